Background: an optimization exercise with open tools, aiming at small area. Do not read the settings as production practice. At most, simulation tests tie the RTL to the original design; equivalence was not proved. Order is by start time. A run may have started before the one above it ended, and the first run may already hold edits. The series may have gaps, and a smaller design here may also do less where the tests do not look. For runs 1, 3 to 7 and 12 to 19, only the layout was checked, not whether the RTL still works. Power is estimated from default activity; no workload was simulated.

<file path="flow/config.mk">
export PLATFORM = sky130hd
export DESIGN_NAME = led_matrix_soc
export DESIGN_NICKNAME = led_matrix_soc
export VERILOG_FILES = /design/flow/design.v
export SDC_FILE = /design/flow/constraint.sdc
export NUM_CORES = 4
export LEC_CHECK = 0
export CAP_MARGIN = 20
export CORE_MARGIN = 2
export CORE_UTILIZATION = 40
export SLEW_MARGIN = 20
</file>
<file path="flow/constraint.sdc">
create_clock -name core_clock -period 5.0 [get_ports {clk}]
set_input_delay 1.0000 -clock core_clock [delete_from_list [all_inputs] [get_ports {clk}]]
set_output_delay 1.0000 -clock core_clock [all_outputs]
set_load 0.01 [all_outputs]
</file>
<file path="flow/design.v">
`timescale 1 ps / 1 ps
module avalon_csr
(
		input   wire		 clk,
		input   wire         rst, 
		output  wire         mm_waitrequest,       
		output  wire [31:0]  mm_readdata,          
		output  wire         mm_readdatavalid,     
		input wire [31:0] 	 mm_writedata,         
		input wire [9:0]  	 mm_address,           
		input wire        	 mm_write,             
		input wire        	 mm_read,             
		output wire [31:0]   reg0,
		output wire [31:0]   reg1,
		output wire [31:0]   reg2,
		output wire [31:0]   reg3,
		output wire [31:0]   reg4,
		output wire [31:0]   reg5,
		output wire [31:0]   reg6,
		output wire [31:0]   reg7,
		input wire  [31:0]   reg8
);
	assign reg0 = slv_reg0;
	assign reg1 = slv_reg1;
	assign reg2 = slv_reg2;
	assign reg3 = slv_reg3;
	assign reg4 = slv_reg4;
	assign reg5 = slv_reg5;
	assign reg6 = slv_reg6;
	assign reg7 = slv_reg7;
	reg [31:0]	slv_reg0;
	reg [31:0]	slv_reg1;
	reg [31:0]	slv_reg2;
	reg [31:0]	slv_reg3;
	reg [31:0]	slv_reg4;
	reg [31:0]	slv_reg5;
	reg [31:0]	slv_reg6;
	reg [31:0]	slv_reg7;
    reg [31:0] reg_mm_readdata;
	reg [31:0] reg_data_out;
	reg reg_readdatavalid;
	wire	 slv_reg_rden;
	wire	 slv_reg_wren;
	assign mm_waitrequest = 1'b0;
	assign mm_readdatavalid = reg_readdatavalid;
    assign mm_readdata = reg_mm_readdata;
	assign slv_reg_rden = mm_read;
	assign slv_reg_wren = mm_write;
	always @(posedge clk)
	begin
		if(rst == 1'b1)
			begin
				slv_reg0 <= 0;
	      		slv_reg1 <= 0;
	      		slv_reg2 <= 0;
	      		slv_reg3 <= 0;
	      		slv_reg4 <= 0;
	      		slv_reg5 <= 0;
	      		slv_reg6 <= 0;
	      		slv_reg7 <= 0;
			end
		else
			begin
				if (slv_reg_wren)
	      		begin
	      	  		case ( mm_address )
	      	    		5'h0:
						  slv_reg0 <= mm_writedata;
	      	    		5'h4:
						  slv_reg1 <= mm_writedata;
	      	    		5'h8:
						  slv_reg2 <= mm_writedata;						  
	      	    		5'hC:
						  slv_reg3 <= mm_writedata;
	      	    		5'h10:
						  slv_reg4 <= mm_writedata;
	      	    		5'h14:
						  slv_reg5 <= mm_writedata;
	      	    		5'h18:
						  slv_reg6 <= mm_writedata;
	      	    		5'h1C:
						  slv_reg7 <= mm_writedata;
	      	    	default : begin
	      	    	            slv_reg0 <= slv_reg0;
	      	    	            slv_reg1 <= slv_reg1;
	      	    	            slv_reg2 <= slv_reg2;
	      	    	            slv_reg3 <= slv_reg3;
	      	    	            slv_reg4 <= slv_reg4;
	      	    	            slv_reg5 <= slv_reg5;
	      	    	            slv_reg6 <= slv_reg6;
	      	    	            slv_reg7 <= slv_reg7;
	      	    	          end
	      	  		endcase
				end
			end
	end	
	always @(*)
	begin
	      case ( mm_address )
	        6'h0   : reg_data_out <= slv_reg0;
	        6'h4   : reg_data_out <= slv_reg1;
	        6'h8   : reg_data_out <= slv_reg2;
	        6'hC   : reg_data_out <= slv_reg3;
	        6'h10   : reg_data_out <= slv_reg4;
	        6'h14   : reg_data_out <= slv_reg5;
	        6'h18   : reg_data_out <= slv_reg6;
	        6'h1C   : reg_data_out <= slv_reg7;
			  6'h20	: reg_data_out <= reg8;
	        default : reg_data_out <= 0;
	      endcase
	end
	always @( posedge clk )
	begin
	  if ( rst == 1'b1 )
	    begin
	      reg_mm_readdata  <= 0;
		  reg_readdatavalid <= 0;
	    end 
	  else
	    begin    
	      if (slv_reg_rden)
	        begin
		      reg_readdatavalid <= 1;			
	          reg_mm_readdata <= reg_data_out;      
	        end
		  else
		  	reg_readdatavalid <= 0;	   
	    end
	 end
	endmodule
`timescale 1 ps / 1 ps
module dma_from_sdram
(
    input wire clk,
    input wire rst,
	input wire start,
	input wire [28:0] begin_address,
	input wire [31:0] size_buffer,
	output  wire [28:0] sdram0_data_address,          
	input wire        sdram0_data_waitrequest,        
	input wire [63:0] sdram0_data_readdata,           
	input wire        sdram0_data_readdatavalid,      
	output  wire        sdram0_data_read,
	output wire [7:0] sdram0_data_burstcount,
	output wire [9:0] dist_address,
	output wire [47:0] dist_data,
	output wire write_enable,
	output wire dist_clk  
);
   	parameter IDLE = 3'b00;
   	parameter READ_FROM_SDRAM = 3'b01;
   	parameter WAIT_RESPONSE_FROM_SDRAM = 3'b10;
   	parameter WRITE_TO_DIST_ONE = 3'b011;
   	parameter WRITE_TO_DIST_TWO = 3'b100;
   	parameter WRITE_TO_DIST_THREE = 3'b101;
   	parameter WRITE_TO_DIST_FOUR = 3'b110;
		parameter WAIT = 3'b111;
  	reg [2:0] state;
	reg [63:0] read_data_from_sdram;
	reg [28:0] reg_address;
   reg [9:0]  reg_dist_address;
	reg [31:0] reg_count_size;
	assign sdram0_data_address = reg_address;
   assign sdram0_data_read = (state == READ_FROM_SDRAM);
   assign sdram0_data_burstcount = 1'b1;
   assign dist_address = reg_dist_address;
   assign dist_clk = clk;
	assign dist_data = read_data_from_sdram;	
	assign write_enable = (state == WRITE_TO_DIST_ONE) || (state == WRITE_TO_DIST_TWO) || (state == WRITE_TO_DIST_THREE) || (state == WRITE_TO_DIST_FOUR);
   	always @(posedge clk)
      	if (rst == 1'b1) begin
        	state <= IDLE;
        	read_data_from_sdram <= 0;
        	reg_address <= 0;
        	reg_dist_address <= 0;
			reg_count_size <= 0;
      	end
      	else
         	case (state)
			 	IDLE : begin
            		if (start) begin
            			state <= READ_FROM_SDRAM;
						reg_address <= begin_address;
						reg_dist_address <= 0;
					end
            		else 
		            	state <= IDLE;
            	end
            	READ_FROM_SDRAM : begin
               		if (sdram0_data_waitrequest == 1'b0) begin 
            			state <= WAIT_RESPONSE_FROM_SDRAM;
					   end
               		else begin
                		state <= READ_FROM_SDRAM;
					   end
            		end
            	WAIT_RESPONSE_FROM_SDRAM : begin
            	    if (sdram0_data_readdatavalid == 1'b1) begin 
            			state <= WRITE_TO_DIST_FOUR;
						reg_count_size <= reg_count_size + 1;
						reg_address <= reg_address + 1;
						read_data_from_sdram <= sdram0_data_readdata;
					   end
               		else begin
                		state <= WAIT_RESPONSE_FROM_SDRAM;
					   end
            		end
				WRITE_TO_DIST_FOUR : begin
					reg_dist_address <= reg_dist_address + 1;
					if(reg_count_size == size_buffer)
						state <= WAIT;
					else
						state <= READ_FROM_SDRAM;
				end
				WAIT : begin
					state <= WAIT;
				end
         	endcase
endmodule
module matrix
(
	input	wire			rst_n,
	input	wire			clk,
	output	reg				r0,
	output	reg				g0,
	output	reg				b0,
	output	reg				r1,
	output	reg				g1,
	output	reg				b1,
	output	reg				r2,
	output	reg				g2,
	output	reg				b2,
	output	reg				r3,
	output	reg				g3,
	output	reg				b3,
	output	reg		[2:0]	a,
	output	reg				blank,
	output	reg				sclk,
	output	reg				latch,
	output wire [9:0] mem_address,
	output wire mem_clk,
	output wire mem_write_enable,
	input wire [47:0] mem_output_data
);
localparam WAIT = 0,
		   BLANK = 1,
		   LATCH = 2,
		   UNBLANK = 3,
		   READ = 4,
		   SHIFT1 = 5,
		   SHIFT2 = 6,
		   WAIT_SHIFT = 7;
reg [8:0] level;
reg [2:0] state;
reg [12:0] timer;
reg [12:0] blanktimer;
reg [3:0] delay;
reg rd_buffer;
reg [1:0] rd_bit;
reg [2:0] rd_row;
reg [6:0] rd_col;
wire [9:0] rd_addr;
reg [9:0] rd_app;
wire [47:0] rd_data;
wire [3:0] rd_r1, rd_g1, rd_b1, rd_r0, rd_g0, rd_b0;
wire rd_r1_bit, rd_g1_bit, rd_b1_bit, rd_r0_bit, rd_g0_bit, rd_b0_bit;
wire [3:0] rd_r3, rd_g3, rd_b3, rd_r2, rd_g2, rd_b2;
wire rd_r3_bit, rd_g3_bit, rd_b3_bit, rd_r2_bit, rd_g2_bit, rd_b2_bit;
assign mem_address = rd_addr;
assign mem_clk = clk;
assign mem_write_enable = 1'b0;
assign rd_data = mem_output_data;
assign rd_addr =  rd_col + rd_app;
assign rd_r3 = rd_data[47:44];
assign rd_g3 = rd_data[43:40];
assign rd_b3 = rd_data[39:36];
assign rd_r2 = rd_data[35: 32];
assign rd_g2 = rd_data[ 31: 28];
assign rd_b2 = rd_data[ 27: 24];
assign rd_r1 = rd_data[23:20];
assign rd_g1 = rd_data[19:16];
assign rd_b1 = rd_data[15:12];
assign rd_r0 = rd_data[11: 8];
assign rd_g0 = rd_data[ 7: 4];
assign rd_b0 = rd_data[ 3: 0];
assign rd_r3_bit = rd_r3[rd_bit];
assign rd_g3_bit = rd_g3[rd_bit];
assign rd_b3_bit = rd_b3[rd_bit];
assign rd_r2_bit = rd_r2[rd_bit];
assign rd_g2_bit = rd_g2[rd_bit];
assign rd_b2_bit = rd_b2[rd_bit];
assign rd_r1_bit = rd_r1[rd_bit];
assign rd_g1_bit = rd_g1[rd_bit];
assign rd_b1_bit = rd_b1[rd_bit];
assign rd_r0_bit = rd_r0[rd_bit];
assign rd_g0_bit = rd_g0[rd_bit];
assign rd_b0_bit = rd_b0[rd_bit];
always @ (posedge clk)
begin
	if (rst_n)
	begin
		r0 <= 0;
		g0 <= 0;
		b0 <= 0;
		r1 <= 0;
		g1 <= 0;
		b1 <= 0;
		r2 <= 0;
		g2 <= 0;
		b2 <= 0;
		r3 <= 0;
		g3 <= 0;
		b3 <= 0;
		a <= 0;
		rd_app <= 0;
		blank <= 1;
		sclk <= 0;
		latch <= 0;
		level <= 0;
		state <= READ;
		timer <= 0;
		blanktimer <= 0;
		delay <= 0;
		rd_buffer <= 0;
		rd_row <= 0;
		rd_bit <= 0;
		rd_col <= 0;
	end
	else
	begin
		if (timer == 0)
		begin
			case (rd_bit)
				0: timer <= 959;
				1: timer <= 1919;
				2: timer <= 3839;
				3: timer <= 7679;
			endcase
			case (rd_bit)
				0: blanktimer <= (959 * level) >> 8;
				1: blanktimer <= (1919 * level) >> 8;
				2: blanktimer <= (3839 * level) >> 8;
				3: blanktimer <= (7679 * level) >> 8;
			endcase
		end
		else
		begin
			timer <= timer - 1;
			blanktimer <= blanktimer - 1;
		end
		if ((blanktimer == 0) || (timer == 0))
		begin
			blank <= 1;
		end
		else if ((state == LATCH) && (delay == 0))
		begin
			blank <= 0;
		end
		case (state)
			WAIT: begin
				sclk <= 0;
				if (timer == 0)
				begin
					delay <= 8;
					state <= BLANK;
				end
			end
			BLANK: begin
				if (delay == 0)
				begin
					latch <= 1;
					delay <= 8;
					state <= LATCH;
					a <= rd_row;
				end
				else
				begin
					delay <= delay - 1;
				end
			end
			LATCH: begin
				if (delay == 0)
				begin
					latch <= 0;
					state <= UNBLANK;
				end
				else
				begin
					delay <= delay - 1;
				end
			end
			UNBLANK: begin
				if (rd_bit == 3)
				begin
					rd_bit <= 0;
					if (rd_row == 7)
					begin
						rd_row <= 0;
						rd_app <= 0;
					end
					else
					begin
						rd_row <= rd_row + 1;
						rd_app <= rd_app + 128;
					end
				end
				else
				begin
					rd_bit <= rd_bit + 1;
				end
				state <= READ;
			end
			READ: begin
				state <= SHIFT1;
				sclk <= 0;
			end
			SHIFT1: begin
				r0 <= rd_r0_bit;
				g0 <= rd_g0_bit;
				b0 <= rd_b0_bit;
				r1 <= rd_r1_bit;
				g1 <= rd_g1_bit;
				b1 <= rd_b1_bit;
				r2 <= rd_r2_bit;
				g2 <= rd_g2_bit;
				b2 <= rd_b2_bit;
				r3 <= rd_r3_bit;
				g3 <= rd_g3_bit;
				b3 <= rd_b3_bit;
				state <= WAIT_SHIFT;
			end
			WAIT_SHIFT: begin
			    state <= SHIFT2;
			end
			SHIFT2: begin
				sclk <= 1;
				if (rd_col == 127)
				begin
					state <= WAIT;
					rd_col<= 0;
				end
				else
				begin
					state <= READ;
					rd_col <= rd_col + 1;
				end
			end
		endcase
	end
end
endmodule
`timescale 1 ps / 1 ps
module memory_mux (
	output wire [47:0] 	slave_0_dist_out,
   	input wire 	[9:0] 	slave_0_dist_address,
	input wire 	[47:0] 	slave_0_dist_data,
	input wire 			slave_0_write_enable,
	input wire 			slave_0_dist_clk, 
	output wire [47:0] 	slave_1_dist_out,
   	input wire 	[9:0] 	slave_1_dist_address,
	input wire 	[47:0] 	slave_1_dist_data,
	input wire 			slave_1_write_enable,
	input wire 			slave_1_dist_clk,  
	input wire  [47:0] 	master_dist_out,
   	output wire [9:0] 	master_dist_address,
	output wire [47:0] 	master_dist_data,
	output wire 		master_write_enable,
	output wire 		master_dist_clk,
	input wire mux
);
assign master_dist_address = mux ? (slave_1_dist_address) : (slave_0_dist_address);
assign master_dist_data = mux ? (slave_1_dist_data) : (slave_0_dist_data);
assign master_write_enable = mux ? (slave_1_write_enable) : (slave_0_write_enable);
assign master_dist_clk = mux ? (slave_1_dist_clk) : (slave_0_dist_clk);
assign slave_1_dist_out = mux ? (master_dist_out) : (0);
assign slave_0_dist_out = 0;
endmodule
module led_matrix_soc (
	input  wire         clk,
	input  wire         rst,
	output wire         mm_waitrequest,
	output wire [31:0]  mm_readdata,
	output wire         mm_readdatavalid,
	input  wire [31:0]  mm_writedata,
	input  wire [9:0]   mm_address,
	input  wire         mm_write,
	input  wire         mm_read,
	output wire [28:0]  sdram_address,
	input  wire         sdram_waitrequest,
	input  wire [63:0]  sdram_readdata,
	input  wire         sdram_readdatavalid,
	output wire         sdram_read,
	output wire [7:0]   sdram_burstcount,
	output wire [9:0]   ram_address,
	output wire [47:0]  ram_data,
	output wire         ram_wren,
	input  wire [47:0]  ram_q,
	output wire         r0,
	output wire         g0,
	output wire         b0,
	output wire         r1,
	output wire         g1,
	output wire         b1,
	output wire         r2,
	output wire         g2,
	output wire         b2,
	output wire         r3,
	output wire         g3,
	output wire         b3,
	output wire [2:0]   a,
	output wire         blank,
	output wire         sclk,
	output wire         latch
);
wire [31:0] dma_start;
wire [31:0] begin_dma_address;
wire [31:0] size_of_buffer;
wire [31:0] mem_mux;
wire [31:0] matrix_rst;
wire [47:0] dist_dma;
wire        write_enable;
wire [9:0]  dist_address;
wire [47:0] matrix_memory_data;
wire        matrix_write_enable;
wire [9:0]  matrix_memory_address;
avalon_csr avalon_csr (
	.clk              (clk),
	.rst              (rst),
	.mm_waitrequest   (mm_waitrequest),
	.mm_readdata      (mm_readdata),
	.mm_readdatavalid (mm_readdatavalid),
	.mm_writedata     (mm_writedata),
	.mm_address       (mm_address),
	.mm_write         (mm_write),
	.mm_read          (mm_read),
	.reg0             (dma_start),
	.reg1             (begin_dma_address),
	.reg2             (size_of_buffer),
	.reg3             (mem_mux),
	.reg4             (matrix_rst),
	.reg5             (),
	.reg6             (),
	.reg7             (),
	.reg8             (32'd0)
);
matrix matrix (
	.rst_n            (matrix_rst[0]),
	.clk              (clk),
	.r0               (r0),
	.g0               (g0),
	.b0               (b0),
	.r1               (r1),
	.g1               (g1),
	.b1               (b1),
	.r2               (r2),
	.g2               (g2),
	.b2               (b2),
	.r3               (r3),
	.g3               (g3),
	.b3               (b3),
	.a                (a),
	.blank            (blank),
	.sclk             (sclk),
	.latch            (latch),
	.mem_address      (matrix_memory_address),
	.mem_clk          (),
	.mem_write_enable (matrix_write_enable),
	.mem_output_data  (matrix_memory_data)
);
dma_from_sdram dma_from_sdram (
	.clk                       (clk),
	.rst                       (rst),
	.start                     (dma_start[0]),
	.begin_address             (begin_dma_address[28:0]),
	.size_buffer               (size_of_buffer),
	.sdram0_data_address       (sdram_address),
	.sdram0_data_waitrequest   (sdram_waitrequest),
	.sdram0_data_readdata      (sdram_readdata),
	.sdram0_data_readdatavalid (sdram_readdatavalid),
	.sdram0_data_read          (sdram_read),
	.sdram0_data_burstcount    (sdram_burstcount),
	.dist_address              (dist_address),
	.dist_data                 (dist_dma),
	.write_enable              (write_enable),
	.dist_clk                  ()
);
memory_mux memory_mux (
	.slave_0_dist_out     (),
	.slave_0_dist_address (dist_address),
	.slave_0_dist_data    (dist_dma),
	.slave_0_write_enable (write_enable),
	.slave_0_dist_clk     (1'b0),
	.slave_1_dist_out     (matrix_memory_data),
	.slave_1_dist_address (matrix_memory_address),
	.slave_1_dist_data    (48'd0),
	.slave_1_write_enable (matrix_write_enable),
	.slave_1_dist_clk     (1'b0),
	.master_dist_out      (ram_q),
	.master_dist_address  (ram_address),
	.master_dist_data     (ram_data),
	.master_write_enable  (ram_wren),
	.master_dist_clk      (),
	.mux                  (mem_mux[0])
);
endmodule
</file>
<file path="flow/run.sh">
#!/bin/bash
# synth_recipe.tcl (not shown) runs the flow's synth.tcl, then flattens the netlist and writes it again
# the make line also repeats each setting of config.mk as NAME=value (left out here)
make -C /OpenROAD-flow-scripts/flow DESIGN_CONFIG=/design/flow/config.mk WORK_HOME=/design/flow/orfs CLKGATE_MAP_FILE= SYNTH_SCRIPT=/design/flow/synth_recipe.tcl finish
</file>
==> results.sh, run 1 <==
export IMPL_min_period_ns=3.43
export IMPL_power_frac_seq_pct=47.2
export IMPL_finalMaxSlewViolations=0
export IMPL_htree_levels=2
export IMPL_drt_initial_drc_count=1832
export IMPL_cts_root_buf="clkbuf_16"
export IMPL_insertion_delay_ns=0.60
export IMPL_worst_slew_pin_slew_ns=1.04
export IMPL_synthMuxAreaShare_pct=6.35
export IMPL_rsz0062_at_grt="no"
export IMPL_fin_skew_ns=0.0136
export IMPL_setup_viol=0
export IMPL_synth_distinct_cells=76
export IMPL_setup_slack_ns=1.57
export IMPL_arrival_ns=2.43
export IMPL_utilization_pct=49.4
export IMPL_pwr_share_comb_pct=9.8
export IMPL_area_growth_pct=21.6
export IMPL_ctsHoldBuffers=0
export IMPL_power_frac_clock_pct=43.0
export IMPL_syn_area_um2=22000
export IMPL_cts_buffers=52
export IMPL_cts_path_max_buffers=3
export IMPL_hold_class="reg2reg"
export IMPL_p_leak_nw=9.15
export IMPL_synth_top_family_by_area="simple AND/OR/NAND/NOR gates"
export IMPL_crit_fanout=32
export IMPL_path_clk_slew_ns=0.06
export IMPL_highest_layer="met4"
export IMPL_critPathRequiredTime_ns=4.00
export IMPL_ys_seq_area_share_pct=43.4
export IMPL_slowest_delay_ns=0.77
export IMPL_max_freq_ghz=0.292
export IMPL_place_ws_ns=1.42
export IMPL_final_hold_violation_count=0
export IMPL_start_kind="flop"
export IMPL_vias_per_cell=5.64
export IMPL_wl_met3_um=6790
export IMPL_hold_path_depth=2
export IMPL_post_route_drc_count=0
export IMPL_end_kind="output port"
export IMPL_grt_max_degree=125
export IMPL_period_share_pct=68.5
export IMPL_die_area_um2=56900
export IMPL_grt_overflow=0
export IMPL_tns_ns=0
export IMPL_path_cells="buf_4 -> nor2b_1 -> clkdlybuf4s50_1"
export IMPL_layout_common_cells="727 x nand2_1, 475 x dfxtp_1, 378 x a21oi_1"
export IMPL_final_layout_size_suffix_gt1_share_pct=8.33
export IMPL_avgSynthCellArea_um2=8.00
export IMPL_post_drt_wl_per_cell_um=20.9
export IMPL_final_common_cell="nand2_1"
export IMPL_cts_setup_buffers=0
export IMPL_drt_pass1_iterations=5
export IMPL_vdd_ir_drop_max_uv=253
export IMPL_cts_resized_gates=0
export IMPL_synth_simple_area_share_pct=24.3
export IMPL_crit_type="reg2out"
export IMPL_ys_async_sr_fraction_pct=0
export IMPL_ys_warn_count=3
export IMPL_clkSinkCount=477
export IMPL_portBuffers=283
export IMPL_die_height_um=239
export IMPL_drt_total_wl_um=76400
export IMPL_track_usage_pct=26.0
export IMPL_initial_core_util_pct=40.6
export IMPL_post_dp_hpwl_um=51700
export IMPL_switching_power_mw=2.20
export IMPL_wl_met1_um=32500
export IMPL_power_density_nw_per_um2=324
export IMPL_maxCapViolCount=0
export IMPL_grt_pass1_vias=19400
export IMPL_wl_met2_um=34700
export IMPL_nets=3097
export IMPL_synth_seq_cells=477
export IMPL_critPathSlowestCell="dfxtp_2"
export IMPL_synthAdderAreaFrac_pct=1.08
export IMPL_r2r_cells=5
export IMPL_synth_xor_area_share_pct=3.30
export IMPL_gp_congestion=0.905
export IMPL_final_antenna_net_count=0
export IMPL_synth_edf_count=0
export IMPL_ios=309
export IMPL_status="complete, no violations"
export IMPL_cts_tree="built"
export IMPL_switching_share_pct=25.4
export IMPL_slew_headroom_pct=30.8
export IMPL_die_width_um=239
export IMPL_core_um2=54100
export IMPL_antenna_found_initial=0
export IMPL_fp_row_count=85
export IMPL_ys_flop_type="dfxtp_1"
export IMPL_p_int_mw=6.45
export IMPL_grt_pass1_wl_um=115000
export IMPL_synthCells=2749
export IMPL_num_vias=20600
export IMPL_synth_compound_area_share_pct=16.2
power groups by stage:
stage,Combinational (mW),Clock [mW],Sequential (mW)
after global placement,0.827,0,4.16
after floorplan,0.565,0,4.11
after CTS,0.846,3.79,4.08
after global routing,0.921,3.93,4.11
final,0.847,3.73,4.08
after detailed placement,0.839,0,4.17
registers in the layout, summed over array words and instances, names as in the netlist, 4 cells and up:
| signal | count |
|---|---|
| avalon_csr.slv_reg1 | 32 |
| avalon_csr.slv_reg6 | 32 |
| avalon_csr.slv_reg5 | 32 |
| matrix.blanktimer | 13 |
| avalon_csr.slv_reg2 | 32 |
| matrix.rd_col | 7 |
| avalon_csr.slv_reg3 | 32 |
| avalon_csr.reg_mm_readdata | 32 |
| matrix.delay | 4 |
| avalon_csr.slv_reg4 | 32 |
| dma_from_sdram.reg_address | 29 |
| dma_from_sdram.read_data_from_sdram | 48 |
| dma_from_sdram.reg_dist_address | 10 |
| avalon_csr.slv_reg7 | 32 |
| dma_from_sdram.reg_count_size | 32 |
| avalon_csr.slv_reg0 | 32 |
| matrix.timer | 13 |
Yosys cell counts (all sizes together) (10+ instances only):
| master | n | area [um2] |
|---|---|---|
| ha | 19 | 238 |
| o21ai | 57 | 285 |
| nor2 | 168 | 636 |
| nand3 | 45 | 225 |
| a22oi | 58 | 435 |
| buf | 86 | 546 |
| a211oi | 14 | 115 |
| and4 | 13 | 114 |
| mux2i | 36 | 360 |
| and2 | 10 | 62.6 |
| xnor2 | 37 | 332 |
| inv | 24 | 90.1 |
| clkbuf | 147 | 552 |
| mux2 | 36 | 405 |
| nor2b | 64 | 400 |
| or2 | 10 | 62.6 |
| and3 | 13 | 81.3 |
| nand4 | 22 | 150 |
| mux4 | 28 | 631 |
| o22ai | 18 | 113 |
| nand2 | 728 | 2730 |
| dfxtp | 477 | 9550 |
| xor2 | 45 | 394 |
| nor3 | 50 | 265 |
| a21oi | 378 | 1890 |
| nor4 | 33 | 236 |
cells by family after synthesis:
kind of cell,after synthesis
fa+ha+maj,19
other cells,2
mux,100
simple gates,1201
compound gates,610
xor+xnor,82
flops,477
buf+inv,258
area by class of cell:
class | instances | area, um2
Multi-Input combinational cell | 2021 | 11300
Fill cell | 5138 | 27400
Timing Repair Buffer | 341 | 3300
Clock buffer | 71 | 1460
Clock inverter | 17 | 145
Inverter | 25 | 93.8
Antenna cell | 1 | 2.50
Tap cell | 696 | 871
Sequential cell | 477 | 9550
final timing paths:
path | to | start | slack [ns]
worst min-delay path | dma_from_sdram.read_data_from_sdram[25]$_SDFFE_PP0P_ | dma_from_sdram.read_data_from_sdram[25]$_SDFFE_PP0P_ | 0.45
worst max-delay path | ram_data[27] | avalon_csr.slv_reg3[0]$_SDFFE_PP0P_ | 1.57
worst min register to register | dma_from_sdram.read_data_from_sdram[25]$_SDFFE_PP0P_ | dma_from_sdram.read_data_from_sdram[25]$_SDFFE_PP0P_ | 0.45
worst max register to register | dma_from_sdram.reg_count_size[31]$_SDFFE_PP0P_ | dma_from_sdram.state[1]$_SDFFE_PP0P_ | 2.24
through the flow:
stage | hold WS (ns) | area [um2] | total power [mW] | cells
global placement | 0.438 | 25100 | 4.98 | 3560
detailed placement | 0.442 | 25100 | 5.01 | 3560
finish | 0.449 | 26700 | 8.66 | 3649
CTS | 0.450 | 26700 | 8.72 | 3648
floorplan | 0.425 | 22000 | 4.68 | 2756
global route | 0.463 | 26700 | 8.96 | 3648
per-layer routing:
layer | vias to the layer above | GRT usage, %
met3 | 161 | 4.75
met4 | 0 | 8.73
met2 | 926 | 42.2
li1 | 9703 | -
met1 | 9793 | 34.9
met5 | - | 0
worst max-delay path, delay by kind of cell (launching register included):
family / cells / cell delay, ns
AND/OR/NAND/NOR: 1 / 0.09
buffers and inverters: 2 / 0.95
flip-flops: 1 / 0.77
==> run 2: changes to the inputs <==
==> flow/design.v (replaced) <==
module avalon_csr
(
	input  wire         clk,
	input  wire         rst,
	output wire         mm_waitrequest,
	output wire [31:0]  mm_readdata,
	output wire         mm_readdatavalid,
	input  wire [31:0]  mm_writedata,
	input  wire [9:0]   mm_address,
	input  wire         mm_write,
	input  wire         mm_read,
	output wire [31:0]  reg0,
	output wire [31:0]  reg1,
	output wire [31:0]  reg2,
	output wire [31:0]  reg3,
	output wire [31:0]  reg4
);
reg [31:0] regs [0:7];
reg        rvalid;
reg [2:0]  ridx;
reg        rhit;
wire        hit = (mm_address[9:5] == 5'd0) && (mm_address[1:0] == 2'd0);
wire [31:0] wdata = mm_writedata & {32{~rst}};
genvar i;
generate
	for (i = 0; i < 8; i = i + 1) begin : g_reg
		always @(posedge clk)
			if (rst || (mm_write && hit && mm_address[4:2] == i))
				regs[i] <= wdata;
	end
endgenerate
always @(posedge clk) begin
	rvalid <= mm_read & ~rst;
	ridx   <= mm_address[4:2];
	rhit   <= hit;
end
assign mm_waitrequest   = 1'b0;
assign mm_readdatavalid = rvalid;
assign mm_readdata      = regs[ridx] & {32{rhit}};
assign reg0 = regs[0];
assign reg1 = regs[1];
assign reg2 = regs[2];
assign reg3 = regs[3];
assign reg4 = regs[4];
endmodule
module dma_from_sdram
(
	input  wire        clk,
	input  wire        rst,
	input  wire        start,
	input  wire [28:0] begin_address,
	input  wire [31:0] size_buffer,
	output wire [28:0] sdram0_data_address,
	input  wire        sdram0_data_waitrequest,
	input  wire [47:0] sdram0_data_readdata,
	input  wire        sdram0_data_readdatavalid,
	output wire        sdram0_data_read,
	output wire [7:0]  sdram0_data_burstcount,
	output wire [9:0]  dist_address,
	output wire [47:0] dist_data,
	output wire        write_enable
);
localparam IDLE = 3'd0, READ = 3'd1, RESP = 3'd2, WRITE = 3'd3, STOP = 3'd4;
reg [2:0]  state;
reg [28:0] addr;
reg [31:0] count;
reg [47:0] data;
wire [31:0] count_inc = count + 32'd1;
always @(posedge clk) begin
	data <= sdram0_data_readdata;
	if (state == IDLE && start)
		addr <= begin_address;
	else if (state == WRITE)
		addr <= addr + 29'd1;
	if (rst) begin
		state <= IDLE;
		count <= 32'd0;
	end else begin
		case (state)
			IDLE:  if (start) state <= READ;
			READ:  if (!sdram0_data_waitrequest) state <= RESP;
			RESP:  if (sdram0_data_readdatavalid) state <= WRITE;
			WRITE: begin
				count <= count_inc;
				state <= (count_inc == size_buffer) ? STOP : READ;
			end
			default: state <= STOP;
		endcase
	end
end
assign sdram0_data_address    = addr;
assign sdram0_data_read       = (state == READ);
assign sdram0_data_burstcount = 8'd1;
assign dist_address           = count[9:0];
assign dist_data              = data;
assign write_enable           = (state == WRITE);
endmodule
module matrix
(
	input  wire        rst_n,
	input  wire        clk,
	output reg         r0,
	output reg         g0,
	output reg         b0,
	output reg         r1,
	output reg         g1,
	output reg         b1,
	output reg         r2,
	output reg         g2,
	output reg         b2,
	output reg         r3,
	output reg         g3,
	output reg         b3,
	output reg  [2:0]  a,
	output reg         blank,
	output reg         sclk,
	output reg         latch,
	output wire [9:0]  mem_address,
	input  wire        mem_enable,
	input  wire [47:0] mem_output_data
);
reg [12:0] t;
reg        first;
reg [1:0]  rd_bit;
reg [2:0]  rd_row;
wire shifting = (t[12:9] == 4'd0);
reg [12:0] t_end;
always @(*) begin
	if (first)
		t_end = 13'd960;
	else
		case (rd_bit)
			2'd1: t_end = 13'd940;
			2'd2: t_end = 13'd1900;
			2'd3: t_end = 13'd3820;
			default: t_end = 13'd7660;
		endcase
end
wire expire = (t == t_end);
wire [11:0] bits;
genvar i;
generate
	for (i = 0; i < 12; i = i + 1) begin : g_bit
		wire [3:0] nib = mem_output_data[4*i+3:4*i];
		assign bits[i] = nib[rd_bit] & mem_enable;
	end
endgenerate
always @(posedge clk) begin
	if (rst_n) begin
		t      <= 13'd0;
		first  <= 1'b1;
		rd_bit <= 2'd0;
		rd_row <= 3'd0;
		a      <= 3'd0;
		blank  <= 1'b1;
		sclk   <= 1'b0;
		latch  <= 1'b0;
		{r3, g3, b3, r2, g2, b2, r1, g1, b1, r0, g0, b0} <= 12'd0;
	end else begin
		if (expire) begin
			t     <= -13'sd19;
			first <= 1'b0;
		end else
			t <= t + 13'd1;
		if (expire)
			blank <= 1'b1;
		else if (t == -13'sd2)
			blank <= 1'b0;
		if (t == -13'sd11) begin
			latch <= 1'b1;
			a     <= rd_row;
		end else if (t == -13'sd2)
			latch <= 1'b0;
		if (t == -13'sd1) begin
			rd_bit <= rd_bit + 2'd1;
			if (rd_bit == 2'd3)
				rd_row <= rd_row + 3'd1;
		end
		sclk <= shifting && (t[1:0] == 2'd3);
		if (shifting && t[1:0] == 2'd1)
			{r3, g3, b3, r2, g2, b2, r1, g1, b1, r0, g0, b0} <= bits;
	end
end
assign mem_address = {rd_row, shifting ? t[8:2] : 7'd0};
endmodule
module memory_mux (
	input  wire [9:0]  slave_0_dist_address,
	input  wire [47:0] slave_0_dist_data,
	input  wire        slave_0_write_enable,
	input  wire [9:0]  slave_1_dist_address,
	output wire [9:0]  master_dist_address,
	output wire [47:0] master_dist_data,
	output wire        master_write_enable,
	input  wire        mux
);
assign master_dist_address = mux ? slave_1_dist_address : slave_0_dist_address;
assign master_dist_data    = slave_0_dist_data;
assign master_write_enable = ~mux & slave_0_write_enable;
endmodule
module led_matrix_soc (
	input  wire         clk,
	input  wire         rst,
	output wire         mm_waitrequest,
	output wire [31:0]  mm_readdata,
	output wire         mm_readdatavalid,
	input  wire [31:0]  mm_writedata,
	input  wire [9:0]   mm_address,
	input  wire         mm_write,
	input  wire         mm_read,
	output wire [28:0]  sdram_address,
	input  wire         sdram_waitrequest,
	input  wire [63:0]  sdram_readdata,
	input  wire         sdram_readdatavalid,
	output wire         sdram_read,
	output wire [7:0]   sdram_burstcount,
	output wire [9:0]   ram_address,
	output wire [47:0]  ram_data,
	output wire         ram_wren,
	input  wire [47:0]  ram_q,
	output wire         r0,
	output wire         g0,
	output wire         b0,
	output wire         r1,
	output wire         g1,
	output wire         b1,
	output wire         r2,
	output wire         g2,
	output wire         b2,
	output wire         r3,
	output wire         g3,
	output wire         b3,
	output wire [2:0]   a,
	output wire         blank,
	output wire         sclk,
	output wire         latch
);
wire [31:0] dma_start;
wire [31:0] begin_dma_address;
wire [31:0] size_of_buffer;
wire [31:0] mem_mux;
wire [31:0] matrix_rst;
wire [47:0] dist_dma;
wire        write_enable;
wire [9:0]  dist_address;
wire [9:0]  matrix_memory_address;
avalon_csr avalon_csr (
	.clk              (clk),
	.rst              (rst),
	.mm_waitrequest   (mm_waitrequest),
	.mm_readdata      (mm_readdata),
	.mm_readdatavalid (mm_readdatavalid),
	.mm_writedata     (mm_writedata),
	.mm_address       (mm_address),
	.mm_write         (mm_write),
	.mm_read          (mm_read),
	.reg0             (dma_start),
	.reg1             (begin_dma_address),
	.reg2             (size_of_buffer),
	.reg3             (mem_mux),
	.reg4             (matrix_rst)
);
matrix matrix (
	.rst_n            (matrix_rst[0]),
	.clk              (clk),
	.r0               (r0),
	.g0               (g0),
	.b0               (b0),
	.r1               (r1),
	.g1               (g1),
	.b1               (b1),
	.r2               (r2),
	.g2               (g2),
	.b2               (b2),
	.r3               (r3),
	.g3               (g3),
	.b3               (b3),
	.a                (a),
	.blank            (blank),
	.sclk             (sclk),
	.latch            (latch),
	.mem_address      (matrix_memory_address),
	.mem_enable       (mem_mux[0]),
	.mem_output_data  (ram_q)
);
dma_from_sdram dma_from_sdram (
	.clk                       (clk),
	.rst                       (rst),
	.start                     (dma_start[0]),
	.begin_address             (begin_dma_address[28:0]),
	.size_buffer               (size_of_buffer),
	.sdram0_data_address       (sdram_address),
	.sdram0_data_waitrequest   (sdram_waitrequest),
	.sdram0_data_readdata      (sdram_readdata[47:0]),
	.sdram0_data_readdatavalid (sdram_readdatavalid),
	.sdram0_data_read          (sdram_read),
	.sdram0_data_burstcount    (sdram_burstcount),
	.dist_address              (dist_address),
	.dist_data                 (dist_dma),
	.write_enable              (write_enable)
);
memory_mux memory_mux (
	.slave_0_dist_address (dist_address),
	.slave_0_dist_data    (dist_dma),
	.slave_0_write_enable (write_enable),
	.slave_1_dist_address (matrix_memory_address),
	.master_dist_address  (ram_address),
	.master_dist_data     (ram_data),
	.master_write_enable  (ram_wren),
	.mux                  (mem_mux[0])
);
endmodule
==> run 2 against run 1 <==
Effect of this change:
- register-to-register slack lost 0.60 ns
- synthesized area down 20%
- critical path depth increased by 4
- via count shrank 40%
- clock-buffer cell count is 6 lower
- wire length shrank 36%
- die area is 20% lower
- global-route usage down 4.6 points
- critical endpoint is now mm_readdata[16]
==> results.sh, run 2 <==
export IMPL_synth_top_cell_by_area="edfxtp_1"
export IMPL_ys_flop_type="edfxtp_1"
export IMPL_cp_startpoint="avalon_csr.ridx[2]$_DFF_P_"
export IMPL_setup_viol=0
export IMPL_final_antenna_net_count=0
export IMPL_end_kind="output port"
export IMPL_fp_row_count=76
export IMPL_cts_root_buf="clkbuf_16"
export IMPL_cp_top_family="buffers and inverters"
export IMPL_reg_top3="avalon_csr.regs (256), dma_from_sdram.data (48), dma_from_sdram.count (32)"
export IMPL_synth_top_area_share_pct=48.8
export IMPL_synth_seq_cells=410
export IMPL_track_usage_pct=21.4
export IMPL_cp_common_cell="buf_4"
export IMPL_hp_start="matrix.blank$_SDFFE_PP1P_"
export IMPL_crit_fanout=25
export IMPL_netlist_top_cells_area="edfxtp_1 49%, dfxtp_1 14%, mux4_2 3.6%"
export IMPL_path_clk_slew_ns=0.06
export IMPL_slowest_delay_ns=0.70
export IMPL_clkSinkCount=410
export IMPL_fin_skew_ns=0.0234
export IMPL_die_area_um2=45500
export IMPL_cts_path_max_buffers=3
export IMPL_rsz0062_at_grt="no"
export IMPL_hold_class="reg2reg"
export IMPL_path_cells="inv_1 -> buf_4 -> nand2_1 -> buf_4 -> o21ai_0 -> a21oi_1 -> clkdlybuf4s50_1"
export IMPL_status="complete, no violations"
export IMPL_ys_async_sr_fraction_pct=0
export IMPL_cts_resized_gates=0
export IMPL_core_um2=43200
export IMPL_num_vias=12400
export IMPL_power_density_nw_per_um2=365
export IMPL_final_common_cell="edfxtp_1"
export IMPL_synthTopCellsByCount="285 x edfxtp_1, 126 x nor2_1, 125 x dfxtp_1, 110 x nand2_1, 100 x o21ai_0"
export IMPL_ys_seq_area_share_pct=63.1
export IMPL_finalMaxSlewViolations=0
export IMPL_portBuffers=283
export IMPL_antenna_found_initial=0
export IMPL_start_kind="flop"
export IMPL_die_height_um=213
export IMPL_cts_buffers=45
export IMPL_worst_slew_pin_slew_ns=0.783
export IMPL_post_route_drc_count=0
export IMPL_avgSynthCellArea_um2=12.2
export IMPL_gp_congestion=0.889
export IMPL_grt_max_degree=59
export IMPL_htree_levels=2
export IMPL_area_growth_pct=28.6
export IMPL_diodes=0
export IMPL_grt_pass1_vias=12300
export IMPL_cts_tree="built"
export IMPL_initial_core_util_pct=40.6
export IMPL_p_total_mw=8.23
export IMPL_yosysMostFrequentCell="edfxtp_1"
export IMPL_vias_per_cell=5.33
export IMPL_reg2reg_from="dma_from_sdram.count[0]$_SDFFE_PP0N_"
export IMPL_synth_distinct_cells=63
export IMPL_critPathRequiredTime_ns=4.00
export IMPL_tns_ns=0
export IMPL_nets=1877
export IMPL_vdd_ir_drop_max_uv=274
export IMPL_final_layout_size_suffix_gt1_share_pct=9.02
export IMPL_max_freq_ghz=0.232
export IMPL_min_period_ns=4.32
export IMPL_cts_setup_buffers=0
export IMPL_drt_initial_drc_count=819
export IMPL_p_leak_nw=7.75
export IMPL_final_hold_violation_count=0
export IMPL_largest_register_ffs=256
export IMPL_arrival_ns=3.32
export IMPL_grt_pass1_wl_um=73400
export IMPL_crit_buf_inv=4
export IMPL_ctsHoldBuffers=0
export IMPL_synthCells=1435
export IMPL_post_drt_wl_per_cell_um=21.0
export IMPL_slew_headroom_pct=47.4
export IMPL_maxCapViolCount=0
export IMPL_insertion_delay_ns=0.58
export IMPL_period_share_pct=86.3
export IMPL_crit_type="reg2out"
export IMPL_synth_edf_count=285
export IMPL_ys_warn_count=4
export IMPL_drt_total_wl_um=48800
export IMPL_post_dp_hpwl_um=32100
export IMPL_syn_area_um2=17500
export IMPL_critPathSlowestCell="dfxtp_2"
export IMPL_grt_overflow=0
export IMPL_ios=309
export IMPL_layout_common_cells="285 x edfxtp_1, 282 x clkdlybuf4s50_1, 126 x nor2_1"
export IMPL_largest_register="avalon_csr.regs"
export IMPL_die_width_um=213
export IMPL_drt_pass1_iterations=5
-- run 2: cell count changes in the layout (fill, tap and decap cells not counted), moves of 29 or more --
cell      change
o21ai_0      +44
dfxtp_1     -355
edfxtp_1    +285
nor3_1       -33
buf_4        -33
a21oi_1     -294
nand2_1     -617
a22oi_1      -42
mux2_2       -29
nor2_1       -35
-- run 2: worst reg2reg max path, stage by stage (launching register included) --
cell	delay (ns)
dfxtp_1	0.49
ha_1	0.29
nand3_2	0.16
or3_1	0.62
nor2_1	0.36
inv_1	0.07
a2111oi_0	0.65
o2111a_1	0.35
and4b_1	0.22
nor3_1	0.05
-- run 2: layout make-up --
cell class                 count  area, um2
clock buffer                  65       1300
clock inverter                18        201
fill                        3845      20600
inverter                      35        131
multi-input combinational    904       6030
sequential                   410      11100
tap                          585        732
timing repair buffer         309       3070
-- run 2: metal layers --
layer | share of wire (%) | track usage [%] | vias up
met5 | 0 | 0 | -
met4 | 2.3 | 5.91 | 0
met3 | 7.8 | 4.57 | 76
met2 | 46 | 34.2 | 462
met1 | 44 | 29.6 | 6092
li1 | - | - | 5765
-- run 2: worst paths after layout --
kind / endpoint / slack (ns) / cells past startpoint
setup / recovery: mm_readdata[16] / 0.68 / 7
hold / removal: matrix.blank$_SDFFE_PP1P_ / 0.44 / 2
setup reg to reg: dma_from_sdram.state[0]$_SDFFE_PP0P_ / 1.64 / 9
hold reg to reg: matrix.blank$_SDFFE_PP1P_ / 0.44 / 2
-- run 2: metrics by stage --
step / util (%) / setup slack [ns] / instances / instance area (um2) / hold slack [ns]
after floorplan: - / 0.756 / 1442 / 17500 / 0.462
after global placement: 48.7 / 1.24 / 2243 / 21000 / 0.437
after detailed placement: 48.7 / 1.24 / 2243 / 21000 / 0.434
after CTS: 52.2 / 0.660 / 2326 / 22500 / 0.444
after global routing: 52.2 / 0.481 / 2326 / 22500 / 0.481
final: 52.2 / 0.683 / 2326 / 22500 / 0.438
-- run 2: kinds of logic after synthesis --
logic type | count (synthesis) | synth area share, %
compound gates | 273 | 9.23
xor+xnor | 106 | 5.30
fa+ha+maj | 12 | 0.857
buf+inv | 128 | 2.98
flops | 410 | 63.1
mux | 82 | 6.73
other cells | 2 | 0.0429
simple gates | 422 | 11.7
-- run 2: power by group --
group,switching [mW],internal [mW],total [mW],leakage [nW]
Combinational,0.409,0.394,0.803,3.22
Clock,1.38,1.98,3.36,0.746
Sequential,0.158,3.91,4.07,3.78
Total,1.95,6.28,8.23,7.75
==> run 3: changes to the inputs <==
--- a/flow/design.v
+++ b/flow/design.v
@@ -17,8 +17,7 @@
 );
 reg [31:0] regs [0:7];
 reg        rvalid;
-reg [2:0]  ridx;
-reg        rhit;
+reg [7:0]  rsel;
 wire        hit = (mm_address[9:5] == 5'd0) && (mm_address[1:0] == 2'd0);
 wire [31:0] wdata = mm_writedata & {32{~rst}};
 genvar i;
@@ -31,12 +30,23 @@
 endgenerate
 always @(posedge clk) begin
 	rvalid <= mm_read & ~rst;
-	ridx   <= mm_address[4:2];
-	rhit   <= hit;
+end
+generate
+	for (i = 0; i < 8; i = i + 1) begin : g_sel
+		always @(posedge clk)
+			rsel[i] <= hit && (mm_address[4:2] == i);
+	end
+endgenerate
+reg [31:0] rdata;
+integer k;
+always @(*) begin
+	rdata = 32'd0;
+	for (k = 0; k < 8; k = k + 1)
+		rdata = rdata | (regs[k] & {32{rsel[k]}});
 end
 assign mm_waitrequest   = 1'b0;
 assign mm_readdatavalid = rvalid;
-assign mm_readdata      = regs[ridx] & {32{rhit}};
+assign mm_readdata      = rdata;
 assign reg0 = regs[0];
 assign reg1 = regs[1];
 assign reg2 = regs[2];
==> flow/flow/run.sh (new file) <==
#!/bin/bash
# The standard layout (standard.sh, standard synthesis unchanged),
# with each port buffered by the smallest buffer cell instead of the
# default clkdlybuf4s50_1.
set -euo pipefail
bash standard.sh "BUFFER_PORTS_ARGS=-buffer_cell sky130_fd_sc_hd__buf_1" finish > flow_standard.log 2>&1
==> flow/standard.sh (new file) <==
#!/bin/bash
# synth_recipe.tcl (not shown) runs the flow's synth.tcl, then flattens the netlist and writes it again
# the make line also repeats each setting of config.mk as NAME=value (left out here)
make -C /OpenROAD-flow-scripts/flow DESIGN_CONFIG=/design/flow/config.mk WORK_HOME=/design/flow/orfs CLKGATE_MAP_FILE= SYNTH_SCRIPT=/design/flow/synth_recipe.tcl "${@:-finish}"
removed: flow/run.sh
==> run 3 against run 2 <==
Effect of this change:
- via count fell by 3.2%
- core utilization down 4.4 points
- die area shrank 3.1%
- wire length decreased by 5.9%
- first-iteration DRC count rose by 22%
- total power is 0.23% lower
- synthesized cell count shrank 6.8%
- clock power about the same
- non-clock buffer count decreased by 12
- synthesized area shrank 3.1%
- cell count shrank 6.6%
- sequential share of layout area rose by 6.4 points
- largest power group unchanged
- highest routed layer unchanged
==> results.sh, run 3 <==
export IMPL_num_vias=12000
export IMPL_r2r_cells=8
export IMPL_drt_pass1_iterations=5
export IMPL_r2r_end="dma_from_sdram.state[2]$_SDFFE_PP0P_"
export IMPL_crit_buf_inv=0
export IMPL_grt_overflow=0
export IMPL_final_common_cell="edfxtp_1"
export IMPL_htree_levels=2
export IMPL_drt_initial_drc_count=1001
export IMPL_setup_viol=0
export IMPL_netlist_top_cells_area="edfxtp_1 50%, dfxtp_1 15%, a22oi_1 6.3%"
export IMPL_ys_flop_type="edfxtp_1"
export IMPL_start_kind="flop"
export IMPL_slew_headroom_pct=32.1
export IMPL_initial_core_util_pct=40.5
export IMPL_nets=1771
export IMPL_cts_setup_buffers=0
export IMPL_cts_root_buf="clkbuf_16"
export IMPL_fin_skew_ns=0.0198
export IMPL_critPathSlowestCell="or4_1"
export IMPL_final_layout_size_suffix_gt1_share_pct=8.08
export IMPL_path_clk_slew_ns=0.06
export IMPL_post_route_drc_count=0
export IMPL_ys_seq_area_share_pct=65.6
export IMPL_finalMaxSlewViolations=0
export IMPL_die_height_um=210
export IMPL_cp_top_family="simple AND/OR/NAND/NOR gates"
export IMPL_core_um2=41900
export IMPL_crit_type="reg2reg"
export IMPL_avgSynthCellArea_um2=12.7
export IMPL_place_area_um2=18600
export IMPL_cts_tree="built"
export IMPL_post_dp_hpwl_um=29400
export IMPL_die_area_um2=44100
export IMPL_min_period_ns=3.41
export IMPL_syn_area_um2=17000
export IMPL_end_kind="flop"
export IMPL_final_hold_violation_count=0
export IMPL_insertion_delay_ns=0.58
export IMPL_synth_distinct_cells=65
export IMPL_p_total_mw=8.21
export IMPL_maxCapViolCount=0
export IMPL_ctsHoldBuffers=0
export IMPL_layout_common_cells="285 x edfxtp_1, 282 x buf_1, 142 x a22oi_1"
export IMPL_synth_seq_cells=414
export IMPL_cts_resized_gates=0
export IMPL_hold_class="reg2reg"
export IMPL_power_density_nw_per_um2=409
export IMPL_stdcell_area_um2=20100
export IMPL_status="complete, no violations"
export IMPL_gp_congestion=0.844
export IMPL_min_to="matrix.a[2]$_SDFFE_PP0P_"
export IMPL_area_growth_pct=18.2
export IMPL_grt_pass1_wl_um=68800
export IMPL_tns_ns=0
export IMPL_max_freq_ghz=0.293
export IMPL_slowest_delay_ns=0.77
export IMPL_die_width_um=210
export IMPL_largest_register="avalon_csr.regs"
export IMPL_ys_async_sr_fraction_pct=0
export IMPL_synth_edf_count=285
export IMPL_synthTopCellsByCount="285 x edfxtp_1, 142 x a22oi_1, 129 x dfxtp_1, 88 x nand2_1, 86 x nor2_1"
export IMPL_vdd_ir_drop_max_uv=250
export IMPL_grt_max_degree=71
export IMPL_cts_buffers=45
export IMPL_reg_top3="avalon_csr.regs (256), dma_from_sdram.data (48), dma_from_sdram.count (32)"
export IMPL_hp_start="matrix.a[2]$_SDFFE_PP0P_"
export IMPL_ys_warn_count=4
export IMPL_critPathRequiredTime_ns=5.51
export IMPL_track_usage_pct=20.5
export IMPL_final_antenna_net_count=0
export IMPL_arrival_ns=3.92
export IMPL_nFillCells=3801
export IMPL_post_drt_wl_per_cell_um=21.1
export IMPL_p_leak_nw=6.52
export IMPL_clkSinkCount=414
export IMPL_rsz0062_at_grt="no"
export IMPL_path_cells="ha_1 -> nand3_1 -> or4_1 -> or4_4 -> a211oi_2 -> o21ai_1 -> nor4_2 -> a22o_1"
export IMPL_fp_row_count=75
export IMPL_hold_ws_ns=0.493
export IMPL_worst_slew_pin_slew_ns=1.02
export IMPL_cts_path_max_buffers=3
export IMPL_synth_top_area_share_pct=50.4
export IMPL_period_share_pct=68.1
export IMPL_r2r_setup_slack_ns=1.59
export IMPL_hold_path_depth=2
export IMPL_largest_register_ffs=256
export IMPL_utilization_pct=47.9
export IMPL_portBuffers=283
export IMPL_diodes=0
export IMPL_crit_fanout=9
export IMPL_yosysMostFrequentCell="edfxtp_1"
export IMPL_grt_pass1_vias=11600
export IMPL_synth_top_cell_by_area="edfxtp_1"
export IMPL_reg2reg_from="dma_from_sdram.count[0]$_SDFFE_PP0P_"
export IMPL_drt_total_wl_um=45900
export IMPL_antenna_found_initial=0
export IMPL_vias_per_cell=5.52
export IMPL_synthCells=1337
export IMPL_ios=309
[run 3: changes by cell type after synthesis, moves of 16 or more]
cell / change
o21ai_0: -47
nand2_1: -22
a22oi_1: +126
a21oi_1: -58
nor2_1: -40
mux2i_1: -42
a211oi_1: -17
mux4_2: -16
nand4_1: +27
[run 3: power breakdown]
part           total, mW  leakage [nW]  switching (mW)  internal, mW
Combinational      0.644          1.98           0.425         0.219
Sequential          4.20          3.81           0.192          4.01
Clock               3.37         0.734            1.37          2.00
[run 3: worst register-to-register path, cell delays in order (launching register included)]
cell and delay (ns):
dfxtp_1 0.49, ha_1 0.31, nand3_1 0.32, or4_1 0.77, or4_4 0.54, a211oi_2 0.23
o21ai_1 0.13, nor4_2 0.40, a22o_1 0.18
[run 3: kinds of logic after synthesis]
logic type	synth area share, %
AO/OA/AOI/OAI	10.4
XOR/XNOR	5.21
adder cells (fa/ha/maj)	0.884
buffers and inverters	2.76
flip-flops	65.6
multiplexers	2.22
other	0.0442
AND/OR/NAND/NOR	12.8
[run 3: how the worst max path moves through the flow]
stage	start	end	slack, ns	cells after the start
after global placement	mm_address[7]	avalon_csr.regs[2][28]$_DFFE_PP_	1.53	8
after floorplan	mm_address[7]	avalon_csr.regs[0][0]$_DFFE_PP_	0.32	6
after global routing	dma_from_sdram.count[9]$_SDFFE_PP0P_	dma_from_sdram.state[2]$_SDFFE_PP0P_	1.35	7
after CTS	dma_from_sdram.count[0]$_SDFFE_PP0P_	dma_from_sdram.state[2]$_SDFFE_PP0P_	1.56	8
final	dma_from_sdram.count[0]$_SDFFE_PP0P_	dma_from_sdram.state[2]$_SDFFE_PP0P_	1.59	8
after detailed placement	mm_address[7]	avalon_csr.regs[2][20]$_DFFE_PP_	1.52	8
[run 3: final cells by class]
type / instances / area, um2 / share of cell area [%]
flip-flops and latches: 414 / 11200 / 55.6
multi-input cells: 818 / 5490 / 27.4
clock buffers: 61 / 1280 / 6.37
repair buffers: 297 / 1170 / 5.82
well taps: 539 / 674 / 3.36
clock inverters: 21 / 220 / 1.10
inverters: 23 / 86.3 / 0.430
[run 3: metrics by stage]
step	setup slack (ns)	std cells
6_report	1.59	2173
5_1_grt	1.35	2173
4_1_cts	1.56	2173
3_5_place_dp	1.52	2091
3_3_place_gp	1.53	2091
2_1_floorplan	0.323	1344
[run 3: routing by layer]
metal	wire length [um]	part of all wire (%)	global-route usage (%)
met5	0	0	0
met4	1220	2.7	7.02
met3	3060	6.7	3.81
met2	21100	46	32.4
met1	20600	45	28.5
==> run 4: changes to the inputs <==
==> flow/run.sh (new file) <==
#!/bin/bash
# synth_recipe.tcl (not shown) runs the flow's synth.tcl, then flattens the netlist and writes it again
# the make line also repeats each setting of config.mk as NAME=value (left out here)
make -C /OpenROAD-flow-scripts/flow DESIGN_CONFIG=/design/flow/config.mk WORK_HOME=/design/flow/orfs CLKGATE_MAP_FILE= SYNTH_SCRIPT=/design/flow/synth_recipe.tcl finish
removed: flow/flow/run.sh
removed: flow/standard.sh
==> run 4 against run 3 <==
Effect of this change:
- largest power group unchanged
- critical path depth fell by 5
- core utilization rose by 4.1 points
- still clean on timing, DRC and antenna
- clock power fell by 3%
- cell count barely moved
- sequential cell count did not move
- wire length rose by 3.6%
- highest routed layer unchanged
- first-iteration DRC count rose by 2.3%
- hold slack improved by 0.0045 ns
==> results.sh, run 4 <==
export IMPL_cts_setup_buffers=0
export IMPL_core_um2=41900
export IMPL_maxCapViolCount=0
export IMPL_post_route_drc_count=0
export IMPL_ys_async_sr_fraction_pct=0
export IMPL_track_usage_pct=21.3
export IMPL_drt_pass1_iterations=5
export IMPL_ys_seq_area_share_pct=65.6
export IMPL_die_width_um=210
export IMPL_tns_ns=0
export IMPL_power_frac_clock_pct=39.3
export IMPL_synth_edf_count=285
export IMPL_antenna_found_initial=0
export IMPL_max_freq_ghz=0.271
export IMPL_finalMaxSlewViolations=0
export IMPL_crit_fanout=32
export IMPL_synthAdderAreaFrac_pct=0.884
export IMPL_path_clk_slew_ns=0.06
export IMPL_period_share_pct=73.9
export IMPL_end_kind="output port"
export IMPL_fin_skew_ns=0.0244
export IMPL_synth_simple_area_share_pct=12.8
export IMPL_vias_per_cell=5.53
export IMPL_vdd_ir_drop_max_uv=267
export IMPL_crit_type="reg2out"
export IMPL_largest_register="avalon_csr.regs"
export IMPL_p_int_mw=6.28
export IMPL_grt_pass1_vias=11800
export IMPL_cts_root_buf="clkbuf_16"
export IMPL_die_area_um2=44100
export IMPL_layout_common_cells="285 x edfxtp_1, 282 x clkdlybuf4s50_1, 142 x a22oi_1"
export IMPL_cts_buffers=45
export IMPL_initial_core_util_pct=40.5
export IMPL_status="complete, no violations"
export IMPL_start_kind="flop"
export IMPL_area_growth_pct=28.4
export IMPL_final_layout_size_suffix_gt1_share_pct=8.19
export IMPL_switching_power_mw=2.03
export IMPL_ctsHoldBuffers=0
export IMPL_grt_max_degree=59
export IMPL_avgSynthCellArea_um2=12.7
export IMPL_critPathRequiredTime_ns=4.00
export IMPL_slew_headroom_pct=33.6
export IMPL_ys_warn_count=4
export IMPL_largest_register_ffs=256
export IMPL_cts_tree="built"
export IMPL_post_drt_wl_per_cell_um=21.9
export IMPL_final_antenna_net_count=0
export IMPL_ios=309
export IMPL_fp_row_count=75
export IMPL_final_common_cell="edfxtp_1"
export IMPL_arrival_ns=2.69
export IMPL_synth_compound_area_share_pct=10.4
export IMPL_place_area_um2=20300
export IMPL_gp_congestion=0.838
export IMPL_min_period_ns=3.69
export IMPL_num_vias=12000
export IMPL_synth_top_family_by_area="simple AND/OR/NAND/NOR gates"
export IMPL_worst_slew_pin_slew_ns=0.996
export IMPL_grt_pass1_wl_um=71300
export IMPL_p_total_mw=8.32
export IMPL_netlist_top_cells_area="edfxtp_1 50%, dfxtp_1 15%, a22oi_1 6.3%"
export IMPL_stdcell_area_um2=21800
export IMPL_cts_resized_gates=0
export IMPL_diodes=0
export IMPL_multi_input_area_um2=5490
export IMPL_nets=1772
export IMPL_portBuffers=283
export IMPL_switching_share_pct=24.5
export IMPL_ys_flop_type="edfxtp_1"
export IMPL_drt_total_wl_um=47600
export IMPL_nFillCells=3563
export IMPL_synthMuxAreaShare_pct=2.22
export IMPL_rsz0062_at_grt="no"
export IMPL_grt_overflow=0
export IMPL_insertion_delay_ns=0.59
export IMPL_die_height_um=210
export IMPL_htree_levels=2
export IMPL_synth_distinct_cells=65
export IMPL_syn_area_um2=17000
export IMPL_power_density_nw_per_um2=382
export IMPL_yosysMostFrequentCell="edfxtp_1"
export IMPL_final_hold_violation_count=0
export IMPL_drt_initial_drc_count=1024
export IMPL_pwr_share_comb_pct=10.1
export IMPL_synth_top_area_share_pct=50.4
export IMPL_synthTopCellsByCount="285 x edfxtp_1, 142 x a22oi_1, 129 x dfxtp_1, 88 x nand2_1, 86 x nor2_1"
export IMPL_synthCells=1337
export IMPL_synth_top_cell_by_area="edfxtp_1"
export IMPL_hold_class="reg2reg"
export IMPL_synth_seq_cells=414
export IMPL_synth_xor_area_share_pct=5.21
export IMPL_cts_path_max_buffers=3
export IMPL_regArea_um2=11200
export IMPL_power_frac_seq_pct=50.6
export IMPL_reg_top3="avalon_csr.regs (256), dma_from_sdram.data (48), dma_from_sdram.count (32)"
export IMPL_p_leak_nw=7.23
export IMPL_clkSinkCount=414
export IMPL_setup_viol=0
export IMPL_post_dp_hpwl_um=30400
[run 4: cell counts after synthesis]
Identical to the previous run, type by type.
[run 4: per-layer routing]
layer | up-vias | track usage, % | wire [um]
met4 | 0 | 6.87 | 1150
met1 | 5931 | 29.6 | 21000
met5 | - | 0 | 0
met2 | 472 | 34.0 | 22100
met3 | 70 | 3.77 | 3350
li1 | 5560 | - | -
[run 4: critical path, stage by stage (launching register included)]
cell and delay (ns):
dfxtp_2 0.97, a22oi_1 0.23, nand4_1 0.28, clkdlybuf4s50_1 0.59
[run 4: area by class of cell]
type,instances,area share [%]
inverters,23,0.396
repair buffers,298,13.5
multi-input cells,818,25.2
flip-flops and latches,414,51.2
clock buffers,54,5.41
clock inverters,29,1.28
well taps,539,3.09
[run 4: cells by family (layout without fill, tap and decap cells)]
logic type,count (synthesis),in the layout
other,2,9
adder cells (fa/ha/maj),12,12
multiplexers,22,22
XOR/XNOR,101,101
flip-flops,414,414
AND/OR/NAND/NOR,414,414
AO/OA/AOI/OAI,260,260
buffers and inverters,112,404
[run 4: per-stage QoR]
stage	worst slack [ns]	util, %	hold slack (ns)	cells
3_5_place_dp	1.36	48.5	0.494	2092
5_1_grt	1.22	52.0	0.533	2175
3_3_place_gp	1.37	48.5	0.479	2092
2_1_floorplan	0.323	-	0.462	1344
6_report	1.31	52.0	0.498	2175
4_1_cts	1.31	52.0	0.506	2175
[run 4: power by group through the flow]
stage	clock (mW)	sequential, mW	combinational (mW)
after detailed placement	0	4.27	0.848
final	3.27	4.21	0.843
after global placement	0	4.26	0.840
after floorplan	0	4.26	0.346
after CTS	3.34	4.21	0.852
after global routing	3.46	4.24	0.918
[run 4: path summary, 6_finish.rpt]
| check | slack [ns] | to | start | cells after the start |
|---|---|---|---|---|
| hold reg to reg | 0.50 | matrix.blank$_SDFFE_PP1P_ | matrix.blank$_SDFFE_PP1P_ | 2 |
| hold / removal | 0.50 | matrix.blank$_SDFFE_PP1P_ | matrix.blank$_SDFFE_PP1P_ | 2 |
| setup reg to reg | 1.56 | dma_from_sdram.state[0]$_SDFFE_PP0P_ | dma_from_sdram.count[0]$_SDFFE_PP0P_ | 8 |
| setup / recovery | 1.31 | mm_readdata[4] | avalon_csr.rsel[0]$_DFF_P_ | 3 |
==> run 5: changes to the inputs <==
==> flow/flow/run.sh (new file) <==
#!/bin/bash
# The standard layout (standard.sh, standard synthesis unchanged),
# with each port buffered by the smallest buffer cell instead of the
# default clkdlybuf4s50_1.
set -euo pipefail
bash standard.sh "BUFFER_PORTS_ARGS=-buffer_cell sky130_fd_sc_hd__buf_1" finish > flow_standard.log 2>&1
==> flow/standard.sh (new file) <==
#!/bin/bash
# synth_recipe.tcl (not shown) runs the flow's synth.tcl, then flattens the netlist and writes it again
# the make line also repeats each setting of config.mk as NAME=value (left out here)
make -C /OpenROAD-flow-scripts/flow DESIGN_CONFIG=/design/flow/config.mk WORK_HOME=/design/flow/orfs CLKGATE_MAP_FILE= SYNTH_SCRIPT=/design/flow/synth_recipe.tcl "${@:-finish}"
--- a/flow/config.mk
+++ b/flow/config.mk
@@ -8,4 +8,5 @@
 export CAP_MARGIN = 20
 export CORE_MARGIN = 2
 export CORE_UTILIZATION = 40
+export CTS_BUF_LIST = sky130_fd_sc_hd__clkbuf_8
 export SLEW_MARGIN = 20
removed: flow/run.sh
==> run 5 against run 4 <==
Effect of this change:
- still clean
- sequential power hardly changed
- sequential share of layout area is 4.8 points higher
- critical path depth up 5
- global-route usage down 0.63 points
- register-to-register slack about the same
- non-clock buffer count shrank 1
- clock-buffer cell count grew 22
- maximum frequency rose by 7.2%
- critical endpoint is now dma_from_sdram.state[0]$_SDFFE_PP0P_
- largest power group unchanged
==> results.sh, run 5 <==
export IMPL_arrival_ns=3.93
export IMPL_r2r_cells=8
export IMPL_max_freq_ghz=0.290
export IMPL_synth_distinct_cells=65
export IMPL_critPathSlowestCell="or4_1"
export IMPL_place_area_um2=18600
export IMPL_hold_path_depth=1
export IMPL_drt_total_wl_um=46300
export IMPL_core_um2=41900
export IMPL_synth_top_cell_by_area="edfxtp_1"
export IMPL_cts_resized_gates=0
export IMPL_netlist_top_cells_area="edfxtp_1 50%, dfxtp_1 15%, a22oi_1 6.3%"
export IMPL_cts_setup_buffers=0
export IMPL_nets=1796
export IMPL_layout_common_cells="285 x edfxtp_1, 282 x buf_1, 142 x a22oi_1"
export IMPL_synth_top_area_share_pct=50.4
export IMPL_num_vias=12100
export IMPL_setup_slack_ns=1.56
export IMPL_maxCapViolCount=0
export IMPL_final_hold_violation_count=0
export IMPL_ys_async_sr_fraction_pct=0
export IMPL_vias_per_cell=5.47
export IMPL_drt_initial_drc_count=925
export IMPL_ios=309
export IMPL_final_antenna_net_count=0
export IMPL_start_kind="flop"
export IMPL_grt_pass1_vias=11900
export IMPL_cts_path_max_buffers=3
export IMPL_status="complete, no violations"
export IMPL_place_ws_ns=1.52
export IMPL_portBuffers=283
export IMPL_cts_tree="built"
export IMPL_track_usage_pct=20.6
export IMPL_hold_ws_ns=0.441
export IMPL_antenna_found_initial=0
export IMPL_gp_congestion=0.844
export IMPL_synthTopCellsByCount="285 x edfxtp_1, 142 x a22oi_1, 129 x dfxtp_1, 88 x nand2_1, 86 x nor2_1"
export IMPL_synth_edf_count=285
export IMPL_grt_overflow=0
export IMPL_r2r_setup_slack_ns=1.56
export IMPL_power_frac_seq_pct=53.7
export IMPL_reg_top3="avalon_csr.regs (256), dma_from_sdram.data (48), dma_from_sdram.count (32)"
export IMPL_utilization_pct=47.5
export IMPL_ctsHoldBuffers=0
export IMPL_grt_max_degree=71
export IMPL_post_drt_wl_per_cell_um=20.9
export IMPL_die_height_um=210
export IMPL_post_route_drc_count=0
export IMPL_syn_area_um2=17000
export IMPL_min_period_ns=3.44
export IMPL_switching_share_pct=25.9
export IMPL_largest_register="avalon_csr.regs"
export IMPL_fp_row_count=75
export IMPL_cts_buffers=70
export IMPL_synthCells=1337
export IMPL_finalMaxSlewViolations=0
export IMPL_initial_core_util_pct=40.5
export IMPL_post_dp_hpwl_um=29400
export IMPL_path_clk_slew_ns=0.06
export IMPL_pwr_share_comb_pct=8.3
export IMPL_largest_register_ffs=256
export IMPL_grt_pass1_wl_um=69300
export IMPL_htree_levels=3
export IMPL_stdcell_area_um2=19900
export IMPL_slew_headroom_pct=32.6
export IMPL_p_total_mw=7.82
export IMPL_power_density_nw_per_um2=392
export IMPL_avgSynthCellArea_um2=12.7
export IMPL_place_inst=2091
export IMPL_switching_power_mw=2.02
export IMPL_power_frac_clock_pct=38.0
export IMPL_final_common_cell="edfxtp_1"
export IMPL_path_cells="ha_1 -> nand3_1 -> or4_1 -> or4_4 -> a211oi_2 -> o21ai_1 -> nor4_2 -> o21ai_1"
export IMPL_synth_seq_cells=414
export IMPL_ys_flop_type="edfxtp_1"
export IMPL_slowest_delay_ns=0.77
export IMPL_end_kind="flop"
export IMPL_setup_viol=0
export IMPL_tns_ns=0
export IMPL_area_growth_pct=17.4
export IMPL_vdd_ir_drop_max_uv=243
export IMPL_critPathRequiredTime_ns=5.48
export IMPL_p_int_mw=5.80
export IMPL_diodes=0
export IMPL_insertion_delay_ns=0.65
export IMPL_die_width_um=210
export IMPL_fin_skew_ns=0.0484
export IMPL_worst_slew_pin_slew_ns=1.01
export IMPL_instances_no_fill=2216
export IMPL_p_leak_nw=6.59
export IMPL_cts_root_buf="clkbuf_8"
export IMPL_crit_type="reg2reg"
export IMPL_yosysMostFrequentCell="edfxtp_1"
export IMPL_period_share_pct=68.9
export IMPL_clkSinkCount=414
export IMPL_drt_pass1_iterations=5
export IMPL_crit_fanout=9
export IMPL_hold_class="in2reg"
export IMPL_rsz0062_at_grt="no"
export IMPL_cp_common_cell="o21ai_1"
export IMPL_final_layout_size_suffix_gt1_share_pct=9.06
export IMPL_die_area_um2=44100
export IMPL_ys_warn_count=4
export IMPL_ys_seq_area_share_pct=65.6
[run 5: cell counts after synthesis]
Identical to the previous run, type by type.
[run 5: cell type report]
type / instances / area (um2)
fillers: 3853 / 22000
clock buffers: 76 / 1050
repair buffers: 297 / 1170
well taps: 539 / 674
clock inverters: 49 / 318
inverters: 23 / 86.3
flip-flops and latches: 414 / 11200
multi-input cells: 818 / 5490
[run 5: path summary, 6_finish.rpt]
kind / start / endpoint
worst max-delay path: dma_from_sdram.count[0]$_SDFFE_PP0P_ / dma_from_sdram.state[0]$_SDFFE_PP0P_
worst min-delay path: sdram_readdata[34] / dma_from_sdram.data[34]$_DFF_P_
worst max register to register: dma_from_sdram.count[0]$_SDFFE_PP0P_ / dma_from_sdram.state[0]$_SDFFE_PP0P_
worst min register to register: matrix.a[2]$_SDFFE_PP0P_ / matrix.a[2]$_SDFFE_PP0P_
[run 5: cell families (layout without fill, tap and decap cells)]
kind of cell / after synthesis / in the layout / synth area share [%]
other: 2 / 9 / 0.0442
buffers and inverters: 112 / 445 / 2.76
multiplexers: 22 / 22 / 2.22
AND/OR/NAND/NOR: 414 / 414 / 12.8
flip-flops: 414 / 414 / 65.6
adder cells (fa/ha/maj): 12 / 12 / 0.884
XOR/XNOR: 101 / 101 / 5.21
AO/OA/AOI/OAI: 260 / 260 / 10.4
[run 5: metal layers]
metal | vias to the layer above | global-route usage [%] | part of all wire [%]
met5 | - | 0 | 0
met4 | 0 | 7.04 | 2.4
met3 | 86 | 4.75 | 7.2
met2 | 452 | 32.5 | 46
met1 | 5967 | 28.2 | 44
li1 | 5616 | - | -
[run 5: power groups by stage]
stage | clock network (mW) | registers [mW] | logic [mW]
detailed placement | 0 | 4.27 | 0.648
floorplan | 0 | 4.26 | 0.346
global placement | 0 | 4.26 | 0.643
CTS | 3.03 | 4.20 | 0.654
global route | 3.17 | 4.23 | 0.713
finish | 2.97 | 4.20 | 0.648
[run 5: critical path: cells and delay by family, from the launching register on]
family | cells | cell delay [ns]
AO/OA/AOI/OAI | 3 | 0.47
adder cells (fa/ha/maj) | 1 | 0.31
flip-flops | 1 | 0.49
AND/OR/NAND/NOR | 4 | 2.01
==> run 6: changes to the inputs <==
--- a/flow/config.mk
+++ b/flow/config.mk
@@ -8,5 +8,5 @@
 export CAP_MARGIN = 20
 export CORE_MARGIN = 2
 export CORE_UTILIZATION = 40
-export CTS_BUF_LIST = sky130_fd_sc_hd__clkbuf_8
+export CTS_BUF_LIST = sky130_fd_sc_hd__clkbuf_4
 export SLEW_MARGIN = 20
==> run 6 against run 5 <==
Effect of this change:
- combinational power is essentially flat
- sequential power hardly changed
- critical path type is now reg2out
- non-clock buffer count did not move
- global-route usage increased by 0.15 points
- cell count grew 2.5%
- worst setup slack lost 0.13 ns
- first-iteration DRC count increased by 5.7%
- clock skew rose by 0.0094 ns
- critical endpoint is now ram_address[4]
==> results.sh, run 6 <==
export IMPL_post_dp_hpwl_um=29400
export IMPL_reg2reg_from="dma_from_sdram.count[0]$_SDFFE_PP0P_"
export IMPL_clkSinkCount=414
export IMPL_regArea_um2=11200
export IMPL_fp_row_count=75
export IMPL_synth_top_cell_by_area="edfxtp_1"
export IMPL_synth_edf_count=285
export IMPL_cts_root_buf="clkbuf_4"
export IMPL_yosysMostFrequentCell="edfxtp_1"
export IMPL_final_layout_size_suffix_gt1_share_pct=13.0
export IMPL_core_um2=41900
export IMPL_rsz0062_at_grt="no"
export IMPL_highest_layer="met4"
export IMPL_ctsHoldBuffers=0
export IMPL_drt_total_wl_um=46500
export IMPL_antenna_found_initial=1
export IMPL_synth_top_area_share_pct=50.4
export IMPL_portBuffers=283
export IMPL_end_kind="output port"
export IMPL_finalMaxSlewViolations=0
export IMPL_die_height_um=210
export IMPL_grt_pass1_vias=12200
export IMPL_ys_flop_type="edfxtp_1"
export IMPL_cp_top_family="simple AND/OR/NAND/NOR gates"
export IMPL_num_vias=12400
export IMPL_arrival_ns=2.58
export IMPL_slowest_delay_ns=0.54
export IMPL_ys_async_sr_fraction_pct=0
export IMPL_cts_buffers=104
export IMPL_fin_skew_ns=0.0579
export IMPL_die_width_um=210
export IMPL_syn_area_um2=17000
export IMPL_synthCells=1337
export IMPL_gp_congestion=0.844
export IMPL_track_usage_pct=20.8
export IMPL_min_to="dma_from_sdram.data[18]$_DFF_P_"
export IMPL_drt_pass1_iterations=8
export IMPL_hold_class="in2reg"
export IMPL_place_area_um2=18600
export IMPL_netlist_top_cells_area="edfxtp_1 50%, dfxtp_1 15%, a22oi_1 6.3%"
export IMPL_synthTopCellsByCount="285 x edfxtp_1, 142 x a22oi_1, 129 x dfxtp_1, 88 x nand2_1, 86 x nor2_1"
export IMPL_start_kind="flop"
export IMPL_avgSynthCellArea_um2=12.7
export IMPL_final_antenna_net_count=0
export IMPL_initial_core_util_pct=40.5
export IMPL_synth_distinct_cells=65
export IMPL_path_clk_slew_ns=0.06
export IMPL_path_cells="nor4_1 -> and2_1 -> nand2_1 -> o21ai_0 -> buf_1"
export IMPL_cts_resized_gates=0
export IMPL_r2r_setup_slack_ns=1.54
export IMPL_synth_seq_cells=414
export IMPL_p_leak_nw=6.59
export IMPL_max_freq_ghz=0.280
export IMPL_hold_path_depth=1
export IMPL_tns_ns=0
export IMPL_largest_register_ffs=256
export IMPL_drt_initial_drc_count=978
export IMPL_wl_met3_um=3330
export IMPL_r2r_end="dma_from_sdram.state[0]$_SDFFE_PP0P_"
export IMPL_maxCapViolCount=0
export IMPL_crit_type="reg2out"
export IMPL_period_share_pct=71.5
export IMPL_ios=309
export IMPL_htree_levels=3
export IMPL_place_inst=2091
export IMPL_power_density_nw_per_um2=391
export IMPL_nFillCells=3901
export IMPL_multi_input_area_um2=5490
export IMPL_grt_overflow=0
export IMPL_wl_met1_um=20300
export IMPL_area_growth_pct=17.4
export IMPL_post_drt_wl_per_cell_um=20.5
export IMPL_slew_headroom_pct=31.9
export IMPL_crit_fanout=8
export IMPL_grt_pass1_wl_um=69600
export IMPL_nets=1830
export IMPL_insertion_delay_ns=0.84
export IMPL_reg_top3="avalon_csr.regs (256), dma_from_sdram.data (48), dma_from_sdram.count (32)"
export IMPL_vias_per_cell=5.45
export IMPL_cts_path_max_buffers=3
export IMPL_stdcell_area_um2=19900
export IMPL_grt_max_degree=71
export IMPL_largest_register="avalon_csr.regs"
export IMPL_setup_viol=0
export IMPL_crit_buf_inv=1
export IMPL_min_period_ns=3.58
export IMPL_final_hold_violation_count=0
export IMPL_post_route_drc_count=0
export IMPL_worst_slew_pin_slew_ns=1.02
export IMPL_r2r_cells=8
export IMPL_die_area_um2=44100
export IMPL_status="complete, no violations"
export IMPL_cts_setup_buffers=0
export IMPL_ys_seq_area_share_pct=65.6
export IMPL_wl_met2_um=21700
export IMPL_ys_warn_count=4
export IMPL_critPathRequiredTime_ns=4.00
export IMPL_hp_start="sdram_readdata[18]"
export IMPL_layout_common_cells="285 x edfxtp_1, 282 x buf_1, 151 x clkbuf_4"
export IMPL_final_common_cell="edfxtp_1"
export IMPL_critPathSlowestCell="nor4_1"
export IMPL_vdd_ir_drop_max_uv=235
export IMPL_cts_tree="built"
export IMPL_instances_no_fill=2271
## run 6: per-stage QoR
step | worst slack, ns | util, % | hold WS (ns) | total power [mW]
detailed placement | 1.52 | 44.3 | 0.487 | 4.92
finish | 1.42 | 47.5 | 0.259 | 7.79
CTS | 1.37 | 47.5 | 0.164 | 7.87
global route | 1.19 | 47.5 | 0.180 | 8.12
global placement | 1.53 | 44.3 | 0.475 | 4.90
floorplan | 0.323 | - | 0.462 | 4.61
## run 6: worst max-delay path by stage
stage,start,end,slack (ns),cells past startpoint
floorplan,mm_address[7],avalon_csr.regs[0][0]$_DFFE_PP_,0.32,6
global placement,mm_address[7],avalon_csr.regs[2][28]$_DFFE_PP_,1.53,8
detailed placement,mm_address[7],avalon_csr.regs[2][20]$_DFFE_PP_,1.52,8
CTS,matrix.t[10]$_SDFF_PP0_,ram_address[0],1.37,5
global route,matrix.t[10]$_SDFF_PP0_,ram_address[0],1.19,5
finish,matrix.t[10]$_SDFF_PP0_,ram_address[4],1.42,5
## run 6: worst register-to-register path: stages (launching register included)
cell and delay (ns):
dfxtp_1 0.50, ha_1 0.32, nand3_1 0.32, or4_1 0.77
or4_4 0.54, a211oi_2 0.23, o21ai_1 0.13, nor4_2 0.40
o21ai_1 0.11
## run 6: logic make-up (layout without fill, tap and decap cells)
group / after synthesis / in the layout / share of synthesized area, %
xor gates and xnor gates: 101 / 101 / 5.21
AOI/OAI and AO/OA: 260 / 260 / 10.4
and+or+nand+nor: 414 / 414 / 12.8
other: 2 / 10 / 0.0442
DFF: 414 / 414 / 65.6
muxes: 22 / 22 / 2.22
buffers and inverters: 112 / 499 / 2.76
adders and majority gates: 12 / 12 / 0.884
## run 6: routing by layer
metal	vias up	global-route usage [%]
li1	5731	-
met1	6071	27.6
met2	496	32.9
met3	83	4.93
met4	0	8.56
met5	-	0
## run 6: area by class of cell
type	instances	area share, %
clock inverter	28	1.13
inverter	23	0.433
clock buffer	151	5.69
timing repair buffer	297	5.86
antenna	1	0.0126
tap	539	3.38
sequential	414	55.9
multi-input combinational	818	27.6
## run 6: where the power goes
part	internal, mW	leakage [nW]	switching [mW]
logic	0.219	1.98	0.427
registers	4.01	3.81	0.193
clock network	1.58	0.804	1.36
total	5.81	6.59	1.98
==> run 7: changes to the inputs <==
--- a/flow/config.mk
+++ b/flow/config.mk
@@ -8,5 +8,7 @@
 export CAP_MARGIN = 20
 export CORE_MARGIN = 2
 export CORE_UTILIZATION = 40
-export CTS_BUF_LIST = sky130_fd_sc_hd__clkbuf_4
+export CTS_BUF_LIST = sky130_fd_sc_hd__clkbuf_16
+export CTS_CLUSTER_DIAMETER = 100
+export CTS_CLUSTER_SIZE = 30
 export SLEW_MARGIN = 20
==> run 7 against run 6 <==
Effect of this change:
- largest cell class unchanged
- still clean
- sequential cell count unchanged
- clock power decreased by 38%
- cell area decreased by 3.9%
==> results.sh, run 7 <==
export IMPL_synth_seq_cells=414
export IMPL_path_cells="ha_1 -> nand3_1 -> or4_1 -> or4_4 -> a211oi_2 -> o21ai_1 -> nor4_2 -> a22o_1"
export IMPL_cts_resized_gates=0
export IMPL_synthTopCellsByCount="285 x edfxtp_1, 142 x a22oi_1, 129 x dfxtp_1, 88 x nand2_1, 86 x nor2_1"
export IMPL_htree_levels=1
export IMPL_max_freq_ghz=0.291
export IMPL_switching_share_pct=25.4
export IMPL_pwr_share_comb_pct=9.7
export IMPL_critPathSlowestCell="or4_1"
export IMPL_drt_initial_drc_count=1147
export IMPL_p_total_mw=6.66
export IMPL_slew_headroom_pct=30.3
export IMPL_finalMaxSlewViolations=0
export IMPL_rsz0062_at_grt="no"
export IMPL_ys_flop_type="edfxtp_1"
export IMPL_fp_row_count=75
export IMPL_fin_skew_ns=0.0297
export IMPL_track_usage_pct=19.9
export IMPL_netlist_top_cells_area="edfxtp_1 50%, dfxtp_1 15%, a22oi_1 6.3%"
export IMPL_stdcell_area_um2=19200
export IMPL_ys_warn_count=4
export IMPL_reg_top3="avalon_csr.regs (256), dma_from_sdram.data (48), dma_from_sdram.count (32)"
export IMPL_power_frac_clock_pct=27.4
export IMPL_critPathRequiredTime_ns=5.50
export IMPL_gp_congestion=0.844
export IMPL_layout_common_cells="285 x edfxtp_1, 282 x buf_1, 142 x a22oi_1"
export IMPL_avgSynthCellArea_um2=12.7
export IMPL_drt_total_wl_um=45400
export IMPL_ios=309
export IMPL_drt_pass1_iterations=5
export IMPL_place_ws_ns=1.52
export IMPL_utilization_pct=45.7
export IMPL_vdd_ir_drop_max_uv=208
export IMPL_path_clk_slew_ns=0.11
export IMPL_slowest_delay_ns=0.77
export IMPL_cts_setup_buffers=0
export IMPL_cts_root_buf="clkbuf_16"
export IMPL_cp_top_family="simple AND/OR/NAND/NOR gates"
export IMPL_synth_distinct_cells=65
export IMPL_hold_class="reg2reg"
export IMPL_syn_area_um2=17000
export IMPL_final_hold_violation_count=0
export IMPL_final_common_cell="edfxtp_1"
export IMPL_grt_pass1_wl_um=67600
export IMPL_ctsHoldBuffers=0
export IMPL_insertion_delay_ns=0.55
export IMPL_largest_register_ffs=256
export IMPL_ys_async_sr_fraction_pct=0
export IMPL_largest_register="avalon_csr.regs"
export IMPL_p_leak_nw=6.10
export IMPL_arrival_ns=3.94
export IMPL_maxCapViolCount=0
export IMPL_clkSinkCount=414
export IMPL_setup_slack_ns=1.56
export IMPL_initial_core_util_pct=40.5
export IMPL_post_dp_hpwl_um=29400
export IMPL_antenna_found_initial=0
export IMPL_crit_fanout=9
export IMPL_setup_viol=0
export IMPL_portBuffers=283
export IMPL_synthCells=1337
export IMPL_switching_power_mw=1.70
export IMPL_die_width_um=210
export IMPL_period_share_pct=68.8
export IMPL_crit_type="reg2reg"
export IMPL_cts_path_max_buffers=3
export IMPL_grt_max_degree=71
export IMPL_power_density_nw_per_um2=348
export IMPL_min_period_ns=3.44
export IMPL_cts_buffers=18
export IMPL_synth_edf_count=285
export IMPL_diodes=0
export IMPL_p_int_mw=4.97
export IMPL_nets=1744
export IMPL_area_growth_pct=12.8
export IMPL_place_area_um2=18600
export IMPL_die_area_um2=44100
export IMPL_status="complete, no violations"
export IMPL_nFillCells=3890
export IMPL_crit_buf_inv=0
export IMPL_vias_per_cell=5.55
export IMPL_synth_top_cell_by_area="edfxtp_1"
export IMPL_ys_seq_area_share_pct=65.6
export IMPL_cts_tree="built"
export IMPL_yosysMostFrequentCell="edfxtp_1"
export IMPL_post_route_drc_count=0
export IMPL_tns_ns=0
export IMPL_grt_overflow=0
export IMPL_grt_pass1_vias=11300
export IMPL_die_height_um=210
export IMPL_worst_slew_pin_slew_ns=1.05
export IMPL_post_drt_wl_per_cell_um=21.4
export IMPL_final_antenna_net_count=0
export IMPL_core_um2=41900
export IMPL_num_vias=11800
export IMPL_power_frac_seq_pct=62.9
export IMPL_start_kind="flop"
export IMPL_final_layout_size_suffix_gt1_share_pct=5.49
export IMPL_synth_top_area_share_pct=50.4
export IMPL_end_kind="flop"
## run 7: cell counts after synthesis
No cell type changed its count.
## run 7: tightest hold or removal path, cell delays in order (launching register included)
cell and delay, ns:
dfxtp_1 0.34, mux2i_1 0.07, nor2_1 0.07
## run 7: cell families after synthesis
kind of cell / Yosys count / synth area share [%]
adder cells (fa/ha/maj): 12 / 0.884
other: 2 / 0.0442
multiplexers: 22 / 2.22
XOR/XNOR: 101 / 5.21
buffers and inverters: 112 / 2.76
AND/OR/NAND/NOR: 414 / 12.8
flip-flops: 414 / 65.6
AO/OA/AOI/OAI: 260 / 10.4
## run 7: metrics by stage
step | hold WS (ns) | instances
3_5_place_dp | 0.487 | 2091
2_1_floorplan | 0.462 | 1344
3_3_place_gp | 0.475 | 2091
4_1_cts | 0.515 | 2123
5_1_grt | 0.512 | 2123
6_report | 0.505 | 2123
## run 7: worst paths after layout
kind | from | to | slack, ns | cells past startpoint
max | dma_from_sdram.count[0]$_SDFFE_PP0P_ | dma_from_sdram.state[2]$_SDFFE_PP0P_ | 1.56 | 8
min reg2reg | matrix.a[2]$_SDFFE_PP0P_ | matrix.a[2]$_SDFFE_PP0P_ | 0.50 | 2
max reg2reg | dma_from_sdram.count[0]$_SDFFE_PP0P_ | dma_from_sdram.state[2]$_SDFFE_PP0P_ | 1.56 | 8
min | matrix.a[2]$_SDFFE_PP0P_ | matrix.a[2]$_SDFFE_PP0P_ | 0.50 | 2
## run 7: power groups by stage
| stage | registers, mW | logic [mW] | clock network, mW |
|---|---|---|---|
| 2_1_floorplan | 4.26 | 0.346 | 0 |
| 3_3_place_gp | 4.26 | 0.643 | 0 |
| 3_5_place_dp | 4.27 | 0.648 | 0 |
| 4_1_cts | 4.19 | 0.653 | 1.86 |
| 5_1_grt | 4.23 | 0.712 | 1.98 |
| 6_report | 4.19 | 0.645 | 1.83 |
## run 7: area by class of cell
| cell class | instances | area (um2) | area share [%] |
|---|---|---|---|
| Timing Repair Buffer | 297 | 1170 | 6.10 |
| Clock buffer | 20 | 500 | 2.61 |
| Tap cell | 539 | 674 | 3.52 |
| Inverter | 23 | 86.3 | 0.451 |
| Sequential cell | 414 | 11200 | 58.2 |
| Multi-Input combinational cell | 818 | 5490 | 28.7 |
| Clock inverter | 12 | 77.6 | 0.405 |
## run 7: per-layer routing
layer,GRT usage [%],up-vias,wire (um)
met5,0,-,0
li1,-,5467,-
met1,28.3,5846,20200
met4,3.94,0,718
met2,32.7,431,21400
met3,3.05,42,3080
==> run 8: changes to the inputs <==
--- a/flow/design.v
+++ b/flow/design.v
@@ -134,19 +134,22 @@
 reg [1:0]  rd_bit;
 reg [2:0]  rd_row;
 wire shifting = (t[12:9] == 4'd0);
-reg [12:0] t_end;
+wire neg = &t[12:9];
+reg  expire;
 always @(*) begin
 	if (first)
-		t_end = 13'd960;
+		expire = t[9] & t[8] & t[7] & t[6];                         
 	else
 		case (rd_bit)
-			2'd1: t_end = 13'd940;
-			2'd2: t_end = 13'd1900;
-			2'd3: t_end = 13'd3820;
-			default: t_end = 13'd7660;
+			2'd1: expire = ~t[12] & t[9] & t[8] & t[7] & t[5] & t[3] & t[2];           
+			2'd2: expire = ~t[12] & t[10] & t[9] & t[8] & t[6] & t[5] & t[3] & t[2];   
+			2'd3: expire = ~t[12] & t[11] & t[10] & t[9] & t[7] & t[6] & t[5] & t[3] & t[2];  
+			default: expire = ~t[9] & t[12] & t[11] & t[10] & t[8] & t[7] & t[6] & t[5] & t[3] & t[2];  
 		endcase
 end
-wire expire = (t == t_end);
+wire at_m11 = neg & (t[4:0] == 5'b10101);    
+wire at_m2  = neg & (t[4:0] == 5'b11110);    
+wire at_m1  = neg & (t[4:0] == 5'b11111);    
 wire [11:0] bits;
 genvar i;
 generate
@@ -174,14 +177,14 @@
 			t <= t + 13'd1;
 		if (expire)
 			blank <= 1'b1;
-		else if (t == -13'sd2)
+		else if (at_m2)
 			blank <= 1'b0;
-		if (t == -13'sd11) begin
+		if (at_m11) begin
 			latch <= 1'b1;
 			a     <= rd_row;
-		end else if (t == -13'sd2)
+		end else if (at_m2)
 			latch <= 1'b0;
-		if (t == -13'sd1) begin
+		if (at_m1) begin
 			rd_bit <= rd_bit + 2'd1;
 			if (rd_bit == 2'd3)
 				rd_row <= rd_row + 3'd1;
==> run 8 against run 7 <==
Effect of this change:
- cell area down 1.8%
- wire length decreased by 2.7%
- via count fell by 3.3%
- total power shrank 5.2%
- clock-buffer cell count down 1
- sequential share of layout area increased by 1.1 points
==> results.sh, run 8 <==
export IMPL_status="complete, no violations"
export IMPL_area_growth_pct=13.4
export IMPL_vdd_ir_drop_max_uv=268
export IMPL_hold_class="reg2reg"
export IMPL_drt_pass1_iterations=5
export IMPL_final_hold_violation_count=0
export IMPL_slowest_delay_ns=0.66
export IMPL_synthTopCellsByCount="285 x edfxtp_1, 140 x a22oi_1, 129 x dfxtp_1, 85 x nor2_1, 79 x nand2_1"
export IMPL_cts_resized_gates=0
export IMPL_ys_seq_area_share_pct=67.1
export IMPL_tns_ns=0
export IMPL_drt_total_wl_um=44100
export IMPL_ios=309
export IMPL_critPathRequiredTime_ns=4.00
export IMPL_synth_distinct_cells=53
export IMPL_nets=1695
export IMPL_synth_edf_count=285
export IMPL_synth_top_cell_by_area="edfxtp_1"
export IMPL_nFillCells=3793
export IMPL_diodes=0
export IMPL_utilization_pct=46.0
export IMPL_syn_area_um2=16600
export IMPL_synthCells=1274
export IMPL_final_antenna_net_count=0
export IMPL_grt_overflow=0
export IMPL_min_period_ns=3.38
export IMPL_portBuffers=283
export IMPL_layout_common_cells="285 x edfxtp_1, 282 x buf_1, 140 x a22oi_1"
export IMPL_cts_tree="built"
export IMPL_ys_flop_type="edfxtp_1"
export IMPL_reg_top3="avalon_csr.regs (256), dma_from_sdram.data (48), dma_from_sdram.count (32)"
export IMPL_crit_buf_inv=1
export IMPL_avgSynthCellArea_um2=13.0
export IMPL_htree_levels=1
export IMPL_final_common_cell="edfxtp_1"
export IMPL_fin_skew_ns=0.0153
export IMPL_synth_seq_cells=414
export IMPL_ctsHoldBuffers=0
export IMPL_arrival_ns=2.38
export IMPL_netlist_top_cells_area="edfxtp_1 52%, dfxtp_1 16%, a22oi_1 6.3%"
export IMPL_initial_core_util_pct=40.5
export IMPL_path_cells="nor4_1 -> and2_1 -> nand2_1 -> o21ai_0 -> buf_1"
export IMPL_die_height_um=208
export IMPL_setup_viol=0
export IMPL_p_leak_nw=6.06
export IMPL_gp_congestion=0.845
export IMPL_yosysMostFrequentCell="edfxtp_1"
export IMPL_cts_buffers=18
export IMPL_grt_pass1_wl_um=67200
export IMPL_worst_slew_pin_slew_ns=0.959
export IMPL_die_area_um2=43100
export IMPL_end_kind="output port"
export IMPL_cts_path_max_buffers=3
export IMPL_ys_async_sr_fraction_pct=0
export IMPL_synth_top_area_share_pct=51.6
export IMPL_grt_pass1_vias=11100
export IMPL_cp_top_family="simple AND/OR/NAND/NOR gates"
export IMPL_period_share_pct=67.6
export IMPL_path_clk_slew_ns=0.10
export IMPL_clkSinkCount=414
export IMPL_track_usage_pct=20.0
export IMPL_cts_setup_buffers=0
export IMPL_slew_headroom_pct=36.0
export IMPL_post_route_drc_count=0
export IMPL_die_width_um=208
export IMPL_max_freq_ghz=0.296
export IMPL_rsz0062_at_grt="no"
export IMPL_vias_per_cell=5.51
export IMPL_finalMaxSlewViolations=0
export IMPL_final_layout_size_suffix_gt1_share_pct=5.40
export IMPL_grt_max_degree=59
export IMPL_cts_root_buf="clkbuf_16"
export IMPL_post_drt_wl_per_cell_um=21.3
export IMPL_crit_type="reg2out"
export IMPL_core_um2=40900
export IMPL_crit_fanout=7
export IMPL_antenna_found_initial=1
export IMPL_insertion_delay_ns=0.54
export IMPL_maxCapViolCount=0
export IMPL_regArea_um2=11200
export IMPL_start_kind="flop"
export IMPL_largest_register_ffs=256
export IMPL_critPathSlowestCell="nor4_1"
export IMPL_power_density_nw_per_um2=336
export IMPL_ys_warn_count=4
export IMPL_drt_initial_drc_count=891
export IMPL_largest_register="avalon_csr.regs"
export IMPL_post_dp_hpwl_um=29500
export IMPL_num_vias=11400
export IMPL_multi_input_area_um2=5170
export IMPL_fp_row_count=74
run 8: cells by family after synthesis:
logic type | share of synthesized area, %
compound gates | 9.81
flops | 67.1
xor+xnor | 5.81
mux | 2.14
fa+ha+maj | 0.754
buf+inv | 2.49
other cells | 0.0453
simple gates | 11.8
run 8: final cells by class:
class                   instances  area share [%]
clock buffers                  19            2.53
flip-flops and latches        414            59.3
well taps                     532            3.54
repair buffers                300            6.33
multi-input cells             770            27.5
inverters                      21           0.419
clock inverters                13           0.432
run 8: final timing paths:
path | start | endpoint | slack (ns) | depth (start not counted)
worst max-delay path | matrix.t[9]$_SDFF_PP0_ | ram_address[6] | 1.62 | 5
worst min-delay path | matrix.first$_SDFFE_PP1P_ | matrix.first$_SDFFE_PP1P_ | 0.47 | 1
worst max register to register | dma_from_sdram.count[0]$_SDFFE_PP0P_ | dma_from_sdram.state[0]$_SDFFE_PP0P_ | 1.91 | 8
worst min register to register | matrix.first$_SDFFE_PP1P_ | matrix.first$_SDFFE_PP1P_ | 0.47 | 1
run 8: power breakdown:
group          total (mW)  internal (mW)  switching, mW
clock                1.77          0.717           1.06
sequential           4.08           3.94          0.139
combinational       0.471          0.158          0.313
total                6.32           4.81           1.51
run 8: metrics by stage:
stage / area, um2 / worst slack (ns) / total power, mW / instances / hold WS (ns)
finish: 18800 / 1.62 / 6.32 / 2069 / 0.468
detailed placement: 18300 / 1.45 / 4.63 / 2037 / 0.448
global route: 18800 / 1.53 / 6.53 / 2069 / 0.505
CTS: 18800 / 1.68 / 6.38 / 2069 / 0.471
floorplan: 16600 / 0.323 / 4.39 / 1281 / 0.427
global placement: 18200 / 1.48 / 4.62 / 2036 / 0.437
run 8: layer usage:
layer  part of all wire, %  GRT usage (%)
met1                    43           27.6
met2                    49           33.5
met3                   6.4           2.62
met4                   2.3           4.99
met5                 0.041              0
==> run 9: changes to the inputs <==
--- a/flow/config.mk
+++ b/flow/config.mk
@@ -10,5 +10,5 @@
 export CORE_UTILIZATION = 40
 export CTS_BUF_LIST = sky130_fd_sc_hd__clkbuf_16
 export CTS_CLUSTER_DIAMETER = 100
-export CTS_CLUSTER_SIZE = 30
+export CTS_CLUSTER_SIZE = 20
 export SLEW_MARGIN = 20
==> run 9 against run 8 <==
Effect of this change:
- total power up 4.3%
- cell area is 0.84% higher
- register-to-register slack gained 0.03 ns
- global-route usage increased by 0.14 points
- critical endpoint unchanged
==> results.sh, run 9 <==
export IMPL_portBuffers=283
export IMPL_period_share_pct=67.3
export IMPL_ys_flop_type="edfxtp_1"
export IMPL_synth_seq_cells=414
export IMPL_ys_warn_count=4
export IMPL_power_frac_clock_pct=31.0
export IMPL_die_height_um=208
export IMPL_diodes=0
export IMPL_r2r_end="dma_from_sdram.state[0]$_SDFFE_PP0P_"
export IMPL_pwr_share_comb_pct=7.2
export IMPL_grt_overflow=0
export IMPL_core_um2=40900
export IMPL_p_total_mw=6.59
export IMPL_place_area_um2=18300
export IMPL_stdcell_area_um2=19000
export IMPL_rsz0062_at_grt="no"
export IMPL_cts_resized_gates=0
export IMPL_reg2reg_from="dma_from_sdram.count[0]$_SDFFE_PP0P_"
export IMPL_worst_slew_pin_slew_ns=0.989
export IMPL_netlist_top_cells_area="edfxtp_1 52%, dfxtp_1 16%, a22oi_1 6.3%"
export IMPL_synth_distinct_cells=53
export IMPL_ys_seq_area_share_pct=67.1
export IMPL_slew_headroom_pct=34.0
export IMPL_vdd_ir_drop_max_uv=264
export IMPL_crit_type="reg2out"
export IMPL_ctsHoldBuffers=0
export IMPL_synthCells=1274
export IMPL_end_kind="output port"
export IMPL_drt_total_wl_um=44500
export IMPL_tns_ns=0
export IMPL_htree_levels=1
export IMPL_min_period_ns=3.37
export IMPL_cts_setup_buffers=0
export IMPL_vias_per_cell=5.49
export IMPL_p_leak_nw=6.16
export IMPL_die_area_um2=43100
export IMPL_antenna_found_initial=1
export IMPL_fp_row_count=74
export IMPL_synthTopCellsByCount="285 x edfxtp_1, 140 x a22oi_1, 129 x dfxtp_1, 85 x nor2_1, 79 x nand2_1"
export IMPL_post_dp_hpwl_um=29500
export IMPL_critPathSlowestCell="nor4_1"
export IMPL_largest_register_ffs=256
export IMPL_final_common_cell="edfxtp_1"
export IMPL_r2r_setup_slack_ns=1.94
export IMPL_hold_ws_ns=0.464
export IMPL_path_cells="nor4_1 -> and2_1 -> nand2_1 -> o21ai_0 -> buf_1"
export IMPL_cts_path_max_buffers=3
export IMPL_setup_slack_ns=1.63
export IMPL_hp_start="matrix.first$_SDFFE_PP1P_"
export IMPL_drt_pass1_iterations=5
export IMPL_yosysMostFrequentCell="edfxtp_1"
export IMPL_grt_pass1_vias=11200
export IMPL_synth_top_area_share_pct=51.6
export IMPL_hold_path_depth=1
export IMPL_max_freq_ghz=0.297
export IMPL_post_drt_wl_per_cell_um=21.4
export IMPL_grt_max_degree=59
export IMPL_area_growth_pct=14.3
export IMPL_instances_no_fill=2081
export IMPL_setup_viol=0
export IMPL_utilization_pct=46.3
export IMPL_num_vias=11400
export IMPL_start_kind="flop"
export IMPL_p_int_mw=5.03
export IMPL_synth_edf_count=285
export IMPL_nFillCells=3778
export IMPL_final_antenna_net_count=0
export IMPL_arrival_ns=2.37
export IMPL_track_usage_pct=20.1
export IMPL_cts_tree="built"
export IMPL_place_ws_ns=1.45
export IMPL_min_to="matrix.first$_SDFFE_PP1P_"
export IMPL_cts_buffers=24
export IMPL_final_layout_size_suffix_gt1_share_pct=5.62
export IMPL_layout_common_cells="285 x edfxtp_1, 282 x buf_1, 140 x a22oi_1"
export IMPL_slowest_delay_ns=0.65
export IMPL_maxCapViolCount=0
export IMPL_critPathRequiredTime_ns=4.00
export IMPL_post_route_drc_count=0
export IMPL_avgSynthCellArea_um2=13.0
export IMPL_largest_register="avalon_csr.regs"
export IMPL_syn_area_um2=16600
export IMPL_reg_top3="avalon_csr.regs (256), dma_from_sdram.data (48), dma_from_sdram.count (32)"
export IMPL_r2r_cells=8
export IMPL_fin_skew_ns=0.0141
export IMPL_path_clk_slew_ns=0.08
export IMPL_nets=1701
export IMPL_final_hold_violation_count=0
export IMPL_finalMaxSlewViolations=0
export IMPL_switching_power_mw=1.56
export IMPL_cts_root_buf="clkbuf_16"
export IMPL_ios=309
export IMPL_hold_class="reg2reg"
export IMPL_grt_pass1_wl_um=67500
export IMPL_die_width_um=208
export IMPL_initial_core_util_pct=40.5
export IMPL_power_density_nw_per_um2=348
export IMPL_gp_congestion=0.845
export IMPL_synth_top_cell_by_area="edfxtp_1"
export IMPL_crit_fanout=7
export IMPL_status="complete, no violations"
export IMPL_switching_share_pct=23.7
export IMPL_insertion_delay_ns=0.58
export IMPL_place_inst=2037
export IMPL_clkSinkCount=414
export IMPL_drt_initial_drc_count=874
export IMPL_power_frac_seq_pct=61.8
export IMPL_ys_async_sr_fraction_pct=0
run 9: changes by cell type in the layout (fill, tap and decap cells not counted), sizes merged:
cell	previous run	this run
clkinv	2	1
bufinv	0	1
clkbuf	19	24
inv	32	39
run 9: cells by family after synthesis:
kind of cell / after synthesis / synth area share, %
buf+inv: 97 / 2.49
flops: 414 / 67.1
other cells: 2 / 0.0453
fa+ha+maj: 10 / 0.754
mux: 20 / 2.14
xor+xnor: 110 / 5.81
compound gates: 246 / 9.81
simple gates: 375 / 11.8
run 9: cell type report:
class | instances | area [um2] | area share, %
inverter | 21 | 78.8 | 0.416
tap | 532 | 666 | 3.51
sequential | 414 | 11200 | 58.8
timing repair buffer | 300 | 1190 | 6.28
clock buffer | 24 | 601 | 3.17
clock inverter | 20 | 114 | 0.600
multi-input combinational | 770 | 5170 | 27.2
run 9: power by group through the flow:
stage               registers [mW]  logic, mW  clock network, mW
floorplan                     4.15      0.243                  0
global placement              4.15      0.468                  0
detailed placement            4.16      0.477                  0
CTS                           4.08      0.480               2.08
global route                  4.10      0.519               2.19
finish                        4.08      0.473               2.04
run 9: worst max path at each step:
stage / end / slack (ns) / cells after the start / start
after floorplan: avalon_csr.regs[0][0]$_DFFE_PP_ / 0.32 / 6 / mm_address[7]
after global placement: avalon_csr.regs[0][29]$_DFFE_PP_ / 1.48 / 8 / mm_address[7]
after detailed placement: avalon_csr.regs[0][29]$_DFFE_PP_ / 1.45 / 8 / mm_address[7]
after CTS: ram_address[6] / 1.66 / 5 / matrix.t[9]$_SDFF_PP0_
after global routing: ram_address[6] / 1.52 / 5 / matrix.t[9]$_SDFF_PP0_
final: ram_address[6] / 1.63 / 5 / matrix.t[9]$_SDFF_PP0_
run 9: per-layer routing:
| layer | part of all wire (%) | track usage, % | vias up |
|---|---|---|---|
| li1 | - | - | 5260 |
| met2 | 48 | 33.4 | 447 |
| met4 | 2.5 | 5.58 | 2 |
| met1 | 43 | 27.8 | 5653 |
| met5 | 0.040 | 0 | - |
| met3 | 6.8 | 2.81 | 53 |
run 9: worst max-delay path, delay by kind of cell (launching register included):
family | cells | cell delay (ns)
DFF | 1 | 0.37
and+or+nand+nor | 3 | 1.10
AOI/OAI and AO/OA | 1 | 0.11
buffers and inverters | 1 | 0.23
==> run 10: changes to the inputs <==
--- a/flow/config.mk
+++ b/flow/config.mk
@@ -7,7 +7,7 @@
 export LEC_CHECK = 0
 export CAP_MARGIN = 20
 export CORE_MARGIN = 2
-export CORE_UTILIZATION = 40
+export CORE_UTILIZATION = 65
 export CTS_BUF_LIST = sky130_fd_sc_hd__clkbuf_16
 export CTS_CLUSTER_DIAMETER = 100
 export CTS_CLUSTER_SIZE = 20
==> run 10 against run 9 <==
Effect of this change:
- highest routed layer unchanged
- maximum frequency rose by 3.6%
- critical path type unchanged
- clock power is 4% lower
- hold slack gained 0.015 ns
- largest cell class unchanged
==> results.sh, run 10 <==
export IMPL_final_hold_violation_count=0
export IMPL_post_dp_hpwl_um=25900
export IMPL_p_total_mw=6.50
export IMPL_cts_path_max_buffers=3
export IMPL_post_drt_wl_per_cell_um=21.4
export IMPL_stdcell_area_um2=18700
export IMPL_cp_startpoint="matrix.t[9]$_SDFF_PP0_"
export IMPL_status="complete, no violations"
export IMPL_nFillCells=1772
export IMPL_cts_setup_buffers=0
export IMPL_switching_share_pct=23.0
export IMPL_finalMaxSlewViolations=0
export IMPL_drt_total_wl_um=40000
export IMPL_grt_overflow=0
export IMPL_setup_viol=0
export IMPL_antenna_found_initial=1
export IMPL_critPathRequiredTime_ns=4.00
export IMPL_ys_async_sr_fraction_pct=0
export IMPL_vias_per_cell=6.05
export IMPL_netlist_top_cells_area="edfxtp_1 52%, dfxtp_1 16%, a22oi_1 6.3%"
export IMPL_r2r_end="dma_from_sdram.state[0]$_SDFFE_PP0P_"
export IMPL_synthCells=1274
export IMPL_cts_tree="built"
export IMPL_fp_row_count=58
export IMPL_synth_edf_count=285
export IMPL_ctsHoldBuffers=0
export IMPL_portBuffers=283
export IMPL_maxCapViolCount=0
export IMPL_htree_levels=1
export IMPL_synth_top_cell_by_area="edfxtp_1"
export IMPL_die_area_um2=26800
export IMPL_insertion_delay_ns=0.55
export IMPL_synth_top_area_share_pct=51.6
export IMPL_arrival_ns=2.25
export IMPL_crit_fanout=7
export IMPL_ys_warn_count=4
export IMPL_tns_ns=0
export IMPL_avgSynthCellArea_um2=13.0
export IMPL_die_width_um=164
export IMPL_crit_type="reg2out"
export IMPL_r2r_cells=8
export IMPL_power_frac_seq_pct=62.9
export IMPL_switching_power_mw=1.49
export IMPL_fin_skew_ns=0.0119
export IMPL_grt_max_degree=70
export IMPL_pwr_share_comb_pct=7.0
export IMPL_p_leak_nw=6.13
export IMPL_area_growth_pct=12.5
export IMPL_r2r_setup_slack_ns=2.06
export IMPL_cts_root_buf="clkbuf_16"
export IMPL_hold_path_depth=1
export IMPL_layout_common_cells="285 x edfxtp_1, 282 x buf_1, 140 x a22oi_1"
export IMPL_yosysMostFrequentCell="edfxtp_1"
export IMPL_hold_class="reg2reg"
export IMPL_drt_pass1_iterations=5
export IMPL_synth_seq_cells=414
export IMPL_cts_resized_gates=0
export IMPL_initial_core_util_pct=66.1
export IMPL_drt_initial_drc_count=1145
export IMPL_hp_start="matrix.first$_SDFFE_PP1P_"
export IMPL_hold_ws_ns=0.479
export IMPL_start_kind="flop"
export IMPL_min_to="matrix.first$_SDFFE_PP1P_"
export IMPL_gp_congestion=0.901
export IMPL_ys_seq_area_share_pct=67.1
export IMPL_syn_area_um2=16600
export IMPL_final_layout_size_suffix_gt1_share_pct=5.38
export IMPL_synth_distinct_cells=53
export IMPL_diodes=0
export IMPL_place_area_um2=18000
export IMPL_max_freq_ghz=0.308
export IMPL_end_kind="output port"
export IMPL_p_int_mw=5.00
export IMPL_rsz0062_at_grt="no"
export IMPL_grt_pass1_vias=10700
export IMPL_slew_headroom_pct=37.7
export IMPL_post_route_drc_count=0
export IMPL_vdd_ir_drop_max_uv=343
export IMPL_largest_register="avalon_csr.regs"
export IMPL_final_common_cell="edfxtp_1"
export IMPL_cts_buffers=24
export IMPL_num_vias=11300
export IMPL_nets=1696
export IMPL_synthTopCellsByCount="285 x edfxtp_1, 140 x a22oi_1, 129 x dfxtp_1, 85 x nor2_1, 79 x nand2_1"
export IMPL_power_density_nw_per_um2=348
export IMPL_largest_register_ffs=256
export IMPL_path_clk_slew_ns=0.08
export IMPL_worst_slew_pin_slew_ns=0.934
export IMPL_grt_pass1_wl_um=59400
export IMPL_ios=309
export IMPL_die_height_um=164
export IMPL_power_frac_clock_pct=30.1
export IMPL_reg_top3="avalon_csr.regs (256), dma_from_sdram.data (48), dma_from_sdram.count (32)"
export IMPL_period_share_pct=65.0
export IMPL_ys_flop_type="edfxtp_1"
export IMPL_reg2reg_from="dma_from_sdram.count[0]$_SDFFE_PP0P_"
export IMPL_clkSinkCount=414
export IMPL_track_usage_pct=29.4
export IMPL_final_antenna_net_count=0
export IMPL_min_period_ns=3.25
export IMPL_core_um2=25100
run 10: how the worst max path moves through the flow:
stage	to	slack [ns]
finish	ram_address[4]	1.75
global route	ram_address[3]	1.56
CTS	ram_address[4]	1.78
detailed placement	avalon_csr.regs[2][25]$_DFFE_PP_	1.53
global placement	avalon_csr.regs[2][25]$_DFFE_PP_	1.57
floorplan	avalon_csr.regs[0][0]$_DFFE_PP_	0.32
run 10: power by group through the flow:
stage          Combinational, mW  Clock (mW)  Sequential (mW)
2_1_floorplan              0.243           0             4.15
3_3_place_gp               0.443           0             4.15
3_5_place_dp               0.451           0             4.17
4_1_cts                    0.454        1.97             4.09
5_1_grt                    0.502        2.09             4.11
6_report                   0.453        1.95             4.09
run 10: kinds of logic (layout without fill, tap and decap cells):
logic type	count (synthesis)	in the layout	share of synthesized area, %
AOI/OAI and AO/OA	246	246	9.81
other	2	9	0.0453
muxes	20	20	2.14
xor gates and xnor gates	110	110	5.81
and+or+nand+nor	375	375	11.8
buffers and inverters	97	359	2.49
adders and majority gates	10	10	0.754
DFF	414	414	67.1
run 10: through the flow:
step	setup WS, ns	util (%)	std cells
4_1_cts	1.78	74.3	1873
6_report	1.75	74.3	1873
3_5_place_dp	1.53	71.5	1830
2_1_floorplan	0.323	-	1281
3_3_place_gp	1.57	71.5	1830
5_1_grt	1.56	74.3	1873
run 10: cell type report:
class	instances	area (um2)	area share (%)
Multi-Input combinational cell	770	5170	27.7
Tap cell	330	413	2.21
Inverter	21	78.8	0.422
Clock inverter	18	72.6	0.389
Timing Repair Buffer	295	1150	6.18
Sequential cell	414	11200	59.7
Clock buffer	25	626	3.35
run 10: critical path, stage by stage, from the launching register on:
cell,delay [ns]
dfxtp_1,0.37
nor4_1,0.64
and2_1,0.34
nand2_1,0.08
o21ai_0,0.09
buf_1,0.17
run 10: per-layer routing:
metal	track usage, %	vias up	routed length (um)
li1	-	5261	-
met1	41.1	5459	16200
met2	47.8	552	18700
met3	4.77	61	3760
met4	9.29	2	1250
met5	0	-	12
==> run 11: changes to the inputs <==
==> flow/config.mk (replaced) <==
export PLATFORM = sky130hd
export DESIGN_NAME = led_matrix_soc
export DESIGN_NICKNAME = led_matrix_soc
export VERILOG_FILES = /design/flow/design.v
export SDC_FILE = /design/flow/constraint.sdc
export NUM_CORES = 4
export LEC_CHECK = 0
export CAP_MARGIN = 0
export CORE_MARGIN = 2
export CORE_UTILIZATION = 65
export CTS_BUF_LIST = sky130_fd_sc_hd__clkbuf_16
export CTS_CLUSTER_DIAMETER = 100
export CTS_CLUSTER_SIZE = 25
export SLEW_MARGIN = 0
==> run 11 against run 10 <==
Effect of this change:
- register-to-register slack lost 0.16 ns
- cell area shrank 0.59%
- non-clock buffer count is the same
- clock-buffer cell count shrank 4
- still clean
- total power shrank 2.4%
- sequential share of layout area grew 0.35 points
- combinational power is essentially flat
- cell count shrank 0.37%
==> results.sh, run 11 <==
export IMPL_status="complete, no violations"
export IMPL_final_common_cell="edfxtp_1"
export IMPL_crit_fanout=7
export IMPL_min_period_ns=3.19
export IMPL_insertion_delay_ns=0.53
export IMPL_finalMaxSlewViolations=0
export IMPL_utilization_pct=73.9
export IMPL_gp_congestion=0.901
export IMPL_grt_overflow=0
export IMPL_fp_row_count=58
export IMPL_cts_path_max_buffers=3
export IMPL_maxCapViolCount=0
export IMPL_die_area_um2=26800
export IMPL_stdcell_area_um2=18600
export IMPL_rsz0062_at_grt="no"
export IMPL_regArea_um2=11200
export IMPL_slew_headroom_pct=18.8
export IMPL_cts_buffers=20
export IMPL_grt_max_degree=70
export IMPL_ys_flop_type="edfxtp_1"
export IMPL_multi_input_area_um2=5170
export IMPL_ios=309
export IMPL_track_usage_pct=29.3
export IMPL_post_route_drc_count=0
export IMPL_power_density_nw_per_um2=342
export IMPL_diodes=0
export IMPL_synth_edf_count=285
export IMPL_layout_common_cells="285 x edfxtp_1, 282 x buf_1, 140 x a22oi_1"
export IMPL_vdd_ir_drop_max_uv=313
export IMPL_tns_ns=0
export IMPL_path_clk_slew_ns=0.10
export IMPL_start_kind="flop"
export IMPL_ys_warn_count=4
export IMPL_synthTopCellsByCount="285 x edfxtp_1, 140 x a22oi_1, 129 x dfxtp_1, 85 x nor2_1, 79 x nand2_1"
export IMPL_cts_setup_buffers=0
export IMPL_grt_pass1_vias=10600
export IMPL_synth_top_cell_by_area="edfxtp_1"
export IMPL_ctsHoldBuffers=0
export IMPL_netlist_top_cells_area="edfxtp_1 52%, dfxtp_1 16%, a22oi_1 6.3%"
export IMPL_cts_tree="built"
export IMPL_p_leak_nw=6.07
export IMPL_reg_top3="avalon_csr.regs (256), dma_from_sdram.data (48), dma_from_sdram.count (32)"
export IMPL_post_drt_wl_per_cell_um=21.5
export IMPL_ys_seq_area_share_pct=67.1
export IMPL_initial_core_util_pct=66.1
export IMPL_antenna_found_initial=0
export IMPL_final_hold_violation_count=0
export IMPL_synth_seq_cells=414
export IMPL_final_antenna_net_count=0
export IMPL_critPathRequiredTime_ns=4.00
export IMPL_cts_resized_gates=0
export IMPL_largest_register_ffs=256
export IMPL_drt_pass1_iterations=7
export IMPL_crit_type="reg2out"
export IMPL_num_vias=11300
export IMPL_portBuffers=283
export IMPL_largest_register="avalon_csr.regs"
export IMPL_max_freq_ghz=0.313
export IMPL_period_share_pct=63.8
export IMPL_ys_async_sr_fraction_pct=0
export IMPL_synth_distinct_cells=53
export IMPL_setup_viol=0
export IMPL_core_um2=25100
export IMPL_avgSynthCellArea_um2=13.0
export IMPL_worst_slew_pin_slew_ns=1.21
export IMPL_arrival_ns=2.19
export IMPL_fin_skew_ns=0.0181
export IMPL_cts_root_buf="clkbuf_16"
export IMPL_vias_per_cell=6.06
export IMPL_p_total_mw=6.34
export IMPL_nFillCells=1785
export IMPL_hold_class="reg2reg"
export IMPL_synth_top_area_share_pct=51.6
export IMPL_clkSinkCount=414
export IMPL_syn_area_um2=16600
export IMPL_yosysMostFrequentCell="edfxtp_1"
export IMPL_end_kind="output port"
export IMPL_die_width_um=164
export IMPL_post_dp_hpwl_um=25900
export IMPL_final_layout_size_suffix_gt1_share_pct=5.08
export IMPL_drt_total_wl_um=40100
export IMPL_drt_initial_drc_count=1075
export IMPL_nets=1692
export IMPL_synthCells=1274
export IMPL_place_area_um2=18000
export IMPL_htree_levels=1
export IMPL_grt_pass1_wl_um=59000
export IMPL_area_growth_pct=11.8
export IMPL_die_height_um=164
[run 11: cell counts after synthesis]
No cell type changed its count.
[run 11: path summary, 6_finish.rpt]
kind                                                    start                        end  cells past startpoint  slack, ns
worst min register to register      matrix.first$_SDFFE_PP1P_  matrix.first$_SDFFE_PP1P_                      1       0.48
worst max register to register  matrix.rd_bit[0]$_SDFFE_PP0P_     matrix.t[1]$_SDFF_PP0_                      8       1.90
worst min-delay path                matrix.first$_SDFFE_PP1P_  matrix.first$_SDFFE_PP1P_                      1       0.48
worst max-delay path                   matrix.t[9]$_SDFF_PP0_             ram_address[4]                      5       1.81
[run 11: logic make-up (layout without fill, tap and decap cells)]
family | after synthesis | after routing | share of synthesized area (%)
and+or+nand+nor | 375 | 375 | 11.8
AOI/OAI and AO/OA | 246 | 246 | 9.81
other | 2 | 9 | 0.0453
DFF | 414 | 414 | 67.1
muxes | 20 | 20 | 2.14
xor gates and xnor gates | 110 | 110 | 5.81
buffers and inverters | 97 | 352 | 2.49
adders and majority gates | 10 | 10 | 0.754
[run 11: per-stage QoR]
| stage | setup WS (ns) | hold WS (ns) | cells |
|---|---|---|---|
| 2_1_floorplan | 0.323 | 0.427 | 1281 |
| 6_report | 1.81 | 0.482 | 1866 |
| 3_5_place_dp | 1.53 | 0.455 | 1830 |
| 4_1_cts | 1.80 | 0.478 | 1866 |
| 5_1_grt | 1.57 | 0.516 | 1866 |
| 3_3_place_gp | 1.57 | 0.438 | 1830 |
[run 11: layout make-up]
| type | instances | share of cell area (%) |
|---|---|---|
| flip-flops and latches | 414 | 60.1 |
| multi-input cells | 770 | 27.8 |
| repair buffers | 295 | 6.22 |
| clock buffers | 21 | 2.83 |
| well taps | 330 | 2.23 |
| inverters | 21 | 0.425 |
| clock inverters | 15 | 0.371 |
[run 11: power breakdown]
group / internal [mW] / switching (mW) / total, mW
clock network: 0.774 / 1.02 / 1.80
logic: 0.157 / 0.296 / 0.453
registers: 3.94 / 0.152 / 4.09
[run 11: worst max-delay path: stages (launching register included)]
cell and delay, ns:
dfxtp_1 0.38, nor4_1 0.60, and2_1 0.34, nand2_1 0.08
o21ai_0 0.09, buf_1 0.17
[run 11: metal layers]
metal / up-vias / wire (um) / GRT usage (%)
li1: 5245 / - / -
met1: 5442 / 16600 / 41.0
met2: 570 / 18700 / 47.5
met3: 60 / 3490 / 4.32
met4: 0 / 1380 / 10.1
met5: - / 0 / 0
==> run 12: changes to the inputs <==
--- a/flow/design.v
+++ b/flow/design.v
@@ -121,10 +121,10 @@
 	output reg         r3,
 	output reg         g3,
 	output reg         b3,
-	output reg  [2:0]  a,
-	output reg         blank,
+	output wire [2:0]  a,
+	output wire        blank,
 	output reg         sclk,
-	output reg         latch,
+	output wire        latch,
 	output wire [9:0]  mem_address,
 	input  wire        mem_enable,
 	input  wire [47:0] mem_output_data
@@ -138,7 +138,7 @@
 reg  expire;
 always @(*) begin
 	if (first)
-		expire = t[9] & t[8] & t[7] & t[6];                         
+		expire = ~t[12] & t[9] & t[8] & t[7] & t[6];               
 	else
 		case (rd_bit)
 			2'd1: expire = ~t[12] & t[9] & t[8] & t[7] & t[5] & t[3] & t[2];           
@@ -147,8 +147,7 @@
 			default: expire = ~t[9] & t[12] & t[11] & t[10] & t[8] & t[7] & t[6] & t[5] & t[3] & t[2];  
 		endcase
 end
-wire at_m11 = neg & (t[4:0] == 5'b10101);    
-wire at_m2  = neg & (t[4:0] == 5'b11110);    
+wire late   = neg & t[4] & (t[3] | (t[2] & t[1]));    
 wire at_m1  = neg & (t[4:0] == 5'b11111);    
 wire [11:0] bits;
 genvar i;
@@ -164,27 +163,15 @@
 		first  <= 1'b1;
 		rd_bit <= 2'd0;
 		rd_row <= 3'd0;
-		a      <= 3'd0;
-		blank  <= 1'b1;
 		sclk   <= 1'b0;
-		latch  <= 1'b0;
 		{r3, g3, b3, r2, g2, b2, r1, g1, b1, r0, g0, b0} <= 12'd0;
 	end else begin
-		if (expire) begin
-			t     <= -13'sd19;
-			first <= 1'b0;
-		end else
-			t <= t + 13'd1;
 		if (expire)
-			blank <= 1'b1;
-		else if (at_m2)
-			blank <= 1'b0;
-		if (at_m11) begin
-			latch <= 1'b1;
-			a     <= rd_row;
-		end else if (at_m2)
-			latch <= 1'b0;
+			t <= -13'sd19;
+		else
+			t <= t + 13'd1;
 		if (at_m1) begin
+			first  <= 1'b0;
 			rd_bit <= rd_bit + 2'd1;
 			if (rd_bit == 2'd3)
 				rd_row <= rd_row + 3'd1;
@@ -194,6 +181,10 @@
 			{r3, g3, b3, r2, g2, b2, r1, g1, b1, r0, g0, b0} <= bits;
 	end
 end
+assign blank = neg ? ~at_m1 : first;
+assign latch = late & ~at_m1;
+wire a_lags = (rd_bit == 2'd0) & ~first & ~late;
+assign a = rd_row - {2'd0, a_lags};
 assign mem_address = {rd_row, shifting ? t[8:2] : 7'd0};
 endmodule
 module memory_mux (
--- a/flow/config.mk
+++ b/flow/config.mk
@@ -5,10 +5,10 @@
 export SDC_FILE = /design/flow/constraint.sdc
 export NUM_CORES = 4
 export LEC_CHECK = 0
-export CAP_MARGIN = 0
+export CAP_MARGIN = 20
 export CORE_MARGIN = 2
-export CORE_UTILIZATION = 65
+export CORE_UTILIZATION = 80
 export CTS_BUF_LIST = sky130_fd_sc_hd__clkbuf_16
 export CTS_CLUSTER_DIAMETER = 100
 export CTS_CLUSTER_SIZE = 25
-export SLEW_MARGIN = 0
+export SLEW_MARGIN = 20
==> run 12 against run 11 <==
Effect of this change:
- cell count down 3.1%
- critical path type unchanged
- worst setup slack lost 0.64 ns
- synthesized cell count down 0.47%
- hold slack improved by 0.014 ns
- cell area is 0.59% lower
- register-to-register slack is essentially flat
- maximum frequency shrank 17%
- wire length grew 30%
- core utilization is 17 points higher
- first-iteration DRC count is 95% higher
==> results.sh, run 12 <==
export IMPL_core_um2=20300
export IMPL_grt_pass1_wl_um=78200
export IMPL_largest_register_ffs=256
export IMPL_synth_seq_cells=409
export IMPL_max_freq_ghz=0.261
export IMPL_netlist_top_cells_area="edfxtp_1 52%, dfxtp_1 15%, a22oi_1 6.4%"
export IMPL_end_kind="output port"
export IMPL_reg_top3="avalon_csr.regs (256), dma_from_sdram.data (48), dma_from_sdram.count (32)"
export IMPL_synth_distinct_cells=62
export IMPL_grt_overflow=0
export IMPL_instances_no_fill=1808
export IMPL_post_dp_hpwl_um=30100
export IMPL_nFillCells=730
export IMPL_die_width_um=148
export IMPL_ios=309
export IMPL_place_inst=1771
export IMPL_place_area_um2=17900
export IMPL_hold_path_depth=1
export IMPL_post_drt_wl_per_cell_um=28.9
export IMPL_grt_pass1_vias=12800
export IMPL_ys_async_sr_fraction_pct=0
export IMPL_slew_headroom_pct=28.3
export IMPL_cts_buffers=20
export IMPL_cts_tree="built"
export IMPL_status="complete, no violations"
export IMPL_setup_viol=0
export IMPL_layout_common_cells="285 x edfxtp_1, 282 x buf_1, 141 x a22oi_1"
export IMPL_clkSinkCount=409
export IMPL_path_clk_slew_ns=0.10
export IMPL_multi_input_area_um2=5190
export IMPL_ctsHoldBuffers=0
export IMPL_critPathRequiredTime_ns=4.00
export IMPL_cp_startpoint="matrix.rd_bit[0]$_SDFFE_PP0P_"
export IMPL_power_density_nw_per_um2=351
export IMPL_start_kind="flop"
export IMPL_r2r_setup_slack_ns=1.89
export IMPL_r2r_end="dma_from_sdram.addr[25]$_DFFE_PP_"
export IMPL_tns_ns=0
export IMPL_vdd_ir_drop_max_uv=360
export IMPL_die_area_um2=21900
export IMPL_arrival_ns=2.83
export IMPL_setup_slack_ns=1.17
export IMPL_syn_area_um2=16600
export IMPL_gp_congestion=0.897
export IMPL_finalMaxSlewViolations=0
export IMPL_hold_ws_ns=0.496
export IMPL_min_period_ns=3.83
export IMPL_final_hold_violation_count=0
export IMPL_drt_initial_drc_count=2096
export IMPL_synthTopCellsByCount="285 x edfxtp_1, 141 x a22oi_1, 124 x dfxtp_1, 85 x nor2_1, 83 x nand2_1"
export IMPL_post_route_drc_count=0
export IMPL_hold_class="reg2reg"
export IMPL_endpoint="a[1]"
export IMPL_worst_slew_pin_slew_ns=1.08
export IMPL_drt_total_wl_um=52300
export IMPL_ys_seq_area_share_pct=66.7
export IMPL_track_usage_pct=48.0
export IMPL_cts_setup_buffers=0
export IMPL_final_antenna_net_count=0
export IMPL_maxCapViolCount=0
export IMPL_avgSynthCellArea_um2=13.1
export IMPL_cts_path_max_buffers=3
export IMPL_final_layout_size_suffix_gt1_share_pct=5.47
export IMPL_synth_edf_count=285
export IMPL_ys_warn_count=4
export IMPL_largest_register="avalon_csr.regs"
export IMPL_synth_top_cell_by_area="edfxtp_1"
export IMPL_p_total_mw=6.47
export IMPL_insertion_delay_ns=0.55
export IMPL_regArea_um2=11000
export IMPL_synthCells=1268
export IMPL_portBuffers=283
export IMPL_cts_resized_gates=0
export IMPL_utilization_pct=90.9
export IMPL_fin_skew_ns=0.0308
export IMPL_htree_levels=1
export IMPL_grt_max_degree=69
export IMPL_cts_root_buf="clkbuf_16"
export IMPL_period_share_pct=76.6
export IMPL_stdcell_area_um2=18400
export IMPL_place_ws_ns=1.56
export IMPL_crit_type="reg2out"
export IMPL_die_height_um=148
export IMPL_antenna_found_initial=0
export IMPL_r2r_cells=8
export IMPL_yosysMostFrequentCell="edfxtp_1"
export IMPL_rsz0062_at_grt="no"
export IMPL_drt_pass1_iterations=9
export IMPL_final_common_cell="edfxtp_1"
export IMPL_initial_core_util_pct=81.6
export IMPL_vias_per_cell=7.29
export IMPL_crit_fanout=15
export IMPL_num_vias=13200
export IMPL_reg2reg_from="dma_from_sdram.addr[2]$_DFFE_PP_"
export IMPL_ys_flop_type="edfxtp_1"
export IMPL_area_growth_pct=11.4
export IMPL_p_leak_nw=6.08
export IMPL_synth_top_area_share_pct=51.7
export IMPL_nets=1695
export IMPL_fp_row_count=52
## run 12: cell types whose count changed after synthesis, sizes merged, moves of 3 or more
cell   change
nor3      +12
nand4      -3
and3       -5
a21oi     -13
inv        +5
xnor2      -4
a31oi      +3
nand2      +5
dfxtp      -5
and4       +4
or3        -8
xor2       +6
nor3b      +4
o21ai      -6
## run 12: final cells by class
| class | instances | share of cell area (%) |
|---|---|---|
| antenna | 1 | 0.0136 |
| multi-input combinational | 768 | 28.1 |
| tap | 270 | 1.83 |
| clock inverter | 15 | 0.373 |
| inverter | 26 | 0.529 |
| sequential | 409 | 59.9 |
| clock buffer | 21 | 2.85 |
| timing repair buffer | 298 | 6.38 |
## run 12: worst min path at each step
stage / startpoint / endpoint / slack (ns)
after floorplan: matrix.t[0]$_SDFF_PP0_ / matrix.t[0]$_SDFF_PP0_ / 0.45
after global placement: matrix.t[0]$_SDFF_PP0_ / matrix.t[0]$_SDFF_PP0_ / 0.47
after detailed placement: matrix.t[0]$_SDFF_PP0_ / matrix.t[0]$_SDFF_PP0_ / 0.48
after CTS: matrix.t[0]$_SDFF_PP0_ / matrix.t[0]$_SDFF_PP0_ / 0.50
after global routing: matrix.t[0]$_SDFF_PP0_ / matrix.t[0]$_SDFF_PP0_ / 0.52
final: matrix.t[0]$_SDFF_PP0_ / matrix.t[0]$_SDFF_PP0_ / 0.50
## run 12: cell families after synthesis
kind of cell / share of synthesized area, %
other cells: 0.0454
mux: 2.03
flops: 66.7
simple gates: 11.8
buf+inv: 2.72
xor+xnor: 5.93
fa+ha+maj: 0.907
compound gates: 9.84
## run 12: critical path: stages (launching register included)
cell and delay, ns:
dfxtp_1 0.90, inv_1 0.23, ha_1 0.27, and3b_1 0.16, ha_1 0.19, ha_1 0.29, inv_1 0.08, buf_1 0.17
## run 12: layer usage
| metal | up-vias | share of wire [%] | track usage [%] |
|---|---|---|---|
| li1 | 5243 | - | - |
| met1 | 6042 | 30 | 59.9 |
| met2 | 1535 | 46 | 75.8 |
| met3 | 366 | 15 | 13.5 |
| met4 | 0 | 8.4 | 28.9 |
| met5 | - | 0 | 0.455 |
## run 12: power by group
group | internal (mW) | switching (mW) | leakage [nW] | total (mW)
registers | 3.90 | 0.211 | 3.77 | 4.11
logic | 0.154 | 0.342 | 1.97 | 0.495
clock network | 0.778 | 1.08 | 0.341 | 1.86
total | 4.83 | 1.64 | 6.08 | 6.47
==> run 13: changes to the inputs <==
--- a/flow/config.mk
+++ b/flow/config.mk
@@ -7,7 +7,7 @@
 export LEC_CHECK = 0
 export CAP_MARGIN = 20
 export CORE_MARGIN = 2
-export CORE_UTILIZATION = 80
+export CORE_UTILIZATION = 65
 export CTS_BUF_LIST = sky130_fd_sc_hd__clkbuf_16
 export CTS_CLUSTER_DIAMETER = 100
 export CTS_CLUSTER_SIZE = 25
==> run 13 against run 12 <==
Effect of this change:
- still clean
- combinational power shrank 11%
- maximum frequency is 2.4% higher
- non-clock buffer count down 2
- total power decreased by 2.9%
- sequential power is 1% lower
- register-to-register slack about the same
- critical path type unchanged
- critical endpoint unchanged
- largest cell class unchanged
- largest power group unchanged
==> results.sh, run 13 <==
export IMPL_drt_initial_drc_count=1322
export IMPL_synth_distinct_cells=62
export IMPL_synth_top_area_share_pct=51.7
export IMPL_slew_headroom_pct=38.3
export IMPL_fin_skew_ns=0.0210
export IMPL_crit_type="reg2out"
export IMPL_tns_ns=0
export IMPL_cts_setup_buffers=0
export IMPL_post_drt_wl_per_cell_um=22.0
export IMPL_antenna_found_initial=0
export IMPL_status="complete, no violations"
export IMPL_end_kind="output port"
export IMPL_worst_slew_pin_slew_ns=0.926
export IMPL_post_route_drc_count=0
export IMPL_die_height_um=164
export IMPL_wl_met1_um=16400
export IMPL_final_common_cell="edfxtp_1"
export IMPL_synthAdderAreaFrac_pct=0.907
export IMPL_hold_class="reg2reg"
export IMPL_nets=1693
export IMPL_synth_simple_area_share_pct=11.9
export IMPL_ys_flop_type="edfxtp_1"
export IMPL_insertion_delay_ns=0.55
export IMPL_synth_seq_cells=409
export IMPL_post_dp_hpwl_um=26600
export IMPL_path_clk_slew_ns=0.10
export IMPL_area_growth_pct=11.8
export IMPL_slowest_delay_ns=0.90
export IMPL_setup_viol=0
export IMPL_htree_levels=1
export IMPL_wl_met3_um=3560
export IMPL_crit_buf_inv=3
export IMPL_ys_seq_area_share_pct=66.7
export IMPL_netlist_top_cells_area="edfxtp_1 52%, dfxtp_1 15%, a22oi_1 6.4%"
export IMPL_setup_slack_ns=1.26
export IMPL_largest_register="avalon_csr.regs"
export IMPL_yosysMostFrequentCell="edfxtp_1"
export IMPL_ctsHoldBuffers=0
export IMPL_ys_async_sr_fraction_pct=0
export IMPL_path_cells="inv_1 -> ha_1 -> and3b_1 -> ha_1 -> ha_1 -> inv_1 -> buf_1"
export IMPL_syn_area_um2=16600
export IMPL_grt_max_degree=69
export IMPL_maxCapViolCount=0
export IMPL_place_ws_ns=1.47
export IMPL_grt_overflow=0
export IMPL_cp_top_family="flip-flops"
export IMPL_critPathRequiredTime_ns=4.00
export IMPL_cts_root_buf="clkbuf_16"
export IMPL_initial_core_util_pct=65.9
export IMPL_num_vias=11400
export IMPL_max_freq_ghz=0.267
export IMPL_ios=309
export IMPL_die_width_um=164
export IMPL_synthTopCellsByCount="285 x edfxtp_1, 141 x a22oi_1, 124 x dfxtp_1, 85 x nor2_1, 83 x nand2_1"
export IMPL_cts_tree="built"
export IMPL_largest_register_ffs=256
export IMPL_cts_buffers=20
export IMPL_die_area_um2=26800
export IMPL_cts_resized_gates=0
export IMPL_finalMaxSlewViolations=0
export IMPL_p_total_mw=6.28
export IMPL_layout_common_cells="285 x edfxtp_1, 282 x buf_1, 141 x a22oi_1"
export IMPL_final_hold_violation_count=0
export IMPL_highest_layer="met4"
export IMPL_wl_met2_um=19700
export IMPL_synth_top_family_by_area="simple AND/OR/NAND/NOR gates"
export IMPL_start_kind="flop"
export IMPL_diodes=0
export IMPL_synthMuxAreaShare_pct=2.03
export IMPL_reg_top3="avalon_csr.regs (256), dma_from_sdram.data (48), dma_from_sdram.count (32)"
export IMPL_place_area_um2=17900
export IMPL_vdd_ir_drop_max_uv=366
export IMPL_avgSynthCellArea_um2=13.1
export IMPL_gp_congestion=0.837
export IMPL_synth_top_cell_by_area="edfxtp_1"
export IMPL_track_usage_pct=30.5
export IMPL_stdcell_area_um2=18500
export IMPL_final_layout_size_suffix_gt1_share_pct=5.54
export IMPL_cts_path_max_buffers=3
export IMPL_drt_pass1_iterations=5
export IMPL_ys_warn_count=4
export IMPL_crit_fanout=15
export IMPL_power_density_nw_per_um2=339
export IMPL_arrival_ns=2.74
export IMPL_min_period_ns=3.74
export IMPL_critPathSlowestCell="dfxtp_1"
export IMPL_synthCells=1268
export IMPL_p_leak_nw=6.07
export IMPL_cp_common_cell="ha_1"
export IMPL_clkSinkCount=409
export IMPL_synth_edf_count=285
export IMPL_portBuffers=283
export IMPL_grt_pass1_wl_um=61000
export IMPL_period_share_pct=74.8
export IMPL_fp_row_count=58
export IMPL_core_um2=25100
export IMPL_final_antenna_net_count=0
export IMPL_rsz0062_at_grt="no"
export IMPL_vias_per_cell=6.11
export IMPL_drt_total_wl_um=41000
export IMPL_synth_compound_area_share_pct=9.84
export IMPL_grt_pass1_vias=10800
export IMPL_synth_xor_area_share_pct=5.93
-- run 13: layout make-up --
type	count	area [um2]
flip-flops and latches	409	11000
clock buffers	20	500
fillers	1755	6600
well taps	330	413
inverters	26	97.6
clock inverters	16	87.6
repair buffers	296	1170
multi-input cells	768	5190
-- run 13: per-stage QoR --
stage / instances / utilization [%] / hold slack, ns
floorplan: 1275 / - / 0.450
global placement: 1828 / 71.3 / 0.486
detailed placement: 1828 / 71.3 / 0.498
CTS: 1864 / 73.7 / 0.522
global route: 1865 / 73.7 / 0.518
finish: 1865 / 73.7 / 0.518
-- run 13: worst register-to-register path, delay by kind of cell, from the launching register on --
kind	cells	cell delay, ns
adders and majority gates	1	0.28
DFF	1	0.48
AOI/OAI and AO/OA	4	1.00
and+or+nand+nor	4	1.24
-- run 13: cell families (layout without fill, tap and decap cells) --
group           after synthesis  after routing
compound gates              238            238
xor+xnor                    112            112
fa+ha+maj                    12             12
buf+inv                      98            358
flops                       409            409
mux                          18             18
other cells                   2              9
simple gates                379            379
-- run 13: final timing paths --
kind | startpoint | endpoint | slack (ns) | depth (start not counted)
setup reg to reg | dma_from_sdram.count[0]$_SDFFE_PP0P_ | dma_from_sdram.state[0]$_SDFFE_PP0P_ | 1.89 | 9
hold reg to reg | matrix.b3$_SDFFE_PP0P_ | matrix.b3$_SDFFE_PP0P_ | 0.52 | 2
hold / removal | matrix.b3$_SDFFE_PP0P_ | matrix.b3$_SDFFE_PP0P_ | 0.52 | 2
setup / recovery | matrix.rd_bit[0]$_SDFFE_PP0P_ | a[1] | 1.26 | 7
-- run 13: power by group --
group	switching (mW)	total (mW)	leakage (nW)	internal (mW)
sequential	0.159	4.06	3.77	3.90
clock	1.03	1.78	0.334	0.749
combinational	0.288	0.442	1.96	0.154
-- run 13: routing by layer --
| metal | up-vias | GRT usage, % |
|---|---|---|
| met5 | - | 0 |
| met1 | 5536 | 42.1 |
| met4 | 0 | 10.6 |
| met3 | 76 | 5.36 |
| met2 | 550 | 49.4 |
| li1 | 5229 | - |
==> run 14: changes to the inputs <==
--- a/flow/config.mk
+++ b/flow/config.mk
@@ -9,6 +9,6 @@
 export CORE_MARGIN = 2
 export CORE_UTILIZATION = 65
 export CTS_BUF_LIST = sky130_fd_sc_hd__clkbuf_16
-export CTS_CLUSTER_DIAMETER = 100
-export CTS_CLUSTER_SIZE = 25
+export CTS_CLUSTER_DIAMETER = 50
+export CTS_CLUSTER_SIZE = 30
 export SLEW_MARGIN = 20
==> run 14 against run 13 <==
Effect of this change:
- sequential power about the same
- largest power group unchanged
- via count increased by 1.8%
- still clean on timing, DRC and antenna
- hold slack got worse by 0.0022 ns
==> results.sh, run 14 <==
export IMPL_status="complete, no violations"
export IMPL_p_leak_nw=6.36
export IMPL_track_usage_pct=31.3
export IMPL_diodes=0
export IMPL_min_period_ns=3.71
export IMPL_regArea_um2=11000
export IMPL_final_hold_violation_count=0
export IMPL_utilization_pct=76.4
export IMPL_layout_common_cells="285 x edfxtp_1, 282 x buf_1, 141 x a22oi_1"
export IMPL_largest_register_ffs=256
export IMPL_synth_top_cell_by_area="edfxtp_1"
export IMPL_cts_tree="built"
export IMPL_nets=1708
export IMPL_initial_core_util_pct=65.9
export IMPL_clkSinkCount=409
export IMPL_switching_power_mw=1.87
export IMPL_rsz0062_at_grt="no"
export IMPL_place_ws_ns=1.47
export IMPL_insertion_delay_ns=0.55
export IMPL_power_density_nw_per_um2=387
export IMPL_synth_distinct_cells=62
export IMPL_grt_max_degree=69
export IMPL_die_width_um=164
export IMPL_nFillCells=1647
export IMPL_crit_fanout=15
export IMPL_final_common_cell="edfxtp_1"
export IMPL_hold_class="reg2reg"
export IMPL_place_area_um2=17900
export IMPL_largest_register="avalon_csr.regs"
export IMPL_drt_total_wl_um=42000
export IMPL_die_area_um2=26800
export IMPL_ios=309
export IMPL_gp_congestion=0.837
export IMPL_max_freq_ghz=0.270
export IMPL_cts_resized_gates=0
export IMPL_period_share_pct=74.1
export IMPL_start_kind="flop"
export IMPL_final_antenna_net_count=0
export IMPL_num_vias=11600
export IMPL_post_drt_wl_per_cell_um=22.2
export IMPL_htree_levels=2
export IMPL_p_int_mw=5.55
export IMPL_maxCapViolCount=0
export IMPL_post_dp_hpwl_um=26600
export IMPL_setup_viol=0
export IMPL_avgSynthCellArea_um2=13.1
export IMPL_cp_startpoint="matrix.rd_bit[0]$_SDFFE_PP0P_"
export IMPL_stdcell_area_um2=19200
export IMPL_reg_top3="avalon_csr.regs (256), dma_from_sdram.data (48), dma_from_sdram.count (32)"
export IMPL_cts_buffers=35
export IMPL_arrival_ns=2.71
export IMPL_area_growth_pct=15.9
export IMPL_finalMaxSlewViolations=0
export IMPL_netlist_top_cells_area="edfxtp_1 52%, dfxtp_1 15%, a22oi_1 6.4%"
export IMPL_vdd_ir_drop_max_uv=401
export IMPL_multi_input_area_um2=5190
export IMPL_die_height_um=164
export IMPL_switching_share_pct=25.2
export IMPL_ys_warn_count=4
export IMPL_portBuffers=283
export IMPL_cts_setup_buffers=0
export IMPL_yosysMostFrequentCell="edfxtp_1"
export IMPL_core_um2=25100
export IMPL_worst_slew_pin_slew_ns=0.997
export IMPL_path_clk_slew_ns=0.09
export IMPL_cts_path_max_buffers=3
export IMPL_cts_root_buf="clkbuf_16"
export IMPL_grt_pass1_wl_um=62600
export IMPL_critPathRequiredTime_ns=4.00
export IMPL_hp_start="matrix.b2$_SDFFE_PP0P_"
export IMPL_hold_ws_ns=0.516
export IMPL_synth_seq_cells=409
export IMPL_antenna_found_initial=0
export IMPL_drt_pass1_iterations=5
export IMPL_fp_row_count=58
export IMPL_tns_ns=0
export IMPL_fin_skew_ns=0.0313
export IMPL_power_frac_seq_pct=54.7
export IMPL_synthTopCellsByCount="285 x edfxtp_1, 141 x a22oi_1, 124 x dfxtp_1, 85 x nor2_1, 83 x nand2_1"
export IMPL_post_route_drc_count=0
export IMPL_grt_overflow=0
export IMPL_end_kind="output port"
export IMPL_synth_edf_count=285
export IMPL_ys_flop_type="edfxtp_1"
export IMPL_synthCells=1268
export IMPL_vias_per_cell=6.13
export IMPL_synth_top_area_share_pct=51.7
export IMPL_slew_headroom_pct=33.5
export IMPL_drt_initial_drc_count=1302
export IMPL_ctsHoldBuffers=0
export IMPL_setup_slack_ns=1.29
export IMPL_crit_type="reg2out"
export IMPL_reg2reg_from="dma_from_sdram.count[0]$_SDFFE_PP0P_"
export IMPL_final_layout_size_suffix_gt1_share_pct=7.75
export IMPL_ys_seq_area_share_pct=66.7
export IMPL_grt_pass1_vias=11000
export IMPL_pwr_share_comb_pct=6.0
export IMPL_syn_area_um2=16600
export IMPL_power_frac_clock_pct=39.3
export IMPL_ys_async_sr_fraction_pct=0
run 14: cell counts after synthesis:
Identical to the previous run, type by type.
run 14: worst paths after layout:
| check | to | slack, ns | cells after the start |
|---|---|---|---|
| hold reg to reg | matrix.b2$_SDFFE_PP0P_ | 0.52 | 2 |
| setup reg to reg | dma_from_sdram.state[0]$_SDFFE_PP0P_ | 1.90 | 9 |
| setup / recovery | a[2] | 1.29 | 7 |
| hold / removal | matrix.b2$_SDFFE_PP0P_ | 0.52 | 2 |
run 14: cell type report:
type                    count  share of cell area (%)
clock buffers              38                    4.96
repair buffers            296                    6.16
inverters                  26                   0.509
multi-input cells         768                    27.1
clock inverters            24                    1.55
flip-flops and latches    409                    57.6
well taps                 330                    2.15
run 14: power groups by stage:
stage	clock network (mW)	logic [mW]	registers [mW]
finish	2.92	0.445	4.06
global route	3.04	0.492	4.08
CTS	2.92	0.439	4.06
detailed placement	0	0.436	4.13
global placement	0	0.426	4.12
floorplan	0	0.237	4.10
run 14: worst max-delay path, cell delays in order (launching register included):
cell and delay [ns]:
dfxtp_1 0.89, inv_1 0.23, ha_1 0.26, and3b_1 0.16, ha_1 0.17, ha_1 0.20
xor2_1 0.13, buf_1 0.16
run 14: kinds of logic after synthesis:
kind of cell	share of synthesized area (%)
multiplexers	2.03
XOR/XNOR	5.93
AO/OA/AOI/OAI	9.84
flip-flops	66.7
adder cells (fa/ha/maj)	0.907
buffers and inverters	2.72
other	0.0454
AND/OR/NAND/NOR	11.8
run 14: layer usage:
metal  global-route usage, %  part of all wire (%)  up-vias  wire (um)
met5                       0                     0        -          0
met4                    9.97                   2.9        0       1230
met3                    4.60                   8.6       92       3610
met2                    51.6                    49      618      20400
met1                    43.6                    40     5616      16800
li1                        -                     -     5275          -
run 14: per-stage QoR:
stage | total power [mW] | instances
final | 7.42 | 1891
after global routing | 7.62 | 1891
after CTS | 7.42 | 1890
after detailed placement | 4.57 | 1828
after global placement | 4.55 | 1828
after floorplan | 4.34 | 1275
==> run 15: changes to the inputs <==
--- a/flow/config.mk
+++ b/flow/config.mk
@@ -9,6 +9,6 @@
 export CORE_MARGIN = 2
 export CORE_UTILIZATION = 65
 export CTS_BUF_LIST = sky130_fd_sc_hd__clkbuf_16
-export CTS_CLUSTER_DIAMETER = 50
-export CTS_CLUSTER_SIZE = 30
+export CTS_CLUSTER_DIAMETER = 60
+export CTS_CLUSTER_SIZE = 40
 export SLEW_MARGIN = 20
==> run 15 against run 14 <==
Effect of this change:
- register-to-register slack improved by 0.02 ns
- clock-buffer cell count is 10 lower
- hold slack got worse by 0.028 ns
- first-iteration DRC count increased by 2.1%
- total power shrank 5.6%
- maximum frequency down 2.2%
- critical path depth unchanged
- non-clock buffer count did not move
- sequential power about the same
- synthesized cell count unchanged
- wire length shrank 1.2%
- via count is 1.1% lower
- critical endpoint is now a[1]
- largest power group unchanged
- highest routed layer unchanged
==> results.sh, run 15 <==
export IMPL_status="complete, no violations"
export IMPL_yosysMostFrequentCell="edfxtp_1"
export IMPL_cts_tree="built"
export IMPL_cts_setup_buffers=0
export IMPL_synthMuxAreaShare_pct=2.03
export IMPL_grt_overflow=0
export IMPL_final_hold_violation_count=0
export IMPL_final_common_cell="edfxtp_1"
export IMPL_initial_core_util_pct=65.9
export IMPL_synthTopCellsByCount="285 x edfxtp_1, 141 x a22oi_1, 124 x dfxtp_1, 85 x nor2_1, 83 x nand2_1"
export IMPL_netlist_top_cells_area="edfxtp_1 52%, dfxtp_1 15%, a22oi_1 6.4%"
export IMPL_finalMaxSlewViolations=0
export IMPL_ctsHoldBuffers=0
export IMPL_synth_seq_cells=409
export IMPL_syn_area_um2=16600
export IMPL_setup_viol=0
export IMPL_p_leak_nw=6.23
export IMPL_synth_top_cell_by_area="edfxtp_1"
export IMPL_cts_resized_gates=0
export IMPL_post_route_drc_count=0
export IMPL_grt_max_degree=69
export IMPL_synth_xor_area_share_pct=5.93
export IMPL_synth_compound_area_share_pct=9.84
export IMPL_diodes=0
export IMPL_vdd_ir_drop_max_uv=323
export IMPL_synth_simple_area_share_pct=11.9
export IMPL_synth_distinct_cells=62
export IMPL_synthAdderAreaFrac_pct=0.907
export IMPL_hold_class="in2reg"
export IMPL_final_layout_size_suffix_gt1_share_pct=7.17
export IMPL_fin_skew_ns=0.0235
export IMPL_drt_total_wl_um=41500
export IMPL_period_share_pct=75.8
export IMPL_ys_async_sr_fraction_pct=0
export IMPL_grt_pass1_wl_um=62000
export IMPL_cts_buffers=27
export IMPL_worst_slew_pin_slew_ns=0.967
export IMPL_die_width_um=164
export IMPL_track_usage_pct=31.0
export IMPL_fp_row_count=58
export IMPL_avgSynthCellArea_um2=13.1
export IMPL_max_freq_ghz=0.264
export IMPL_insertion_delay_ns=0.59
export IMPL_crit_fanout=15
export IMPL_path_clk_slew_ns=0.10
export IMPL_ys_warn_count=4
export IMPL_largest_register="avalon_csr.regs"
export IMPL_cts_root_buf="clkbuf_16"
export IMPL_crit_type="reg2out"
export IMPL_drt_initial_drc_count=1329
export IMPL_vias_per_cell=6.10
export IMPL_die_area_um2=26800
export IMPL_htree_levels=1
export IMPL_reg_top3="avalon_csr.regs (256), dma_from_sdram.data (48), dma_from_sdram.count (32)"
export IMPL_critPathRequiredTime_ns=4.00
export IMPL_ios=309
export IMPL_tns_ns=0
export IMPL_grt_pass1_vias=10800
export IMPL_gp_congestion=0.837
export IMPL_area_growth_pct=14.5
export IMPL_start_kind="flop"
export IMPL_core_um2=25100
export IMPL_final_antenna_net_count=0
export IMPL_synth_top_family_by_area="simple AND/OR/NAND/NOR gates"
export IMPL_arrival_ns=2.79
export IMPL_synthCells=1268
export IMPL_maxCapViolCount=0
export IMPL_synth_top_area_share_pct=51.7
export IMPL_nets=1700
export IMPL_drt_pass1_iterations=5
export IMPL_num_vias=11500
export IMPL_rsz0062_at_grt="no"
export IMPL_ys_seq_area_share_pct=66.7
export IMPL_end_kind="output port"
export IMPL_synth_edf_count=285
export IMPL_clkSinkCount=409
export IMPL_antenna_found_initial=0
export IMPL_ys_flop_type="edfxtp_1"
export IMPL_slew_headroom_pct=35.6
export IMPL_die_height_um=164
export IMPL_p_total_mw=7.01
export IMPL_power_density_nw_per_um2=370
export IMPL_portBuffers=283
export IMPL_min_period_ns=3.79
export IMPL_post_dp_hpwl_um=26600
export IMPL_post_drt_wl_per_cell_um=22.1
export IMPL_cts_path_max_buffers=3
export IMPL_nFillCells=1676
export IMPL_largest_register_ffs=256
export IMPL_layout_common_cells="285 x edfxtp_1, 282 x buf_1, 141 x a22oi_1"
run 15: final timing paths:
check | startpoint | endpoint | slack [ns] | cells after the start
setup reg to reg | dma_from_sdram.count[0]$_SDFFE_PP0P_ | dma_from_sdram.state[0]$_SDFFE_PP0P_ | 1.92 | 9
hold / removal | sdram_readdata[35] | dma_from_sdram.data[35]$_DFF_P_ | 0.49 | 1
setup / recovery | matrix.rd_bit[0]$_SDFFE_PP0P_ | a[1] | 1.21 | 7
hold reg to reg | matrix.b3$_SDFFE_PP0P_ | matrix.b3$_SDFFE_PP0P_ | 0.52 | 2
run 15: power by group:
group,switching [mW],internal (mW),total (mW)
Combinational,0.289,0.154,0.443
Sequential,0.160,3.90,4.06
Clock,1.36,1.15,2.51
Total,1.81,5.20,7.01
run 15: stage by stage:
stage | hold slack [ns] | cells | cell area, um2 | util [%] | setup slack (ns)
2_1_floorplan | 0.450 | 1275 | 16600 | - | 0.323
3_3_place_gp | 0.486 | 1828 | 17900 | 71.3 | 1.52
3_5_place_dp | 0.498 | 1828 | 17900 | 71.3 | 1.47
4_1_cts | 0.480 | 1878 | 18900 | 75.4 | 1.13
5_1_grt | 0.473 | 1879 | 19000 | 75.5 | 0.971
6_report | 0.487 | 1879 | 19000 | 75.5 | 1.21
run 15: metal layers:
| layer | track usage (%) | wire length, um | up-vias |
|---|---|---|---|
| li1 | - | - | 5270 |
| met2 | 50.7 | 20100 | 566 |
| met5 | 0 | 0 | - |
| met1 | 43.9 | 17000 | 5553 |
| met4 | 9.73 | 1230 | 0 |
| met3 | 3.99 | 3180 | 82 |
run 15: kinds of logic (layout without fill, tap and decap cells):
family / Yosys count / in the layout
DFF: 409 / 409
and+or+nand+nor: 379 / 379
AOI/OAI and AO/OA: 238 / 238
xor gates and xnor gates: 112 / 112
buffers and inverters: 98 / 372
muxes: 18 / 18
adders and majority gates: 12 / 12
other: 2 / 9
run 15: critical path, stage by stage, from the launching register on:
cell	delay (ns)
dfxtp_1	0.89
inv_1	0.22
ha_1	0.27
and3b_1	0.16
ha_1	0.17
ha_1	0.26
inv_1	0.05
buf_1	0.18
run 15: final cells by class:
type	instances	area, um2	area share [%]
tap	330	413	2.18
timing repair buffer	296	1170	6.17
sequential	409	11000	58.3
inverter	26	97.6	0.515
multi-input combinational	768	5190	27.4
clock buffer	28	701	3.70
clock inverter	22	332	1.75
==> run 16: changes to the inputs <==
--- a/flow/config.mk
+++ b/flow/config.mk
@@ -9,6 +9,6 @@
 export CORE_MARGIN = 2
 export CORE_UTILIZATION = 65
 export CTS_BUF_LIST = sky130_fd_sc_hd__clkbuf_16
-export CTS_CLUSTER_DIAMETER = 60
-export CTS_CLUSTER_SIZE = 40
+export CTS_CLUSTER_DIAMETER = 300
+export CTS_CLUSTER_SIZE = 20
 export SLEW_MARGIN = 20
==> run 16 against run 15 <==
Effect of this change:
- total power is 7.5% lower
- cell area is 1.6% lower
- wire length is 0.26% higher
- largest cell class unchanged
- sequential cell count stayed put
- critical path depth stayed put
- cell count is 0.32% lower
- global-route usage is 0.11 points lower
- sequential share of layout area is 0.97 points higher
- highest routed layer is now met5
==> results.sh, run 16 <==
export IMPL_status="complete, no violations"
export IMPL_rsz0062_at_grt="no"
export IMPL_worst_slew_pin_slew_ns=0.932
export IMPL_p_leak_nw=6.15
export IMPL_grt_pass1_wl_um=61900
export IMPL_cts_root_buf="clkbuf_16"
export IMPL_layout_common_cells="285 x edfxtp_1, 282 x buf_1, 141 x a22oi_1"
export IMPL_cts_setup_buffers=0
export IMPL_utilization_pct=74.2
export IMPL_ys_seq_area_share_pct=66.7
export IMPL_critPathSlowestCell="dfxtp_1"
export IMPL_grt_max_degree=69
export IMPL_synth_seq_cells=409
export IMPL_reg_top3="avalon_csr.regs (256), dma_from_sdram.data (48), dma_from_sdram.count (32)"
export IMPL_largest_register_ffs=256
export IMPL_tns_ns=0
export IMPL_hold_class="reg2reg"
export IMPL_critPathRequiredTime_ns=4.00
export IMPL_largest_register="avalon_csr.regs"
export IMPL_area_growth_pct=12.6
export IMPL_period_share_pct=75.6
export IMPL_num_vias=11400
export IMPL_grt_pass1_vias=10900
export IMPL_slew_headroom_pct=37.9
export IMPL_start_kind="flop"
export IMPL_min_period_ns=3.78
export IMPL_htree_levels=1
export IMPL_ys_async_sr_fraction_pct=0
export IMPL_avgSynthCellArea_um2=13.1
export IMPL_core_um2=25100
export IMPL_nFillCells=1746
export IMPL_grt_overflow=0
export IMPL_insertion_delay_ns=0.55
export IMPL_path_cells="inv_1 -> ha_1 -> and3b_1 -> ha_1 -> ha_1 -> inv_1 -> buf_1"
export IMPL_fin_skew_ns=0.0188
export IMPL_min_to="matrix.b2$_SDFFE_PP0P_"
export IMPL_cts_tree="built"
export IMPL_synthTopCellsByCount="285 x edfxtp_1, 141 x a22oi_1, 124 x dfxtp_1, 85 x nor2_1, 83 x nand2_1"
export IMPL_cts_buffers=24
export IMPL_synth_top_area_share_pct=51.7
export IMPL_place_inst=1828
export IMPL_vias_per_cell=6.09
export IMPL_synth_edf_count=285
export IMPL_yosysMostFrequentCell="edfxtp_1"
export IMPL_cp_common_cell="ha_1"
export IMPL_drt_initial_drc_count=1126
export IMPL_final_hold_violation_count=0
export IMPL_ys_flop_type="edfxtp_1"
export IMPL_die_width_um=164
export IMPL_instances_no_fill=1873
export IMPL_vdd_ir_drop_max_uv=333
export IMPL_path_clk_slew_ns=0.09
export IMPL_cts_resized_gates=0
export IMPL_slowest_delay_ns=0.91
export IMPL_hp_start="matrix.b2$_SDFFE_PP0P_"
export IMPL_setup_viol=0
export IMPL_reg2reg_from="dma_from_sdram.count[0]$_SDFFE_PP0P_"
export IMPL_ys_warn_count=4
export IMPL_arrival_ns=2.78
export IMPL_antenna_found_initial=1
export IMPL_synthCells=1268
export IMPL_ctsHoldBuffers=0
export IMPL_maxCapViolCount=0
export IMPL_post_route_drc_count=0
export IMPL_end_kind="output port"
export IMPL_portBuffers=283
export IMPL_synth_distinct_cells=62
export IMPL_crit_buf_inv=3
export IMPL_die_area_um2=26800
export IMPL_r2r_end="dma_from_sdram.state[0]$_SDFFE_PP0P_"
export IMPL_finalMaxSlewViolations=0
export IMPL_clkSinkCount=409
export IMPL_power_density_nw_per_um2=348
export IMPL_synth_top_cell_by_area="edfxtp_1"
export IMPL_nets=1697
export IMPL_ios=309
export IMPL_initial_core_util_pct=65.9
export IMPL_final_layout_size_suffix_gt1_share_pct=5.70
export IMPL_r2r_setup_slack_ns=1.88
export IMPL_post_drt_wl_per_cell_um=22.2
export IMPL_netlist_top_cells_area="edfxtp_1 52%, dfxtp_1 15%, a22oi_1 6.4%"
export IMPL_diodes=0
export IMPL_syn_area_um2=16600
export IMPL_crit_fanout=15
export IMPL_final_common_cell="edfxtp_1"
export IMPL_hold_path_depth=2
export IMPL_post_dp_hpwl_um=26600
export IMPL_gp_congestion=0.837
export IMPL_drt_total_wl_um=41600
export IMPL_cp_top_family="flip-flops"
export IMPL_track_usage_pct=30.9
export IMPL_cts_path_max_buffers=3
export IMPL_die_height_um=164
export IMPL_max_freq_ghz=0.265
export IMPL_crit_type="reg2out"
export IMPL_r2r_cells=9
export IMPL_final_antenna_net_count=0
export IMPL_fp_row_count=58
export IMPL_drt_pass1_iterations=5
export IMPL_hold_ws_ns=0.516
run 16: cell counts after synthesis:
Identical to the previous run, type by type.
run 16: power by group:
group          internal, mW  leakage, nW  switching, mW
clock network         0.911        0.411           1.07
registers              3.90         3.77          0.160
logic                 0.156         1.97          0.289
run 16: worst max path at each step:
stage	from	end	slack, ns	depth (start not counted)
2_1_floorplan	mm_address[7]	avalon_csr.regs[0][0]$_DFFE_PP_	0.32	6
3_3_place_gp	mm_address[7]	avalon_csr.regs[2][11]$_DFFE_PP_	1.52	8
3_5_place_dp	mm_address[7]	avalon_csr.regs[2][11]$_DFFE_PP_	1.47	8
4_1_cts	matrix.rd_bit[0]$_SDFFE_PP0P_	a[2]	1.15	7
5_1_grt	matrix.rd_bit[0]$_SDFFE_PP0P_	a[2]	1.01	7
6_report	matrix.rd_bit[0]$_SDFFE_PP0P_	a[1]	1.22	7
run 16: worst reg2reg max path: cells and delay by family (launching register included):
kind / cells / cell delay [ns]
AOI/OAI and AO/OA: 4 / 1.00
adders and majority gates: 1 / 0.28
DFF: 1 / 0.48
and+or+nand+nor: 4 / 1.24
run 16: kinds of logic after synthesis:
group	after synthesis	share of synthesized area, %
xor+xnor	112	5.93
mux	18	2.03
other cells	2	0.0454
buf+inv	98	2.72
flops	409	66.7
fa+ha+maj	12	0.907
compound gates	238	9.84
simple gates	379	11.8
run 16: final cells by class:
cell class | count | area, um2 | share of cell area [%]
sequential | 409 | 11000 | 59.3
multi-input combinational | 768 | 5190 | 27.9
timing repair buffer | 296 | 1180 | 6.34
clock buffer | 25 | 626 | 3.36
tap | 330 | 413 | 2.21
inverter | 26 | 97.6 | 0.523
clock inverter | 19 | 83.8 | 0.450
run 16: metal layers:
layer  wire length [um]  GRT usage (%)  vias to the layer above
met5                  7              0                        -
met4               1420           10.1                        2
met3               3580           6.04                       91
met2              19900           50.4                      534
met1              16700           42.2                     5531
li1                   -              -                     5246
run 16: metrics by stage:
step	area [um2]	worst slack, ns	total power [mW]
final	18600	1.22	6.48
after global routing	18600	1.01	6.67
after CTS	18600	1.15	6.49
after detailed placement	17900	1.47	4.57
after global placement	17900	1.52	4.55
after floorplan	16600	0.323	4.34
==> run 17: changes to the inputs <==
--- a/flow/config.mk
+++ b/flow/config.mk
@@ -9,6 +9,6 @@
 export CORE_MARGIN = 2
 export CORE_UTILIZATION = 65
 export CTS_BUF_LIST = sky130_fd_sc_hd__clkbuf_16
-export CTS_CLUSTER_DIAMETER = 300
-export CTS_CLUSTER_SIZE = 20
+export CTS_CLUSTER_DIAMETER = 200
+export CTS_CLUSTER_SIZE = 25
 export SLEW_MARGIN = 20
==> run 17 against run 16 <==
Effect of this change:
- cell area shrank 0.73%
- global-route usage shrank 0.33 points
- critical path depth is the same
- core utilization shrank 0.54 points
- largest cell class unchanged
- hold slack gained 0.0031 ns
- sequential cell count is the same
- synthesized cell count is the same
- wire length shrank 1.5%
- die area is the same
==> results.sh, run 17 <==
export IMPL_status="complete, no violations"
export IMPL_highest_layer="met4"
export IMPL_end_kind="output port"
export IMPL_period_share_pct=74.7
export IMPL_place_inst=1828
export IMPL_reg_top3="avalon_csr.regs (256), dma_from_sdram.data (48), dma_from_sdram.count (32)"
export IMPL_synthTopCellsByCount="285 x edfxtp_1, 141 x a22oi_1, 124 x dfxtp_1, 85 x nor2_1, 83 x nand2_1"
export IMPL_finalMaxSlewViolations=0
export IMPL_p_leak_nw=6.07
export IMPL_arrival_ns=2.74
export IMPL_start_kind="flop"
export IMPL_yosysMostFrequentCell="edfxtp_1"
export IMPL_netlist_top_cells_area="edfxtp_1 52%, dfxtp_1 15%, a22oi_1 6.4%"
export IMPL_grt_pass1_vias=10700
export IMPL_synth_edf_count=285
export IMPL_drt_initial_drc_count=1268
export IMPL_ios=309
export IMPL_synth_top_cell_by_area="edfxtp_1"
export IMPL_wl_met3_um=3440
export IMPL_wl_met2_um=19700
export IMPL_max_freq_ghz=0.268
export IMPL_insertion_delay_ns=0.56
export IMPL_layout_common_cells="285 x edfxtp_1, 282 x buf_1, 141 x a22oi_1"
export IMPL_final_antenna_net_count=0
export IMPL_cts_root_buf="clkbuf_16"
export IMPL_ctsHoldBuffers=0
export IMPL_syn_area_um2=16600
export IMPL_initial_core_util_pct=65.9
export IMPL_synth_seq_cells=409
export IMPL_grt_max_degree=69
export IMPL_crit_fanout=15
export IMPL_crit_type="reg2out"
export IMPL_die_area_um2=26800
export IMPL_die_height_um=164
export IMPL_tns_ns=0
export IMPL_largest_register="avalon_csr.regs"
export IMPL_vias_per_cell=6.10
export IMPL_drt_total_wl_um=40900
export IMPL_instances_no_fill=1865
export IMPL_worst_slew_pin_slew_ns=0.930
export IMPL_grt_overflow=0
export IMPL_post_drt_wl_per_cell_um=22.0
export IMPL_avgSynthCellArea_um2=13.1
export IMPL_cts_path_max_buffers=3
export IMPL_largest_register_ffs=256
export IMPL_synth_top_area_share_pct=51.7
export IMPL_critPathRequiredTime_ns=4.00
export IMPL_htree_levels=1
export IMPL_gp_congestion=0.837
export IMPL_rsz0062_at_grt="no"
export IMPL_cts_tree="built"
export IMPL_wl_met1_um=16500
export IMPL_drt_pass1_iterations=5
export IMPL_final_common_cell="edfxtp_1"
export IMPL_cts_setup_buffers=0
export IMPL_path_clk_slew_ns=0.10
export IMPL_ys_seq_area_share_pct=66.7
export IMPL_hold_class="reg2reg"
export IMPL_core_um2=25100
export IMPL_fin_skew_ns=0.0329
export IMPL_vdd_ir_drop_max_uv=389
export IMPL_num_vias=11400
export IMPL_setup_viol=0
export IMPL_fp_row_count=58
export IMPL_cts_buffers=20
export IMPL_cts_resized_gates=0
export IMPL_grt_pass1_wl_um=61200
export IMPL_die_width_um=164
export IMPL_ys_warn_count=4
export IMPL_area_growth_pct=11.8
export IMPL_maxCapViolCount=0
export IMPL_antenna_found_initial=0
export IMPL_synthCells=1268
export IMPL_ys_async_sr_fraction_pct=0
export IMPL_post_dp_hpwl_um=26600
export IMPL_nets=1693
export IMPL_final_layout_size_suffix_gt1_share_pct=5.47
export IMPL_diodes=0
export IMPL_portBuffers=283
export IMPL_slew_headroom_pct=38.0
export IMPL_post_route_drc_count=0
export IMPL_clkSinkCount=409
export IMPL_min_period_ns=3.74
export IMPL_synth_distinct_cells=62
export IMPL_track_usage_pct=30.6
export IMPL_final_hold_violation_count=0
export IMPL_power_density_nw_per_um2=339
export IMPL_ys_flop_type="edfxtp_1"
## run 17: cell counts after synthesis
No cell type changed its count.
## run 17: layer usage
layer,vias up,global-route usage [%]
met5,-,0
met1,5496,42.9
met4,0,9.17
li1,5228,-
met2,568,49.9
met3,84,4.85
## run 17: layout make-up
cell class | count | area [um2]
sequential | 409 | 11000
clock buffer | 20 | 500
multi-input combinational | 768 | 5190
inverter | 26 | 97.6
clock inverter | 16 | 85.1
fill | 1741 | 6600
timing repair buffer | 296 | 1170
tap | 330 | 413
## run 17: logic make-up (layout without fill, tap and decap cells)
logic type | after synthesis | after routing | synth area share (%)
AOI/OAI and AO/OA | 238 | 238 | 9.84
xor gates and xnor gates | 112 | 112 | 5.93
adders and majority gates | 12 | 12 | 0.907
buffers and inverters | 98 | 358 | 2.72
DFF | 409 | 409 | 66.7
muxes | 18 | 18 | 2.03
other | 2 | 9 | 0.0454
and+or+nand+nor | 379 | 379 | 11.8
## run 17: metrics by stage
step                      hold WS (ns)  power, mW  utilization, %  area, um2  setup WS, ns
after CTS                        0.515       6.28            73.6      18500          1.18
final                            0.520       6.28            73.7      18500          1.26
after floorplan                  0.450       4.34               -      16600         0.323
after detailed placement         0.498       4.57            71.3      17900          1.47
after global routing             0.512       6.47            73.7      18500          1.02
after global placement           0.486       4.55            71.3      17900          1.52
## run 17: worst paths after layout
kind,startpoint,endpoint,slack (ns),depth (start not counted)
setup reg to reg,dma_from_sdram.count[0]$_SDFFE_PP0P_,dma_from_sdram.state[0]$_SDFFE_PP0P_,1.93,9
hold reg to reg,matrix.b3$_SDFFE_PP0P_,matrix.b3$_SDFFE_PP0P_,0.52,2
setup / recovery,matrix.rd_bit[0]$_SDFFE_PP0P_,a[1],1.26,7
hold / removal,matrix.b3$_SDFFE_PP0P_,matrix.b3$_SDFFE_PP0P_,0.52,2
## run 17: worst max-delay path: stages (launching register included)
cell	delay, ns
dfxtp_1	0.90
inv_1	0.22
ha_1	0.26
and3b_1	0.16
ha_1	0.17
ha_1	0.26
inv_1	0.05
buf_1	0.18
## run 17: power by group
group / internal [mW] / total [mW] / switching (mW)
sequential: 3.90 / 4.06 / 0.159
combinational: 0.154 / 0.442 / 0.288
clock: 0.749 / 1.78 / 1.03
==> run 18: changes to the inputs <==
--- a/flow/design.v
+++ b/flow/design.v
@@ -75,13 +75,27 @@
 reg [28:0] addr;
 reg [31:0] count;
 reg [47:0] data;
-wire [31:0] count_inc = count + 32'd1;
+wire [32:0] count_c;
+wire [29:0] addr_c;
+assign count_c[0] = 1'b1;
+assign addr_c[0]  = 1'b1;
+genvar i;
+generate
+	for (i = 0; i < 32; i = i + 1) begin : g_cinc
+		assign count_c[i+1] = count_c[i] & count[i];
+	end
+	for (i = 0; i < 29; i = i + 1) begin : g_ainc
+		assign addr_c[i+1] = addr_c[i] & addr[i];
+	end
+endgenerate
+wire [31:0] count_inc = count ^ count_c[31:0];
+wire [28:0] addr_inc  = addr ^ addr_c[28:0];
 always @(posedge clk) begin
 	data <= sdram0_data_readdata;
 	if (state == IDLE && start)
 		addr <= begin_address;
 	else if (state == WRITE)
-		addr <= addr + 29'd1;
+		addr <= addr_inc;
 	if (rst) begin
 		state <= IDLE;
 		count <= 32'd0;
@@ -134,6 +148,15 @@
 reg [1:0]  rd_bit;
 reg [2:0]  rd_row;
 wire shifting = (t[12:9] == 4'd0);
+wire [13:0] t_c;
+assign t_c[0] = 1'b1;
+genvar j;
+generate
+	for (j = 0; j < 13; j = j + 1) begin : g_tinc
+		assign t_c[j+1] = t_c[j] & t[j];
+	end
+endgenerate
+wire [12:0] t_inc = t ^ t_c[12:0];
 wire neg = &t[12:9];
 reg  expire;
 always @(*) begin
@@ -169,7 +192,7 @@
 		if (expire)
 			t <= -13'sd19;
 		else
-			t <= t + 13'd1;
+			t <= t_inc;
 		if (at_m1) begin
 			first  <= 1'b0;
 			rd_bit <= rd_bit + 2'd1;
--- a/flow/config.mk
+++ b/flow/config.mk
@@ -9,6 +9,6 @@
 export CORE_MARGIN = 2
 export CORE_UTILIZATION = 65
 export CTS_BUF_LIST = sky130_fd_sc_hd__clkbuf_16
-export CTS_CLUSTER_DIAMETER = 200
+export CTS_CLUSTER_DIAMETER = 100
 export CTS_CLUSTER_SIZE = 25
 export SLEW_MARGIN = 20
==> run 18 against run 17 <==
Effect of this change:
- the layout now fails its checks (negative setup slack)
- first-iteration DRC count fell by 32%
- wire length down 6.6%
- die area is 3.5% lower
- hold slack got worse by 0.029 ns
- sequential power fell by 1%
- clock power about the same
- clock skew is 0.015 ns lower
- via count fell by 9.6%
- sequential cell count did not move
- maximum frequency fell by 40%
- synthesized cell count down 14%
- critical endpoint is now dma_from_sdram.state[0]$_SDFFE_PP0P_
- highest routed layer unchanged
==> results.sh, run 18 <==
export IMPL_largest_register_ffs=256
export IMPL_core_um2=24200
export IMPL_grt_max_degree=49
export IMPL_synth_top_family_by_area="compound AO/OA/AOI/OAI gates"
export IMPL_cts_buffers=20
export IMPL_synthTopCellsByCount="285 x edfxtp_1, 140 x a22oi_1, 124 x dfxtp_1, 81 x nand2_1, 76 x ha_1"
export IMPL_reg2reg_from="dma_from_sdram.count[0]$_SDFFE_PP0P_"
export IMPL_yosysMostFrequentCell="edfxtp_1"
export IMPL_maxCapViolCount=0
export IMPL_post_dp_hpwl_um=25100
export IMPL_num_vias=10300
export IMPL_syn_area_um2=16000
export IMPL_synthMuxAreaShare_pct=3.94
export IMPL_ios=309
export IMPL_synthCells=1093
export IMPL_crit_type="reg2reg"
export IMPL_nets=1605
export IMPL_die_width_um=161
export IMPL_post_route_drc_count=0
export IMPL_synth_edf_count=285
export IMPL_setup_viol=9
export IMPL_fp_row_count=57
export IMPL_antenna_found_initial=0
export IMPL_setup_slack_ns=-1.18
export IMPL_ys_async_sr_fraction_pct=0
export IMPL_fin_skew_ns=0.0178
export IMPL_end_kind="flop"
export IMPL_reg_top3="avalon_csr.regs (256), dma_from_sdram.data (48), dma_from_sdram.count (32)"
export IMPL_status="complete, but fails checks"
export IMPL_max_freq_ghz=0.162
export IMPL_r2r_cells=35
export IMPL_ys_seq_area_share_pct=69.1
export IMPL_rsz0062_at_grt="yes"
export IMPL_grt_pass1_vias=10200
export IMPL_slowest_delay_ns=0.35
export IMPL_finalMaxSlewViolations=0
export IMPL_period_share_pct=124
export IMPL_final_common_cell="edfxtp_1"
export IMPL_gp_congestion=0.821
export IMPL_synth_compound_area_share_pct=8.91
export IMPL_initial_core_util_pct=65.9
export IMPL_critPathRequiredTime_ns=5.41
export IMPL_final_layout_size_suffix_gt1_share_pct=13.6
export IMPL_area_growth_pct=17.9
export IMPL_diodes=0
export IMPL_hold_class="reg2reg"
export IMPL_path_clk_slew_ns=0.11
export IMPL_ctsHoldBuffers=0
export IMPL_avgSynthCellArea_um2=14.6
export IMPL_final_antenna_net_count=0
export IMPL_grt_pass1_wl_um=57100
export IMPL_clkSinkCount=409
export IMPL_drt_pass1_iterations=7
export IMPL_critPathSlowestCell="dfxtp_2"
export IMPL_cp_startpoint="dma_from_sdram.count[0]$_SDFFE_PP0P_"
export IMPL_htree_levels=1
export IMPL_power_density_nw_per_um2=332
export IMPL_crit_fanout=2
export IMPL_start_kind="flop"
export IMPL_die_area_um2=25800
export IMPL_track_usage_pct=29.0
export IMPL_synth_top_area_share_pct=53.6
export IMPL_final_hold_violation_count=0
export IMPL_synth_top_cell_by_area="edfxtp_1"
export IMPL_cts_path_max_buffers=3
export IMPL_min_period_ns=6.18
export IMPL_netlist_top_cells_area="edfxtp_1 54%, dfxtp_1 16%, a22oi_1 6.6%"
export IMPL_drt_initial_drc_count=861
export IMPL_largest_register="avalon_csr.regs"
export IMPL_synth_xor_area_share_pct=2.25
export IMPL_worst_slew_pin_slew_ns=0.987
export IMPL_synth_distinct_cells=48
export IMPL_insertion_delay_ns=0.52
export IMPL_arrival_ns=6.59
export IMPL_p_leak_nw=6.36
export IMPL_portBuffers=283
export IMPL_die_height_um=161
export IMPL_cts_tree="built"
export IMPL_synth_seq_cells=409
export IMPL_slew_headroom_pct=34.2
export IMPL_synth_simple_area_share_pct=7.26
export IMPL_grt_overflow=0
export IMPL_so_faults="negative setup slack"
export IMPL_endpoint="dma_from_sdram.state[0]$_SDFFE_PP0P_"
export IMPL_hold_ws_ns=0.490
export IMPL_r2r_end="dma_from_sdram.state[0]$_SDFFE_PP0P_"
export IMPL_drt_total_wl_um=38200
export IMPL_cp_common_cell="ha_4"
export IMPL_ys_warn_count=4
export IMPL_p_total_mw=6.25
export IMPL_vdd_ir_drop_max_uv=458
export IMPL_post_drt_wl_per_cell_um=22.4
export IMPL_vias_per_cell=6.03
export IMPL_layout_common_cells="285 x edfxtp_1, 282 x buf_1, 140 x a22oi_1"
export IMPL_tns_ns=-3.93
export IMPL_ys_flop_type="edfxtp_1"
export IMPL_cts_root_buf="clkbuf_16"
export IMPL_r2r_setup_slack_ns=-1.18
export IMPL_synthAdderAreaFrac_pct=5.96
run 18: changes by cell type after synthesis, sizes merged, moves of 19 or more:
cell / change
nand3: -22
nor2: -53
o21ai: -33
a21oi: +24
ha: +64
xnor2: -42
mux2: +27
nand4: -24
clkbuf: -19
xor2: -29
nor3: -24
run 18: cell type report:
class                      count  area [um2]
fill                        1485        5420
clock buffer                  21         526
multi-input combinational    602        5400
clock inverter                14        65.1
tap                          324         405
inverter                      27         101
sequential                   409       11100
timing repair buffer         309        1280
run 18: power by group:
part / internal, mW / total, mW / switching [mW] / leakage [nW]
Combinational: 0.176 / 0.449 / 0.273 / 2.26
Sequential: 3.89 / 4.02 / 0.133 / 3.77
Clock: 0.775 / 1.78 / 1.00 / 0.335
run 18: stage by stage:
| step | setup slack (ns) | std cells | area (um2) | util [%] |
|---|---|---|---|---|
| global route | -1.41 | 1706 | 18800 | 77.6 |
| detailed placement | -1.05 | 1668 | 18100 | 74.8 |
| CTS | -1.01 | 1705 | 18800 | 77.4 |
| finish | -1.18 | 1706 | 18800 | 77.6 |
| global placement | -1.00 | 1668 | 18100 | 74.8 |
| floorplan | -0.845 | 1100 | 16700 | - |
run 18: cells by family (layout without fill, tap and decap cells):
group / count (synthesis) / in the layout
DFF: 409 / 409
buffers and inverters: 89 / 371
other: 2 / 9
adders and majority gates: 76 / 76
AOI/OAI and AO/OA: 209 / 209
and+or+nand+nor: 223 / 223
muxes: 44 / 44
xor gates and xnor gates: 41 / 41
run 18: per-layer routing:
layer	track usage, %	wire, um	vias to the layer above	share of wire, %
met1	38.7	15200	5013	40
met3	3.49	3100	50	8.1
li1	-	-	4685	-
met5	0	0	-	0
met2	51.4	19100	533	50
met4	7.39	856	0	2.2
run 18: how the worst min path moves through the flow:
| stage | startpoint | to | slack [ns] | cells after the start |
|---|---|---|---|---|
| 3_3_place_gp | matrix.t[0]$_SDFF_PP0_ | matrix.t[0]$_SDFF_PP0_ | 0.46 | 1 |
| 2_1_floorplan | matrix.t[0]$_SDFF_PP0_ | matrix.t[0]$_SDFF_PP0_ | 0.44 | 1 |
| 6_report | matrix.t[0]$_SDFF_PP0_ | matrix.t[0]$_SDFF_PP0_ | 0.49 | 1 |
| 5_1_grt | matrix.t[0]$_SDFF_PP0_ | matrix.t[0]$_SDFF_PP0_ | 0.52 | 1 |
| 4_1_cts | matrix.t[0]$_SDFF_PP0_ | matrix.t[0]$_SDFF_PP0_ | 0.49 | 1 |
| 3_5_place_dp | matrix.t[0]$_SDFF_PP0_ | matrix.t[0]$_SDFF_PP0_ | 0.47 | 1 |
run 18: worst max-delay path, delay by kind of cell (launching register included):
family | cells | cell delay [ns]
fa+ha+maj | 30 | 4.68
simple gates | 3 | 0.69
flops | 1 | 0.35
xor+xnor | 1 | 0.17
compound gates | 1 | 0.12
run 18: what timing repair did:
item / in CTS / in global routing
endpoints found under the setup margin: 9 / 11
cloned: 0 / 0
buffers inserted: 2 / 0
pin swaps: 3 / 4
gates resized for setup: 7 / 6
==> run 19: changes to the inputs <==
--- a/flow/design.v
+++ b/flow/design.v
@@ -75,10 +75,11 @@
 reg [28:0] addr;
 reg [31:0] count;
 reg [47:0] data;
+wire        step = (state == WRITE);
 wire [32:0] count_c;
 wire [29:0] addr_c;
-assign count_c[0] = 1'b1;
-assign addr_c[0]  = 1'b1;
+assign count_c[0] = step;
+assign addr_c[0]  = step;
 genvar i;
 generate
 	for (i = 0; i < 32; i = i + 1) begin : g_cinc
@@ -88,29 +89,21 @@
 		assign addr_c[i+1] = addr_c[i] & addr[i];
 	end
 endgenerate
-wire [31:0] count_inc = count ^ count_c[31:0];
-wire [28:0] addr_inc  = addr ^ addr_c[28:0];
+wire [31:0] count_next = count ^ count_c[31:0];
 always @(posedge clk) begin
 	data <= sdram0_data_readdata;
-	if (state == IDLE && start)
-		addr <= begin_address;
-	else if (state == WRITE)
-		addr <= addr_inc;
-	if (rst) begin
+	addr  <= (state == IDLE) ? begin_address : (addr ^ addr_c[28:0]);
+	count <= count_next & {32{~rst}};
+	if (rst)
 		state <= IDLE;
-		count <= 32'd0;
-	end else begin
+	else
 		case (state)
 			IDLE:  if (start) state <= READ;
 			READ:  if (!sdram0_data_waitrequest) state <= RESP;
 			RESP:  if (sdram0_data_readdatavalid) state <= WRITE;
-			WRITE: begin
-				count <= count_inc;
-				state <= (count_inc == size_buffer) ? STOP : READ;
-			end
+			WRITE: state <= (count_next == size_buffer) ? STOP : READ;
 			default: state <= STOP;
 		endcase
-	end
 end
 assign sdram0_data_address    = addr;
 assign sdram0_data_read       = (state == READ);
@@ -172,6 +165,14 @@
 end
 wire late   = neg & t[4] & (t[3] | (t[2] & t[1]));    
 wire at_m1  = neg & (t[4:0] == 5'b11111);    
+wire [4:0] plane = {rd_row, rd_bit};
+wire [5:0] p_c;
+assign p_c[0] = at_m1;
+generate
+	for (j = 0; j < 5; j = j + 1) begin : g_pinc
+		assign p_c[j+1] = p_c[j] & plane[j];
+	end
+endgenerate
 wire [11:0] bits;
 genvar i;
 generate
@@ -193,12 +194,9 @@
 			t <= -13'sd19;
 		else
 			t <= t_inc;
-		if (at_m1) begin
-			first  <= 1'b0;
-			rd_bit <= rd_bit + 2'd1;
-			if (rd_bit == 2'd3)
-				rd_row <= rd_row + 3'd1;
-		end
+		if (at_m1)
+			first <= 1'b0;
+		{rd_row, rd_bit} <= plane ^ p_c[4:0];
 		sclk <= shifting && (t[1:0] == 2'd3);
 		if (shifting && t[1:0] == 2'd1)
 			{r3, g3, b3, r2, g2, b2, r1, g1, b1, r0, g0, b0} <= bits;
==> run 19 against run 18 <==
Effect of this change:
- the layout still fails its checks (negative setup slack)
- die area down 3.5%
- combinational power increased by 7.1%
- total power is 0.26% higher
- clock power barely moved
- sequential cell count is the same
- critical path type unchanged
- largest power group unchanged
- highest routed layer unchanged
==> results.sh, run 19 <==
export IMPL_status="complete, but fails checks"
export IMPL_so_faults="negative setup slack"
export IMPL_vias_per_cell=5.91
export IMPL_grt_pass1_vias=9651
export IMPL_p_int_mw=4.82
export IMPL_ys_flop_type="edfxtp_1"
export IMPL_final_layout_size_suffix_gt1_share_pct=14.3
export IMPL_core_um2=23300
export IMPL_clkSinkCount=409
export IMPL_slew_headroom_pct=30.5
export IMPL_power_frac_seq_pct=63.7
export IMPL_switching_power_mw=1.44
export IMPL_die_area_um2=24900
export IMPL_synth_xor_area_share_pct=2.11
export IMPL_cts_buffers=20
export IMPL_syn_area_um2=15400
export IMPL_post_drt_wl_per_cell_um=22.3
export IMPL_synth_distinct_cells=43
export IMPL_htree_levels=1
export IMPL_grt_max_degree=70
export IMPL_fin_skew_ns=0.0169
export IMPL_crit_fanout=2
export IMPL_path_clk_slew_ns=0.10
export IMPL_p_leak_nw=6.39
export IMPL_final_common_cell="buf_1"
export IMPL_critPathSlowestCell="dfxtp_2"
export IMPL_max_freq_ghz=0.159
export IMPL_synthMuxAreaShare_pct=4.15
export IMPL_ys_warn_count=4
export IMPL_largest_register="avalon_csr.regs"
export IMPL_period_share_pct=125
export IMPL_post_route_drc_count=0
export IMPL_cts_tree="built"
export IMPL_vdd_ir_drop_max_uv=396
export IMPL_hold_class="reg2reg"
export IMPL_grt_overflow=0
export IMPL_final_antenna_net_count=0
export IMPL_synth_top_family_by_area="compound AO/OA/AOI/OAI gates"
export IMPL_synthTopCellsByCount="256 x edfxtp_1, 153 x dfxtp_1, 140 x a22oi_1, 77 x ha_1, 69 x nor2b_1"
export IMPL_ys_seq_area_share_pct=69.8
export IMPL_num_vias=9687
export IMPL_fp_row_count=56
export IMPL_drt_initial_drc_count=868
export IMPL_cts_path_max_buffers=3
export IMPL_ios=309
export IMPL_nets=1544
export IMPL_synth_simple_area_share_pct=7.11
export IMPL_grt_pass1_wl_um=54300
export IMPL_end_kind="flop"
export IMPL_grt_busiest_layer="met2"
export IMPL_die_height_um=158
export IMPL_antenna_found_initial=0
export IMPL_netlist_top_cells_area="edfxtp_1 50%, dfxtp_1 20%, a22oi_1 6.8%"
export IMPL_drt_total_wl_um=36600
export IMPL_critPathRequiredTime_ns=5.40
export IMPL_synth_top_cell_by_area="edfxtp_1"
export IMPL_start_kind="flop"
export IMPL_synth_edf_count=256
export IMPL_min_period_ns=6.27
export IMPL_cp_common_cell="ha_4"
export IMPL_synth_seq_cells=409
export IMPL_synthAdderAreaFrac_pct=6.26
export IMPL_drt_pass1_iterations=5
export IMPL_place_ws_ns=-1.47
export IMPL_rsz0062_at_grt="yes"
export IMPL_cts_root_buf="clkbuf_16"
export IMPL_largest_register_ffs=256
export IMPL_layout_common_cells="282 x buf_1, 256 x edfxtp_1, 144 x dfxtp_1"
export IMPL_power_density_nw_per_um2=341
export IMPL_synthCells=1017
export IMPL_die_width_um=158
export IMPL_synth_top_area_share_pct=49.9
export IMPL_diodes=0
export IMPL_p_total_mw=6.27
export IMPL_post_dp_hpwl_um=22800
export IMPL_met3_usage_pct=3.56
export IMPL_ctsHoldBuffers=0
export IMPL_area_growth_pct=19.2
export IMPL_final_hold_violation_count=0
export IMPL_portBuffers=283
export IMPL_crit_type="reg2reg"
export IMPL_grt_met2_usage_pct=51.2
export IMPL_slowest_delay_ns=0.33
export IMPL_worst_slew_pin_slew_ns=1.04
export IMPL_switching_share_pct=23.0
export IMPL_insertion_delay_ns=0.53
export IMPL_power_frac_clock_pct=28.6
export IMPL_avgSynthCellArea_um2=15.1
export IMPL_track_usage_pct=29.2
export IMPL_maxCapViolCount=0
export IMPL_ys_async_sr_fraction_pct=0
export IMPL_initial_core_util_pct=66.0
export IMPL_arrival_ns=6.67
export IMPL_reg_top3="avalon_csr.regs (256), dma_from_sdram.data (48), dma_from_sdram.count (32)"
export IMPL_yosysMostFrequentCell="edfxtp_1"
export IMPL_setup_viol=13
export IMPL_use_met1_pct=39.7
export IMPL_synth_compound_area_share_pct=8.19
export IMPL_finalMaxSlewViolations=0
export IMPL_setup_slack_ns=-1.27
export IMPL_gp_congestion=0.759
export IMPL_hold_ws_ns=0.488
export IMPL_pwr_share_comb_pct=7.7
[run 19: cell types whose count changed in the layout (fill, tap and decap cells not counted), moves of 6 or more]
| cell | delta |
|---|---|
| buf_4 | +7 |
| xnor2_1 | -11 |
| nand3_1 | -6 |
| dfxtp_1 | +29 |
| a21oi_1 | -25 |
| nor2b_1 | +36 |
| edfxtp_1 | -29 |
| nand2_1 | -62 |
[run 19: critical path, delay by kind of cell, from the launching register on]
| family | cells | cell delay, ns |
|---|---|---|
| adders and majority gates | 31 | 4.87 |
| DFF | 1 | 0.33 |
| buffers and inverters | 1 | 0.07 |
| AOI/OAI and AO/OA | 1 | 0.08 |
| xor gates and xnor gates | 1 | 0.17 |
| and+or+nand+nor | 4 | 0.60 |
[run 19: power by group through the flow]
stage                     Combinational [mW]  Sequential, mW  Clock, mW
after CTS                              0.471            3.99       1.81
after floorplan                        0.212            4.04          0
after detailed placement               0.454            4.04          0
after global routing                   0.531            4.02       1.91
final                                  0.481            3.99       1.79
after global placement                 0.445            4.03          0
[run 19: area by class of cell]
| class | count | area, um2 |
|---|---|---|
| clock buffers | 21 | 526 |
| clock inverters | 15 | 68.8 |
| multi-input cells | 534 | 5160 |
| fillers | 1410 | 4980 |
| flip-flops and latches | 409 | 10800 |
| inverters | 25 | 93.8 |
| well taps | 319 | 399 |
| repair buffers | 317 | 1340 |
[run 19: cells by family (layout without fill, tap and decap cells)]
| family | after synthesis | in the layout |
|---|---|---|
| mux | 45 | 45 |
| compound gates | 179 | 179 |
| flops | 409 | 409 |
| simple gates | 187 | 187 |
| fa+ha+maj | 77 | 77 |
| buf+inv | 81 | 378 |
| xor+xnor | 37 | 37 |
| other cells | 2 | 9 |
[run 19: worst paths after layout]
check                                                             to  slack, ns                                 start  cells after the start
worst max-delay path            dma_from_sdram.state[0]$_SDFFE_PP0P_      -1.27  dma_from_sdram.state[2]$_SDFFE_PP0P_                     38
worst min-delay path                          matrix.t[0]$_SDFF_PP0_       0.49                matrix.t[0]$_SDFF_PP0_                      1
worst max register to register  dma_from_sdram.state[0]$_SDFFE_PP0P_      -1.27  dma_from_sdram.state[2]$_SDFFE_PP0P_                     38
worst min register to register                matrix.t[0]$_SDFF_PP0_       0.49                matrix.t[0]$_SDFF_PP0_                      1
[run 19: metal layers]
metal	up-vias	wire length [um]	share of wire (%)
li1	4427	-	-
met1	4758	14900	41
met2	458	18500	50
met3	44	2800	7.6
met4	0	498	1.4
met5	-	0	0
[run 19: what timing repair did]
| item | in CTS | in global routing |
|---|---|---|
| pin swaps | 25 | 6 |
| resized for setup | 59 | 6 |
| setup endpoints to repair | 17 | 14 |
| buffers inserted | 1 | 1 |
[run 19: per-stage QoR]
stage / instance area, um2 / cells / util, % / setup TNS, ns
final: 18400 / 1640 / 78.7 / -6.75
after global routing: 18400 / 1640 / 78.7 / -8.71
after CTS: 18300 / 1640 / 78.5 / -6.81
after detailed placement: 17300 / 1603 / 74.4 / -12.55
after global placement: 17300 / 1603 / 74.4 / -11.57
after floorplan: 15800 / 1024 / - / -8.47
==> run 20: changes to the inputs <==
--- a/flow/design.v
+++ b/flow/design.v
@@ -76,23 +76,35 @@
 reg [31:0] count;
 reg [47:0] data;
 wire        step = (state == WRITE);
-wire [32:0] count_c;
-wire [29:0] addr_c;
-assign count_c[0] = step;
-assign addr_c[0]  = step;
+wire [31:0] count_c;
+wire [28:0] addr_c;
 genvar i;
 generate
 	for (i = 0; i < 32; i = i + 1) begin : g_cinc
-		assign count_c[i+1] = count_c[i] & count[i];
+		if (i % 8 == 0) begin : g_blk
+			if (i == 0)
+				assign count_c[i] = step;
+			else
+				assign count_c[i] = step & (&count[i-1:0]);
+		end else begin : g_rip
+			assign count_c[i] = count_c[i-1] & count[i-1];
+		end
 	end
 	for (i = 0; i < 29; i = i + 1) begin : g_ainc
-		assign addr_c[i+1] = addr_c[i] & addr[i];
+		if (i % 8 == 0) begin : g_blk
+			if (i == 0)
+				assign addr_c[i] = step;
+			else
+				assign addr_c[i] = step & (&addr[i-1:0]);
+		end else begin : g_rip
+			assign addr_c[i] = addr_c[i-1] & addr[i-1];
+		end
 	end
 endgenerate
-wire [31:0] count_next = count ^ count_c[31:0];
+wire [31:0] count_next = count ^ count_c;
 always @(posedge clk) begin
 	data <= sdram0_data_readdata;
-	addr  <= (state == IDLE) ? begin_address : (addr ^ addr_c[28:0]);
+	addr  <= (state == IDLE) ? begin_address : (addr ^ addr_c);
 	count <= count_next & {32{~rst}};
 	if (rst)
 		state <= IDLE;
==> run 20 against run 19 <==
Effect of this change:
- the run now finishes clean
- cell area shrank 4.1%
- clock-buffer cell count is the same
- sequential share of layout area is 2.5 points higher
- wire length fell by 4.0%
- non-clock buffer count down 23
- maximum frequency is 69% higher
- sequential power barely moved
- sequential cell count stayed put
- global-route usage down 1.8 points
==> results.sh, run 20 <==
export IMPL_end_kind="flop"
export IMPL_diodes=0
export IMPL_critPathRequiredTime_ns=5.48
export IMPL_cts_path_max_buffers=3
export IMPL_drt_pass1_iterations=5
export IMPL_num_vias=9800
export IMPL_cts_resized_gates=0
export IMPL_final_hold_violation_count=0
export IMPL_slew_headroom_pct=35.6
export IMPL_p_leak_nw=6.40
export IMPL_max_freq_ghz=0.269
export IMPL_hold_path_depth=1
export IMPL_setup_viol=0
export IMPL_utilization_pct=74.8
export IMPL_insertion_delay_ns=0.54
export IMPL_start_kind="flop"
export IMPL_cts_buffers=20
export IMPL_post_dp_hpwl_um=22800
export IMPL_finalMaxSlewViolations=0
export IMPL_reg_top3="avalon_csr.regs (256), dma_from_sdram.data (48), dma_from_sdram.count (32)"
export IMPL_ys_async_sr_fraction_pct=0
export IMPL_layout_common_cells="282 x buf_1, 256 x edfxtp_1, 144 x dfxtp_1"
export IMPL_path_cells="nand3b_4 -> nor3_2 -> inv_2 -> nor3_2 -> ha_1 -> ha_1 -> ha_1 -> ha_1 -> ha_1 -> ha_1 -> ha_1 -> xor2_1 -> nor4_1 -> nand4_1 -> nor4b_2 -> o21ba_1"
export IMPL_nets=1544
export IMPL_grt_pass1_wl_um=53800
export IMPL_drt_initial_drc_count=819
export IMPL_cts_setup_buffers=0
export IMPL_netlist_top_cells_area="edfxtp_1 49%, dfxtp_1 20%, a22oi_1 6.7%"
export IMPL_fin_skew_ns=0.0194
export IMPL_area_growth_pct=12.5
export IMPL_cp_common_cell="ha_1"
export IMPL_min_to="matrix.t[0]$_SDFF_PP0_"
export IMPL_nFillCells=1581
export IMPL_post_route_drc_count=0
export IMPL_vdd_ir_drop_max_uv=369
export IMPL_wl_met2_um=17100
export IMPL_tns_ns=0
export IMPL_gp_congestion=0.836
export IMPL_hold_ws_ns=0.484
export IMPL_synth_seq_cells=409
export IMPL_antenna_found_initial=0
export IMPL_worst_slew_pin_slew_ns=0.964
export IMPL_final_antenna_net_count=0
export IMPL_wl_met1_um=14300
export IMPL_largest_register_ffs=256
export IMPL_largest_register="avalon_csr.regs"
export IMPL_synth_top_area_share_pct=49.1
export IMPL_core_um2=23500
export IMPL_cts_tree="built"
export IMPL_synth_top_cell_by_area="edfxtp_1"
export IMPL_cts_root_buf="clkbuf_16"
export IMPL_reg2reg_from="dma_from_sdram.state[0]$_SDFFE_PP0P_"
export IMPL_die_height_um=159
export IMPL_yosysMostFrequentCell="edfxtp_1"
export IMPL_fp_row_count=56
export IMPL_synth_distinct_cells=50
export IMPL_power_density_nw_per_um2=352
export IMPL_hp_start="matrix.t[0]$_SDFF_PP0_"
export IMPL_crit_fanout=7
export IMPL_initial_core_util_pct=66.5
export IMPL_hold_class="reg2reg"
export IMPL_synthCells=1048
export IMPL_critPathSlowestCell="dfxtp_1"
export IMPL_ys_warn_count=4
export IMPL_rsz0062_at_grt="no"
export IMPL_drt_total_wl_um=35200
export IMPL_wl_met3_um=3080
export IMPL_status="complete, no violations"
export IMPL_final_layout_size_suffix_gt1_share_pct=8.74
export IMPL_regArea_um2=10800
export IMPL_final_common_cell="buf_1"
export IMPL_post_drt_wl_per_cell_um=21.4
export IMPL_avgSynthCellArea_um2=14.9
export IMPL_synth_edf_count=256
export IMPL_track_usage_pct=27.4
export IMPL_grt_overflow=0
export IMPL_ctsHoldBuffers=0
export IMPL_vias_per_cell=5.95
export IMPL_portBuffers=283
export IMPL_path_clk_slew_ns=0.10
export IMPL_die_width_um=159
export IMPL_clkSinkCount=409
export IMPL_grt_max_degree=47
export IMPL_slowest_delay_ns=0.54
export IMPL_crit_type="reg2reg"
export IMPL_highest_layer="met4"
export IMPL_synthTopCellsByCount="256 x edfxtp_1, 153 x dfxtp_1, 140 x a22oi_1, 71 x ha_1, 66 x nor2b_1"
export IMPL_r2r_cells=16
export IMPL_grt_pass1_vias=9602
export IMPL_htree_levels=1
export IMPL_die_area_um2=25300
export IMPL_r2r_setup_slack_ns=1.28
export IMPL_period_share_pct=74.3
export IMPL_min_period_ns=3.72
export IMPL_syn_area_um2=15700
export IMPL_multi_input_area_um2=4600
export IMPL_ios=309
export IMPL_r2r_end="dma_from_sdram.state[2]$_SDFFE_PP0P_"
export IMPL_ys_seq_area_share_pct=68.7
export IMPL_ys_flop_type="edfxtp_1"
export IMPL_arrival_ns=4.20
export IMPL_maxCapViolCount=0
-- run 20: cell count changes after synthesis, sizes merged, moves of 3 or more --
cell / before / now
buf: 17 / 24
clkbuf: 39 / 34
ha: 77 / 71
inv: 25 / 28
nand2: 14 / 19
nand2b: 5 / 2
nand4: 35 / 48
nor2: 31 / 35
nor2b: 69 / 66
nor3: 5 / 8
o21ai: 18 / 14
o21bai: 0 / 8
xnor2: 5 / 13
-- run 20: cell families (layout without fill, tap and decap cells) --
kind of cell	after synthesis	count (layout)	share of synthesized area [%]
flops	409	409	68.7
simple gates	211	211	8.10
compound gates	183	183	8.57
buf+inv	86	358	2.59
fa+ha+maj	71	71	5.68
xor+xnor	44	44	2.46
mux	42	42	3.88
other cells	2	9	0.0480
-- run 20: power breakdown --
group	switching (mW)	internal (mW)	total [mW]
clock	1.01	0.776	1.79
combinational	0.267	0.163	0.430
sequential	0.127	3.85	3.97
total	1.40	4.79	6.19
-- run 20: worst max path at each step --
stage | startpoint | to | slack (ns)
global route | dma_from_sdram.state[0]$_SDFFE_PP0P_ | dma_from_sdram.state[2]$_SDFFE_PP0P_ | 0.98
global placement | dma_from_sdram.state[1]$_SDFFE_PP0P_ | dma_from_sdram.state[2]$_SDFFE_PP0P_ | 1.46
CTS | dma_from_sdram.state[0]$_SDFFE_PP0P_ | dma_from_sdram.state[2]$_SDFFE_PP0P_ | 1.28
detailed placement | dma_from_sdram.state[0]$_SDFFE_PP0P_ | dma_from_sdram.state[2]$_SDFFE_PP0P_ | 1.41
floorplan | mm_address[7] | avalon_csr.regs[1][0]$_DFFE_PP_ | 1.48
finish | dma_from_sdram.state[0]$_SDFFE_PP0P_ | dma_from_sdram.state[2]$_SDFFE_PP0P_ | 1.28
-- run 20: critical path, delay by kind of cell, from the launching register on --
family | cells | cell delay, ns
and+or+nand+nor | 6 | 1.56
adders and majority gates | 7 | 1.18
DFF | 1 | 0.54
xor gates and xnor gates | 1 | 0.17
AOI/OAI and AO/OA | 1 | 0.16
buffers and inverters | 1 | 0.05
-- run 20: layer usage --
layer	up-vias	GRT usage, %
met5	-	0
met3	51	4.22
met2	488	45.7
met1	4775	38.5
met4	0	6.65
li1	4486	-
-- run 20: final cells by class --
type,instances,share of cell area (%)
multi-input cells,560,26.1
repair buffers,294,6.51
well taps,319,2.27
inverters,28,0.597
flip-flops and latches,409,61.1
clock inverters,15,0.391
clock buffers,21,2.99
-- run 20: through the flow --
| stage | instances | power (mW) | worst slack (ns) | cell area, um2 |
|---|---|---|---|---|
| final | 1646 | 6.19 | 1.28 | 17600 |
| after global placement | 1610 | 4.46 | 1.46 | 17000 |
| after global routing | 1646 | 6.39 | 0.980 | 17600 |
| after CTS | 1646 | 6.21 | 1.28 | 17600 |
| after detailed placement | 1610 | 4.48 | 1.41 | 17000 |
| after floorplan | 1055 | 4.27 | 1.48 | 15700 |
==> run 21: changes to the inputs <==
--- a/flow/config.mk
+++ b/flow/config.mk
@@ -8,7 +8,7 @@
 export CAP_MARGIN = 20
 export CORE_MARGIN = 2
 export CORE_UTILIZATION = 65
-export CTS_BUF_LIST = sky130_fd_sc_hd__clkbuf_16
+export CTS_BUF_LIST = sky130_fd_sc_hd__clkbuf_8
 export CTS_CLUSTER_DIAMETER = 100
-export CTS_CLUSTER_SIZE = 25
+export CTS_CLUSTER_SIZE = 15
 export SLEW_MARGIN = 20
==> run 21 against run 20 <==
Effect of this change:
- still clean on timing, DRC and antenna
- via count hardly changed
- clock-buffer cell count increased by 10
- sequential cell count stayed put
- global-route usage is essentially flat
- hold slack better by 0.0021 ns
- critical path depth did not move
- critical path type unchanged
- critical endpoint unchanged
- largest cell class unchanged
==> results.sh, run 21 <==
export IMPL_status="complete, no violations"
export IMPL_syn_area_um2=15700
export IMPL_multi_input_area_um2=4600
export IMPL_drt_total_wl_um=35200
export IMPL_arrival_ns=4.17
export IMPL_gp_congestion=0.836
export IMPL_die_area_um2=25300
export IMPL_cts_path_max_buffers=3
export IMPL_power_frac_seq_pct=66.1
export IMPL_utilization_pct=74.5
export IMPL_power_frac_clock_pct=26.8
export IMPL_grt_max_degree=47
export IMPL_setup_viol=0
export IMPL_slew_headroom_pct=36.0
export IMPL_portBuffers=283
export IMPL_pwr_share_comb_pct=7.1
export IMPL_largest_register_ffs=256
export IMPL_layout_common_cells="282 x buf_1, 256 x edfxtp_1, 144 x dfxtp_1"
export IMPL_start_kind="flop"
export IMPL_track_usage_pct=27.4
export IMPL_post_route_drc_count=0
export IMPL_switching_share_pct=23.6
export IMPL_die_width_um=159
export IMPL_critPathRequiredTime_ns=5.55
export IMPL_cts_tree="built"
export IMPL_cts_buffers=31
export IMPL_ys_async_sr_fraction_pct=0
export IMPL_path_clk_slew_ns=0.11
export IMPL_ios=309
export IMPL_insertion_delay_ns=0.60
export IMPL_diodes=0
export IMPL_p_total_mw=6.02
export IMPL_avgSynthCellArea_um2=14.9
export IMPL_num_vias=9793
export IMPL_crit_fanout=7
export IMPL_hold_path_depth=1
export IMPL_nFillCells=1590
export IMPL_cts_setup_buffers=0
export IMPL_post_dp_hpwl_um=22800
export IMPL_die_height_um=159
export IMPL_initial_core_util_pct=66.5
export IMPL_grt_pass1_wl_um=53900
export IMPL_grt_overflow=0
export IMPL_synth_top_cell_by_area="edfxtp_1"
export IMPL_core_um2=23500
export IMPL_largest_register="avalon_csr.regs"
export IMPL_min_to="dma_from_sdram.data[23]$_DFF_P_"
export IMPL_place_inst=1610
export IMPL_ys_flop_type="edfxtp_1"
export IMPL_synthTopCellsByCount="256 x edfxtp_1, 153 x dfxtp_1, 140 x a22oi_1, 71 x ha_1, 66 x nor2b_1"
export IMPL_r2r_setup_slack_ns=1.38
export IMPL_synth_top_area_share_pct=49.1
export IMPL_netlist_top_cells_area="edfxtp_1 49%, dfxtp_1 20%, a22oi_1 6.7%"
export IMPL_worst_slew_pin_slew_ns=0.957
export IMPL_min_period_ns=3.62
export IMPL_cts_resized_gates=0
export IMPL_final_common_cell="buf_1"
export IMPL_p_int_mw=4.60
export IMPL_final_layout_size_suffix_gt1_share_pct=9.35
export IMPL_vdd_ir_drop_max_uv=334
export IMPL_switching_power_mw=1.42
export IMPL_end_kind="flop"
export IMPL_tns_ns=0
export IMPL_power_density_nw_per_um2=343
export IMPL_final_antenna_net_count=0
export IMPL_synth_distinct_cells=50
export IMPL_reg_top3="avalon_csr.regs (256), dma_from_sdram.data (48), dma_from_sdram.count (32)"
export IMPL_fp_row_count=56
export IMPL_clkSinkCount=409
export IMPL_drt_initial_drc_count=784
export IMPL_antenna_found_initial=0
export IMPL_ys_warn_count=4
export IMPL_max_freq_ghz=0.276
export IMPL_vias_per_cell=5.87
export IMPL_reg2reg_from="dma_from_sdram.state[1]$_SDFFE_PP0P_"
export IMPL_final_hold_violation_count=0
export IMPL_crit_type="reg2reg"
export IMPL_setup_slack_ns=1.38
export IMPL_grt_pass1_vias=9613
export IMPL_p_leak_nw=6.43
export IMPL_r2r_cells=16
export IMPL_period_share_pct=72.4
export IMPL_synth_edf_count=256
export IMPL_hold_class="in2reg"
export IMPL_ctsHoldBuffers=0
export IMPL_maxCapViolCount=0
export IMPL_hp_start="sdram_readdata[23]"
export IMPL_finalMaxSlewViolations=0
export IMPL_synthCells=1048
export IMPL_post_drt_wl_per_cell_um=21.1
export IMPL_fin_skew_ns=0.0141
export IMPL_cts_root_buf="clkbuf_8"
export IMPL_rsz0062_at_grt="no"
export IMPL_r2r_end="dma_from_sdram.state[2]$_SDFFE_PP0P_"
export IMPL_htree_levels=1
export IMPL_nets=1555
export IMPL_drt_pass1_iterations=7
export IMPL_instances_no_fill=1667
export IMPL_regArea_um2=10800
export IMPL_ys_seq_area_share_pct=68.7
export IMPL_area_growth_pct=12.1
export IMPL_place_ws_ns=1.41
export IMPL_yosysMostFrequentCell="edfxtp_1"
export IMPL_synth_seq_cells=409
run 21: critical path, stage by stage (launching register included):
cell and delay (ns):
dfxtp_1 0.56, nand3b_4 0.18, nor3_2 0.30, inv_2 0.05, nor3_2 0.24, ha_1 0.20, ha_1 0.15, ha_1 0.14
ha_1 0.14, ha_1 0.14, ha_1 0.14, ha_1 0.24, xor2_1 0.16, nor4_1 0.31, nand4_1 0.20, nor4b_2 0.28
o21ba_1 0.14
run 21: area by class of cell:
| cell class | count | area share [%] |
|---|---|---|
| Clock buffer | 31 | 2.43 |
| Tap cell | 319 | 2.27 |
| Sequential cell | 409 | 61.3 |
| Inverter | 28 | 0.599 |
| Clock inverter | 26 | 0.627 |
| Timing Repair Buffer | 294 | 6.53 |
| Multi-Input combinational cell | 560 | 26.2 |
run 21: worst max path at each step:
| stage | startpoint | endpoint | cells past startpoint |
|---|---|---|---|
| finish | dma_from_sdram.state[1]$_SDFFE_PP0P_ | dma_from_sdram.state[2]$_SDFFE_PP0P_ | 16 |
| global route | dma_from_sdram.state[0]$_SDFFE_PP0P_ | dma_from_sdram.state[2]$_SDFFE_PP0P_ | 16 |
| CTS | matrix.rd_bit[0]$_SDFF_PP0_ | a[2] | 5 |
| detailed placement | dma_from_sdram.state[0]$_SDFFE_PP0P_ | dma_from_sdram.state[2]$_SDFFE_PP0P_ | 17 |
| global placement | dma_from_sdram.state[1]$_SDFFE_PP0P_ | dma_from_sdram.state[2]$_SDFFE_PP0P_ | 16 |
| floorplan | mm_address[7] | avalon_csr.regs[1][0]$_DFFE_PP_ | 5 |
run 21: kinds of logic after synthesis:
| kind of cell | share of synthesized area, % |
|---|---|
| flops | 68.7 |
| xor+xnor | 2.46 |
| mux | 3.88 |
| compound gates | 8.57 |
| fa+ha+maj | 5.68 |
| other cells | 0.0480 |
| buf+inv | 2.59 |
| simple gates | 8.10 |
run 21: per-stage QoR:
step,hold WS [ns],instance area [um2]
final,0.487,17500
after global routing,0.460,17500
after CTS,0.460,17500
after detailed placement,0.465,17000
after global placement,0.457,17000
after floorplan,0.442,15700
run 21: routing by layer:
layer | global-route usage (%) | vias to the layer above | part of all wire (%)
met5 | 0 | - | 0
met4 | 6.65 | 0 | 1.8
met3 | 4.09 | 41 | 8.1
met2 | 45.4 | 497 | 48
met1 | 39.0 | 4744 | 42
li1 | - | 4511 | -
run 21: power groups by stage:
stage | clock (mW) | combinational, mW | sequential (mW)
after global placement | 0 | 0.420 | 4.04
after global routing | 1.75 | 0.472 | 4.00
after detailed placement | 0 | 0.429 | 4.05
after CTS | 1.62 | 0.433 | 3.98
final | 1.61 | 0.429 | 3.98
after floorplan | 0 | 0.220 | 4.05
==> run 22: changes to the inputs <==
--- a/flow/config.mk
+++ b/flow/config.mk
@@ -8,7 +8,7 @@
 export CAP_MARGIN = 20
 export CORE_MARGIN = 2
 export CORE_UTILIZATION = 65
-export CTS_BUF_LIST = sky130_fd_sc_hd__clkbuf_8
+export CTS_BUF_LIST = sky130_fd_sc_hd__clkbuf_4 sky130_fd_sc_hd__clkbuf_8 sky130_fd_sc_hd__clkbuf_16
 export CTS_CLUSTER_DIAMETER = 100
 export CTS_CLUSTER_SIZE = 15
 export SLEW_MARGIN = 20
==> run 22 against run 21 <==
Effect of this change:
- clock-buffer cell count increased by 25
- still clean
- core utilization increased by 1.9 points
- first-iteration DRC count increased by 14%
==> results.sh, run 22 <==
export IMPL_status="complete, no violations"
export IMPL_largest_register_ffs=256
export IMPL_htree_levels=1
export IMPL_pwr_share_comb_pct=6.3
export IMPL_place_ws_ns=1.41
export IMPL_layout_common_cells="282 x buf_1, 256 x edfxtp_1, 144 x dfxtp_1"
export IMPL_slew_headroom_pct=36.8
export IMPL_power_frac_clock_pct=35.3
export IMPL_drt_total_wl_um=35500
export IMPL_slowest_delay_ns=0.54
export IMPL_post_drt_wl_per_cell_um=21.3
export IMPL_die_area_um2=25300
export IMPL_rsz0062_at_grt="no"
export IMPL_crit_fanout=7
export IMPL_synth_top_cell_by_area="edfxtp_1"
export IMPL_cp_top_family="simple AND/OR/NAND/NOR gates"
export IMPL_power_frac_seq_pct=58.4
export IMPL_synth_distinct_cells=50
export IMPL_final_layout_size_suffix_gt1_share_pct=11.2
export IMPL_cts_path_max_buffers=3
export IMPL_fin_skew_ns=0.0149
export IMPL_clkSinkCount=409
export IMPL_netlist_top_cells_area="edfxtp_1 49%, dfxtp_1 20%, a22oi_1 6.7%"
export IMPL_hold_class="reg2reg"
export IMPL_reg_top3="avalon_csr.regs (256), dma_from_sdram.data (48), dma_from_sdram.count (32)"
export IMPL_initial_core_util_pct=66.5
export IMPL_ys_flop_type="edfxtp_1"
export IMPL_period_share_pct=73.2
export IMPL_synthTopCellsByCount="256 x edfxtp_1, 153 x dfxtp_1, 140 x a22oi_1, 71 x ha_1, 66 x nor2b_1"
export IMPL_p_int_mw=5.32
export IMPL_vias_per_cell=5.93
export IMPL_synthCells=1048
export IMPL_nFillCells=1524
export IMPL_synth_edf_count=256
export IMPL_cp_common_cell="ha_1"
export IMPL_arrival_ns=4.18
export IMPL_critPathRequiredTime_ns=5.52
export IMPL_maxCapViolCount=0
export IMPL_area_growth_pct=14.9
export IMPL_synth_top_area_share_pct=49.1
export IMPL_grt_pass1_wl_um=54300
export IMPL_grt_overflow=0
export IMPL_diodes=0
export IMPL_die_width_um=159
export IMPL_final_hold_violation_count=0
export IMPL_die_height_um=159
export IMPL_final_common_cell="buf_1"
export IMPL_vdd_ir_drop_max_uv=392
export IMPL_place_area_um2=17000
export IMPL_yosysMostFrequentCell="edfxtp_1"
export IMPL_synth_seq_cells=409
export IMPL_ctsHoldBuffers=0
export IMPL_portBuffers=283
export IMPL_finalMaxSlewViolations=0
export IMPL_antenna_found_initial=0
export IMPL_gp_congestion=0.836
export IMPL_nets=1555
export IMPL_grt_pass1_vias=9697
export IMPL_core_um2=23500
export IMPL_ys_warn_count=4
export IMPL_ys_seq_area_share_pct=68.7
export IMPL_crit_type="reg2reg"
export IMPL_max_freq_ghz=0.273
export IMPL_largest_register="avalon_csr.regs"
export IMPL_tns_ns=0
export IMPL_r2r_setup_slack_ns=1.34
export IMPL_cts_setup_buffers=0
export IMPL_final_antenna_net_count=0
export IMPL_ys_async_sr_fraction_pct=0
export IMPL_cts_tree="built"
export IMPL_setup_viol=0
export IMPL_utilization_pct=76.4
export IMPL_syn_area_um2=15700
export IMPL_stdcell_area_um2=18000
export IMPL_grt_max_degree=47
export IMPL_drt_initial_drc_count=892
export IMPL_insertion_delay_ns=0.57
export IMPL_start_kind="flop"
export IMPL_cts_root_buf="clkbuf_16"
export IMPL_end_kind="flop"
export IMPL_worst_slew_pin_slew_ns=0.948
export IMPL_min_period_ns=3.66
export IMPL_crit_buf_inv=1
export IMPL_switching_power_mw=1.49
export IMPL_path_cells="nand3b_4 -> nor3_2 -> inv_2 -> nor3_2 -> ha_1 -> ha_1 -> ha_1 -> ha_1 -> ha_1 -> ha_1 -> ha_1 -> xor2_1 -> nor4_1 -> nand4_1 -> nor4b_2 -> o21ba_1"
export IMPL_path_clk_slew_ns=0.07
export IMPL_post_dp_hpwl_um=22800
export IMPL_track_usage_pct=27.6
export IMPL_fp_row_count=56
export IMPL_setup_slack_ns=1.34
export IMPL_ios=309
export IMPL_power_density_nw_per_um2=378
export IMPL_p_total_mw=6.81
export IMPL_avgSynthCellArea_um2=14.9
export IMPL_critPathSlowestCell="dfxtp_1"
export IMPL_cts_resized_gates=0
export IMPL_p_leak_nw=6.57
export IMPL_post_route_drc_count=0
export IMPL_cts_buffers=31
export IMPL_drt_pass1_iterations=6
export IMPL_switching_share_pct=21.9
export IMPL_num_vias=9891
[run 22: cell counts after synthesis]
No cell type changed its count.
[run 22: area by class of cell]
| cell class | instances | area (um2) | share of cell area, % |
|---|---|---|---|
| tap | 319 | 399 | 2.22 |
| clock buffer | 56 | 963 | 5.36 |
| multi-input combinational | 560 | 4600 | 25.6 |
| timing repair buffer | 294 | 1150 | 6.37 |
| inverter | 28 | 105 | 0.584 |
| clock inverter | 1 | 16.3 | 0.0904 |
| sequential | 409 | 10800 | 59.8 |
[run 22: final timing paths]
path | from | endpoint | cells after the start
worst max-delay path | dma_from_sdram.state[0]$_SDFFE_PP0P_ | dma_from_sdram.state[2]$_SDFFE_PP0P_ | 16
worst min-delay path | matrix.t[0]$_SDFF_PP0_ | matrix.t[0]$_SDFF_PP0_ | 1
worst max register to register | dma_from_sdram.state[0]$_SDFFE_PP0P_ | dma_from_sdram.state[2]$_SDFFE_PP0P_ | 16
worst min register to register | matrix.t[0]$_SDFF_PP0_ | matrix.t[0]$_SDFF_PP0_ | 1
[run 22: cell families (layout without fill, tap and decap cells)]
group / count (synthesis) / after routing / share of synthesized area (%)
DFF: 409 / 409 / 68.7
other: 2 / 9 / 0.0480
muxes: 42 / 42 / 3.88
AOI/OAI and AO/OA: 183 / 183 / 8.57
xor gates and xnor gates: 44 / 44 / 2.46
adders and majority gates: 71 / 71 / 5.68
and+or+nand+nor: 211 / 211 / 8.10
buffers and inverters: 86 / 379 / 2.59
[run 22: power groups by stage]
stage                     clock network [mW]  registers, mW  logic (mW)
after floorplan                            0           4.05       0.220
final                                   2.40           3.98       0.429
after detailed placement                   0           4.05       0.429
after global placement                     0           4.04       0.420
after global routing                    2.55           4.00       0.470
after CTS                               2.43           3.98       0.432
[run 22: layer usage]
metal	vias up	wire length [um]	GRT usage [%]
met5	-	0	0
met1	4789	14500	38.9
met2	528	17200	46.0
met3	52	3150	4.32
met4	0	684	6.53
li1	4522	-	-
[run 22: through the flow]
step | hold slack, ns | std cells
2_1_floorplan | 0.442 | 1055
3_3_place_gp | 0.457 | 1610
3_5_place_dp | 0.465 | 1610
4_1_cts | 0.486 | 1667
5_1_grt | 0.500 | 1667
6_report | 0.481 | 1667
==> run 23: changes to the inputs <==
--- a/flow/design.v
+++ b/flow/design.v
@@ -185,12 +185,17 @@
 		assign p_c[j+1] = p_c[j] & plane[j];
 	end
 endgenerate
+wire [3:0] psel;
+assign psel[0] = mem_enable & (rd_bit == 2'd0);
+assign psel[1] = mem_enable & (rd_bit == 2'd1);
+assign psel[2] = mem_enable & (rd_bit == 2'd2);
+assign psel[3] = mem_enable & (rd_bit == 2'd3);
 wire [11:0] bits;
 genvar i;
 generate
 	for (i = 0; i < 12; i = i + 1) begin : g_bit
 		wire [3:0] nib = mem_output_data[4*i+3:4*i];
-		assign bits[i] = nib[rd_bit] & mem_enable;
+		assign bits[i] = |(nib & psel);
 	end
 endgenerate
 always @(posedge clk) begin
==> flow/flow/run.sh (replaced) <==
#!/bin/bash
# The standard layout (standard.sh, standard synthesis unchanged),
# with each port buffered by the smallest buffer cell instead of the
# default clkdlybuf4s50_1, and cells on paths with slack to spare sized
# down after global routing (ORFS's RECOVER_POWER step).
set -euo pipefail
bash standard.sh "BUFFER_PORTS_ARGS=-buffer_cell sky130_fd_sc_hd__buf_1" RECOVER_POWER=100 finish > flow_standard.log 2>&1
--- a/flow/config.mk
+++ b/flow/config.mk
@@ -8,7 +8,7 @@
 export CAP_MARGIN = 20
 export CORE_MARGIN = 2
 export CORE_UTILIZATION = 65
-export CTS_BUF_LIST = sky130_fd_sc_hd__clkbuf_4 sky130_fd_sc_hd__clkbuf_8 sky130_fd_sc_hd__clkbuf_16
+export CTS_BUF_LIST = sky130_fd_sc_hd__clkbuf_8
 export CTS_CLUSTER_DIAMETER = 100
 export CTS_CLUSTER_SIZE = 15
 export SLEW_MARGIN = 20
==> run 23 against run 22 <==
Effect of this change:
- the layout now fails its checks (max-capacitance violations, max-slew violations)
- highest routed layer unchanged
- core utilization fell by 2.5 points
- cell area fell by 3.3%
- largest cell class unchanged
- combinational power fell by 3%
- hold slack got worse by 0.0086 ns
- critical path depth fell by 9
- clock-buffer cell count fell by 25
==> results.sh, run 23 <==
export IMPL_path_clk_slew_ns=0.09
export IMPL_clkSinkCount=409
export IMPL_vdd_ir_drop_max_uv=310
export IMPL_synth_compound_area_share_pct=8.67
export IMPL_rsz0062_at_grt="no"
export IMPL_period_share_pct=84.6
export IMPL_die_height_um=159
export IMPL_p_int_mw=4.60
export IMPL_stdcell_area_um2=17400
export IMPL_track_usage_pct=27.4
export IMPL_tns_ns=0
export IMPL_ys_seq_area_share_pct=68.9
export IMPL_post_drt_wl_per_cell_um=21.3
export IMPL_avgSynthCellArea_um2=15.0
export IMPL_place_area_um2=17000
export IMPL_status="complete, but fails checks"
export IMPL_cts_path_max_buffers=3
export IMPL_crit_fanout=23
export IMPL_final_antenna_net_count=0
export IMPL_maxCapViolCount=11
export IMPL_diodes=0
export IMPL_pwr_share_comb_pct=6.9
export IMPL_power_frac_seq_pct=66.1
export IMPL_slew_headroom_pct=-104
export IMPL_cts_buffers=31
export IMPL_num_vias=9813
export IMPL_switching_share_pct=23.5
export IMPL_arrival_ns=4.53
export IMPL_synth_top_family_by_area="compound AO/OA/AOI/OAI gates"
export IMPL_cts_setup_buffers=0
export IMPL_final_hold_violation_count=0
export IMPL_nets=1548
export IMPL_syn_area_um2=15600
export IMPL_post_dp_hpwl_um=22400
export IMPL_post_route_drc_count=0
export IMPL_fin_skew_ns=0.0130
export IMPL_synth_edf_count=256
export IMPL_vias_per_cell=5.91
export IMPL_area_growth_pct=11.5
export IMPL_netlist_top_cells_area="edfxtp_1 49%, dfxtp_1 20%, a22oi_1 6.7%"
export IMPL_drt_initial_drc_count=875
export IMPL_grt_max_degree=60
export IMPL_synth_top_cell_by_area="edfxtp_1"
export IMPL_ys_warn_count=4
export IMPL_reg_top3="avalon_csr.regs (256), dma_from_sdram.data (48), dma_from_sdram.count (32)"
export IMPL_die_area_um2=25200
export IMPL_end_kind="flop"
export IMPL_cts_resized_gates=0
export IMPL_ctsHoldBuffers=0
export IMPL_synthTopCellsByCount="256 x edfxtp_1, 153 x dfxtp_1, 140 x a22oi_1, 71 x ha_1, 65 x nor2b_1"
export IMPL_final_layout_size_suffix_gt1_share_pct=7.68
export IMPL_met3_usage_pct=3.84
export IMPL_cts_tree="built"
export IMPL_core_um2=23500
export IMPL_synth_simple_area_share_pct=7.73
export IMPL_largest_register="avalon_csr.regs"
export IMPL_grt_busiest_layer="met2"
export IMPL_power_density_nw_per_um2=346
export IMPL_synthCells=1041
export IMPL_largest_register_ffs=256
export IMPL_synth_top_area_share_pct=49.3
export IMPL_max_freq_ghz=0.236
export IMPL_gp_congestion=0.805
export IMPL_die_width_um=159
export IMPL_synthMuxAreaShare_pct=3.89
export IMPL_critPathRequiredTime_ns=5.30
export IMPL_so_faults="max-capacitance violations, max-slew violations"
export IMPL_drt_pass1_iterations=5
export IMPL_initial_core_util_pct=66.2
export IMPL_htree_levels=1
export IMPL_fp_row_count=56
export IMPL_synth_distinct_cells=53
export IMPL_grt_met2_usage_pct=46.9
export IMPL_finalMaxSlewViolations=270
export IMPL_synth_xor_area_share_pct=2.42
export IMPL_start_kind="input pin"
export IMPL_use_met1_pct=38.3
export IMPL_grt_pass1_wl_um=53700
export IMPL_p_leak_nw=6.33
export IMPL_portBuffers=283
export IMPL_switching_power_mw=1.41
export IMPL_worst_slew_pin_slew_ns=3.05
export IMPL_hold_class="in2reg"
export IMPL_grt_pass1_vias=9745
export IMPL_grt_overflow=0
export IMPL_ys_async_sr_fraction_pct=0
export IMPL_layout_common_cells="282 x buf_1, 256 x edfxtp_1, 146 x dfxtp_1"
export IMPL_power_frac_clock_pct=27.0
export IMPL_final_common_cell="buf_1"
export IMPL_min_period_ns=4.23
export IMPL_cts_root_buf="clkbuf_8"
export IMPL_setup_viol=0
export IMPL_drt_total_wl_um=35300
export IMPL_ios=309
export IMPL_insertion_delay_ns=0.62
export IMPL_synthAdderAreaFrac_pct=5.70
export IMPL_antenna_found_initial=0
export IMPL_synth_seq_cells=409
export IMPL_crit_type="in2reg"
export IMPL_ys_flop_type="edfxtp_1"
export IMPL_yosysMostFrequentCell="edfxtp_1"
run 23: cell types whose count changed in the layout (fill, tap and decap cells not counted), moves of 7 or more:
cell / before / now
inv_1: 26 / 53
clkbuf_8: 0 / 31
clkbuf_4: 25 / 0
clkbuf_1: 0 / 8
clkbuf_16: 31 / 0
buf_4: 11 / 4
run 23: layer usage:
layer,share of wire [%],vias to the layer above
met5,0,-
met4,1.7,0
met3,8.9,44
met2,49,511
met1,40,4769
li1,-,4489
run 23: area by class of cell:
type	instances	area (um2)
clock buffers	31	427
clock inverters	27	121
fillers	1575	6150
inverters	28	105
multi-input cells	553	4460
flip-flops and latches	409	10800
well taps	319	399
repair buffers	294	1120
run 23: worst paths after layout:
kind	startpoint	endpoint	slack [ns]	cells past startpoint
worst min-delay path	sdram_readdata[31]	dma_from_sdram.data[31]$_DFF_P_	0.47	1
worst max-delay path	mm_address[7]	avalon_csr.regs[3][1]$_DFFE_PP_	0.77	7
worst min register to register	matrix.t[0]$_SDFF_PP0_	matrix.t[0]$_SDFF_PP0_	0.50	1
worst max register to register	dma_from_sdram.state[1]$_SDFFE_PP0P_	dma_from_sdram.state[2]$_SDFFE_PP0P_	0.95	17
run 23: cell families (layout without fill, tap and decap cells):
kind of cell,after synthesis,in the layout
buffers and inverters,86,380
xor gates and xnor gates,43,43
AOI/OAI and AO/OA,183,183
muxes,42,42
other,2,9
DFF,409,409
and+or+nand+nor,205,205
adders and majority gates,71,71
run 23: power by group through the flow:
stage          combinational [mW]  sequential, mW  clock [mW]
2_1_floorplan               0.217            4.05           0
3_3_place_gp                0.414            4.04           0
3_5_place_dp                0.425            4.05           0
4_1_cts                     0.427            3.97        1.64
5_1_grt                     0.456            4.00        1.76
6_report                    0.414            3.98        1.62
run 23: stage by stage:
step	utilization, %	power, mW	hold WS (ns)	worst slack, ns	std cells
3_5_place_dp	72.1	4.48	0.471	1.23	1603
2_1_floorplan	-	4.27	0.441	1.48	1048
5_1_grt	73.9	6.22	0.448	0.649	1661
6_report	73.9	6.01	0.472	0.769	1661
4_1_cts	74.4	6.04	0.447	1.16	1661
3_3_place_gp	72.1	4.45	0.460	1.35	1603
run 23: critical path: stages:
cell and delay, ns:
buf_1 0.07, nor4_1 0.26, nand2_1 0.12, inv_1 0.09
nand3_1 0.15, o21bai_1 2.29, buf_4 0.54
==> run 24: changes to the inputs <==
==> flow/flow/run.sh (replaced) <==
#!/bin/bash
# The standard layout (standard.sh, standard synthesis unchanged),
# with each port buffered by the smallest buffer cell instead of the
# default clkdlybuf4s50_1.
set -euo pipefail
bash standard.sh "BUFFER_PORTS_ARGS=-buffer_cell sky130_fd_sc_hd__buf_1" finish > flow_standard.log 2>&1
==> run 24 against run 23 <==
Effect of this change:
- now clean on timing, DRC and antenna
- cell count is the same
- synthesized cell count is the same
- sequential power is essentially flat
- cell area increased by 0.68%
- sequential cell count unchanged
- largest cell class unchanged
- highest routed layer unchanged
==> results.sh, run 24 <==
export IMPL_max_freq_ghz=0.260
export IMPL_cts_path_max_buffers=3
export IMPL_grt_pass1_vias=9745
export IMPL_num_vias=9796
export IMPL_insertion_delay_ns=0.62
export IMPL_worst_slew_pin_slew_ns=1.01
export IMPL_hold_class="in2reg"
export IMPL_initial_core_util_pct=66.2
export IMPL_place_ws_ns=1.23
export IMPL_ys_seq_area_share_pct=68.9
export IMPL_core_um2=23500
export IMPL_ys_flop_type="edfxtp_1"
export IMPL_path_cells="nand3b_4 -> nor3_2 -> inv_1 -> nor3_1 -> and2_1 -> ha_1 -> ha_1 -> ha_1 -> ha_1 -> ha_1 -> ha_1 -> ha_1 -> xor2_1 -> nor4_1 -> nand4_1 -> nor4b_1 -> o21ba_2"
export IMPL_cts_root_buf="clkbuf_8"
export IMPL_slowest_delay_ns=0.56
export IMPL_final_common_cell="buf_1"
export IMPL_largest_register_ffs=256
export IMPL_final_layout_size_suffix_gt1_share_pct=9.17
export IMPL_period_share_pct=76.8
export IMPL_cts_resized_gates=0
export IMPL_post_drt_wl_per_cell_um=21.3
export IMPL_post_dp_hpwl_um=22400
export IMPL_p_total_mw=6.02
export IMPL_final_antenna_net_count=0
export IMPL_critPathSlowestCell="dfxtp_1"
export IMPL_stdcell_area_um2=17500
export IMPL_grt_pass1_wl_um=53700
export IMPL_instances_no_fill=1661
export IMPL_synth_top_area_share_pct=49.3
export IMPL_cts_buffers=31
export IMPL_place_area_um2=17000
export IMPL_final_hold_violation_count=0
export IMPL_synthTopCellsByCount="256 x edfxtp_1, 153 x dfxtp_1, 140 x a22oi_1, 71 x ha_1, 65 x nor2b_1"
export IMPL_track_usage_pct=27.4
export IMPL_setup_viol=0
export IMPL_setup_slack_ns=1.16
export IMPL_slew_headroom_pct=32.9
export IMPL_hold_ws_ns=0.472
export IMPL_syn_area_um2=15600
export IMPL_maxCapViolCount=0
export IMPL_synth_top_cell_by_area="edfxtp_1"
export IMPL_place_inst=1603
export IMPL_start_kind="flop"
export IMPL_min_period_ns=3.84
export IMPL_grt_overflow=0
export IMPL_post_route_drc_count=0
export IMPL_finalMaxSlewViolations=0
export IMPL_ctsHoldBuffers=0
export IMPL_largest_register="avalon_csr.regs"
export IMPL_avgSynthCellArea_um2=15.0
export IMPL_area_growth_pct=12.3
export IMPL_synthCells=1041
export IMPL_cts_tree="built"
export IMPL_rsz0062_at_grt="no"
export IMPL_nets=1548
export IMPL_tns_ns=0
export IMPL_yosysMostFrequentCell="edfxtp_1"
export IMPL_crit_fanout=7
export IMPL_die_area_um2=25200
export IMPL_antenna_found_initial=0
export IMPL_utilization_pct=74.4
export IMPL_power_density_nw_per_um2=344
export IMPL_ys_warn_count=4
export IMPL_end_kind="flop"
export IMPL_die_height_um=159
export IMPL_crit_type="reg2reg"
export IMPL_synth_seq_cells=409
export IMPL_ios=309
export IMPL_clkSinkCount=409
export IMPL_portBuffers=283
export IMPL_path_clk_slew_ns=0.10
export IMPL_fin_skew_ns=0.0155
export IMPL_drt_pass1_iterations=7
export IMPL_htree_levels=1
export IMPL_vias_per_cell=5.90
export IMPL_nFillCells=1558
export IMPL_diodes=0
export IMPL_vdd_ir_drop_max_uv=315
export IMPL_drt_initial_drc_count=900
export IMPL_synth_edf_count=256
export IMPL_grt_max_degree=60
export IMPL_die_width_um=159
export IMPL_layout_common_cells="282 x buf_1, 256 x edfxtp_1, 145 x dfxtp_1"
export IMPL_critPathRequiredTime_ns=5.57
export IMPL_p_leak_nw=6.41
export IMPL_gp_congestion=0.805
export IMPL_netlist_top_cells_area="edfxtp_1 49%, dfxtp_1 20%, a22oi_1 6.7%"
export IMPL_arrival_ns=4.41
export IMPL_reg_top3="avalon_csr.regs (256), dma_from_sdram.data (48), dma_from_sdram.count (32)"
export IMPL_synth_distinct_cells=53
export IMPL_fp_row_count=56
export IMPL_cts_setup_buffers=0
export IMPL_drt_total_wl_um=35300
export IMPL_ys_async_sr_fraction_pct=0
export IMPL_status="complete, no violations"
export IMPL_cp_common_cell="ha_1"
-- run 24: cell counts after synthesis --
Identical to the previous run, type by type.
-- run 24: power by group --
| part | internal [mW] | total [mW] | switching (mW) |
|---|---|---|---|
| sequential | 3.85 | 3.97 | 0.125 |
| clock | 0.590 | 1.62 | 1.03 |
| combinational | 0.161 | 0.422 | 0.261 |
| total | 4.60 | 6.02 | 1.42 |
-- run 24: kinds of logic (layout without fill, tap and decap cells) --
group	count (synthesis)	in the layout	share of synthesized area [%]
buffers and inverters	86	380	2.60
AND/OR/NAND/NOR	205	205	7.73
XOR/XNOR	43	43	2.42
flip-flops	409	409	68.9
multiplexers	42	42	3.89
adder cells (fa/ha/maj)	71	71	5.70
other	2	9	0.0482
AO/OA/AOI/OAI	183	183	8.67
-- run 24: layer usage --
metal | GRT usage [%] | vias up | part of all wire [%]
li1 | - | 4500 | -
met5 | 0 | - | 0
met3 | 3.84 | 43 | 8.3
met2 | 46.9 | 460 | 49
met1 | 38.3 | 4793 | 41
met4 | 5.00 | 0 | 1.6
-- run 24: path summary, 6_finish.rpt --
path | from | end | slack [ns] | cells past startpoint
min | sdram_readdata[31] | dma_from_sdram.data[31]$_DFF_P_ | 0.47 | 1
max | dma_from_sdram.state[1]$_SDFFE_PP0P_ | dma_from_sdram.state[2]$_SDFFE_PP0P_ | 1.16 | 17
min reg2reg | matrix.t[0]$_SDFF_PP0_ | matrix.t[0]$_SDFF_PP0_ | 0.50 | 1
max reg2reg | dma_from_sdram.state[1]$_SDFFE_PP0P_ | dma_from_sdram.state[2]$_SDFFE_PP0P_ | 1.16 | 17
-- run 24: worst max-delay path: cells and delay by family (launching register included) --
kind	cells	cell delay, ns
flip-flops	1	0.56
AO/OA/AOI/OAI	1	0.16
adder cells (fa/ha/maj)	7	1.19
AND/OR/NAND/NOR	7	1.66
XOR/XNOR	1	0.17
buffers and inverters	1	0.06
-- run 24: area by class of cell --
type                       instances  area, um2  share of cell area (%)
sequential                       409      10800                    61.5
multi-input combinational        553       4550                    26.0
timing repair buffer             294       1150                    6.55
clock buffer                      31        427                    2.44
tap                              319        399                    2.28
clock inverter                    27        121                   0.693
inverter                          28        105                   0.600
==> run 25: changes to the inputs <==
==> flow/flow/run.sh (replaced) <==
#!/bin/bash
# The standard layout (standard.sh, standard synthesis unchanged),
# with each port buffered by the smallest buffer cell instead of the
# default clkdlybuf4s50_1, and a clock tree of clkbuf_8 without dummy loads.
set -euo pipefail
bash standard.sh "BUFFER_PORTS_ARGS=-buffer_cell sky130_fd_sc_hd__buf_1" \
  "CTS_ARGS=-sink_clustering_enable -repair_clock_nets -sink_clustering_size 15 -sink_clustering_max_diameter 100 -buf_list sky130_fd_sc_hd__clkbuf_8 -dont_use_dummy_load" \
  finish > flow_standard.log 2>&1
--- a/flow/config.mk
+++ b/flow/config.mk
@@ -8,7 +8,4 @@
 export CAP_MARGIN = 20
 export CORE_MARGIN = 2
 export CORE_UTILIZATION = 65
-export CTS_BUF_LIST = sky130_fd_sc_hd__clkbuf_8
-export CTS_CLUSTER_DIAMETER = 100
-export CTS_CLUSTER_SIZE = 15
 export SLEW_MARGIN = 20
==> run 25 against run 24 <==
Effect of this change:
- still clean on timing, DRC and antenna
- wire length down 0.74%
- maximum frequency up 0.26%
- hold slack better by 0.0029 ns
- via count decreased by 0.28%
- first-iteration DRC count is 5.4% lower
- sequential cell count did not move
- critical path depth is the same
- worst setup slack improved by 0.010 ns
- die area is the same
- largest cell class unchanged
==> results.sh, run 25 <==
export IMPL_rsz0062_at_grt="no"
export IMPL_tns_ns=0
export IMPL_hold_ws_ns=0.474
export IMPL_nets=1548
export IMPL_cts_root_buf="clkbuf_8"
export IMPL_grt_pass1_vias=9745
export IMPL_portBuffers=283
export IMPL_cts_tree="built"
export IMPL_drt_initial_drc_count=851
export IMPL_largest_register_ffs=256
export IMPL_htree_levels=1
export IMPL_synth_top_cell_by_area="edfxtp_1"
export IMPL_cp_common_cell="ha_1"
export IMPL_avgSynthCellArea_um2=15.0
export IMPL_hold_class="in2reg"
export IMPL_synth_seq_cells=409
export IMPL_netlist_top_cells_area="edfxtp_1 49%, dfxtp_1 20%, a22oi_1 6.7%"
export IMPL_slew_headroom_pct=33.3
export IMPL_finalMaxSlewViolations=0
export IMPL_post_dp_hpwl_um=22400
export IMPL_cts_path_max_buffers=3
export IMPL_clkSinkCount=409
export IMPL_drt_total_wl_um=35100
export IMPL_wl_met1_um=14200
export IMPL_ctsHoldBuffers=0
export IMPL_synth_top_area_share_pct=49.3
export IMPL_die_area_um2=25200
export IMPL_place_ws_ns=1.23
export IMPL_track_usage_pct=27.3
export IMPL_power_density_nw_per_um2=340
export IMPL_yosysMostFrequentCell="edfxtp_1"
export IMPL_core_um2=23500
export IMPL_vdd_ir_drop_max_uv=300
export IMPL_area_growth_pct=11.5
export IMPL_synth_edf_count=256
export IMPL_syn_area_um2=15600
export IMPL_status="complete, no violations"
export IMPL_wl_met3_um=3110
export IMPL_stdcell_area_um2=17400
export IMPL_cts_setup_buffers=0
export IMPL_ios=309
export IMPL_arrival_ns=4.36
export IMPL_max_freq_ghz=0.261
export IMPL_post_drt_wl_per_cell_um=21.5
export IMPL_gp_congestion=0.805
export IMPL_critPathRequiredTime_ns=5.53
export IMPL_num_vias=9769
export IMPL_crit_fanout=7
export IMPL_cts_resized_gates=0
export IMPL_place_area_um2=17000
export IMPL_period_share_pct=76.6
export IMPL_final_hold_violation_count=0
export IMPL_p_leak_nw=6.27
export IMPL_drt_pass1_iterations=5
export IMPL_final_common_cell="buf_1"
export IMPL_worst_slew_pin_slew_ns=1.00
export IMPL_critPathSlowestCell="dfxtp_1"
export IMPL_ys_seq_area_share_pct=68.9
export IMPL_slowest_delay_ns=0.56
export IMPL_fp_row_count=56
export IMPL_synth_distinct_cells=53
export IMPL_ys_async_sr_fraction_pct=0
export IMPL_crit_type="reg2reg"
export IMPL_reg_top3="avalon_csr.regs (256), dma_from_sdram.data (48), dma_from_sdram.count (32)"
export IMPL_insertion_delay_ns=0.61
export IMPL_ys_warn_count=4
export IMPL_final_layout_size_suffix_gt1_share_pct=9.20
export IMPL_layout_common_cells="282 x buf_1, 256 x edfxtp_1, 145 x dfxtp_1"
export IMPL_grt_pass1_wl_um=53400
export IMPL_setup_viol=0
export IMPL_path_clk_slew_ns=0.10
export IMPL_p_total_mw=5.91
export IMPL_grt_max_degree=60
export IMPL_synthCells=1041
export IMPL_antenna_found_initial=0
export IMPL_diodes=0
export IMPL_path_cells="nand3b_4 -> nor3_2 -> inv_1 -> nor3_1 -> and2_1 -> ha_1 -> ha_1 -> ha_1 -> ha_1 -> ha_1 -> ha_1 -> ha_1 -> xor2_1 -> nor4_1 -> nand4_1 -> nor4b_1 -> o21ba_2"
export IMPL_highest_layer="met4"
export IMPL_initial_core_util_pct=66.2
export IMPL_min_period_ns=3.83
export IMPL_synthTopCellsByCount="256 x edfxtp_1, 153 x dfxtp_1, 140 x a22oi_1, 71 x ha_1, 65 x nor2b_1"
export IMPL_vias_per_cell=5.98
export IMPL_setup_slack_ns=1.17
export IMPL_end_kind="flop"
export IMPL_grt_overflow=0
export IMPL_post_route_drc_count=0
export IMPL_ys_flop_type="edfxtp_1"
export IMPL_final_antenna_net_count=0
export IMPL_fin_skew_ns=0.0406
export IMPL_die_height_um=159
export IMPL_start_kind="flop"
export IMPL_largest_register="avalon_csr.regs"
export IMPL_die_width_um=159
export IMPL_maxCapViolCount=0
export IMPL_cts_buffers=31
export IMPL_wl_met2_um=17100
==> run 25: cell count changes in the layout (fill, tap and decap cells not counted) <==
cell / delta
clkinv_8: -1
inv_1: -25
inv_8: -1
==> run 25: path summary, 6_finish.rpt <==
path	depth (start not counted)	slack [ns]	startpoint	end
worst max-delay path	17	1.17	dma_from_sdram.state[1]$_SDFFE_PP0P_	dma_from_sdram.state[2]$_SDFFE_PP0P_
worst min-delay path	1	0.47	sdram_readdata[31]	dma_from_sdram.data[31]$_DFF_P_
worst max register to register	17	1.17	dma_from_sdram.state[1]$_SDFFE_PP0P_	dma_from_sdram.state[2]$_SDFFE_PP0P_
worst min register to register	1	0.50	matrix.t[0]$_SDFF_PP0_	matrix.t[0]$_SDFF_PP0_
==> run 25: layer usage <==
metal,global-route usage (%),up-vias
met2,46.7,509
met1,37.7,4745
li1,-,4467
met3,4.10,48
met5,0,-
met4,5.37,0
==> run 25: per-stage QoR <==
| stage | utilization (%) | cells |
|---|---|---|
| detailed placement | 72.1 | 1603 |
| CTS | 73.9 | 1634 |
| global placement | 72.1 | 1603 |
| global route | 73.9 | 1634 |
| finish | 73.9 | 1634 |
| floorplan | - | 1048 |
==> run 25: area by class of cell <==
class                      count  area (um2)
timing repair buffer         294        1150
tap                          319         399
inverter                      28         105
sequential                   409       10800
multi-input combinational    553        4550
clock buffer                  31         427
fill                        1558        6150
==> run 25: power breakdown <==
group | switching [mW] | internal (mW)
logic | 0.261 | 0.161
clock network | 0.960 | 0.552
registers | 0.125 | 3.85
total | 1.35 | 4.56
==> run 25: kinds of logic (layout without fill, tap and decap cells) <==
logic type                 count (synthesis)  count (layout)  share of synthesized area, %
AOI/OAI and AO/OA                        183             183                          8.67
xor gates and xnor gates                  43              43                          2.42
adders and majority gates                 71              71                          5.70
buffers and inverters                     86             353                          2.60
DFF                                      409             409                          68.9
muxes                                     42              42                          3.89
other                                      2               9                        0.0482
and+or+nand+nor                          205             205                          7.73
==> run 25: critical path: cells and delay by family, from the launching register on <==
kind	cells	cell delay [ns]
DFF	1	0.56
buffers and inverters	1	0.06
AOI/OAI and AO/OA	1	0.16
xor gates and xnor gates	1	0.17
adders and majority gates	7	1.19
and+or+nand+nor	7	1.65
==> run 26: changes to the inputs <==
--- a/flow/config.mk
+++ b/flow/config.mk
@@ -7,5 +7,5 @@
 export LEC_CHECK = 0
 export CAP_MARGIN = 20
 export CORE_MARGIN = 2
-export CORE_UTILIZATION = 65
+export CORE_UTILIZATION = 55
 export SLEW_MARGIN = 20
==> run 26 against run 25 <==
Effect of this change:
- highest routed layer unchanged
- first-iteration DRC count decreased by 20%
- die area up 18%
- sequential cell count stayed put
- clock skew increased by 0.022 ns
- critical path depth did not move
- wire length increased by 2.5%
- clock power about the same
- global-route usage fell by 3.3 points
- synthesized area unchanged
- via count decreased by 2.9%
==> results.sh, run 26 <==
export IMPL_status="complete, no violations"
export IMPL_min_period_ns=3.87
export IMPL_finalMaxSlewViolations=0
export IMPL_wl_met3_um=1680
export IMPL_htree_levels=1
export IMPL_synth_compound_area_share_pct=8.67
export IMPL_wl_met2_um=16900
export IMPL_gp_congestion=0.832
export IMPL_post_drt_wl_per_cell_um=21.2
export IMPL_slew_headroom_pct=29.0
export IMPL_die_height_um=172
export IMPL_synth_simple_area_share_pct=7.73
export IMPL_drt_pass1_iterations=4
export IMPL_hold_class="in2reg"
export IMPL_synth_edf_count=256
export IMPL_final_antenna_net_count=0
export IMPL_place_ws_ns=1.22
export IMPL_grt_overflow=0
export IMPL_ctsHoldBuffers=0
export IMPL_die_width_um=172
export IMPL_largest_register_ffs=256
export IMPL_worst_slew_pin_slew_ns=1.06
export IMPL_p_leak_nw=6.28
export IMPL_portBuffers=283
export IMPL_synth_top_cell_by_area="edfxtp_1"
export IMPL_vdd_ir_drop_max_uv=241
export IMPL_r2r_end="dma_from_sdram.state[2]$_SDFFE_PP0P_"
export IMPL_maxCapViolCount=0
export IMPL_grt_pass1_wl_um=53200
export IMPL_ys_async_sr_fraction_pct=0
export IMPL_power_density_nw_per_um2=338
export IMPL_r2r_cells=17
export IMPL_ys_warn_count=4
export IMPL_ios=309
export IMPL_endpoint="dma_from_sdram.state[2]$_SDFFE_PP0P_"
export IMPL_track_usage_pct=23.9
export IMPL_ys_flop_type="edfxtp_1"
export IMPL_reg2reg_from="dma_from_sdram.state[0]$_SDFFE_PP0P_"
export IMPL_critPathRequiredTime_ns=5.52
export IMPL_die_area_um2=29700
export IMPL_yosysMostFrequentCell="edfxtp_1"
export IMPL_drt_total_wl_um=35900
export IMPL_antenna_found_initial=2
export IMPL_synthCells=1041
export IMPL_synth_top_area_share_pct=49.3
export IMPL_hp_start="sdram_readdata[34]"
export IMPL_core_um2=27900
export IMPL_fp_row_count=61
export IMPL_synth_distinct_cells=53
export IMPL_insertion_delay_ns=0.62
export IMPL_nFillCells=2208
export IMPL_period_share_pct=77.3
export IMPL_synthMuxAreaShare_pct=3.89
export IMPL_rsz0062_at_grt="no"
export IMPL_r2r_setup_slack_ns=1.13
export IMPL_max_freq_ghz=0.259
export IMPL_synthAdderAreaFrac_pct=5.70
export IMPL_final_hold_violation_count=0
export IMPL_nets=1551
export IMPL_num_vias=9482
export IMPL_cp_startpoint="dma_from_sdram.state[0]$_SDFFE_PP0P_"
export IMPL_post_route_drc_count=0
export IMPL_cts_setup_buffers=0
export IMPL_setup_slack_ns=1.13
export IMPL_layout_common_cells="282 x buf_1, 256 x edfxtp_1, 145 x dfxtp_1"
export IMPL_cts_tree="built"
export IMPL_netlist_top_cells_area="edfxtp_1 49%, dfxtp_1 20%, a22oi_1 6.7%"
export IMPL_tns_ns=0
export IMPL_vias_per_cell=5.58
export IMPL_synthTopCellsByCount="256 x edfxtp_1, 153 x dfxtp_1, 140 x a22oi_1, 71 x ha_1, 65 x nor2b_1"
export IMPL_initial_core_util_pct=56.0
export IMPL_final_layout_size_suffix_gt1_share_pct=9.41
export IMPL_synth_top_family_by_area="compound AO/OA/AOI/OAI gates"
export IMPL_avgSynthCellArea_um2=15.0
export IMPL_setup_viol=0
export IMPL_start_kind="flop"
export IMPL_arrival_ns=4.39
export IMPL_cts_root_buf="clkbuf_8"
export IMPL_crit_fanout=7
export IMPL_end_kind="flop"
export IMPL_regArea_um2=10800
export IMPL_highest_layer="met4"
export IMPL_path_clk_slew_ns=0.10
export IMPL_syn_area_um2=15600
export IMPL_grt_pass1_vias=9259
export IMPL_synth_seq_cells=409
export IMPL_post_dp_hpwl_um=22900
export IMPL_fin_skew_ns=0.0630
export IMPL_area_growth_pct=12.2
export IMPL_crit_type="reg2reg"
export IMPL_wl_met1_um=16800
export IMPL_ys_seq_area_share_pct=68.9
export IMPL_clkSinkCount=409
export IMPL_largest_register="avalon_csr.regs"
export IMPL_synth_xor_area_share_pct=2.42
export IMPL_cts_buffers=31
export IMPL_multi_input_area_um2=4560
export IMPL_drt_initial_drc_count=678
export IMPL_cts_path_max_buffers=3
export IMPL_cts_resized_gates=0
export IMPL_final_common_cell="buf_1"
export IMPL_reg_top3="avalon_csr.regs (256), dma_from_sdram.data (48), dma_from_sdram.count (32)"
export IMPL_grt_max_degree=60
[run 26: cell families after synthesis]
group                    Yosys count
multiplexers                      42
flip-flops                       409
buffers and inverters             86
AO/OA/AOI/OAI                    183
adder cells (fa/ha/maj)           71
XOR/XNOR                          43
AND/OR/NAND/NOR                  205
other                              2
[run 26: metrics by stage]
stage	instances	instance area, um2	hold slack, ns	total power, mW	utilization (%)
after floorplan	1048	15600	0.441	4.27	-
after global placement	1665	17100	0.459	4.47	61.3
after detailed placement	1665	17100	0.495	4.48	61.3
after CTS	1696	17500	0.418	5.97	62.8
after global routing	1698	17500	0.431	6.14	62.8
final	1698	17500	0.463	5.92	62.8
[run 26: worst max-delay path: stages (launching register included)]
cell and delay (ns):
dfxtp_1 0.54, nand3b_4 0.16, nor3_2 0.27, inv_1 0.06, nor3_1 0.29, and2_1 0.18
ha_1 0.18, ha_1 0.16, ha_1 0.15, ha_1 0.15, ha_1 0.14, ha_1 0.14
ha_1 0.24, xor2_1 0.17, nor4_1 0.29, nand4_1 0.18, nor4b_1 0.31, o21ba_2 0.16
[run 26: layout make-up]
| cell class | instances | area share (%) |
|---|---|---|
| antenna | 2 | 0.0286 |
| clock buffer | 31 | 2.44 |
| timing repair buffer | 297 | 6.68 |
| tap | 378 | 2.70 |
| multi-input combinational | 553 | 26.1 |
| sequential | 409 | 61.5 |
| inverter | 28 | 0.601 |
[run 26: report_power, final]
part	switching (mW)	internal, mW	total [mW]
Clock	0.972	0.552	1.52
Combinational	0.260	0.163	0.423
Sequential	0.122	3.85	3.97
[run 26: worst min-delay path by stage]
stage                                                  to  slack [ns]  cells past startpoint
after floorplan                    matrix.t[0]$_SDFF_PP0_        0.44                      1
after global placement             matrix.t[0]$_SDFF_PP0_        0.46                      1
after global routing      dma_from_sdram.data[37]$_DFF_P_        0.43                      1
after CTS                 dma_from_sdram.data[10]$_DFF_P_        0.42                      1
after detailed placement  dma_from_sdram.addr[17]$_DFF_P_        0.50                      1
final                     dma_from_sdram.data[34]$_DFF_P_        0.46                      1
[run 26: metal layers]
metal	track usage, %	up-vias
li1	-	4480
met1	35.6	4676
met2	38.9	288
met3	2.61	38
met4	3.95	0
met5	0	-
==> run 27: changes to the inputs <==
--- a/flow/config.mk
+++ b/flow/config.mk
@@ -7,5 +7,5 @@
 export LEC_CHECK = 0
 export CAP_MARGIN = 20
 export CORE_MARGIN = 2
-export CORE_UTILIZATION = 55
+export CORE_UTILIZATION = 75
 export SLEW_MARGIN = 20
==> run 27 against run 26 <==
Effect of this change:
- still clean
- cell count decreased by 6.7%
- via count increased by 6.7%
- sequential share of layout area increased by 0.68 points
- worst setup slack got worse by 0.11 ns
- combinational power increased by 3%
- largest power group unchanged
==> results.sh, run 27 <==
export IMPL_status="complete, no violations"
export IMPL_p_total_mw=5.95
export IMPL_maxCapViolCount=0
export IMPL_finalMaxSlewViolations=0
export IMPL_min_period_ns=3.98
export IMPL_cts_root_buf="clkbuf_8"
export IMPL_drt_pass1_iterations=5
export IMPL_ios=309
export IMPL_core_um2=20300
export IMPL_reg_top3="avalon_csr.regs (256), dma_from_sdram.data (48), dma_from_sdram.count (32)"
export IMPL_setup_viol=0
export IMPL_tns_ns=0
export IMPL_path_cells="nand3b_4 -> nor3_2 -> inv_1 -> nor3_1 -> and2_1 -> ha_1 -> ha_1 -> ha_1 -> ha_1 -> ha_1 -> ha_1 -> ha_1 -> xor2_1 -> nor4_1 -> nand4_1 -> nor4b_1 -> o21ba_2"
export IMPL_start_kind="flop"
export IMPL_r2r_cells=17
export IMPL_hold_class="in2reg"
export IMPL_track_usage_pct=34.1
export IMPL_fp_row_count=52
export IMPL_clkSinkCount=409
export IMPL_largest_register_ffs=256
export IMPL_place_inst=1554
export IMPL_ys_flop_type="edfxtp_1"
export IMPL_end_kind="flop"
export IMPL_die_width_um=148
export IMPL_endpoint="dma_from_sdram.state[2]$_SDFFE_PP0P_"
export IMPL_diodes=0
export IMPL_initial_core_util_pct=76.8
export IMPL_largest_register="avalon_csr.regs"
export IMPL_layout_common_cells="282 x buf_1, 256 x edfxtp_1, 145 x dfxtp_1"
export IMPL_grt_max_degree=57
export IMPL_grt_pass1_vias=10600
export IMPL_gp_congestion=0.851
export IMPL_fin_skew_ns=0.0152
export IMPL_critPathSlowestCell="dfxtp_1"
export IMPL_instances_no_fill=1585
export IMPL_synth_edf_count=256
export IMPL_critPathRequiredTime_ns=5.55
export IMPL_area_growth_pct=11.0
export IMPL_final_hold_violation_count=0
export IMPL_synth_distinct_cells=53
export IMPL_path_clk_slew_ns=0.09
export IMPL_power_density_nw_per_um2=344
export IMPL_cp_top_family="simple AND/OR/NAND/NOR gates"
export IMPL_multi_input_area_um2=4530
export IMPL_crit_buf_inv=1
export IMPL_vdd_ir_drop_max_uv=306
export IMPL_antenna_found_initial=1
export IMPL_ys_warn_count=4
export IMPL_htree_levels=1
export IMPL_slew_headroom_pct=35.3
export IMPL_synth_top_cell_by_area="edfxtp_1"
export IMPL_synth_top_area_share_pct=49.3
export IMPL_r2r_end="dma_from_sdram.state[2]$_SDFFE_PP0P_"
export IMPL_reg2reg_from="dma_from_sdram.state[0]$_SDFFE_PP0P_"
export IMPL_max_freq_ghz=0.251
export IMPL_portBuffers=283
export IMPL_cts_path_max_buffers=3
export IMPL_netlist_top_cells_area="edfxtp_1 49%, dfxtp_1 20%, a22oi_1 6.7%"
export IMPL_cts_buffers=31
export IMPL_final_layout_size_suffix_gt1_share_pct=9.20
export IMPL_worst_slew_pin_slew_ns=0.971
export IMPL_grt_pass1_wl_um=56700
export IMPL_drt_total_wl_um=37500
export IMPL_slowest_delay_ns=0.55
export IMPL_final_common_cell="buf_1"
export IMPL_regArea_um2=10800
export IMPL_rsz0062_at_grt="no"
export IMPL_period_share_pct=79.6
export IMPL_post_route_drc_count=0
export IMPL_r2r_setup_slack_ns=1.02
export IMPL_crit_fanout=7
export IMPL_nFillCells=994
export IMPL_die_height_um=148
export IMPL_yosysMostFrequentCell="edfxtp_1"
export IMPL_ctsHoldBuffers=0
export IMPL_cts_setup_buffers=0
export IMPL_ys_async_sr_fraction_pct=0
export IMPL_nets=1548
export IMPL_cp_common_cell="ha_1"
export IMPL_synthTopCellsByCount="256 x edfxtp_1, 153 x dfxtp_1, 140 x a22oi_1, 71 x ha_1, 65 x nor2b_1"
export IMPL_cts_tree="built"
export IMPL_avgSynthCellArea_um2=15.0
export IMPL_synth_seq_cells=409
export IMPL_syn_area_um2=15600
export IMPL_cp_startpoint="dma_from_sdram.state[0]$_SDFFE_PP0P_"
export IMPL_grt_overflow=0
export IMPL_cp_depth=17
export IMPL_drt_initial_drc_count=1026
export IMPL_insertion_delay_ns=0.61
export IMPL_ys_seq_area_share_pct=68.9
export IMPL_post_dp_hpwl_um=24400
export IMPL_final_antenna_net_count=0
export IMPL_cts_resized_gates=0
export IMPL_p_leak_nw=6.27
export IMPL_synthCells=1041
export IMPL_post_drt_wl_per_cell_um=23.7
export IMPL_arrival_ns=4.53
export IMPL_num_vias=10100
export IMPL_die_area_um2=22000
export IMPL_vias_per_cell=6.38
export IMPL_crit_type="reg2reg"
-- run 27: cell counts after synthesis --
No cell type changed its count.
-- run 27: layout make-up --
cell class / instances / share of cell area (%)
Clock buffer: 31 / 2.47
Inverter: 28 / 0.607
Multi-Input combinational cell: 553 / 26.2
Sequential cell: 409 / 62.2
Tap cell: 270 / 1.95
Timing Repair Buffer: 294 / 6.62
-- run 27: where the power goes --
group | total, mW | switching [mW] | internal (mW)
registers | 3.98 | 0.134 | 3.85
clock network | 1.53 | 0.973 | 0.552
logic | 0.437 | 0.275 | 0.162
-- run 27: stage by stage --
stage	worst slack (ns)	area (um2)	util (%)	hold slack [ns]
2_1_floorplan	1.48	15600	-	0.441
3_3_place_gp	1.23	16900	83.1	0.459
3_5_place_dp	1.08	16900	83.1	0.465
4_1_cts	1.05	17300	85.3	0.451
5_1_grt	0.822	17300	85.3	0.460
6_report	1.02	17300	85.3	0.481
-- run 27: kinds of logic (layout without fill, tap and decap cells) --
family                   Yosys count  after routing  synth area share [%]
AO/OA/AOI/OAI                    183            183                  8.67
multiplexers                      42             42                  3.89
flip-flops                       409            409                  68.9
other                              2              9                0.0482
AND/OR/NAND/NOR                  205            205                  7.73
XOR/XNOR                          43             43                  2.42
adder cells (fa/ha/maj)           71             71                  5.70
buffers and inverters             86            353                  2.60
-- run 27: worst min path at each step --
stage	startpoint	to	slack, ns	depth (start not counted)
2_1_floorplan	matrix.t[0]$_SDFF_PP0_	matrix.t[0]$_SDFF_PP0_	0.44	1
3_3_place_gp	matrix.t[0]$_SDFF_PP0_	matrix.t[0]$_SDFF_PP0_	0.46	1
3_5_place_dp	matrix.t[0]$_SDFF_PP0_	matrix.t[0]$_SDFF_PP0_	0.47	1
4_1_cts	sdram_readdata[27]	dma_from_sdram.data[27]$_DFF_P_	0.45	1
5_1_grt	sdram_readdata[27]	dma_from_sdram.data[27]$_DFF_P_	0.46	1
6_report	sdram_readdata[38]	dma_from_sdram.data[38]$_DFF_P_	0.48	1
-- run 27: layer usage --
layer,up-vias,share of wire (%),GRT usage (%)
li1,4472,-,-
met1,4875,36,43.8
met2,677,51,59.4
met3,91,11,6.17
met4,0,2.9,11.9
met5,-,0,0
==> run 28: changes to the inputs <==
==> flow/run.sh (new file) <==
#!/bin/bash
# synth_recipe.tcl (not shown) runs the flow's synth.tcl, then flattens the netlist and writes it again
# the make line also repeats each setting of config.mk as NAME=value (left out here)
make -C /OpenROAD-flow-scripts/flow DESIGN_CONFIG=/design/flow/config.mk WORK_HOME=/design/flow/orfs CLKGATE_MAP_FILE= SYNTH_SCRIPT=/design/flow/synth_recipe.tcl finish
--- a/flow/config.mk
+++ b/flow/config.mk
@@ -7,5 +7,8 @@
 export LEC_CHECK = 0
 export CAP_MARGIN = 20
 export CORE_MARGIN = 2
-export CORE_UTILIZATION = 75
+export CORE_UTILIZATION = 65
+export CTS_BUF_LIST = sky130_fd_sc_hd__clkbuf_8
+export CTS_CLUSTER_DIAMETER = 100
+export CTS_CLUSTER_SIZE = 15
 export SLEW_MARGIN = 20
removed: flow/flow/run.sh
removed: flow/standard.sh
==> run 28 against run 27 <==
Effect of this change:
- worst setup slack gained 0.11 ns
- highest routed layer unchanged
- critical path depth unchanged
- sequential share of layout area decreased by 6.2 points
- core utilization decreased by 3.6 points
- combinational power up 34%
- still clean
- critical path type unchanged
- maximum frequency grew 2.8%
- register-to-register slack better by 0.11 ns
- clock skew rose by 0.025 ns
- first-iteration DRC count is 14% lower
==> results.sh, run 28 <==
export IMPL_status="complete, no violations"
export IMPL_largest_register="avalon_csr.regs"
export IMPL_cp_common_cell="ha_1"
export IMPL_syn_area_um2=15600
export IMPL_arrival_ns=4.46
export IMPL_p_total_mw=6.19
export IMPL_cp_top_family="simple AND/OR/NAND/NOR gates"
export IMPL_gp_congestion=0.815
export IMPL_vias_per_cell=5.95
export IMPL_diodes=0
export IMPL_synth_top_cell_by_area="edfxtp_1"
export IMPL_htree_levels=1
export IMPL_synthCells=1041
export IMPL_max_freq_ghz=0.258
export IMPL_insertion_delay_ns=0.63
export IMPL_maxCapViolCount=0
export IMPL_yosysMostFrequentCell="edfxtp_1"
export IMPL_drt_pass1_iterations=5
export IMPL_clkSinkCount=409
export IMPL_multi_input_area_um2=4500
export IMPL_die_width_um=159
export IMPL_core_um2=23500
export IMPL_final_common_cell="clkdlybuf4s50_1"
export IMPL_ys_warn_count=4
export IMPL_track_usage_pct=28.6
export IMPL_vdd_ir_drop_max_uv=306
export IMPL_synth_distinct_cells=53
export IMPL_reg_top3="avalon_csr.regs (256), dma_from_sdram.data (48), dma_from_sdram.count (32)"
export IMPL_setup_viol=0
export IMPL_fin_skew_ns=0.0403
export IMPL_cts_buffers=31
export IMPL_start_kind="flop"
export IMPL_nets=1549
export IMPL_synth_seq_cells=409
export IMPL_cts_path_max_buffers=3
export IMPL_crit_fanout=7
export IMPL_period_share_pct=77.5
export IMPL_nFillCells=1348
export IMPL_post_route_drc_count=0
export IMPL_drt_initial_drc_count=886
export IMPL_cts_tree="built"
export IMPL_die_height_um=159
export IMPL_area_growth_pct=23.3
export IMPL_r2r_setup_slack_ns=1.13
export IMPL_worst_slew_pin_slew_ns=1.03
export IMPL_ys_seq_area_share_pct=68.9
export IMPL_regArea_um2=10800
export IMPL_finalMaxSlewViolations=0
export IMPL_path_clk_slew_ns=0.10
export IMPL_tns_ns=0
export IMPL_die_area_um2=25200
export IMPL_synth_edf_count=256
export IMPL_slowest_delay_ns=0.56
export IMPL_final_antenna_net_count=0
export IMPL_end_kind="flop"
export IMPL_reg2reg_from="dma_from_sdram.state[0]$_SDFFE_PP0P_"
export IMPL_hp_start="matrix.t[0]$_SDFF_PP0_"
export IMPL_initial_core_util_pct=66.2
export IMPL_grt_overflow=0
export IMPL_path_cells="nand3b_4 -> nor3_2 -> inv_1 -> nor3_1 -> and2_1 -> ha_1 -> ha_1 -> ha_1 -> ha_1 -> ha_1 -> ha_1 -> ha_1 -> xor2_1 -> nor4_1 -> nand4_1 -> nor4b_1 -> o21ba_2"
export IMPL_post_drt_wl_per_cell_um=22.0
export IMPL_final_layout_size_suffix_gt1_share_pct=9.23
export IMPL_portBuffers=283
export IMPL_avgSynthCellArea_um2=15.0
export IMPL_final_hold_violation_count=0
export IMPL_netlist_top_cells_area="edfxtp_1 49%, dfxtp_1 20%, a22oi_1 6.7%"
export IMPL_cts_setup_buffers=0
export IMPL_cp_startpoint="dma_from_sdram.state[0]$_SDFFE_PP0P_"
export IMPL_utilization_pct=81.7
export IMPL_layout_common_cells="282 x clkdlybuf4s50_1, 256 x edfxtp_1, 145 x dfxtp_1"
export IMPL_grt_pass1_wl_um=56100
export IMPL_power_density_nw_per_um2=322
export IMPL_num_vias=9891
export IMPL_slew_headroom_pct=31.0
export IMPL_cts_resized_gates=0
export IMPL_hold_class="reg2reg"
export IMPL_cts_root_buf="clkbuf_8"
export IMPL_largest_register_ffs=256
export IMPL_crit_buf_inv=1
export IMPL_drt_total_wl_um=36600
export IMPL_min_period_ns=3.87
export IMPL_rsz0062_at_grt="no"
export IMPL_ys_async_sr_fraction_pct=0
export IMPL_ios=309
export IMPL_post_dp_hpwl_um=23700
export IMPL_synth_top_area_share_pct=49.3
export IMPL_grt_max_degree=60
export IMPL_critPathSlowestCell="dfxtp_1"
export IMPL_p_leak_nw=7.15
export IMPL_critPathRequiredTime_ns=5.59
export IMPL_ctsHoldBuffers=0
export IMPL_crit_type="reg2reg"
export IMPL_grt_pass1_vias=10200
export IMPL_fp_row_count=56
export IMPL_antenna_found_initial=0
export IMPL_synthTopCellsByCount="256 x edfxtp_1, 153 x dfxtp_1, 140 x a22oi_1, 71 x ha_1, 65 x nor2b_1"
export IMPL_ys_flop_type="edfxtp_1"
==> run 28: cell counts after synthesis <==
No cell type changed its count.
==> run 28: cell type report <==
cell class              count  area share (%)
flip-flops and latches    409            56.0
repair buffers            295            15.2
clock buffers              31            2.22
clock inverters            27           0.631
multi-input cells         553            23.4
well taps                 319            2.08
inverters                  28           0.547
==> run 28: per-layer routing <==
metal,vias up,GRT usage (%),routed length [um]
met5,-,0,0
met4,0,7.36,941
met3,76,6.69,3700
met2,549,48.4,18100
met1,4775,37.6,13900
li1,4491,-,-
==> run 28: final timing paths <==
kind | endpoint | depth (start not counted)
max | dma_from_sdram.state[2]$_SDFFE_PP0P_ | 17
min | matrix.t[0]$_SDFF_PP0_ | 1
max reg2reg | dma_from_sdram.state[2]$_SDFFE_PP0P_ | 17
min reg2reg | matrix.t[0]$_SDFF_PP0_ | 1
==> run 28: worst reg2reg max path: stages (launching register included) <==
cell and delay (ns):
dfxtp_1 0.56, nand3b_4 0.17, nor3_2 0.26, inv_1 0.07, nor3_1 0.29, and2_1 0.18, ha_1 0.18, ha_1 0.18
ha_1 0.15, ha_1 0.15, ha_1 0.14, ha_1 0.15, ha_1 0.24, xor2_1 0.16, nor4_1 0.33, nand4_1 0.17
nor4b_1 0.31, o21ba_2 0.16
==> run 28: cells by family after synthesis <==
group | after synthesis | share of synthesized area, %
adder cells (fa/ha/maj) | 71 | 5.70
AND/OR/NAND/NOR | 205 | 7.73
buffers and inverters | 86 | 2.60
other | 2 | 0.0482
AO/OA/AOI/OAI | 183 | 8.67
XOR/XNOR | 43 | 2.42
multiplexers | 42 | 3.89
flip-flops | 409 | 68.9
==> run 28: metrics by stage <==
step / setup WS (ns) / std cells / area (um2) / hold WS, ns
detailed placement: 1.12 / 1604 / 18700 / 0.478
CTS: 1.10 / 1662 / 19200 / 0.504
finish: 1.13 / 1662 / 19200 / 0.507
global route: 0.800 / 1662 / 19200 / 0.533
global placement: 1.29 / 1604 / 18700 / 0.458
floorplan: 1.48 / 1048 / 15600 / 0.441
==> run 28: power by group <==
| group | internal (mW) | total (mW) | leakage [nW] | switching [mW] |
|---|---|---|---|---|
| clock network | 0.590 | 1.63 | 0.369 | 1.04 |
| registers | 3.85 | 3.98 | 3.74 | 0.130 |
| logic | 0.323 | 0.587 | 3.05 | 0.264 |
| total | 4.76 | 6.19 | 7.15 | 1.43 |
==> run 29: changes to the inputs <==
==> flow/flow/run.sh (new file) <==
#!/bin/bash
# The standard layout (standard.sh, standard synthesis unchanged),
# with each port buffered by the smallest buffer cell instead of the
# default clkdlybuf4s50_1, and a clock tree of clkbuf_16 without dummy loads.
set -euo pipefail
bash standard.sh "BUFFER_PORTS_ARGS=-buffer_cell sky130_fd_sc_hd__buf_1" \
  "CTS_ARGS=-sink_clustering_enable -repair_clock_nets -sink_clustering_size 22 -sink_clustering_max_diameter 100 -buf_list sky130_fd_sc_hd__clkbuf_16 -dont_use_dummy_load" \
  finish > flow_standard.log 2>&1
==> flow/standard.sh (new file) <==
#!/bin/bash
# synth_recipe.tcl (not shown) runs the flow's synth.tcl, then flattens the netlist and writes it again
# the make line also repeats each setting of config.mk as NAME=value (left out here)
make -C /OpenROAD-flow-scripts/flow DESIGN_CONFIG=/design/flow/config.mk WORK_HOME=/design/flow/orfs CLKGATE_MAP_FILE= SYNTH_SCRIPT=/design/flow/synth_recipe.tcl "${@:-finish}"
--- a/flow/config.mk
+++ b/flow/config.mk
@@ -8,7 +8,4 @@
 export CAP_MARGIN = 20
 export CORE_MARGIN = 2
 export CORE_UTILIZATION = 65
-export CTS_BUF_LIST = sky130_fd_sc_hd__clkbuf_8
-export CTS_CLUSTER_DIAMETER = 100
-export CTS_CLUSTER_SIZE = 15
 export SLEW_MARGIN = 20
removed: flow/run.sh
==> run 29 against run 28 <==
Effect of this change:
- hold slack worse by 0.0076 ns
- wire length is 3.1% lower
- global-route usage decreased by 1.0 points
- cell area decreased by 8.9%
- die area unchanged
- total power is 0.47% lower
- synthesized cell count is the same
- clock skew down 0.013 ns
- clock power increased by 9%
- critical endpoint unchanged
- highest routed layer unchanged
==> results.sh, run 29 <==
export IMPL_path_cells="nand3b_4 -> nor3_2 -> inv_1 -> nor3_1 -> and2_1 -> ha_1 -> ha_1 -> ha_1 -> ha_1 -> ha_1 -> ha_1 -> ha_1 -> xor2_1 -> nor4_1 -> nand4_1 -> nor4b_1 -> o21ba_2"
export IMPL_final_common_cell="buf_1"
export IMPL_grt_max_degree=60
export IMPL_stdcell_area_um2=17500
export IMPL_cts_setup_buffers=0
export IMPL_power_frac_clock_pct=28.7
export IMPL_insertion_delay_ns=0.54
export IMPL_cts_path_max_buffers=3
export IMPL_arrival_ns=4.25
export IMPL_post_dp_hpwl_um=22400
export IMPL_antenna_found_initial=0
export IMPL_fp_row_count=56
export IMPL_portBuffers=283
export IMPL_slowest_delay_ns=0.55
export IMPL_switching_power_mw=1.37
export IMPL_final_antenna_net_count=0
export IMPL_core_um2=23500
export IMPL_drt_total_wl_um=35500
export IMPL_pwr_share_comb_pct=6.8
export IMPL_switching_share_pct=22.2
export IMPL_critPathRequiredTime_ns=5.47
export IMPL_cts_root_buf="clkbuf_16"
export IMPL_yosysMostFrequentCell="edfxtp_1"
export IMPL_power_frac_seq_pct=64.5
export IMPL_period_share_pct=75.6
export IMPL_min_period_ns=3.78
export IMPL_status="complete, no violations"
export IMPL_critPathSlowestCell="dfxtp_1"
export IMPL_nets=1539
export IMPL_ys_async_sr_fraction_pct=0
export IMPL_setup_viol=0
export IMPL_grt_pass1_wl_um=53800
export IMPL_ios=309
export IMPL_p_leak_nw=6.32
export IMPL_grt_met2_usage_pct=47.4
export IMPL_cp_common_cell="ha_1"
export IMPL_synthCells=1041
export IMPL_ys_seq_area_share_pct=68.9
export IMPL_die_height_um=159
export IMPL_synth_top_area_share_pct=49.3
export IMPL_netlist_top_cells_area="edfxtp_1 49%, dfxtp_1 20%, a22oi_1 6.7%"
export IMPL_clkSinkCount=409
export IMPL_drt_initial_drc_count=821
export IMPL_diodes=0
export IMPL_ys_flop_type="edfxtp_1"
export IMPL_p_int_mw=4.80
export IMPL_finalMaxSlewViolations=0
export IMPL_reg_top3="avalon_csr.regs (256), dma_from_sdram.data (48), dma_from_sdram.count (32)"
export IMPL_initial_core_util_pct=66.2
export IMPL_avgSynthCellArea_um2=15.0
export IMPL_die_width_um=159
export IMPL_nFillCells=1544
export IMPL_grt_overflow=0
export IMPL_crit_type="reg2reg"
export IMPL_synth_edf_count=256
export IMPL_cts_buffers=22
export IMPL_max_freq_ghz=0.264
export IMPL_path_clk_slew_ns=0.09
export IMPL_tns_ns=0
export IMPL_setup_slack_ns=1.22
export IMPL_vias_per_cell=5.99
export IMPL_cts_tree="built"
export IMPL_start_kind="flop"
export IMPL_num_vias=9726
export IMPL_fin_skew_ns=0.0272
export IMPL_synth_top_cell_by_area="edfxtp_1"
export IMPL_maxCapViolCount=0
export IMPL_post_drt_wl_per_cell_um=21.8
export IMPL_synth_seq_cells=409
export IMPL_grt_pass1_vias=9730
export IMPL_final_layout_size_suffix_gt1_share_pct=8.58
export IMPL_vdd_ir_drop_max_uv=360
export IMPL_rsz0062_at_grt="no"
export IMPL_track_usage_pct=27.5
export IMPL_end_kind="flop"
export IMPL_synthTopCellsByCount="256 x edfxtp_1, 153 x dfxtp_1, 140 x a22oi_1, 71 x ha_1, 65 x nor2b_1"
export IMPL_ctsHoldBuffers=0
export IMPL_met3_usage_pct=4.02
export IMPL_cts_resized_gates=0
export IMPL_grt_busiest_layer="met2"
export IMPL_place_area_um2=17000
export IMPL_die_area_um2=25200
export IMPL_slew_headroom_pct=32.9
export IMPL_post_route_drc_count=0
export IMPL_gp_congestion=0.805
export IMPL_synth_distinct_cells=53
export IMPL_syn_area_um2=15600
export IMPL_largest_register_ffs=256
export IMPL_final_hold_violation_count=0
export IMPL_area_growth_pct=12.3
export IMPL_hold_class="reg2reg"
export IMPL_worst_slew_pin_slew_ns=1.01
export IMPL_use_met1_pct=37.6
export IMPL_power_density_nw_per_um2=352
export IMPL_largest_register="avalon_csr.regs"
export IMPL_htree_levels=1
export IMPL_crit_fanout=7
export IMPL_ys_warn_count=4
export IMPL_place_ws_ns=1.23
export IMPL_drt_pass1_iterations=6
export IMPL_layout_common_cells="282 x buf_1, 256 x edfxtp_1, 145 x dfxtp_1"
run 29: per-layer routing:
layer  up-vias  wire, um  part of all wire (%)
met3        48      2920                   8.2
met2       467     17300                    49
li1       4462         -                     -
met1      4749     14500                    41
met4         0       754                   2.1
met5         -         0                     0
run 29: layout make-up:
class / instances / area [um2] / area share [%]
Tap cell: 319 / 399 / 2.28
Inverter: 28 / 105 / 0.600
Sequential cell: 409 / 10800 / 61.4
Timing Repair Buffer: 294 / 1150 / 6.54
Multi-Input combinational cell: 553 / 4550 / 26.0
Clock buffer: 22 / 551 / 3.14
run 29: kinds of logic after synthesis:
| family | after synthesis | synth area share [%] |
|---|---|---|
| xor+xnor | 43 | 2.42 |
| flops | 409 | 68.9 |
| simple gates | 205 | 7.73 |
| mux | 42 | 3.89 |
| buf+inv | 86 | 2.60 |
| compound gates | 183 | 8.67 |
| other cells | 2 | 0.0482 |
| fa+ha+maj | 71 | 5.70 |
run 29: worst paths after layout:
check                                                           from                              endpoint  slack, ns  cells past startpoint
worst min register to register                matrix.t[0]$_SDFF_PP0_                matrix.t[0]$_SDFF_PP0_       0.50                      1
worst max-delay path            dma_from_sdram.state[1]$_SDFFE_PP0P_  dma_from_sdram.state[2]$_SDFFE_PP0P_       1.22                     17
worst min-delay path                          matrix.t[0]$_SDFF_PP0_                matrix.t[0]$_SDFF_PP0_       0.50                      1
worst max register to register  dma_from_sdram.state[1]$_SDFFE_PP0P_  dma_from_sdram.state[2]$_SDFFE_PP0P_       1.22                     17
run 29: worst max-delay path: cells and delay by family, from the launching register on:
kind,cells,cell delay (ns)
compound gates,1,0.16
buf+inv,1,0.06
simple gates,7,1.65
xor+xnor,1,0.17
flops,1,0.55
fa+ha+maj,7,1.15
run 29: power by group through the flow:
stage / clock, mW / sequential, mW / combinational (mW)
after floorplan: 0 / 4.05 / 0.217
after global placement: 0 / 4.04 / 0.414
after detailed placement: 0 / 4.05 / 0.425
after CTS: 1.78 / 3.97 / 0.427
after global routing: 1.90 / 4.00 / 0.463
final: 1.77 / 3.97 / 0.422
run 29: through the flow:
| stage | utilization (%) | hold slack, ns | cells | power (mW) |
|---|---|---|---|---|
| after floorplan | - | 0.441 | 1048 | 4.27 |
| after global placement | 72.1 | 0.460 | 1603 | 4.45 |
| after detailed placement | 72.1 | 0.471 | 1603 | 4.48 |
| after CTS | 74.4 | 0.495 | 1625 | 6.18 |
| after global routing | 74.4 | 0.520 | 1625 | 6.36 |
| final | 74.4 | 0.500 | 1625 | 6.16 |
==> run 30: changes to the inputs <==
==> flow/flow/run.sh (replaced) <==
#!/bin/bash
# The standard layout (standard.sh, standard synthesis unchanged),
# with each port buffered by the smallest buffer cell instead of the
# default clkdlybuf4s50_1, and a clock tree of clkbuf_4 without dummy loads.
set -euo pipefail
bash standard.sh "BUFFER_PORTS_ARGS=-buffer_cell sky130_fd_sc_hd__buf_1" \
  "CTS_ARGS=-sink_clustering_enable -repair_clock_nets -sink_clustering_size 8 -sink_clustering_max_diameter 100 -buf_list sky130_fd_sc_hd__clkbuf_4 -dont_use_dummy_load" \
  finish > flow_standard.log 2>&1
==> run 30 against run 29 <==
Effect of this change:
- still clean on timing, DRC and antenna
- sequential share of layout area increased by 0.43 points
- non-clock buffer count unchanged
- register-to-register slack about the same
- combinational power about the same
- sequential power about the same
- wire length decreased by 0.39%
- critical path type unchanged
==> results.sh, run 30 <==
export IMPL_fp_row_count=56
export IMPL_vdd_ir_drop_max_uv=269
export IMPL_ios=309
export IMPL_ys_flop_type="edfxtp_1"
export IMPL_track_usage_pct=27.7
export IMPL_synth_top_area_share_pct=49.3
export IMPL_cts_setup_buffers=0
export IMPL_setup_slack_ns=1.21
export IMPL_ys_async_sr_fraction_pct=0
export IMPL_drt_pass1_iterations=5
export IMPL_cts_resized_gates=0
export IMPL_clkSinkCount=409
export IMPL_slew_headroom_pct=33.8
export IMPL_avgSynthCellArea_um2=15.0
export IMPL_crit_fanout=7
export IMPL_r2r_setup_slack_ns=1.21
export IMPL_antenna_found_initial=0
export IMPL_netlist_top_cells_area="edfxtp_1 49%, dfxtp_1 20%, a22oi_1 6.7%"
export IMPL_post_dp_hpwl_um=22400
export IMPL_tns_ns=0
export IMPL_arrival_ns=4.36
export IMPL_reg_top3="avalon_csr.regs (256), dma_from_sdram.data (48), dma_from_sdram.count (32)"
export IMPL_diodes=0
export IMPL_crit_type="reg2reg"
export IMPL_status="complete, no violations"
export IMPL_worst_slew_pin_slew_ns=0.993
export IMPL_grt_pass1_wl_um=54100
export IMPL_gp_congestion=0.805
export IMPL_p_leak_nw=6.31
export IMPL_post_drt_wl_per_cell_um=21.3
export IMPL_synth_edf_count=256
export IMPL_grt_max_degree=60
export IMPL_synthCells=1041
export IMPL_syn_area_um2=15600
export IMPL_area_growth_pct=11.5
export IMPL_path_clk_slew_ns=0.08
export IMPL_die_area_um2=25200
export IMPL_synth_seq_cells=409
export IMPL_nets=1574
export IMPL_vias_per_cell=5.93
export IMPL_place_ws_ns=1.23
export IMPL_min_period_ns=3.79
export IMPL_ys_seq_area_share_pct=68.9
export IMPL_hold_class="in2reg"
export IMPL_final_common_cell="buf_1"
export IMPL_reg2reg_from="dma_from_sdram.state[1]$_SDFFE_PP0P_"
export IMPL_final_hold_violation_count=0
export IMPL_cts_path_max_buffers=3
export IMPL_cts_tree="built"
export IMPL_core_um2=23500
export IMPL_min_to="dma_from_sdram.data[13]$_DFF_P_"
export IMPL_initial_core_util_pct=66.2
export IMPL_portBuffers=283
export IMPL_r2r_cells=17
export IMPL_start_kind="flop"
export IMPL_hp_start="sdram_readdata[13]"
export IMPL_power_density_nw_per_um2=340
export IMPL_grt_overflow=0
export IMPL_htree_levels=2
export IMPL_ys_warn_count=4
export IMPL_insertion_delay_ns=0.72
export IMPL_die_width_um=159
export IMPL_final_antenna_net_count=0
export IMPL_maxCapViolCount=0
export IMPL_grt_pass1_vias=9963
export IMPL_die_height_um=159
export IMPL_fin_skew_ns=0.103
export IMPL_largest_register_ffs=256
export IMPL_critPathRequiredTime_ns=5.57
export IMPL_finalMaxSlewViolations=0
export IMPL_synth_distinct_cells=53
export IMPL_ctsHoldBuffers=0
export IMPL_cts_root_buf="clkbuf_4"
export IMPL_setup_viol=0
export IMPL_drt_total_wl_um=35400
export IMPL_period_share_pct=75.8
export IMPL_drt_initial_drc_count=782
export IMPL_post_route_drc_count=0
export IMPL_rsz0062_at_grt="no"
export IMPL_max_freq_ghz=0.264
export IMPL_r2r_end="dma_from_sdram.state[2]$_SDFFE_PP0P_"
export IMPL_hold_path_depth=1
export IMPL_final_layout_size_suffix_gt1_share_pct=11.0
export IMPL_num_vias=9852
export IMPL_layout_common_cells="282 x buf_1, 256 x edfxtp_1, 145 x dfxtp_1"
export IMPL_cts_buffers=57
export IMPL_largest_register="avalon_csr.regs"
export IMPL_synth_top_cell_by_area="edfxtp_1"
export IMPL_end_kind="flop"
export IMPL_yosysMostFrequentCell="edfxtp_1"
export IMPL_synthTopCellsByCount="256 x edfxtp_1, 153 x dfxtp_1, 140 x a22oi_1, 71 x ha_1, 65 x nor2b_1"
[run 30: worst max-delay path by stage]
stage                                                     from                              endpoint  slack, ns  cells after the start
after floorplan                                  mm_address[7]       avalon_csr.regs[1][0]$_DFFE_PP_       1.48                      5
after global placement    dma_from_sdram.state[0]$_SDFFE_PP0P_  dma_from_sdram.state[2]$_SDFFE_PP0P_       1.35                     17
after detailed placement  dma_from_sdram.state[0]$_SDFFE_PP0P_  dma_from_sdram.state[2]$_SDFFE_PP0P_       1.23                     17
after CTS                 dma_from_sdram.state[1]$_SDFFE_PP0P_  dma_from_sdram.state[2]$_SDFFE_PP0P_       1.20                     17
after global routing      dma_from_sdram.state[1]$_SDFFE_PP0P_  dma_from_sdram.state[2]$_SDFFE_PP0P_       0.90                     16
final                     dma_from_sdram.state[1]$_SDFFE_PP0P_  dma_from_sdram.state[2]$_SDFFE_PP0P_       1.21                     17
[run 30: stage by stage]
step / instance area (um2) / cells / util (%) / total power, mW / hold WS [ns]
after global placement: 17000 / 1603 / 72.1 / 4.45 / 0.460
after CTS: 17400 / 1660 / 73.9 / 5.94 / 0.336
final: 17400 / 1660 / 73.9 / 5.91 / 0.373
after floorplan: 15600 / 1048 / - / 4.27 / 0.441
after detailed placement: 17000 / 1603 / 72.1 / 4.48 / 0.471
after global routing: 17400 / 1660 / 73.9 / 6.13 / 0.328
[run 30: layout make-up]
type	count	area [um2]
tap	319	399
timing repair buffer	294	1150
sequential	409	10800
inverter	28	105
multi-input combinational	553	4550
fill	1574	6150
clock buffer	57	428
[run 30: metal layers]
metal	vias to the layer above	track usage [%]	part of all wire (%)
met2	476	47.0	49
met4	0	6.32	1.9
met1	4782	37.9	41
met5	-	0	0
li1	4538	-	-
met3	56	4.65	8.6
[run 30: worst max-delay path: stages, from the launching register on]
cell and delay [ns]:
dfxtp_1 0.55, nand3b_4 0.16, nor3_2 0.27, inv_1 0.06, nor3_1 0.27, and2_1 0.18, ha_1 0.17, ha_1 0.17
ha_1 0.15, ha_1 0.14, ha_1 0.14, ha_1 0.14, ha_1 0.24, xor2_1 0.17, nor4_1 0.28, nand4_1 0.17
nor4b_1 0.31, o21ba_2 0.16
[run 30: power by group]
| group | internal, mW | total (mW) | switching [mW] |
|---|---|---|---|
| Clock | 0.521 | 1.51 | 0.992 |
| Sequential | 3.85 | 3.97 | 0.126 |
| Combinational | 0.161 | 0.421 | 0.260 |
[run 30: cells by family (layout without fill, tap and decap cells)]
group                    after synthesis  in the layout  share of synthesized area (%)
buffers and inverters                 86            379                           2.60
flip-flops                           409            409                           68.9
AND/OR/NAND/NOR                      205            205                           7.73
XOR/XNOR                              43             43                           2.42
multiplexers                          42             42                           3.89
adder cells (fa/ha/maj)               71             71                           5.70
AO/OA/AOI/OAI                        183            183                           8.67
other                                  2              9                         0.0482

static timing again, ports no longer ideal:
How much do the figures lean on ideal ports? The routed layouts below were timed once more, with nothing changed but the port constraints. Step 1 (the two cells are an assumption about what drives the block):
set clk [get_ports {clk}]
set_driving_cell -lib_cell sky130_fd_sc_hd__clkbuf_16 $clk
set_driving_cell -lib_cell sky130_fd_sc_hd__buf_2 [delete_from_list [all_inputs] $clk]
Step 2 adds t to the input delays and takes it off the output delays; t is the mean of the earliest and latest rising clock arrival at the registers after step 1. Input paths then give back, and output paths get back, about the clock's delay inside the block. a / b / c = ideal ports / drivers / drivers and shift; a / b = the first two.
run | t, ns | setup slack, ns | hold WS [ns] | worst setup path after step 2 | worst register clock-pin slew, ns
run 1 | 0.651 | 1.573 / 1.518 / 1.240 | 0.449 / 0.449 / 0.449 | input to register | 0.06 / 0.06
run 2 | 0.629 | 0.683 / 0.626 / 1.223 | 0.438 / 0.438 / 0.438 | input to register | 0.07 / 0.07
run 3 | 0.623 | 1.593 / 1.593 / 1.530 | 0.493 / 0.484 / 0.493 | input to register | 0.07 / 0.07
run 4 | 0.635 | 1.307 / 1.251 / 1.371 | 0.498 / 0.498 / 0.498 | input to register | 0.06 / 0.06
run 5 | 0.678 | 1.556 / 1.556 / 1.521 | 0.441 / 0.411 / 0.492 | input to register | 0.07 / 0.07
run 6 | 0.865 | 1.423 / 1.373 / 1.499 | 0.259 / 0.231 / 0.496 | input to register | 0.07 / 0.07
run 7 | 0.596 | 1.559 / 1.559 / 1.544 | 0.505 / 0.491 / 0.505 | input to register | 0.12 / 0.12
run 8 | 0.587 | 1.620 / 1.564 / 1.475 | 0.468 / 0.468 / 0.468 | input to register | 0.12 / 0.12
run 9 | 0.612 | 1.633 / 1.588 / 1.475 | 0.464 / 0.464 / 0.464 | input to register | 0.09 / 0.09
run 10 | 0.585 | 1.751 / 1.705 / 1.544 | 0.479 / 0.479 / 0.479 | input to register | 0.09 / 0.09
run 11 | 0.568 | 1.810 / 1.765 / 1.554 | 0.482 / 0.482 / 0.482 | input to register | 0.10 / 0.10
run 12 | 0.589 | 1.169 / 1.118 / 1.350 | 0.496 / 0.496 / 0.496 | input to register | 0.11 / 0.11
run 13 | 0.584 | 1.260 / 1.214 / 1.440 | 0.518 / 0.511 / 0.518 | input to register | 0.11 / 0.11
run 14 | 0.576 | 1.294 / 1.247 / 1.430 | 0.516 / 0.516 / 0.516 | input to register | 0.10 / 0.10
run 15 | 0.629 | 1.211 / 1.163 / 1.440 | 0.487 / 0.462 / 0.517 | input to register | 0.11 / 0.11
run 16 | 0.591 | 1.220 / 1.171 / 1.417 | 0.516 / 0.515 / 0.516 | input to register | 0.09 / 0.09
run 17 | 0.589 | 1.263 / 1.213 / 1.424 | 0.520 / 0.503 / 0.520 | input to register | 0.11 / 0.11
run 18 | 0.556 | -1.182 / -1.182 / -1.182 | 0.490 / 0.490 / 0.490 | register to register | 0.11 / 0.11
run 19 | 0.568 | -1.273 / -1.273 / -1.273 | 0.488 / 0.488 / 0.488 | register to register | 0.10 / 0.10
run 20 | 0.573 | 1.283 / 1.283 / 1.283 | 0.484 / 0.484 / 0.484 | register to register | 0.10 / 0.10
run 21 | 0.631 | 1.378 / 1.378 / 1.378 | 0.487 / 0.462 / 0.489 | register to register | 0.11 / 0.11
run 22 | 0.605 | 1.339 / 1.339 / 1.339 | 0.481 / 0.481 / 0.481 | register to register | 0.07 / 0.07
run 23 | 0.639 | 0.769 / 0.782 / 0.142 | 0.472 / 0.458 / 0.497 | input to register | 0.10 / 0.10
run 24 | 0.641 | 1.161 / 1.161 / 1.161 | 0.472 / 0.457 / 0.495 | register to register | 0.10 / 0.10
run 25 | 0.619 | 1.171 / 1.171 / 1.171 | 0.474 / 0.460 / 0.496 | register to register | 0.10 / 0.10
run 26 | 0.629 | 1.133 / 1.133 / 1.133 | 0.463 / 0.449 / 0.481 | register to register | 0.10 / 0.10
run 27 | 0.615 | 1.020 / 1.020 / 1.020 | 0.481 / 0.468 / 0.486 | register to register | 0.10 / 0.10
run 28 | 0.647 | 1.127 / 1.127 / 1.127 | 0.507 / 0.507 / 0.507 | register to register | 0.10 / 0.10
run 29 | 0.551 | 1.218 / 1.218 / 1.218 | 0.500 / 0.500 / 0.500 | register to register | 0.09 / 0.09
run 30 | 0.699 | 1.210 / 1.210 / 1.210 | 0.373 / 0.364 / 0.497 | register to register | 0.10 / 0.10
For run 23, which loses most, drivers alone change the setup slack by +0.013 ns; drivers and shift together by -0.627 ns.
